What follows belongs to an exercise in optimizing a design on an open flow for small area; a production flow would make more cautious choices.
Only simulation tests tie the RTL to the original design; equivalence was not proved.
The runs stand in the order in which they began. Some may have run side by side, so a run need not build on the results above it, and the first need not be the original design.
Some runs may be left out. An edit can pass the tests and still lose a function that they never use.
In runs 17 and 18 the design's own scripts or RTL, not TritonCTS, make the clock network.
The clock input has no modelled driver; a real chip could not lean on it and would need a root buffer or a full tree.
Power and IR drop assume default switching activity.

--- design/flow/config.mk ---
export PLATFORM = sky130hd
export DESIGN_NAME = top
export DESIGN_NICKNAME = top
export VERILOG_FILES = /design/flow/design.v
export SDC_FILE = /design/flow/constraint.sdc
export NUM_CORES = 4
export LEC_CHECK = 0
export CAP_MARGIN = 20
export CORE_MARGIN = 2
export CORE_UTILIZATION = 40
export SLEW_MARGIN = 20
--- design/flow/design.v ---
module sync(input clk, rst, output hsync, vsync, output reg [9:0] row, col, output indisplayinterval);
localparam
	H_DISPLAY = 640,
	H_FRONT_PORCH = 16,
	H_BACK_PORCH = 48,
	H_SYNC_PULSE = 96;
localparam
	V_DISPLAY = 480,
	V_FRONT_PORCH = 10,
	V_BACK_PORCH = 33,
	V_SYNC_PULSE = 2;
wire hsync_done, vsync_done;
reg hsync_pulse, vsync_pulse;
reg pclk;
	always @(posedge clk or posedge rst)
	begin
		if(rst == 1)
			pclk <= 1'b0;
		else
			pclk <= ~ pclk;
	end
always @(posedge clk or posedge rst)
begin
	if(rst == 1)
	begin
		row <= 10'd0;
		col <= 10'd0;
	end
	else if(pclk == 1'b0)
	begin
		if(hsync_done)
		begin
			col <= 10'd0;
			if(vsync_done)
				row <= 10'd0;
			else
				row <= row + 10'd1;
		end
		else
			col <= col + 10'd1;
	end
end
always @(posedge clk or posedge rst)
begin
	if(rst == 1)
	begin
		hsync_pulse <= 1'b0;
		vsync_pulse <= 1'b0;
	end
	else if(pclk == 1'b0)
	begin
	hsync_pulse <= (col >= (H_DISPLAY + H_FRONT_PORCH)) && (col < (H_DISPLAY + H_FRONT_PORCH + H_BACK_PORCH));  
	vsync_pulse <= (row >= (V_DISPLAY + V_FRONT_PORCH)) && (row < (V_DISPLAY + V_FRONT_PORCH + V_BACK_PORCH));  
	end
end
assign indisplayinterval = (col < H_DISPLAY) && (row < V_DISPLAY);
assign hsync_done = (col >= (H_DISPLAY + H_FRONT_PORCH + H_BACK_PORCH + H_SYNC_PULSE));
assign vsync_done = (row >= (V_DISPLAY + V_FRONT_PORCH + V_BACK_PORCH + V_SYNC_PULSE));
assign hsync = hsync_pulse;
assign vsync = vsync_pulse;
endmodule
module render(
	input clk, reset,
	input sw,
	input indisplayinterval,
	input square_on,
	output [11:0]rgb,
	input [8:0] switches
	);
	reg [11:0] rgb_reg;
	always @(posedge clk)
	begin
			if(square_on)
			begin
				rgb_reg[11] = 1'b0;
				rgb_reg[7] = 1'b0;
				rgb_reg[3] = 1'b0;
				rgb_reg[10:8] = switches[8:6];
				rgb_reg[6:4] = switches[5:3];
				rgb_reg[2:0] = switches[2:0];
			end
			else
				rgb_reg <= 12'b111111111111;
	end
	assign rgb = (indisplayinterval) ? rgb_reg : 12'b000000000000;
endmodule
module shapeselector(input[9:0] x, y,
            input clk, input rst,
				output square_on,
				input fkey,input bkey);
reg so;
reg [1:0] shapeSel;
integer temp, abc, abp,apb, pbc;
reg rec_on;
reg[31:0] fshapecounter;
reg[31:0] bshapecounter;
localparam
	centerX = 320,
	centerY = 240,
	radius = 100;
localparam
	RECT = 0,
	SQUARE = 1,
	CIRCLE = 2,
	TRIANGLE = 3;
localparam
	SAx = 270, SAy=340,
	SCx = 370, SCy = 340,
	SBx = 320, SBy = 140;
always @(posedge clk or posedge rst)
begin
  if(rst == 1)
  begin
    fshapecounter <= 32'd0;
    bshapecounter <= 32'd0;
    shapeSel <= 2'd0;
    rec_on <= 1'b0;
  end
  else
  begin
   if(fkey == 0)
	begin
	  fshapecounter = fshapecounter + 32'd1;
	  bshapecounter = 32'd0;
	end
	else if(bkey == 0)
	begin
	  bshapecounter = bshapecounter + 32'd1;
	  fshapecounter = 32'd0;
	end
	if(fkey == 1 && fshapecounter > 0)
	begin
	   fshapecounter = 32'd0;
		bshapecounter = 32'd0;
		if(shapeSel == 2'd3)
		   shapeSel = 2'd0;
	   else
	      shapeSel = shapeSel + 2'd1;
	end
	else if(bkey == 1 && bshapecounter > 0)
	begin
	   bshapecounter = 32'd0;
		fshapecounter = 32'd0;
		if(shapeSel == 2'd0)
		   shapeSel = 2'd3;
		else
	      shapeSel = shapeSel - 2'd1;
	end
   if(shapeSel == RECT)
	  rec_on <= (x >= (centerX-200) && x <= (centerX+200)) && (y>= (centerY-100) && y <= (centerY+100)) ?1:0;
	else if(shapeSel == SQUARE)
	  rec_on <= (x >= (centerX-150) && x <= (centerX+150)) && (y>= (centerY-150) && y <= (centerY+150)) ?1:0;
	else if(shapeSel == CIRCLE)
	begin
		temp = ((x - centerX) * (x - centerX)) + ((y - centerY) * (y - centerY));
		rec_on <= temp <= (radius * radius);
	end
	else if(shapeSel == TRIANGLE)
	begin
		 abc = ((SAx * (SBy-SCy)) + (SBx * (SCy-SAy)) + (SCx * (SAy-SBy)));
		 if(abc[31] == 1'b1)
		     abc = -abc;
		 abp = ((SAx * (SBy-y)) + (SBx * (y-SAy)) + (x *(SAy-SBy)));
		 if(abp[31] == 1'b1)
		     abp = -abp;
		 apb = ((SAx * (y-SCy)) + (x * (SCy-SAy)) + (SCx * (SAy-y)));
		 if(apb[31] == 1'b1)
		     apb = -apb;
		 pbc = ((x * (SBy-SCy)) + (SBx * (SCy-y)) + (SCx * (y-SBy)));
		 if(pbc[31] == 1'b1)
		     pbc = -pbc;
		 rec_on <= abc == (abp+apb+pbc);
	end
  end
end
assign square_on = rec_on;
endmodule 
module top (
	input clk, reset,
	input[8:0] switches,
	input fkey,
	input bkey,
	output [11:0] rgb,
	output [7:0]sevseg0,sevseg1,sevseg2,
	output hsync, vsync
	);
	wire [9:0] x,y;
	wire indisplayinterval;
	wire square_on;
	sync v1 (.clk(clk), .rst(reset), .hsync(hsync), .vsync(vsync), .col(x), .row(y), .indisplayinterval(indisplayinterval));
	render r1 (.clk(clk), .reset(reset), .sw(1'b0), .indisplayinterval(indisplayinterval), .square_on(square_on), .rgb(rgb),.switches(switches));
	shapeselector ss1 (.x(x), .y(y), .clk(clk), .rst(reset), .square_on(square_on), .fkey(fkey),.bkey(bkey));
	DisplayDecoder d2({1'b0, switches[8:6]},sevseg2[6:0]);
	DisplayDecoder d1({1'b0, switches[5:3]},sevseg1[6:0]);
	DisplayDecoder d0({1'b0, switches[2:0]},sevseg0[6:0]);
	assign sevseg2[7] = 1'b1;
	assign sevseg1[7] = 1'b1;
	assign sevseg0[7] = 1'b1;
endmodule
module DisplayDecoder(hex_input,sevseg);
   input [0:3]hex_input;
   output [0:6]sevseg;
	hex1 zero(sevseg,hex_input);
endmodule
module hex1(out,H);
  input  [3:0] H;
  output [6:0]out;
	assign out[0] = (~H[3]&~H[2]&~H[1]&H[0])|(~H[3]&H[2]&~H[1]&~H[0])|(H[3]&~H[2]&H[1]&H[0])|(H[3]&H[2]&~H[1]&H[0]);
	assign out[1] = (~H[3]&H[2]&~H[1]&H[0])|(~H[3]&H[2]&H[1]&~H[0])|(H[3]&~H[2]&H[1]&H[0])|(H[3]&H[2]&~H[1]&~H[0])|(H[3]&H[2]&H[1]&~H[0])|(H[3]&H[2]&H[1]&H[0]);
	assign out[2] = (~H[3]&~H[2]&H[1]&~H[0])|(H[3]&H[2]&~H[1]&~H[0])|(H[3]&H[2]&H[1]&~H[0])|(H[3]&H[2]&H[1]&H[0]);
	assign out[3] = (~H[3]&~H[2]&~H[1]&H[0])|(~H[3]&H[2]&~H[1]&~H[0])|(~H[3]&H[2]&H[1]&H[0])|(H[3]&~H[2]&~H[1]&H[0])|(H[3]&~H[2]&H[1]&~H[0])|(H[3]&H[2]&H[1]&H[0]);
	assign out[4] = (~H[3]&~H[2]&~H[1]&H[0])|(~H[3]&~H[2]&H[1]&H[0])|(~H[3]&H[2]&~H[1]&~H[0])|(~H[3]&H[2]&~H[1]&H[0])|(~H[3]&H[2]&H[1]&H[0])|(H[3]&~H[2]&~H[1]&H[0]);
	assign out[5] = (~H[3]&~H[2]&~H[1]&H[0])|(~H[3]&~H[2]&H[1]&~H[0])|(~H[3]&~H[2]&H[1]&H[0])|(~H[3]&H[2]&H[1]&H[0])|(H[3]&H[2]&~H[1]&H[0]);
	assign out[6] = (~H[3]&~H[2]&~H[1]&~H[0])|(~H[3]&~H[2]&~H[1]&H[0])|(~H[3]&H[2]&H[1]&H[0])|(H[3]&H[2]&~H[1]&~H[0]);
endmodule
--- design/flow/constraint.sdc ---
create_clock -name core_clock -period 20.0 [get_ports {clk}]
set_input_delay 4.0000 -clock core_clock [delete_from_list [all_inputs] [get_ports {clk}]]
set_output_delay 4.0000 -clock core_clock [all_outputs]
set_load 0.01 [all_outputs]
--- design/flow/run.sh ---
#!/bin/bash
# synth_recipe.tcl (not shown) runs the flow's synth.tcl, then flattens the netlist and writes it again
# the make line also repeats each setting of config.mk as NAME=value (left out here)
make -C /OpenROAD-flow-scripts/flow DESIGN_CONFIG=/design/flow/config.mk WORK_HOME=/design/flow/orfs CLKGATE_MAP_FILE= SYNTH_SCRIPT=/design/flow/synth_recipe.tcl finish
==> results of run 1 <==
## cell type report
type | count | area share
sequential | 100 | 0.0506
clock buffer | 9 | 0.00465
clock inverter | 7 | 0.00178
timing repair buffer | 83 | 0.0153
inverter | 1203 | 0.0933
tap | 1512 | 0.0391
multi-input combinational | 3882 | 0.795
## cells by family after synthesis
family	after synthesis
AND/OR/NAND/NOR	1137
AO/OA/AOI/OAI	878
flip-flops	100
XOR/XNOR	423
other	2
buffers and inverters	1318
multiplexers	28
adder cells (fa/ha/maj)	1411
## where the power goes
| part | internal [mW] | total (mW) | switching [mW] |
|---|---|---|---|
| logic | 0.155 | 0.395 | 0.240 |
| clock network | 0.0908 | 0.194 | 0.103 |
| registers | 0.205 | 0.207 | 0.00291 |
| total | 0.451 | 0.796 | 0.345 |
## cells in the final DEF, fill, tap and decap left out, types with 11 or more instances in the layout
cell | synthesis | routed
a2111oi_0 | 12 | 11
a211oi_1 | 22 | 22
a21boi_0 | 24 | 23
a21o_1 | 76 | 76
a21oi_1 | 241 | 239
a31oi_1 | 33 | 33
and2_1 | 47 | 47
and3_1 | 41 | 41
buf_4 | 7 | 36
clkdlybuf4s50_1 | 0 | 47
dfrtp_1 | 90 | 90
fa_1 | 732 | 732
ha_1 | 679 | 679
inv_1 | 1192 | 1191
mux2_2 | 11 | 11
mux2i_1 | 17 | 17
nand2_1 | 272 | 272
nand2b_1 | 66 | 66
nand3_1 | 94 | 94
nand3b_1 | 13 | 13
nand4_1 | 39 | 39
nor2_1 | 326 | 325
nor2b_1 | 38 | 38
nor3_1 | 75 | 75
nor4_1 | 21 | 21
o211ai_1 | 24 | 24
o21a_1 | 50 | 50
o21ai_0 | 207 | 207
o21bai_1 | 30 | 30
o22ai_1 | 11 | 11
o31ai_1 | 34 | 33
or2_2 | 12 | 12
or3_1 | 26 | 26
or4_1 | 11 | 11
xnor2_1 | 282 | 280
xor2_1 | 140 | 139
## metal layers
| metal | part of all wire | wire [um] | vias up |
|---|---|---|---|
| met5 | 0 | 0 | - |
| met4 | 0.021 | 2460 | 0 |
| met3 | 0.041 | 4860 | 103 |
| met2 | 0.49 | 59200 | 675 |
| met1 | 0.44 | 53200 | 17400 |
| li1 | - | - | 17000 |
## worst max path at each step
stage / endpoint / slack (ns)
6_report: ss1.rec_on / 5.26
5_1_grt: ss1.rec_on / 4.12
4_1_cts: ss1.rec_on / 4.86
3_5_place_dp: ss1.rec_on / 4.90
3_3_place_gp: ss1.rec_on / 5.23
2_1_floorplan: ss1.rec_on / 7.31
## critical path, delay by kind of cell, from the launching register on
family | cells | cell delay, ns
compound gates | 21 | 4.74
fa+ha+maj | 9 | 3.91
simple gates | 14 | 3.26
buf+inv | 8 | 1.70
flops | 1 | 0.65
xor+xnor | 2 | 0.35
==> run notes, run 1 <==
Compound-Gate Fraction of Synth Area 0.124; via/cell ratio 5.18; Hold-fix buffers, CTS 0; Max-Slew Margin vs Limit 0.270; hold slack 0.540 ns; clk sinks 100; Area contributors post-synth fa_1 (32%), ha_1 (19%), inv_1 (9.7%); # fillers 11500; core box area 114000 um^2; setup bufs post-CTS 0; vias in the first global route 36500; maximum clock rate 67.9 MHz; CP Class flip-flop to flip-flop; PnR Total Power 796 uW; Slowest-stage cell, CP inv_1; DRC 0; Tightest Pin Transition 1.09 ns; R2R Setup Slk 5.26 ns; Core Rows 124; Area Overhead vs Synth 5.53%; most frequent cell after synthesis inv_1; Leakage 24.2 nW; GPL Wtd Cong 0.927; die height 343 um; IO Count 51; mux share of post-synthesis cell area 0.00641; share of Yosys cell area claimed by the top area cell type 0.319; Final Core Density 0.425; CTS Buffer Depth 2; final net count 6703; R2R Path End ss1.rec_on; Final min period 14.74 ns; Post-Synth Simple-Gate Area 0.122; Inst Count DP 6780; Global Route Usage Sum 0.210; IO Port Bufs 47; total power per unit cell area 16.4 nW/um^2; Remaining Overflow, GRT 0; clock latency (worst-skew pair) 0.39 ns; Die Footprint 117000 um^2; EDFF count, synth 0; status finished clean; post-synth top area cell fa_1; layout cells sized above 1 0.0208; storage element area 2450 um^2; TNS Setup 0 ns; clk_skew 0.0183 ns; post-synthesis sequential area ratio 0.0534; hold path endpoint v1.hsync_pulse; DP Wirelength 105000 um; Post-Syn Instances 5297; Worst path max stage delay 0.70 ns; TritonCTS clock tree built; post-CTS resize count 0; post-synthesis cell type count 100; post-synthesis xor/xnor area fraction 0.0810; H-tree depth 3; Slew Viols, Final 0; placed cell areas 48100 um^2; CTS root buf clkbuf_16; Final period util 0.737; Final Setup Violations 0; gr busiest metal met2; Tightest Hold Check Type flip-flop to flip-flop; CP max FO 17; commonest cells in the netlist inv_1 (1192), fa_1 (732), ha_1 (679), nor2_1 (326), xnor2_1 (282); worst r2r src v1.row[2]; Non-Filler Instances 6796; crit start category flip-flop; CP most frequent cell inv_1; RSZ-0062 raised after global routing false; First-pass DRT Iterations 6; n_diodes 0; Syn Area/Cell 8.66 um^2; dpl ws 4.90 ns; Die W 343 um; DR iter-0 viols 2114; Hold Vio Cnt, Final 0; CTS Buf Count 9; reg2reg path depth 54; M3 GR Usage 0.0194; Worst VDD drop 0.0000433 V; number of max-cap violations 0; clock slew at reported path FFs 0.08 ns; register bit total from synthesis 100; starting density of the core 0.402; Adder-Cell Fraction of Synth Area 0.504; Hold Path Depth 1; fin area 48400 um^2; async set-or-reset flop fraction in the synthesized netlist 0.900; area of the multi-input gates 38500 um^2; worst hold path startpoint v1.hsync_pulse; Final WS setup 5.26 ns; crit end category flip-flop; met2 Usage GRT 0.370; worst setup path startpoint v1.row[2]; WL per Instance 17.6 um; largest net degree at the start of global routing 51; Final ANT Viol Nets 0; Required @ worst endpoint 20.30 ns; CP arrival 15.03 ns; initial antenna violation count 0; Synth Cell Area 45900 um^2; final wirelength 120000 um; Vias 35200; largest family of logic cells by synthesized area adder cells; predominant post-synthesis flop cell dfrtp_1; M1 GR Usage 0.282; first-pass GRT wire length 197000 um; YS warnings 3
==> inputs of run 2 (changes only) <==
==> design/flow/design.v (replaced) <==
module sync(input clk, rst, output hsync, vsync, output reg [9:0] row, col, output indisplayinterval);
reg pclk;
reg hsync_pulse, vsync_pulse;
wire hsync_done = col[9] & col[8] & col[5];
wire vsync_done = row[9] & row[3] & row[2] & row[0];
always @(posedge clk or posedge rst)
begin
	if (rst)
		pclk <= 1'b0;
	else
		pclk <= ~pclk;
end
always @(posedge clk or posedge rst)
begin
	if (rst) begin
		row <= 10'd0;
		col <= 10'd0;
	end else if (!pclk) begin
		if (hsync_done) begin
			col <= 10'd0;
			if (vsync_done)
				row <= 10'd0;
			else
				row <= row + 10'd1;
		end else
			col <= col + 10'd1;
	end
end
always @(posedge clk or posedge rst)
begin
	if (rst) begin
		hsync_pulse <= 1'b0;
		vsync_pulse <= 1'b0;
	end else if (!pclk) begin
		hsync_pulse <= (col >= 10'd656) && (col < 10'd704);
		vsync_pulse <= (row >= 10'd490) && (row < 10'd523);
	end
end
assign indisplayinterval = (col < 10'd640) && (row < 10'd480);
assign hsync = hsync_pulse;
assign vsync = vsync_pulse;
endmodule
module render(
	input clk,
	input indisplayinterval,
	input square_on,
	output [11:0] rgb,
	input [8:0] switches
	);
reg [8:0] sw_reg;
reg hitd;
always @(posedge clk)
begin
	sw_reg <= switches;
	hitd <= square_on;
end
wire [11:0] rgb_reg = hitd ? {1'b0, sw_reg[8:6], 1'b0, sw_reg[5:3], 1'b0, sw_reg[2:0]} : 12'hFFF;
assign rgb = indisplayinterval ? rgb_reg : 12'h000;
endmodule
module shapeselector(input [9:0] x, y,
		input clk, input rst,
		output square_on,
		input fkey, input bkey);
reg [1:0] shapeSel;
reg fpend, bpend;
reg rec_on;
wire fgo = fkey & bkey & fpend;
wire bgo = fkey & bkey & bpend;
wire [1:0] s_new = fgo ? shapeSel + 2'd1 : bgo ? shapeSel - 2'd1 : shapeSel;
always @(posedge clk or posedge rst)
begin
	if (rst) begin
		shapeSel <= 2'd0;
		fpend <= 1'b0;
		bpend <= 1'b0;
	end else begin
		shapeSel <= s_new;
		fpend <= ~fkey | (bkey & fpend & ~fgo);
		bpend <= fkey & (~bkey | (bpend & ~bgo));
	end
end
wire [9:0] m = (x >= 10'd320) ? x - 10'd320 : 10'd320 - x;
wire [9:0] dy = (y >= 10'd240) ? y - 10'd240 : 10'd240 - y;
reg [7:0] wc;
always @(*)
begin
	case (dy[6:0])
		7'd0: wc = 8'd100;
		7'd1: wc = 8'd99;
		7'd2: wc = 8'd99;
		7'd3: wc = 8'd99;
		7'd4: wc = 8'd99;
		7'd5: wc = 8'd99;
		7'd6: wc = 8'd99;
		7'd7: wc = 8'd99;
		7'd8: wc = 8'd99;
		7'd9: wc = 8'd99;
		7'd10: wc = 8'd99;
		7'd11: wc = 8'd99;
		7'd12: wc = 8'd99;
		7'd13: wc = 8'd99;
		7'd14: wc = 8'd99;
		7'd15: wc = 8'd98;
		7'd16: wc = 8'd98;
		7'd17: wc = 8'd98;
		7'd18: wc = 8'd98;
		7'd19: wc = 8'd98;
		7'd20: wc = 8'd97;
		7'd21: wc = 8'd97;
		7'd22: wc = 8'd97;
		7'd23: wc = 8'd97;
		7'd24: wc = 8'd97;
		7'd25: wc = 8'd96;
		7'd26: wc = 8'd96;
		7'd27: wc = 8'd96;
		7'd28: wc = 8'd96;
		7'd29: wc = 8'd95;
		7'd30: wc = 8'd95;
		7'd31: wc = 8'd95;
		7'd32: wc = 8'd94;
		7'd33: wc = 8'd94;
		7'd34: wc = 8'd94;
		7'd35: wc = 8'd93;
		7'd36: wc = 8'd93;
		7'd37: wc = 8'd92;
		7'd38: wc = 8'd92;
		7'd39: wc = 8'd92;
		7'd40: wc = 8'd91;
		7'd41: wc = 8'd91;
		7'd42: wc = 8'd90;
		7'd43: wc = 8'd90;
		7'd44: wc = 8'd89;
		7'd45: wc = 8'd89;
		7'd46: wc = 8'd88;
		7'd47: wc = 8'd88;
		7'd48: wc = 8'd87;
		7'd49: wc = 8'd87;
		7'd50: wc = 8'd86;
		7'd51: wc = 8'd86;
		7'd52: wc = 8'd85;
		7'd53: wc = 8'd84;
		7'd54: wc = 8'd84;
		7'd55: wc = 8'd83;
		7'd56: wc = 8'd82;
		7'd57: wc = 8'd82;
		7'd58: wc = 8'd81;
		7'd59: wc = 8'd80;
		7'd60: wc = 8'd80;
		7'd61: wc = 8'd79;
		7'd62: wc = 8'd78;
		7'd63: wc = 8'd77;
		7'd64: wc = 8'd76;
		7'd65: wc = 8'd75;
		7'd66: wc = 8'd75;
		7'd67: wc = 8'd74;
		7'd68: wc = 8'd73;
		7'd69: wc = 8'd72;
		7'd70: wc = 8'd71;
		7'd71: wc = 8'd70;
		7'd72: wc = 8'd69;
		7'd73: wc = 8'd68;
		7'd74: wc = 8'd67;
		7'd75: wc = 8'd66;
		7'd76: wc = 8'd64;
		7'd77: wc = 8'd63;
		7'd78: wc = 8'd62;
		7'd79: wc = 8'd61;
		7'd80: wc = 8'd60;
		7'd81: wc = 8'd58;
		7'd82: wc = 8'd57;
		7'd83: wc = 8'd55;
		7'd84: wc = 8'd54;
		7'd85: wc = 8'd52;
		7'd86: wc = 8'd51;
		7'd87: wc = 8'd49;
		7'd88: wc = 8'd47;
		7'd89: wc = 8'd45;
		7'd90: wc = 8'd43;
		7'd91: wc = 8'd41;
		7'd92: wc = 8'd39;
		7'd93: wc = 8'd36;
		7'd94: wc = 8'd34;
		7'd95: wc = 8'd31;
		7'd96: wc = 8'd28;
		7'd97: wc = 8'd24;
		7'd98: wc = 8'd19;
		7'd99: wc = 8'd14;
		7'd100: wc = 8'd0;
		7'd101: wc = 8'd0;
		7'd102: wc = 8'd0;
		7'd103: wc = 8'd0;
		7'd104: wc = 8'd0;
		7'd105: wc = 8'd0;
		7'd106: wc = 8'd0;
		7'd107: wc = 8'd0;
		7'd108: wc = 8'd0;
		7'd109: wc = 8'd0;
		7'd110: wc = 8'd0;
		7'd111: wc = 8'd0;
		7'd112: wc = 8'd0;
		7'd113: wc = 8'd0;
		7'd114: wc = 8'd0;
		7'd115: wc = 8'd0;
		7'd116: wc = 8'd0;
		7'd117: wc = 8'd0;
		7'd118: wc = 8'd0;
		7'd119: wc = 8'd0;
		7'd120: wc = 8'd0;
		7'd121: wc = 8'd0;
		7'd122: wc = 8'd0;
		7'd123: wc = 8'd0;
		7'd124: wc = 8'd0;
		7'd125: wc = 8'd0;
		7'd126: wc = 8'd0;
		7'd127: wc = 8'd0;
	endcase
end
wire rows_mid = (y >= 10'd140) && (y <= 10'd340);
wire rows_sq  = (y >= 10'd90) && (y <= 10'd390);
wire [7:0] wt = y[9:2] - 8'd35;
reg [7:0] w;
reg valid;
always @(*)
begin
	case (s_new)
	2'd0: begin w = 8'd200; valid = rows_mid; end
	2'd1: begin w = 8'd150; valid = rows_sq; end
	2'd2: begin w = wc;     valid = rows_mid; end
	default: begin w = wt;  valid = rows_mid; end
	endcase
end
always @(posedge clk or posedge rst)
begin
	if (rst)
		rec_on <= 1'b0;
	else
		rec_on <= valid && (m <= {2'b00, w});
end
assign square_on = rec_on;
endmodule
module top (
	input clk, reset,
	input [8:0] switches,
	input fkey,
	input bkey,
	output [11:0] rgb,
	output [7:0] sevseg0, sevseg1, sevseg2,
	output hsync, vsync
	);
	wire [9:0] x, y;
	wire indisplayinterval;
	wire square_on;
	sync v1 (.clk(clk), .rst(reset), .hsync(hsync), .vsync(vsync), .col(x), .row(y), .indisplayinterval(indisplayinterval));
	render r1 (.clk(clk), .indisplayinterval(indisplayinterval), .square_on(square_on), .rgb(rgb), .switches(switches));
	shapeselector ss1 (.x(x), .y(y), .clk(clk), .rst(reset), .square_on(square_on), .fkey(fkey), .bkey(bkey));
	DisplayDecoder d2(switches[8:6], sevseg2);
	DisplayDecoder d1(switches[5:3], sevseg1);
	DisplayDecoder d0(switches[2:0], sevseg0);
endmodule
module DisplayDecoder(input [2:0] v, output reg [7:0] seg);
	always @(*)
	begin
		case (v)
		3'd0: seg = 8'hC0;
		3'd1: seg = 8'hF9;
		3'd2: seg = 8'hA4;
		3'd3: seg = 8'hB0;
		3'd4: seg = 8'h99;
		3'd5: seg = 8'h92;
		3'd6: seg = 8'h82;
		default: seg = 8'hF8;
		endcase
	end
endmodule
--- a/design/flow/config.mk
+++ b/design/flow/config.mk
@@ -6,4 +6,5 @@
 export NUM_CORES = 4
 export LEC_CHECK = 0
+export ABC_AREA = 1
 export CAP_MARGIN = 20
 export CORE_MARGIN = 2
==> run 2 against run 1 <==
Against the previous run:
- non-clock buffer count is 35 lower
- utilization rose by 5.9 points
- clock-buffer cell count decreased by 1
- clock skew decreased by 0.0047 ns
- still clean
- critical endpoint is now sevseg0[3]
- clock power down 67%
- register-to-register slack improved by 11 ns
- total power is 75% lower
- largest power group is now sequential cells
- critical path depth decreased by 49
==> run notes, run 2 <==
Remaining Overflow, GRT 0; initial antenna violation count 0; most common cell after layout, fill and taps aside nand2_1; status finished clean; commonest non-fill, non-tap cells in the layout nand2_1 (120), inv_1 (73), nor2_1 (50), nand3_1 (50), clkdlybuf4s50_1 (47); post-synth top area cell dfrtp_1; first-pass GRT wire length 17400 um; CP Class input port to output pin; Combinational Power Share 0.281; GPL Wtd Cong 0.909; RSZ-0062 raised after global routing false; total power per unit cell area 44.7 nW/um^2; P_int 138 uW; Die W 102 um; CTS Buf Count 5; H-tree depth 2; R2R Setup Slk 16.06 ns; final net count 667; number of max-cap violations 0; CP Capture Point sevseg0[3]; DRC 0; post-synthesis sequential area ratio 0.233; PnR Total Power 202 uW; clk_skew 0.0136 ns; Global Route Usage Sum 0.206; reg2reg path depth 25; IO Port Bufs 47; Final ANT Viol Nets 0; setup bufs post-CTS 0; crit start category input port; Hold-fix buffers, CTS 0; CTS Buffer Depth 2; TritonCTS clock tree built; Leakage 2.18 nW; maximum clock rate 105 MHz; Sw Ratio 0.315; final wirelength 10400 um; post-CTS resize count 0; CP arrival 5.51 ns; Area contributors post-synth dfrtp_1 (18%), nand2_1 (12%), ha_1 (11%); YS warnings 4; async set-or-reset flop fraction in the synthesized netlist 0.737; Tightest Hold Check Type flip-flop to flip-flop; via/cell ratio 5.12; Vias 3847; most frequent cell after synthesis nand2_1; First-pass DRT Iterations 5; Worst path depth 5; Post-Syn Instances 579; Area Overhead vs Synth 16.8%; WL per Instance 13.8 um; share of Yosys cell area claimed by the top area cell type 0.181; clock share of power 0.316; Die Footprint 10500 um^2; IO Count 51; worst r2r src v1.row[2]; Core Rows 35; layout cells sized above 1 0.0772; EDFF count, synth 0; worst setup path startpoint switches[0]; DP Wirelength 8030 um; TNS Setup 0 ns; Slew Viols, Final 0; Synth Cell Area 3860 um^2; largest net degree at the start of global routing 29; Psw 63.5 uW; register bit total from synthesis 38; Final min period 9.51 ns; Seq pwr share 0.403; clock latency (worst-skew pair) 0.29 ns; Final Setup Violations 0; core box area 9330 um^2; commonest cells in the netlist nand2_1 (120), inv_1 (73), nand3_1 (50), nor2_1 (50), a21oi_1 (45); Slowest-stage cell, CP clkdlybuf4s50_1; predominant post-synthesis flop cell dfrtp_1; n_diodes 0; Final WS setup 10.49 ns; crit path buf inv count 2; dpl ws 10.50 ns; die height 102 um; DR iter-0 viols 149; Max-Slew Margin vs Limit 0.616; vias in the first global route 3641; Syn Area/Cell 6.68 um^2; post-synthesis cell type count 47; clk sinks 38; Required @ worst endpoint 16.00 ns; Final period util 0.475; CP max FO 7; Hold Vio Cnt, Final 0; Tightest Pin Transition 0.571 ns; crit end category output pin; R2R Path End ss1.rec_on; CP delay by family, top buffers and inverters; clock slew at reported path FFs 0.08 ns; starting density of the core 0.414; Critical Path, Cell by Cell clkdlybuf4s50_1 > nor2_1 > nor2_1 > o21ai_0 > clkdlybuf4s50_1; Worst VDD drop 0.0000297 V; CTS root buf clkbuf_8; Worst path max stage delay 0.55 ns
-- run 2: metrics by stage --
step	util	hold WS, ns	cells	area [um^2]
after CTS	0.484	0.338	751	4510
after global routing	0.484	0.351	751	4510
after global placement	0.472	0.335	743	4400
after detailed placement	0.472	0.335	743	4400
after floorplan	-	0.324	581	3870
final	0.484	0.333	751	4510
-- run 2: how the worst min path moves through the flow --
stage | slack [ns] | cells after the start | from | to
finish | 0.33 | 0 | ss1.rec_on | r1.hitd
CTS | 0.34 | 0 | ss1.rec_on | r1.hitd
floorplan | 0.32 | 0 | ss1.rec_on | r1.hitd
detailed placement | 0.33 | 0 | ss1.rec_on | r1.hitd
global placement | 0.33 | 0 | ss1.rec_on | r1.hitd
global route | 0.35 | 0 | ss1.rec_on | r1.hitd
-- run 2: logic make-up (layout without fill, tap and decap cells) --
kind of cell,after synthesis,after routing,synth area share
AO/OA/AOI/OAI,110,110,0.162
other,1,3,0.000970
buffers and inverters,97,138,0.108
AND/OR/NAND/NOR,282,282,0.348
adder cells (fa/ha/maj),33,33,0.107
multiplexers,1,1,0.00259
flip-flops,38,38,0.233
XOR/XNOR,17,17,0.0385
-- run 2: cell type report --
class	instances	area (um^2)
flip-flops and latches	38	901
inverters	82	310
clock buffers	8	111
fillers	976	4810
multi-input cells	446	2550
repair buffers	48	478
well taps	129	161
-- run 2: routing by layer --
layer,wire length (um),up-vias,GRT usage
li1,-,1981,-
met1,4830,1739,0.287
met2,4780,114,0.329
met3,609,13,0.0424
met4,136,0,0.0472
met5,0,-,0
-- run 2: power by group through the flow --
stage	clock, mW	sequential (mW)	combinational, mW
2_1_floorplan	0	0.0826	0.0375
3_3_place_gp	0	0.0829	0.0550
3_5_place_dp	0	0.0830	0.0567
4_1_cts	0.0662	0.0813	0.0573
5_1_grt	0.0708	0.0818	0.0639
6_report	0.0638	0.0813	0.0567
==> inputs of run 3 (changes only) <==
==> design/flow/design.v (replaced) <==
module sync(input clk, rst, output hsync, vsync, output reg [9:0] row, col, output indisplayinterval);
reg pclk;
wire hsync_done = col[9] & col[8] & col[5];
wire vsync_done = row[9] & row[3] & row[2] & row[0];
always @(posedge clk or posedge rst)
begin
	if (rst)
		pclk <= 1'b0;
	else
		pclk <= ~pclk;
end
always @(posedge clk or posedge rst)
begin
	if (rst) begin
		row <= 10'd0;
		col <= 10'd0;
	end else if (!pclk) begin
		if (hsync_done) begin
			col <= 10'd0;
			if (vsync_done)
				row <= 10'd0;
			else
				row <= row + 10'd1;
		end else
			col <= col + 10'd1;
	end
end
assign indisplayinterval = (col < 10'd640) && (row < 10'd480);
assign hsync = (col >= 10'd657) && (col <= 10'd704);
assign vsync = (col == 10'd0) ? ((row >= 10'd491) && (row <= 10'd523)) : ((row >= 10'd490) && (row <= 10'd522));
endmodule
module render(
	input clk,
	input indisplayinterval,
	input square_on,
	output [11:0] rgb,
	input [8:0] switches
	);
reg [8:0] sw_reg;
reg hitd;
always @(posedge clk)
begin
	sw_reg <= switches;
	hitd <= square_on;
end
wire [11:0] rgb_reg = hitd ? {1'b0, sw_reg[8:6], 1'b0, sw_reg[5:3], 1'b0, sw_reg[2:0]} : 12'hFFF;
assign rgb = indisplayinterval ? rgb_reg : 12'h000;
endmodule
module shapeselector(input [9:0] x, y,
		input clk, input rst,
		output square_on,
		input fkey, input bkey);
reg [1:0] shapeSel;
reg fpend, bpend;
reg rec_on;
wire fgo = fkey & bkey & fpend;
wire bgo = fkey & bkey & bpend;
wire [1:0] s_new = fgo ? shapeSel + 2'd1 : bgo ? shapeSel - 2'd1 : shapeSel;
always @(posedge clk or posedge rst)
begin
	if (rst) begin
		shapeSel <= 2'd0;
		fpend <= 1'b0;
		bpend <= 1'b0;
	end else begin
		shapeSel <= s_new;
		fpend <= ~fkey;
		bpend <= fkey & ~bkey;
	end
end
wire [9:0] ady = (y >= 10'd240) ? y - 10'd240 : 10'd240 - y;
reg [6:0] wc;
always @(*)
begin
	case (ady[6:0])
	7'd0: wc = 7'd100;
	7'd1: wc = 7'd99;
	7'd2: wc = 7'd99;
	7'd3: wc = 7'd99;
	7'd4: wc = 7'd99;
	7'd5: wc = 7'd99;
	7'd6: wc = 7'd99;
	7'd7: wc = 7'd99;
	7'd8: wc = 7'd99;
	7'd9: wc = 7'd99;
	7'd10: wc = 7'd99;
	7'd11: wc = 7'd99;
	7'd12: wc = 7'd99;
	7'd13: wc = 7'd99;
	7'd14: wc = 7'd99;
	7'd15: wc = 7'd98;
	7'd16: wc = 7'd98;
	7'd17: wc = 7'd98;
	7'd18: wc = 7'd98;
	7'd19: wc = 7'd98;
	7'd20: wc = 7'd97;
	7'd21: wc = 7'd97;
	7'd22: wc = 7'd97;
	7'd23: wc = 7'd97;
	7'd24: wc = 7'd97;
	7'd25: wc = 7'd96;
	7'd26: wc = 7'd96;
	7'd27: wc = 7'd96;
	7'd28: wc = 7'd96;
	7'd29: wc = 7'd95;
	7'd30: wc = 7'd95;
	7'd31: wc = 7'd95;
	7'd32: wc = 7'd94;
	7'd33: wc = 7'd94;
	7'd34: wc = 7'd94;
	7'd35: wc = 7'd93;
	7'd36: wc = 7'd93;
	7'd37: wc = 7'd92;
	7'd38: wc = 7'd92;
	7'd39: wc = 7'd92;
	7'd40: wc = 7'd91;
	7'd41: wc = 7'd91;
	7'd42: wc = 7'd90;
	7'd43: wc = 7'd90;
	7'd44: wc = 7'd89;
	7'd45: wc = 7'd89;
	7'd46: wc = 7'd88;
	7'd47: wc = 7'd88;
	7'd48: wc = 7'd87;
	7'd49: wc = 7'd87;
	7'd50: wc = 7'd86;
	7'd51: wc = 7'd86;
	7'd52: wc = 7'd85;
	7'd53: wc = 7'd84;
	7'd54: wc = 7'd84;
	7'd55: wc = 7'd83;
	7'd56: wc = 7'd82;
	7'd57: wc = 7'd82;
	7'd58: wc = 7'd81;
	7'd59: wc = 7'd80;
	7'd60: wc = 7'd80;
	7'd61: wc = 7'd79;
	7'd62: wc = 7'd78;
	7'd63: wc = 7'd77;
	7'd64: wc = 7'd76;
	7'd65: wc = 7'd75;
	7'd66: wc = 7'd75;
	7'd67: wc = 7'd74;
	7'd68: wc = 7'd73;
	7'd69: wc = 7'd72;
	7'd70: wc = 7'd71;
	7'd71: wc = 7'd70;
	7'd72: wc = 7'd69;
	7'd73: wc = 7'd68;
	7'd74: wc = 7'd67;
	7'd75: wc = 7'd66;
	7'd76: wc = 7'd64;
	7'd77: wc = 7'd63;
	7'd78: wc = 7'd62;
	7'd79: wc = 7'd61;
	7'd80: wc = 7'd60;
	7'd81: wc = 7'd58;
	7'd82: wc = 7'd57;
	7'd83: wc = 7'd55;
	7'd84: wc = 7'd54;
	7'd85: wc = 7'd52;
	7'd86: wc = 7'd51;
	7'd87: wc = 7'd49;
	7'd88: wc = 7'd47;
	7'd89: wc = 7'd45;
	7'd90: wc = 7'd43;
	7'd91: wc = 7'd41;
	7'd92: wc = 7'd39;
	7'd93: wc = 7'd36;
	7'd94: wc = 7'd34;
	7'd95: wc = 7'd31;
	7'd96: wc = 7'd28;
	7'd97: wc = 7'd24;
	7'd98: wc = 7'd19;
	7'd99: wc = 7'd14;
	7'd100: wc = 7'd0;
	default: wc = 7'd0;
	endcase
end
wire rows_mid = (y >= 10'd140) && (y <= 10'd340);
wire rows_sq  = (y >= 10'd90) && (y <= 10'd390);
wire [6:0] wt = y[8:2] - 7'd35;
wire [6:0] wv = s_new[0] ? wt : wc;
wire nx = x < 10'd320;
wire [9:0] dx = x - 10'd320;
wire [8:0] m1 = dx[8:0] ^ {9{nx}};
wire inv = (m1[8:7] == 2'b00) && ({m1[6:0], nx} <= {wv, 1'b0});
wire in_rect = (x >= 10'd120) && (x <= 10'd520);
wire in_sq   = (x >= 10'd170) && (x <= 10'd470);
wire hit = s_new[1] ? (rows_mid & inv) :
           s_new[0] ? (rows_sq & in_sq) : (rows_mid & in_rect);
always @(posedge clk)
	rec_on <= hit;
assign square_on = rec_on;
endmodule
module top (
	input clk, reset,
	input [8:0] switches,
	input fkey,
	input bkey,
	output [11:0] rgb,
	output [7:0] sevseg0, sevseg1, sevseg2,
	output hsync, vsync
	);
	wire [9:0] x, y;
	wire indisplayinterval;
	wire square_on;
	sync v1 (.clk(clk), .rst(reset), .hsync(hsync), .vsync(vsync), .col(x), .row(y), .indisplayinterval(indisplayinterval));
	render r1 (.clk(clk), .indisplayinterval(indisplayinterval), .square_on(square_on), .rgb(rgb), .switches(switches));
	shapeselector ss1 (.x(x), .y(y), .clk(clk), .rst(reset), .square_on(square_on), .fkey(fkey), .bkey(bkey));
	DisplayDecoder d2(switches[8:6], sevseg2);
	DisplayDecoder d1(switches[5:3], sevseg1);
	DisplayDecoder d0(switches[2:0], sevseg0);
endmodule
module DisplayDecoder(input [2:0] v, output reg [7:0] seg);
	always @(*)
	begin
		case (v)
		3'd0: seg = 8'hC0;
		3'd1: seg = 8'hF9;
		3'd2: seg = 8'hA4;
		3'd3: seg = 8'hB0;
		3'd4: seg = 8'h99;
		3'd5: seg = 8'h92;
		3'd6: seg = 8'h82;
		default: seg = 8'hF8;
		endcase
	end
endmodule
==> design/flow/flow/run.sh (new file) <==
#!/bin/bash
# Layout flow: the standard synthesis, then the combinational logic between the
# registers is re-optimised and re-mapped for area with ABC (registers, their names
# and cells are kept as the standard synthesis made them), then the standard ORFS
# steps from floorplan to finish, with the port buffers made of the smallest buffer.
set -euo pipefail
HERE=$(pwd)
export BUFFER_PORTS_ARGS="-buffer_cell sky130_fd_sc_hd__buf_1"

bash standard.sh synth > log_synth.txt 2>&1

RES=$HERE/orfs/results/$FLOW_PLATFORM/top/base
LIB=$FLOW_HOME/platforms/sky130hd/lib/sky130_fd_sc_hd__tt_025C_1v80.lib
cp $RES/1_2_yosys.v $HERE/std_synth.v
DONT=$(grep -o "cell *( *\"\?sky130_fd_sc_hd__[a-z0-9_]*" $LIB | grep -o "sky130_fd_sc_hd__[a-z0-9_]*" | grep -E "probe|lpflow|clkdly|dlygate|dlymetal|clkbuf|clkinv|einv|ebuf|sparecell|__fa_|__ha_|__fah" | sed "s/^/-dont_use /" | tr "\n" " ")
cat > remap.ys <<EOT
read_liberty -ignore_miss_func $LIB
setattr -mod -set blackbox 1 sky130_fd_sc_hd__df* sky130_fd_sc_hd__conb*
read_verilog $HERE/std_synth.v
hierarchy -top $FLOW_TOP
flatten
opt_clean -purge
tee -o $HERE/stat_before.txt stat -liberty $LIB
abc -liberty $LIB $DONT -script $HERE/flow/remap.abc
opt_clean -purge
write_verilog -noattr $HERE/remap_raw.v
design -reset
read_liberty -lib $LIB
read_verilog $HERE/remap_raw.v
hierarchy -top $FLOW_TOP
check -assert
splitnets
opt_clean -purge
hilomap -hicell sky130_fd_sc_hd__conb_1 HI -locell sky130_fd_sc_hd__conb_1 LO
insbuf -buf sky130_fd_sc_hd__buf_1 A X
opt_clean -purge
check -assert -mapped
tee -o $HERE/stat_after.txt stat -liberty $LIB
write_verilog -noattr -noexpr -nohex -nodec $HERE/remapped.v
EOT
yosys remap.ys > log_remap.txt 2>&1

# equivalence of the re-mapped netlist with the standard one (registers matched by name)
cat > equiv.ys <<EOT
read_liberty -ignore_miss_func $LIB
read_verilog $HERE/std_synth.v
rename $FLOW_TOP gold
read_verilog $HERE/remapped.v
rename $FLOW_TOP gate
hierarchy -check
flatten
opt_clean
async2sync
equiv_make gold gate eq
hierarchy -top eq
equiv_simple -undef
equiv_induct -undef
equiv_status -assert
EOT
yosys equiv.ys > log_equiv.txt 2>&1

cp $HERE/remapped.v $RES/1_2_yosys.v
rm -f $RES/1_synth.odb $RES/1_synth.sdc
bash standard.sh finish > log_finish.txt 2>&1
==> design/flow/flow/remap.abc (new file) <==
strash
&get -n
&deepsyn -T 30
&put
dch
amap
topo
==> design/flow/standard.sh (new file) <==
#!/bin/bash
# synth_recipe.tcl (not shown) runs the flow's synth.tcl, then flattens the netlist and writes it again
# the make line also repeats each setting of config.mk as NAME=value (left out here)
make -C /OpenROAD-flow-scripts/flow DESIGN_CONFIG=/design/flow/config.mk WORK_HOME=/design/flow/orfs CLKGATE_MAP_FILE= SYNTH_SCRIPT=/design/flow/synth_recipe.tcl "${@:-finish}"
removed: design/flow/run.sh
==> run 3 against run 2 <==
Against the previous run:
- setup slack improved by 0.41 ns
- clock-buffer cell count fell by 3
- combinational power fell by 62%
- utilization fell by 1.2 points
- clock power fell by about 20%
- critical endpoint is now sevseg0[1]
- largest cell class unchanged
==> run notes, run 3 <==
Final period util 0.455; most common cell after layout, fill and taps aside nor2_1; setup bufs post-CTS 0; Synth Cell Area 2550 um^2; # fillers 650; initial antenna violation count 0; First-pass DRT Iterations 5; status finished clean; Die Footprint 7030 um^2; WL per Instance 13.4 um; YS warnings 4; Slew Viols, Final 0; Required @ worst endpoint 16.00 ns; clock slew at reported path FFs 0.08 ns; CTS root buf clkbuf_8; DRC 0; TNS Setup 0 ns; Worst VDD drop 0.0000291 V; CP delay by family, top buffers and inverters; reg2reg path depth 19; first-pass GRT wire length 11600 um; DR iter-0 viols 231; Critical Path, Cell by Cell buf_1 > inv_1 > o21ai_0 > or2_0 > o21ai_0 > nor2_1 > buf_1; Leakage 1.22 nW; Global Route Usage Sum 0.197; Final WS setup 10.91 ns; commonest non-fill, non-tap cells in the layout nor2_1 (110), inv_1 (55), buf_1 (47), nand2_1 (30), o21ai_0 (29); Syn Area/Cell 6.62 um^2; Max-Slew Margin vs Limit 0.404; final net count 453; Slowest-stage cell, CP o21ai_0; Area Overhead vs Synth 15.7%; crit path buf inv count 3; largest net degree at the start of global routing 26; layout cells sized above 1 0.0272; H-tree depth 2; via/cell ratio 5.61; R2R Path End ss1.rec_on; RSZ-0062 raised after global routing false; Final Setup Violations 0; Remaining Overflow, GRT 0; die height 83.8 um; CTS Buf Count 5; Hold-fix buffers, CTS 0; clk_skew 0.00892 ns; vias in the first global route 2602; starting density of the core 0.408; Hold Vio Cnt, Final 0; CP Class input port to output pin; Die W 83.8 um; IO Port Bufs 47; TritonCTS clock tree built; Worst path max stage delay 0.25 ns; dpl ws 10.92 ns; CP arrival 5.09 ns; total power per unit cell area 50.3 nW/um^2; Core Rows 29; Tightest Pin Transition 0.888 ns; clk sinks 36; Final min period 9.09 ns; IO Count 51; hold path endpoint r1.hitd; crit start category input port; Final ANT Viol Nets 0; worst hold path startpoint ss1.rec_on; GPL Wtd Cong 0.971; CTS Buffer Depth 2; DP Wirelength 5360 um; Vias 2905; n_diodes 0; number of max-cap violations 0; crit end category output pin; Post-Syn Instances 385; core box area 6240 um^2; Tightest Hold Check Type flip-flop to flip-flop; worst r2r src v1.row[4]; post-CTS resize count 0; R2R Setup Slk 15.66 ns; maximum clock rate 110 MHz; Hold Path Depth 0; clock latency (worst-skew pair) 0.29 ns; CP max FO 5; final wirelength 6930 um
run 3: changes by cell type in the layout (fill, tap and decap cells not counted), moves of 7 or more:
| cell | before | now |
|---|---|---|
| a211oi_1 | 0 | 13 |
| a21oi_1 | 45 | 18 |
| o22ai_1 | 3 | 12 |
| nor2_1 | 50 | 110 |
| inv_1 | 73 | 55 |
| clkdlybuf4s50_1 | 47 | 0 |
| nand2_1 | 120 | 30 |
| xor2_1 | 15 | 0 |
| o21ai_1 | 8 | 1 |
| ha_1 | 33 | 0 |
| nand2_2 | 10 | 0 |
| nand3_1 | 50 | 1 |
| buf_1 | 0 | 47 |
run 3: report_power, final:
group / switching, mW / internal [mW]
Clock: 0.0266 / 0.0243
Sequential: 0.000823 / 0.0751
Combinational: 0.0140 / 0.00736
Total: 0.0415 / 0.107
run 3: metrics by stage:
| stage | utilization | area [um^2] | std cells | hold WS (ns) | power (mW) |
|---|---|---|---|---|---|
| 2_1_floorplan | - | 2560 | 387 | 0.310 | 0.0907 |
| 3_3_place_gp | 0.454 | 2830 | 509 | 0.332 | 0.0976 |
| 3_5_place_dp | 0.454 | 2830 | 509 | 0.320 | 0.0981 |
| 4_1_cts | 0.468 | 2920 | 517 | 0.343 | 0.149 |
| 5_1_grt | 0.472 | 2950 | 518 | 0.357 | 0.156 |
| 6_report | 0.472 | 2950 | 518 | 0.334 | 0.148 |
run 3: routing by layer:
layer | GRT usage | share of wire
met1 | 0.270 | 0.47
met2 | 0.321 | 0.44
met3 | 0.0307 | 0.069
met4 | 0.0601 | 0.020
met5 | 0 | 0
run 3: how the worst max path moves through the flow:
| stage | endpoint | start | cells past startpoint | slack (ns) |
|---|---|---|---|---|
| 2_1_floorplan | sevseg2[1] | switches[8] | 5 | 11.15 |
| 3_3_place_gp | sevseg0[1] | switches[2] | 7 | 11.05 |
| 4_1_cts | sevseg0[1] | switches[2] | 7 | 10.91 |
| 3_5_place_dp | sevseg0[1] | switches[2] | 7 | 10.92 |
| 5_1_grt | sevseg0[1] | switches[2] | 7 | 10.67 |
| 6_report | sevseg0[1] | switches[2] | 7 | 10.91 |
run 3: area by class of cell:
cell class	count	area [um^2]	area share
clock buffer	5	68.8	0.0233
timing repair buffer	51	226	0.0768
inverter	55	206	0.0700
tap	77	96.3	0.0327
sequential	36	846	0.287
clock inverter	3	18.8	0.00637
multi-input combinational	291	1490	0.504
==> inputs of run 4 (changes only) <==
--- a/design/flow/flow/run.sh
+++ b/design/flow/flow/run.sh
@@ -7,4 +7,5 @@
 HERE=$(pwd)
 export BUFFER_PORTS_ARGS="-buffer_cell sky130_fd_sc_hd__buf_1"
+export CTS_ARGS="-buf_list sky130_fd_sc_hd__clkbuf_8 -root_buf sky130_fd_sc_hd__clkbuf_8 -sink_clustering_enable -sink_clustering_size 50 -sink_clustering_max_diameter 500 -dont_use_dummy_load -repair_clock_nets"
 
 bash standard.sh synth > log_synth.txt 2>&1
==> run 4 against run 3 <==
Against the previous run:
- setup slack improved by 0.0016 ns
- die area unchanged
- worst hold slack got worse by 0.011 ns
- clock skew up 0.013 ns
- critical path type unchanged
- largest cell class unchanged
==> run notes, run 4 <==
status finished clean; DR iter-0 viols 194; WL per Instance 13.4 um; vias in the first global route 2595; Final period util 0.455; largest net degree at the start of global routing 26; Hold-fix buffers, CTS 0; number of max-cap violations 0; Post-Syn Instances 385; Final min period 9.09 ns; Tightest Hold Check Type flip-flop to flip-flop; clock latency (worst-skew pair) 0.29 ns; maximum clock rate 110 MHz; crit start category input port; Die Footprint 7030 um^2; clk sinks 36; clk_skew 0.0223 ns; H-tree depth 2; Max-Slew Margin vs Limit 0.402; final wirelength 6910 um; TritonCTS clock tree built; layout cells sized above 1 0.0205; TNS Setup 0 ns; Global Route Usage Sum 0.197; Final Setup Violations 0; Worst VDD drop 0.0000281 V; first-pass GRT wire length 11600 um; placed cell areas 2830 um^2; Core Rows 29; PnR Total Power 142 uW; Synth Cell Area 2550 um^2; via/cell ratio 5.58; fin area 2930 um^2; # fillers 648; initial antenna violation count 0; Vias 2875; setup bufs post-CTS 0; CP Class input port to output pin; GPL Wtd Cong 0.971; Slew Viols, Final 0; final net count 453; Tightest Pin Transition 0.890 ns; DRC 0; Leakage 1.21 nW; RSZ-0062 raised after global routing false; starting density of the core 0.408; YS warnings 4; Die W 83.8 um; CTS Buf Count 5; most common cell after layout, fill and taps aside nor2_1; core box area 6240 um^2; Remaining Overflow, GRT 0; die height 83.8 um; CP max FO 5; CP arrival 5.09 ns; Area Overhead vs Synth 14.9%; total power per unit cell area 48.6 nW/um^2; Syn Area/Cell 6.62 um^2; IO Count 51; CTS root buf clkbuf_8; First-pass DRT Iterations 6; DP Wirelength 5360 um; crit end category output pin; n_diodes 0; Hold Vio Cnt, Final 0; CTS Buffer Depth 2; IO Port Bufs 47; post-CTS resize count 0; Required @ worst endpoint 16.00 ns; Final ANT Viol Nets 0; commonest non-fill, non-tap cells in the layout nor2_1 (110), inv_1 (55), buf_1 (47), nand2_1 (30), o21ai_0 (29); clock slew at reported path FFs 0.08 ns
run 4: cell count changes in the layout (fill, tap and decap cells not counted), sizes merged:
cell / delta
clkinv: -3
run 4: stage by stage:
stage / setup WS (ns) / util / hold slack [ns] / instances
floorplan: 11.15 / - / 0.310 / 387
detailed placement: 10.92 / 0.454 / 0.320 / 509
finish: 10.91 / 0.469 / 0.323 / 515
global placement: 11.05 / 0.454 / 0.332 / 509
global route: 10.67 / 0.469 / 0.346 / 515
CTS: 10.91 / 0.465 / 0.334 / 514
run 4: path summary, 6_finish.rpt:
kind                       cells after the start        start  slack (ns)              end
max reg2reg                                   19    v1.row[4]       15.69       ss1.rec_on
min                                            0   ss1.rec_on        0.32          r1.hitd
max in group asynchronous                      3        reset       15.84  ss1.shapeSel[1]
min reg2reg                                    0   ss1.rec_on        0.32          r1.hitd
max                                            7  switches[2]       10.91       sevseg0[1]
min in group asynchronous                      2        reset        3.72        v1.row[5]
run 4: layer usage:
metal / track usage / vias up / wire length (um)
met2: 0.321 / 142 / 3070
met4: 0.0587 / 0 / 105
met5: 0 / - / 0
met3: 0.0307 / 10 / 491
met1: 0.270 / 1276 / 3240
li1: - / 1447 / -
run 4: final cells by class:
type | instances | area (um^2) | share of cell area
inverters | 55 | 206 | 0.0705
repair buffers | 51 | 226 | 0.0773
well taps | 77 | 96.3 | 0.0329
flip-flops and latches | 36 | 846 | 0.289
clock buffers | 5 | 68.8 | 0.0235
multi-input cells | 291 | 1490 | 0.507
run 4: where the power goes:
part / leakage [nW] / internal (mW) / switching [mW]
sequential: 0.412 / 0.0752 / 0.000831
clock: 0.0359 / 0.0224 / 0.0226
combinational: 0.757 / 0.00736 / 0.0140
total: 1.21 / 0.105 / 0.0374
run 4: worst max-delay path, cell delays in order:
cell and delay [ns]:
buf_1 0.17, inv_1 0.10, o21ai_0 0.24, or2_0 0.17
o21ai_0 0.13, nor2_1 0.12, buf_1 0.16
==> inputs of run 5 (changes only) <==
--- a/design/flow/flow/run.sh
+++ b/design/flow/flow/run.sh
@@ -7,5 +7,5 @@
 HERE=$(pwd)
 export BUFFER_PORTS_ARGS="-buffer_cell sky130_fd_sc_hd__buf_1"
-export CTS_ARGS="-buf_list sky130_fd_sc_hd__clkbuf_8 -root_buf sky130_fd_sc_hd__clkbuf_8 -sink_clustering_enable -sink_clustering_size 50 -sink_clustering_max_diameter 500 -dont_use_dummy_load -repair_clock_nets"
+export CTS_ARGS="-buf_list sky130_fd_sc_hd__clkbuf_4 -root_buf sky130_fd_sc_hd__clkbuf_4 -sink_clustering_enable -sink_clustering_size 50 -sink_clustering_max_diameter 500 -dont_use_dummy_load -repair_clock_nets"
 
 bash standard.sh synth > log_synth.txt 2>&1
==> run 5 against run 4 <==
Against the previous run:
- sequential share of layout area increased by 0.31 points
- still clean on timing, DRC and antenna
- highest routed layer unchanged
- clock skew increased by 0.013 ns
- clock-buffer cell count unchanged
- wire length increased by 0.55%
- sequential cell count unchanged
- non-clock buffer count unchanged
- clock power decreased by 26%
- combinational power about the same
==> run notes, run 5 <==
layout cells sized above 1 0.0205; dpl ws 10.92 ns; crit end category output pin; Die W 83.8 um; Final Setup Violations 0; R2R Path End ss1.rec_on; most common cell after layout, fill and taps aside nor2_1; clock latency (worst-skew pair) 0.35 ns; CTS root buf clkbuf_4; TNS Setup 0 ns; Required @ worst endpoint 16.00 ns; CP Class input port to output pin; GPL Wtd Cong 0.971; vias in the first global route 2606; initial antenna violation count 0; status finished clean; Max Used Layer met4; R2R Setup Slk 15.70 ns; IO Count 51; maximum clock rate 110 MHz; First-pass DRT Iterations 5; Area Overhead vs Synth 13.7%; CP arrival 5.09 ns; Hold-fix buffers, CTS 0; largest net degree at the start of global routing 26; TritonCTS clock tree built; RSZ-0062 raised after global routing false; Hold Vio Cnt, Final 0; commonest non-fill, non-tap cells in the layout nor2_1 (110), inv_1 (55), buf_1 (47), nand2_1 (30), o21ai_0 (29); Die Footprint 7030 um^2; Max-Slew Margin vs Limit 0.401; worst setup path startpoint switches[2]; CP Capture Point sevseg0[1]; DRC 0; IO Port Bufs 47; Synth Cell Area 2550 um^2; DR iter-0 viols 206; n_diodes 0; Final Core Density 0.464; Post-Syn Instances 385; setup bufs post-CTS 0; core box area 6240 um^2; Slew Viols, Final 0; wire length on met3 413 um; Core Rows 29; Tightest Pin Transition 0.891 ns; reg2reg path depth 19; Global Route Usage Sum 0.199; Final ANT Viol Nets 0; clk sinks 36; number of max-cap violations 0; clk_skew 0.0351 ns; worst r2r src v1.row[4]; CTS Buffer Depth 2; Final WS setup 10.91 ns; CTS Buf Count 5; Remaining Overflow, GRT 0; CP max FO 5; post-CTS resize count 0; crit start category input port; Non-Filler Instances 515; die height 83.8 um; Final min period 9.09 ns; Inst Count DP 509; Worst VDD drop 0.0000256 V; # fillers 658; final net count 453; starting density of the core 0.408; DRT met1 WL 3310 um; Vias 2899; final wirelength 6950 um; DR WL met2 3110 um; via/cell ratio 5.63; H-tree depth 2; Final period util 0.455; WL per Instance 13.5 um; first-pass GRT wire length 11600 um; total power per unit cell area 45.0 nW/um^2; Syn Area/Cell 6.62 um^2; Tightest Hold Check Type flip-flop to flip-flop; clock slew at reported path FFs 0.12 ns; DP Wirelength 5360 um; Leakage 1.19 nW; YS warnings 4
## run 5: how the worst min path moves through the flow
stage | from | endpoint | cells past startpoint
after floorplan | ss1.rec_on | r1.hitd | 0
after global placement | ss1.rec_on | r1.hitd | 0
after global routing | ss1.rec_on | r1.hitd | 0
after detailed placement | ss1.rec_on | r1.hitd | 0
after CTS | ss1.rec_on | r1.hitd | 0
final | ss1.rec_on | r1.hitd | 0
## run 5: area by class of cell
class / count / area [um^2] / area share
clock buffers: 5 / 37.5 / 0.0130
multi-input cells: 291 / 1490 / 0.513
well taps: 77 / 96.3 / 0.0332
flip-flops and latches: 36 / 846 / 0.292
inverters: 55 / 206 / 0.0712
repair buffers: 51 / 226 / 0.0782
## run 5: critical path: stages
cell     delay [ns]
buf_1          0.17
inv_1          0.10
o21ai_0        0.24
or2_0          0.17
o21ai_0        0.13
nor2_1         0.12
buf_1          0.16
## run 5: power breakdown
part / internal [mW] / total (mW) / leakage (nW) / switching (mW)
Clock: 0.0117 / 0.0331 / 0.0230 / 0.0214
Sequential: 0.0751 / 0.0759 / 0.412 / 0.000824
Combinational: 0.00736 / 0.0213 / 0.757 / 0.0140
Total: 0.0942 / 0.130 / 1.19 / 0.0361
## run 5: per-layer routing
metal	track usage	up-vias
met5	0	-
met4	0.0660	0
met3	0.0376	9
met2	0.321	130
met1	0.269	1307
li1	-	1453
## run 5: metrics by stage
step	cell area [um^2]	power [mW]	hold slack (ns)
detailed placement	2830	0.0981	0.320
global route	2900	0.139	0.339
finish	2900	0.130	0.321
floorplan	2560	0.0907	0.310
CTS	2870	0.131	0.325
global placement	2830	0.0976	0.332
==> inputs of run 6 (changes only) <==
--- a/design/flow/design.v
+++ b/design/flow/design.v
@@ -1,6 +1,10 @@
-module sync(input clk, rst, output hsync, vsync, output reg [9:0] row, col, output indisplayinterval);
+module sync(input clk, rst, output hsync, vsync, output reg [8:0] cdist, rdist,
+	output reg cleft, rtop, output indisplayinterval);
 reg pclk;
-wire hsync_done = col[9] & col[8] & col[5];
-wire vsync_done = row[9] & row[3] & row[2] & row[0];
+wire hsync_done = ~cleft & cdist[8] & cdist[7] & cdist[6] & cdist[5];
+wire vsync_done = ~rtop & rdist[8] & rdist[4] & rdist[3] & rdist[2] & rdist[0];
+wire cdist_one = (cdist == 9'd1);
+wire rdist_one = (rdist == 9'd1);
+wire col_zero = cleft & cdist[8] & cdist[6];
 always @(posedge clk or posedge rst)
 begin
@@ -13,20 +17,30 @@
 begin
 	if (rst) begin
-		row <= 10'd0;
-		col <= 10'd0;
+		cleft <= 1'b1;
+		cdist <= 9'd320;    
+		rtop <= 1'b1;
+		rdist <= 9'd240;    
 	end else if (!pclk) begin
 		if (hsync_done) begin
-			col <= 10'd0;
-			if (vsync_done)
-				row <= 10'd0;
-			else
-				row <= row + 10'd1;
+			cleft <= 1'b1;
+			cdist <= 9'd320;
+			if (rtop) begin
+				rdist <= rdist - 9'd1;
+				rtop <= ~rdist_one;
+			end else if (vsync_done) begin
+				rtop <= 1'b1;
+				rdist <= 9'd240;
+			end else
+				rdist <= rdist + 9'd1;
+		end else if (cleft) begin
+			cdist <= cdist - 9'd1;
+			cleft <= ~cdist_one;
 		end else
-			col <= col + 10'd1;
+			cdist <= cdist + 9'd1;
 	end
 end
-assign indisplayinterval = (col < 10'd640) && (row < 10'd480);
-assign hsync = (col >= 10'd657) && (col <= 10'd704);
-assign vsync = (col == 10'd0) ? ((row >= 10'd491) && (row <= 10'd523)) : ((row >= 10'd490) && (row <= 10'd522));
+assign hsync = ~cleft && (cdist >= 9'd337) && (cdist <= 9'd384);
+assign vsync = ~rtop && (col_zero ? ((rdist >= 9'd251) && (rdist <= 9'd283)) : ((rdist >= 9'd250) && (rdist <= 9'd282)));
+assign indisplayinterval = (cleft || (cdist < 9'd320)) && (rtop || (rdist < 9'd240));
 endmodule
 module render(
@@ -47,5 +61,5 @@
 assign rgb = indisplayinterval ? rgb_reg : 12'h000;
 endmodule
-module shapeselector(input [9:0] x, y,
+module shapeselector(input [8:0] m, d, input top,
 		input clk, input rst,
 		output square_on,
@@ -69,9 +83,8 @@
 	end
 end
-wire [9:0] ady = (y >= 10'd240) ? y - 10'd240 : 10'd240 - y;
 reg [6:0] wc;
 always @(*)
 begin
-	case (ady[6:0])
+	case (d[6:0])
 	7'd0: wc = 7'd100;
 	7'd1: wc = 7'd99;
@@ -178,16 +191,14 @@
 	endcase
 end
-wire rows_mid = (y >= 10'd140) && (y <= 10'd340);
-wire rows_sq  = (y >= 10'd90) && (y <= 10'd390);
-wire [6:0] wt = y[8:2] - 7'd35;
-wire [6:0] wv = s_new[0] ? wt : wc;
-wire nx = x < 10'd320;
-wire [9:0] dx = x - 10'd320;
-wire [8:0] m1 = dx[8:0] ^ {9{nx}};
-wire inv = (m1[8:7] == 2'b00) && ({m1[6:0], nx} <= {wv, 1'b0});
-wire in_rect = (x >= 10'd120) && (x <= 10'd520);
-wire in_sq   = (x >= 10'd170) && (x <= 10'd470);
-wire hit = s_new[1] ? (rows_mid & inv) :
-           s_new[0] ? (rows_sq & in_sq) : (rows_mid & in_rect);
+wire [4:0] q = d[6:2];
+wire frac = d[1] | d[0];
+wire [6:0] wt = top ? 7'd25 - q - frac : 7'd25 + q;
+wire rows_mid = d <= 9'd100;
+wire in_circ = rows_mid && (m <= {2'b00, wc});
+wire in_tri  = rows_mid && (m <= {2'b00, wt});
+wire in_rect = rows_mid && (m <= 9'd200);
+wire in_sq   = (d <= 9'd150) && (m <= 9'd150);
+wire hit = s_new[1] ? (s_new[0] ? in_tri : in_circ) :
+           (s_new[0] ? in_sq : in_rect);
 always @(posedge clk)
 	rec_on <= hit;
@@ -203,10 +214,11 @@
 	output hsync, vsync
 	);
-	wire [9:0] x, y;
+	wire [8:0] m, d;
+	wire cleft, rtop;
 	wire indisplayinterval;
 	wire square_on;
-	sync v1 (.clk(clk), .rst(reset), .hsync(hsync), .vsync(vsync), .col(x), .row(y), .indisplayinterval(indisplayinterval));
+	sync v1 (.clk(clk), .rst(reset), .hsync(hsync), .vsync(vsync), .cdist(m), .rdist(d), .cleft(cleft), .rtop(rtop), .indisplayinterval(indisplayinterval));
 	render r1 (.clk(clk), .indisplayinterval(indisplayinterval), .square_on(square_on), .rgb(rgb), .switches(switches));
-	shapeselector ss1 (.x(x), .y(y), .clk(clk), .rst(reset), .square_on(square_on), .fkey(fkey), .bkey(bkey));
+	shapeselector ss1 (.m(m), .d(d), .top(rtop), .clk(clk), .rst(reset), .square_on(square_on), .fkey(fkey), .bkey(bkey));
 	DisplayDecoder d2(switches[8:6], sevseg2);
 	DisplayDecoder d1(switches[5:3], sevseg1);
--- a/design/flow/flow/run.sh
+++ b/design/flow/flow/run.sh
@@ -7,5 +7,5 @@
 HERE=$(pwd)
 export BUFFER_PORTS_ARGS="-buffer_cell sky130_fd_sc_hd__buf_1"
-export CTS_ARGS="-buf_list sky130_fd_sc_hd__clkbuf_4 -root_buf sky130_fd_sc_hd__clkbuf_4 -sink_clustering_enable -sink_clustering_size 50 -sink_clustering_max_diameter 500 -dont_use_dummy_load -repair_clock_nets"
+export CTS_ARGS="-buf_list {sky130_fd_sc_hd__clkbuf_2 sky130_fd_sc_hd__clkbuf_4} -root_buf sky130_fd_sc_hd__clkbuf_4 -sink_clustering_enable -sink_clustering_size 8 -sink_clustering_max_diameter 40 -dont_use_dummy_load -repair_clock_nets"
 
 bash standard.sh synth > log_synth.txt 2>&1
==> run 6 against run 5 <==
Against the previous run:
- register-to-register slack got worse by 0.24 ns
- critical path depth increased by 1
- cell area decreased by 4.7%
- worst hold slack improved by 0.017 ns
- synthesized cell count decreased by 6.8%
- largest cell class unchanged
==> run notes, run 6 <==
Synth Cell Area 2470 um^2; Max-Slew Margin vs Limit 0.382; DRC 0; YS warnings 4; starting density of the core 0.414; IO Port Bufs 47; commonest non-fill, non-tap cells in the layout nor2_1 (85), inv_1 (47), buf_1 (47), o21ai_0 (35), nand2_1 (29); TNS Setup 0 ns; Final ANT Viol Nets 0; initial antenna violation count 0; Worst VDD drop 0.0000421 V; # fillers 613; CP max FO 6; CP delay by family, top compound AO/OA/AOI/OAI gates; clk_skew 0.0118 ns; H-tree depth 2; Syn Area/Cell 6.87 um^2; vias in the first global route 2534; Hold Vio Cnt, Final 0; WL per Instance 15.1 um; layout cells sized above 1 0.0319; clock latency (worst-skew pair) 0.33 ns; storage element area 856 um^2; first-pass GRT wire length 12300 um; total power per unit cell area 50.9 nW/um^2; First-pass DRT Iterations 8; CP Class input port to output pin; Die Footprint 6810 um^2; Tightest Hold Check Type flip-flop to flip-flop; Worst path max stage delay 0.22 ns; post-CTS resize count 0; Final Setup Violations 0; met2 Usage GRT 0.349; crit end category output pin; Final min period 9.12 ns; GPL Wtd Cong 0.947; CP arrival 5.12 ns; maximum clock rate 110 MHz; most common cell after layout, fill and taps aside nor2_1; Required @ worst endpoint 16.00 ns; Inst Count DP 478; Tightest Pin Transition 0.922 ns; PnR Total Power 141 uW; DR iter-0 viols 332; core box area 5960 um^2; Final period util 0.456; Slew Viols, Final 0; M3 GR Usage 0.0457; RSZ-0062 raised after global routing false; final wirelength 7280 um; Slowest-stage cell, CP o21ai_0; clock slew at reported path FFs 0.11 ns; CP most frequent cell o21ai_0; crit start category input port; CTS Buf Count 5; Critical Path, Cell by Cell buf_1 > inv_1 > o21ai_0 > o21ai_0 > nand2_1 > o21ai_0 > nor2_1 > buf_1; setup bufs post-CTS 0; CTS root buf clkbuf_4; n_diodes 0; area of the multi-input gates 1420 um^2; Global Route Usage Sum 0.232; M1 GR Usage 0.333; Vias 2849; clk sinks 36; fin area 2760 um^2; Hold-fix buffers, CTS 0; Area Overhead vs Synth 12.0%; Core Rows 28; gr busiest metal met2; Non-Filler Instances 483; Remaining Overflow, GRT 0; final net count 423; DP Wirelength 5390 um; IO Count 51; placed cell areas 2730 um^2; crit path buf inv count 3; die height 82.5 um; Leakage 1.10 nW; number of max-cap violations 0; TritonCTS clock tree built; Die W 82.5 um; status finished clean; via/cell ratio 5.90; largest net degree at the start of global routing 26; CTS Buffer Depth 2; Post-Syn Instances 359
## run 6: routing by layer
layer  vias up  part of all wire
li1       1363                 -
met1      1264              0.45
met2       192              0.42
met3        30              0.10
met4         0             0.029
met5         -                 0
## run 6: cell type report
type,instances,share of cell area
Clock buffer,5,0.0136
Tap cell,75,0.0340
Sequential cell,36,0.310
Inverter,48,0.0652
Multi-Input combinational cell,272,0.514
Timing Repair Buffer,47,0.0639
## run 6: worst reg2reg max path: stages, from the launching register on
cell	delay [ns]
dfrtp_1	0.56
inv_1	0.29
nor2_1	0.33
inv_1	0.10
nor2_1	0.31
inv_1	0.15
nor2_1	0.21
a21oi_1	0.07
o22ai_1	0.43
nor2_1	0.10
a21oi_1	0.30
nor2_1	0.07
a21oi_1	0.12
nor2_1	0.07
a211oi_1	0.27
a21oi_1	0.11
o211ai_1	0.08
o21ai_0	0.09
o21ai_0	0.08
o211ai_1	0.10
nand2_1	0.09
a222oi_1	0.08
nor3_1	0.17
nor2_1	0.07
nor4_1	0.21
## run 6: worst paths after layout
path | startpoint | to | slack (ns) | depth (start not counted)
min in group asynchronous | reset | ss1.shapeSel[0] | 3.71 | 2
hold reg to reg | ss1.rec_on | r1.hitd | 0.34 | 0
hold / removal | ss1.rec_on | r1.hitd | 0.34 | 0
max in group asynchronous | reset | v1.rdist[2] | 15.85 | 2
setup reg to reg | v1.rdist[3] | ss1.rec_on | 15.46 | 24
setup / recovery | switches[2] | sevseg0[1] | 10.88 | 8
## run 6: metrics by stage
stage / utilization / hold slack, ns / setup slack [ns]
2_1_floorplan: - / 0.310 / 10.99
3_3_place_gp: 0.458 / 0.319 / 11.00
3_5_place_dp: 0.458 / 0.312 / 10.92
4_1_cts: 0.464 / 0.338 / 10.90
5_1_grt: 0.464 / 0.348 / 10.72
6_report: 0.464 / 0.338 / 10.88
## run 6: power by group
group          total, mW  switching, mW  internal, mW
clock network     0.0344         0.0227        0.0118
registers         0.0776        0.00131        0.0763
logic             0.0285         0.0186       0.00989
==> inputs of run 7 (changes only) <==
--- a/design/flow/flow/run.sh
+++ b/design/flow/flow/run.sh
@@ -7,5 +7,5 @@
 HERE=$(pwd)
 export BUFFER_PORTS_ARGS="-buffer_cell sky130_fd_sc_hd__buf_1"
-export CTS_ARGS="-buf_list {sky130_fd_sc_hd__clkbuf_2 sky130_fd_sc_hd__clkbuf_4} -root_buf sky130_fd_sc_hd__clkbuf_4 -sink_clustering_enable -sink_clustering_size 8 -sink_clustering_max_diameter 40 -dont_use_dummy_load -repair_clock_nets"
+export CTS_ARGS="-buf_list sky130_fd_sc_hd__clkbuf_4 -root_buf sky130_fd_sc_hd__clkbuf_4 -sink_clustering_enable -sink_clustering_size 12 -sink_clustering_max_diameter 60 -dont_use_dummy_load -repair_clock_nets"
 
 bash standard.sh synth > log_synth.txt 2>&1
==> run 7 against run 6 <==
Against the previous run:
- register-to-register slack better by 0.93 ns
- utilization is 0.19 points higher
- combinational power shrank 2%
- first-iteration DRC count shrank 9.0%
- non-clock buffer count increased by 1
- sequential share of layout area increased by 0.056 points
- critical path depth decreased by 1
- total power shrank 1.2%
- largest power group unchanged
- sequential power about the same
- synthesized cell count grew 0.28%
==> run notes, run 7 <==
status finished clean; first-pass GRT wire length 11500 um; RSZ-0062 raised after global routing false; clk_skew 0.0130 ns; M3 GR Usage 0.0424; Remaining Overflow, GRT 0; First-pass DRT Iterations 7; Final ANT Viol Nets 0; # fillers 605; crit start category input port; Combinational Power Share 0.201; initial antenna violation count 0; Seq pwr share 0.558; layout cells sized above 1 0.0366; CTS Buffer Depth 2; CP max FO 6; dpl ws 10.93 ns; Final Setup Violations 0; gr busiest metal met2; Inst Count DP 480; die height 82.3 um; DP Wirelength 5190 um; CTS root buf clkbuf_4; final net count 425; core box area 5920 um^2; YS warnings 4; H-tree depth 2; CP arrival 5.10 ns; Worst VDD drop 0.0000582 V; GPL Wtd Cong 0.907; clock latency (worst-skew pair) 0.34 ns; Syn Area/Cell 6.82 um^2; largest net degree at the start of global routing 26; Final period util 0.455; R2R Path End ss1.rec_on; TNS Setup 0 ns; via/cell ratio 5.65; Psw 41.7 uW; clock share of power 0.241; Non-Filler Instances 485; Die Footprint 6780 um^2; post-CTS resize count 0; TritonCTS clock tree built; worst r2r src v1.rdist[0]; vias in the first global route 2443; P_int 97.2 uW; WL per Instance 14.4 um; Slew Viols, Final 0; hold slack 0.338 ns; DRC 0; setup bufs post-CTS 0; Hold Path Depth 0; starting density of the core 0.414; Leakage 1.19 nW; clk sinks 36; Hold Vio Cnt, Final 0; Final WS setup 10.90 ns; maximum clock rate 110 MHz; Final min period 9.10 ns; Max-Slew Margin vs Limit 0.332; IO Port Bufs 47; Tightest Hold Check Type flip-flop to flip-flop; Post-Syn Instances 360; PnR Total Power 139 uW; Synth Cell Area 2450 um^2; hold path endpoint r1.hitd; CTS Buf Count 5; n_diodes 0; Hold-fix buffers, CTS 0; IO Count 51; DR iter-0 viols 302; met2 Usage GRT 0.343; Sw Ratio 0.300; Area Overhead vs Synth 12.4%; reg2reg path depth 17; Die W 82.3 um; Required @ worst endpoint 16.00 ns; R2R Setup Slk 16.39 ns; M1 GR Usage 0.305; final wirelength 6970 um; total power per unit cell area 50.4 nW/um^2; worst hold path startpoint ss1.rec_on; CP Class input port to output pin; most common cell after layout, fill and taps aside nor2_1; number of max-cap violations 0; crit end category output pin; Tightest Pin Transition 0.992 ns; clock slew at reported path FFs 0.10 ns; commonest non-fill, non-tap cells in the layout nor2_1 (98), inv_1 (48), buf_1 (47), o21ai_0 (30), nand2_1 (28); Core Rows 28; Vias 2741; Global Route Usage Sum 0.219
## run 7: layout make-up
type	instances	area [um^2]	area share
clock buffer	5	37.5	0.0136
sequential	36	856	0.310
inverter	49	184	0.0667
timing repair buffer	48	184	0.0667
tap	75	93.8	0.0340
multi-input combinational	272	1400	0.509
## run 7: how the worst max path moves through the flow
stage | depth (start not counted) | endpoint | startpoint | slack [ns]
after floorplan | 5 | sevseg2[5] | switches[6] | 10.97
after global placement | 7 | sevseg2[5] | switches[6] | 10.97
after detailed placement | 7 | sevseg1[1] | switches[5] | 10.93
after CTS | 7 | sevseg1[1] | switches[5] | 10.93
after global routing | 7 | sevseg1[1] | switches[5] | 10.68
final | 7 | sevseg1[1] | switches[5] | 10.90
## run 7: routing by layer
layer  vias to the layer above  wire length (um)  part of all wire
met1                      1207              3180              0.46
met4                         0               129             0.019
met3                        16               620             0.089
li1                       1367                 -                 -
met5                         -                 0                 0
met2                       151              3040              0.44
## run 7: critical path: stages
cell and delay (ns):
buf_1 0.18, inv_1 0.09, a22oi_1 0.35, nand3_1 0.14, o21ai_0 0.14, nor2_1 0.08, buf_1 0.13
## run 7: through the flow
step	utilization	instance area (um^2)
after floorplan	-	2460
after global placement	0.459	2720
after detailed placement	0.459	2720
after CTS	0.466	2760
after global routing	0.466	2760
final	0.466	2760
## run 7: power groups by stage
stage	registers, mW	logic (mW)	clock network, mW
2_1_floorplan	0.0788	0.0190	0
3_3_place_gp	0.0790	0.0279	0
3_5_place_dp	0.0791	0.0279	0
4_1_cts	0.0776	0.0282	0.0353
5_1_grt	0.0781	0.0318	0.0379
6_report	0.0775	0.0279	0.0335
==> inputs of run 8 (changes only) <==
--- a/design/flow/flow/run.sh
+++ b/design/flow/flow/run.sh
@@ -2,6 +2,8 @@
 # Layout flow: the standard synthesis, then the combinational logic between the
 # registers is re-optimised and re-mapped for area with ABC (registers, their names
-# and cells are kept as the standard synthesis made them), then the standard ORFS
-# steps from floorplan to finish, with the port buffers made of the smallest buffer.
+# and cells are kept as the standard synthesis made them; several ABC seeds are
+# tried and the smallest result is kept), then the standard ORFS steps from
+# floorplan to finish, with the port buffers made of the smallest buffer and a
+# small clock tree.
 set -euo pipefail
 HERE=$(pwd)
@@ -15,5 +17,9 @@
 cp $RES/1_2_yosys.v $HERE/std_synth.v
 DONT=$(grep -o "cell *( *\"\?sky130_fd_sc_hd__[a-z0-9_]*" $LIB | grep -o "sky130_fd_sc_hd__[a-z0-9_]*" | grep -E "probe|lpflow|clkdly|dlygate|dlymetal|clkbuf|clkinv|einv|ebuf|sparecell|__fa_|__ha_|__fah" | sed "s/^/-dont_use /" | tr "\n" " ")
-cat > remap.ys <<EOT
+
+remap() {
+  local S=$1
+  sed "s/SEED/$S/" $HERE/flow/remap.abc > $HERE/remap_$S.abc
+  cat > remap_$S.ys <<EOT
 read_liberty -ignore_miss_func $LIB
 setattr -mod -set blackbox 1 sky130_fd_sc_hd__df* sky130_fd_sc_hd__conb*
@@ -23,10 +29,10 @@
 opt_clean -purge
 tee -o $HERE/stat_before.txt stat -liberty $LIB
-abc -liberty $LIB $DONT -script $HERE/flow/remap.abc
+abc -liberty $LIB $DONT -script $HERE/remap_$S.abc
 opt_clean -purge
-write_verilog -noattr $HERE/remap_raw.v
+write_verilog -noattr $HERE/remap_raw_$S.v
 design -reset
 read_liberty -lib $LIB
-read_verilog $HERE/remap_raw.v
+read_verilog $HERE/remap_raw_$S.v
 hierarchy -top $FLOW_TOP
 check -assert
@@ -37,8 +43,26 @@
 opt_clean -purge
 check -assert -mapped
-tee -o $HERE/stat_after.txt stat -liberty $LIB
-write_verilog -noattr -noexpr -nohex -nodec $HERE/remapped.v
+tee -o $HERE/stat_after_$S.txt stat -liberty $LIB
+write_verilog -noattr -noexpr -nohex -nodec $HERE/remapped_$S.v
 EOT
-yosys remap.ys > log_remap.txt 2>&1
+  yosys remap_$S.ys > log_remap_$S.txt 2>&1 || true
+}
+
+SEEDS="0 1 2 3 4 5 6 7"
+for S in $SEEDS; do
+  remap $S &
+  while [ $(jobs -r | wc -l) -ge 4 ]; do sleep 1; done
+done
+wait
+
+BEST=""; BESTA=""
+for S in $SEEDS; do
+  [ -f $HERE/remapped_$S.v ] || continue
+  A=$(grep "Chip area" $HERE/stat_after_$S.txt | awk '{print $NF}')
+  echo "seed $S area $A" >> $HERE/remap_areas.txt
+  if [ -z "$BEST" ] || awk -v a=$A -v b=$BESTA 'BEGIN{exit !(a<b)}'; then BEST=$S; BESTA=$A; fi
+done
+echo "best seed $BEST area $BESTA" >> $HERE/remap_areas.txt
+cp $HERE/remapped_$BEST.v $HERE/remapped.v
 
 # equivalence of the re-mapped netlist with the standard one (registers matched by name)
==> design/flow/flow/remap.abc (replaced) <==
strash
&get -n
&deepsyn -T 30 -S SEED
&put
dch
amap
topo
==> run 8 against run 7 <==
Against the previous run:
- still clean on timing, DRC and antenna
- global-route usage increased by 1.0 points
- total power decreased by 8.4%
- clock-buffer cell count unchanged
- synthesized cell count increased by 0.28%
- register-to-register slack got worse by 0.13 ns
- largest power group unchanged
==> run notes, run 8 <==
clock latency (worst-skew pair) 0.34 ns; Core Rows 28; Hold Path Depth 0; status finished clean; IO Count 51; Die W 82.0 um; initial antenna violation count 0; CTS Buf Count 5; n_diodes 0; Synth Cell Area 2440 um^2; fin area 2760 um^2; Final min period 9.13 ns; reg2reg path depth 13; maximum clock rate 110 MHz; CP Class input port to output pin; Critical Path, Cell by Cell buf_1 > inv_1 > o21ai_0 > o21ai_0 > nand2_1 > o21ai_0 > nor2_1 > buf_1; vias in the first global route 2459; Worst path max stage delay 0.21 ns; CP arrival 5.13 ns; DR iter-0 viols 250; via/cell ratio 5.81; first-pass GRT wire length 12000 um; total power per unit cell area 46.1 nW/um^2; CTS root buf clkbuf_4; clk_skew 0.0280 ns; setup bufs post-CTS 0; Slowest-stage cell, CP o21ai_0; clock slew at reported path FFs 0.12 ns; R2R Setup Slk 16.26 ns; CTS Buffer Depth 2; crit end category output pin; starting density of the core 0.411; placed cell areas 2700 um^2; CP most frequent cell o21ai_0; Leakage 1.15 nW; Hold-fix buffers, CTS 0; TNS Setup 0 ns; TritonCTS clock tree built; Hold Vio Cnt, Final 0; Final period util 0.456; die height 82.0 um; H-tree depth 2; Slew Viols, Final 0; crit path buf inv count 3; commonest non-fill, non-tap cells in the layout nor2_1 (93), buf_1 (47), inv_1 (43), o21ai_0 (35), nand2_1 (26); most common cell after layout, fill and taps aside nor2_1; Worst VDD drop 0.0000256 V; Vias 2824; Final Setup Violations 0; CP max FO 6; IO Port Bufs 47; # fillers 620; R2R Path End v1.rdist[7]; GPL Wtd Cong 0.984; worst hold path startpoint ss1.rec_on; core box area 5920 um^2; post-CTS resize count 0; RSZ-0062 raised after global routing false; worst r2r src v1.cdist[6]; YS warnings 4; DP Wirelength 5540 um; DRC 0; Post-Syn Instances 361; hold path endpoint r1.hitd; WL per Instance 15.1 um; Required @ worst endpoint 16.00 ns; First-pass DRT Iterations 5; Remaining Overflow, GRT 0; final wirelength 7350 um; Tightest Hold Check Type flip-flop to flip-flop; number of max-cap violations 0; Global Route Usage Sum 0.230; hold slack 0.342 ns; Final ANT Viol Nets 0; Area Overhead vs Synth 13.3%; largest net degree at the start of global routing 26; layout cells sized above 1 0.0341; Tightest Pin Transition 0.573 ns; crit start category input port; Die Footprint 6730 um^2; clk sinks 36; CP delay by family, top compound AO/OA/AOI/OAI gates; Max-Slew Margin vs Limit 0.615; final net count 426; Syn Area/Cell 6.75 um^2
[run 8: metal layers]
layer | vias to the layer above | track usage | share of wire
met5 | - | 0 | 0
met4 | 0 | 0.0850 | 0.025
met3 | 19 | 0.0352 | 0.065
met2 | 137 | 0.367 | 0.46
met1 | 1308 | 0.313 | 0.45
li1 | 1360 | - | -
[run 8: through the flow]
step / worst slack [ns] / power, mW / std cells / utilization
after global placement: 11.00 / 0.0940 / 480 / 0.455
after CTS: 10.88 / 0.129 / 485 / 0.462
after floorplan: 10.99 / 0.0876 / 363 / -
after detailed placement: 10.89 / 0.0944 / 480 / 0.455
final: 10.87 / 0.127 / 486 / 0.466
after global routing: 10.67 / 0.135 / 486 / 0.466
[run 8: final cells by class]
| cell class | instances | area, um^2 | area share |
|---|---|---|---|
| flip-flops and latches | 36 | 856 | 0.310 |
| clock buffers | 5 | 37.5 | 0.0136 |
| repair buffers | 48 | 204 | 0.0739 |
| inverters | 44 | 165 | 0.0598 |
| well taps | 75 | 93.8 | 0.0340 |
| multi-input cells | 278 | 1400 | 0.509 |
[run 8: power breakdown]
part,switching (mW),total [mW],internal [mW]
registers,0.000892,0.0760,0.0752
clock network,0.0220,0.0338,0.0118
logic,0.0120,0.0175,0.00549
[run 8: worst max path at each step]
stage,endpoint,slack [ns],depth (start not counted),startpoint
after floorplan,sevseg1[5],10.99,5,switches[5]
after global placement,sevseg1[5],11.00,7,switches[5]
after detailed placement,sevseg0[1],10.89,8,switches[2]
after CTS,sevseg0[1],10.88,8,switches[2]
after global routing,sevseg0[1],10.67,8,switches[2]
final,sevseg0[1],10.87,8,switches[2]
[run 8: worst reg2reg max path, cell delays in order (launching register included)]
cell and delay [ns]:
dfstp_2 0.60, inv_1 0.12, nor2_1 0.20, nand3_1 0.35
nor2_1 0.43, nand3_1 0.27, a31oi_1 0.40, a21oi_1 0.18
or2_0 0.35, nor2_1 0.17, inv_1 0.09, nor3_1 0.26
o21ai_0 0.13, o311ai_0 0.10
==> inputs of run 9 (changes only) <==
--- a/design/flow/flow/run.sh
+++ b/design/flow/flow/run.sh
@@ -9,5 +9,5 @@
 HERE=$(pwd)
 export BUFFER_PORTS_ARGS="-buffer_cell sky130_fd_sc_hd__buf_1"
-export CTS_ARGS="-buf_list sky130_fd_sc_hd__clkbuf_4 -root_buf sky130_fd_sc_hd__clkbuf_4 -sink_clustering_enable -sink_clustering_size 12 -sink_clustering_max_diameter 60 -dont_use_dummy_load -repair_clock_nets"
+export CTS_ARGS="-buf_list sky130_fd_sc_hd__clkbuf_4 -root_buf sky130_fd_sc_hd__clkbuf_4 -sink_clustering_enable -sink_clustering_size 10 -sink_clustering_max_diameter 30 -dont_use_dummy_load -repair_clock_nets"
 
 bash standard.sh synth > log_synth.txt 2>&1
@@ -20,5 +20,7 @@
 remap() {
   local S=$1
-  sed "s/SEED/$S/" $HERE/flow/remap.abc > $HERE/remap_$S.abc
+  local SEED=${S%_*} MAP=${S#*_}
+  if [ "$MAP" = m ]; then MAPCMD="amap -m"; else MAPCMD="amap"; fi
+  sed -e "s/SEED/$SEED/" -e "s/MAPCMD/$MAPCMD/" $HERE/flow/remap.abc > $HERE/remap_$S.abc
   cat > remap_$S.ys <<EOT
 read_liberty -ignore_miss_func $LIB
@@ -49,5 +51,5 @@
 }
 
-SEEDS="0 1 2 3 4 5 6 7"
+SEEDS="0_a 0_m 1_a 1_m 2_a 2_m 3_a 3_m 4_a 4_m 5_a 5_m 6_a 6_m 7_a 7_m"
 for S in $SEEDS; do
   remap $S &
@@ -56,22 +58,23 @@
 wait
 
-BEST=""; BESTA=""
+# candidates from smallest to largest; keep the first that is proven equivalent
+# to the standard netlist (registers matched by name; the combinational cells'
+# own names are hidden so that only ports and registers are matched)
 for S in $SEEDS; do
   [ -f $HERE/remapped_$S.v ] || continue
   A=$(grep "Chip area" $HERE/stat_after_$S.txt | awk '{print $NF}')
-  echo "seed $S area $A" >> $HERE/remap_areas.txt
-  if [ -z "$BEST" ] || awk -v a=$A -v b=$BESTA 'BEGIN{exit !(a<b)}'; then BEST=$S; BESTA=$A; fi
-done
-echo "best seed $BEST area $BESTA" >> $HERE/remap_areas.txt
-cp $HERE/remapped_$BEST.v $HERE/remapped.v
-
-# equivalence of the re-mapped netlist with the standard one (registers matched by name)
-cat > equiv.ys <<EOT
+  echo "$A $S"
+done | sort -n > $HERE/remap_areas.txt
+BEST=""
+while read A S; do
+  cat > equiv_$S.ys <<EOT
 read_liberty -ignore_miss_func $LIB
 read_verilog $HERE/std_synth.v
 rename $FLOW_TOP gold
-read_verilog $HERE/remapped.v
+read_verilog $HERE/remapped_$S.v
 rename $FLOW_TOP gate
 hierarchy -check
+rename -hide gold/w:_* gate/w:_*
+rename -hide gold/c:_* gate/c:_*
 flatten
 opt_clean
@@ -83,5 +86,13 @@
 equiv_status -assert
 EOT
-yosys equiv.ys > log_equiv.txt 2>&1
+  if yosys equiv_$S.ys < /dev/null > log_equiv_$S.txt 2>&1; then BEST=$S; break; fi
+done < $HERE/remap_areas.txt
+if [ -n "$BEST" ]; then
+  echo "chosen $BEST" >> $HERE/remap_areas.txt
+  cp $HERE/remapped_$BEST.v $HERE/remapped.v
+else
+  echo "no candidate proven, keeping the standard netlist" >> $HERE/remap_areas.txt
+  cp $HERE/std_synth.v $HERE/remapped.v
+fi
 
 cp $HERE/remapped.v $RES/1_2_yosys.v
==> design/flow/flow/remap.abc (replaced) <==
strash
&get -n
&deepsyn -T 30 -S SEED
&put
dch
MAPCMD
topo
--- a/design/flow/config.mk
+++ b/design/flow/config.mk
@@ -7,6 +7,6 @@
 export LEC_CHECK = 0
 export ABC_AREA = 1
-export CAP_MARGIN = 20
+export CAP_MARGIN = 0
 export CORE_MARGIN = 2
 export CORE_UTILIZATION = 40
-export SLEW_MARGIN = 20
+export SLEW_MARGIN = 0
==> run 9 against run 8 <==
Against the previous run:
- largest cell class unchanged
- critical path depth is 1 lower
- critical endpoint is now sevseg0[5]
- clock power is 4% higher
- fmax is 2.1% higher
- largest power group unchanged
- still clean
- combinational power is 9% lower
==> run notes, run 9 <==
H-tree depth 2; Final ANT Viol Nets 0; clock share of power 0.276; Tightest Hold Check Type flip-flop to flip-flop; Remaining Overflow, GRT 0; vias in the first global route 2520; commonest non-fill, non-tap cells in the layout nor2_1 (89), inv_1 (52), buf_1 (47), o21ai_0 (30), nand2_1 (23); Vias 2829; clk sinks 36; Max-Slew Margin vs Limit 0.368; IO Count 51; Psw 35.0 uW; Hold-fix buffers, CTS 0; layout cells sized above 1 0.0322; Worst VDD drop 0.0000332 V; starting density of the core 0.412; GPL Wtd Cong 0.992; Slew Viols, Final 0; Tightest Pin Transition 0.947 ns; number of max-cap violations 0; CTS root buf clkbuf_4; PnR Total Power 127 uW; CP Class input port to output pin; Area Overhead vs Synth 12.2%; YS warnings 4; Worst path max stage delay 0.19 ns; crit start category input port; final wirelength 7160 um; first-pass GRT wire length 11700 um; Die Footprint 6740 um^2; crit end category output pin; First-pass DRT Iterations 5; core box area 5920 um^2; Synth Cell Area 2440 um^2; P_int 92.0 uW; initial antenna violation count 0; DR iter-0 viols 443; CTS Buffer Depth 2; RSZ-0062 raised after global routing false; most common cell after layout, fill and taps aside nor2_1; post-CTS resize count 0; CP arrival 4.94 ns; Critical Path, Cell by Cell buf_1 > nand2_1 > o211ai_1 > o21ai_0 > nor2b_1 > nor2_1 > buf_1; DRC 0; WL per Instance 15.0 um; crit path buf inv count 2; Global Route Usage Sum 0.223; status finished clean; maximum clock rate 112 MHz; CP delay by family, top simple AND/OR/NAND/NOR gates; Slowest-stage cell, CP buf_1; clock slew at reported path FFs 0.12 ns; IO Port Bufs 47; Die W 82.1 um; Combinational Power Share 0.125; Syn Area/Cell 6.87 um^2; Required @ worst endpoint 16.00 ns; hold slack 0.369 ns; clock latency (worst-skew pair) 0.36 ns; CTS Buf Count 5; Final Setup Violations 0; TNS Setup 0 ns; Core Rows 28; die height 82.1 um; via/cell ratio 5.91; total power per unit cell area 46.4 nW/um^2; Seq pwr share 0.599; Hold Vio Cnt, Final 0; final net count 419; Sw Ratio 0.275; TritonCTS clock tree built; # fillers 617; R2R Setup Slk 16.38 ns; setup bufs post-CTS 0; CP most frequent cell buf_1; Leakage 1.17 nW; n_diodes 0; Final period util 0.447; DP Wirelength 5360 um; largest net degree at the start of global routing 26; clk_skew 0.0283 ns; Final min period 8.94 ns; CP max FO 6; Post-Syn Instances 355
## run 9: path summary, 6_finish.rpt
kind                          endpoint   startpoint  cells after the start
max                         sevseg0[5]  switches[2]                      7
min                            r1.hitd   ss1.rec_on                      0
max reg2reg                 ss1.rec_on  v1.rdist[2]                     19
min reg2reg                    r1.hitd   ss1.rec_on                      0
max in group asynchronous  v1.cdist[1]        reset                      2
min in group asynchronous  v1.cdist[7]        reset                      2
## run 9: stage by stage
stage          area [um^2]  setup WS (ns)  std cells  utilization
5_1_grt               2740          10.90        479        0.462
3_3_place_gp          2700          11.14        474        0.456
2_1_floorplan         2450          11.13        357            -
6_report              2740          11.06        479        0.462
4_1_cts               2740          11.05        479        0.462
3_5_place_dp          2700          11.06        474        0.456
## run 9: metal layers
metal  part of all wire  GRT usage  vias up
li1                   -          -     1357
met1               0.43      0.303     1266
met2               0.45      0.350      180
met3              0.095     0.0478       26
met4              0.025     0.0783        0
met5                  0          0        -
## run 9: cell type report
| cell class | instances | area, um^2 | share of cell area |
|---|---|---|---|
| Clock buffer | 5 | 37.5 | 0.0137 |
| Inverter | 52 | 195 | 0.0713 |
| Multi-Input combinational cell | 264 | 1380 | 0.503 |
| Sequential cell | 36 | 856 | 0.313 |
| Tap cell | 75 | 93.8 | 0.0343 |
| Timing Repair Buffer | 47 | 176 | 0.0645 |
## run 9: power groups by stage
stage                     Sequential [mW]  Combinational, mW  Clock, mW
after CTS                          0.0761             0.0162     0.0363
after floorplan                    0.0773             0.0104          0
after detailed placement           0.0775             0.0160          0
after global placement             0.0775             0.0157          0
after global routing               0.0766             0.0187     0.0393
final                              0.0761             0.0159     0.0351
==> inputs of run 10 (changes only) <==
--- a/design/flow/flow/run.sh
+++ b/design/flow/flow/run.sh
@@ -9,5 +9,5 @@
 HERE=$(pwd)
 export BUFFER_PORTS_ARGS="-buffer_cell sky130_fd_sc_hd__buf_1"
-export CTS_ARGS="-buf_list sky130_fd_sc_hd__clkbuf_4 -root_buf sky130_fd_sc_hd__clkbuf_4 -sink_clustering_enable -sink_clustering_size 10 -sink_clustering_max_diameter 30 -dont_use_dummy_load -repair_clock_nets"
+export CTS_ARGS="-buf_list sky130_fd_sc_hd__clkbuf_4 -root_buf sky130_fd_sc_hd__clkbuf_8 -sink_clustering_enable -sink_clustering_size 12 -sink_clustering_max_diameter 60 -dont_use_dummy_load -repair_clock_nets"
 
 bash standard.sh synth > log_synth.txt 2>&1
==> run 10 against run 9 <==
Against the previous run:
- first-iteration DRC count is 28% lower
- clock skew is 0.016 ns lower
- utilization grew 0.68 points
- setup slack got worse by 0.10 ns
- final cell count is 0.21% lower
- via count is 0.46% lower
- cell area increased by 1.5%
- die area about the same
- global-route usage shrank 0.93 points
- fmax decreased by 1.1%
- worst hold slack lost 0.037 ns
- synthesized area is essentially flat
- largest cell class unchanged
- largest power group unchanged
==> run notes, run 10 <==
status finished clean; Core Rows 28; Final ANT Viol Nets 0; CTS Buffer Depth 2; CP delay by family, top simple AND/OR/NAND/NOR gates; maximum clock rate 111 MHz; Critical Path, Cell by Cell buf_1 > or2_0 > and3_1 > o21bai_1 > nor2b_1 > nor2_1 > buf_1; CP Class input port to output pin; M1 GR Usage 0.304; final net count 418; CP most frequent cell buf_1; IO Port Bufs 47; Remaining Overflow, GRT 0; DR iter-0 viols 319; First-pass DRT Iterations 6; setup bufs post-CTS 0; CTS root buf clkbuf_8; fin area 2780 um^2; Worst VDD drop 0.0000319 V; Global Route Usage Sum 0.214; Syn Area/Cell 6.92 um^2; initial antenna violation count 0; crit start category input port; Slew Viols, Final 0; Final min period 9.05 ns; final wirelength 7190 um; Hold-fix buffers, CTS 0; met2 Usage GRT 0.323; starting density of the core 0.412; layout cells sized above 1 0.0347; core box area 5920 um^2; TritonCTS clock tree built; CP max FO 5; YS warnings 4; die height 82.1 um; Post-Syn Instances 353; gr busiest metal met2; RSZ-0062 raised after global routing false; CTS Buf Count 5; Synth Cell Area 2440 um^2; n_diodes 0; Slowest-stage cell, CP or2_0; crit end category output pin; largest net degree at the start of global routing 26; Tightest Pin Transition 1.17 ns; number of max-cap violations 0; Leakage 1.12 nW; clock latency (worst-skew pair) 0.29 ns; dpl ws 10.95 ns; Area Overhead vs Synth 13.7%; TNS Setup 0 ns; M3 GR Usage 0.0511; DRC 0; total power per unit cell area 50.0 nW/um^2; Die W 82.1 um; Die Footprint 6740 um^2; GPL Wtd Cong 1.03; vias in the first global route 2368; Max-Slew Margin vs Limit 0.213; H-tree depth 2; placed cell areas 2710 um^2; most common cell after layout, fill and taps aside nor2_1; Final Setup Violations 0; Vias 2816; CP arrival 5.05 ns; DP Wirelength 5420 um; WL per Instance 15.0 um; post-CTS resize count 0; Hold Vio Cnt, Final 0; Final period util 0.452; commonest non-fill, non-tap cells in the layout nor2_1 (91), inv_1 (48), buf_1 (47), nand2_1 (24); IO Count 51; via/cell ratio 5.89; Worst path max stage delay 0.24 ns; Required @ worst endpoint 16.00 ns; Tightest Hold Check Type flip-flop to flip-flop; clk_skew 0.0127 ns; crit path buf inv count 2; clk sinks 36; Final WS setup 10.95 ns; clock slew at reported path FFs 0.08 ns; first-pass GRT wire length 11200 um
[run 10: per-stage QoR]
stage | hold slack (ns) | power (mW) | utilization | cells
2_1_floorplan | 0.310 | 0.0877 | - | 355
3_3_place_gp | 0.314 | 0.0930 | 0.457 | 473
3_5_place_dp | 0.318 | 0.0936 | 0.457 | 473
4_1_cts | 0.336 | 0.141 | 0.469 | 478
5_1_grt | 0.351 | 0.147 | 0.469 | 478
6_report | 0.332 | 0.139 | 0.469 | 478
[run 10: final timing paths]
kind,endpoint,cells past startpoint,slack (ns),start
min,r1.hitd,0,0.33,ss1.rec_on
min in group asynchronous,v1.cdist[4],2,3.89,reset
max reg2reg,ss1.rec_on,18,16.27,v1.rdist[2]
max,sevseg1[5],7,10.95,switches[5]
min reg2reg,r1.hitd,0,0.33,ss1.rec_on
max in group asynchronous,v1.pclk,2,15.52,reset
[run 10: area by class of cell]
class                      count  area (um^2)
timing repair buffer          48          184
sequential                    36          856
tap                           75         93.8
clock buffer                   5         68.8
inverter                      48          180
fill                         642         3140
multi-input combinational    266         1390
[run 10: where the power goes]
group | internal (mW) | switching, mW
combinational | 0.00528 | 0.0105
sequential | 0.0752 | 0.000911
clock | 0.0225 | 0.0244
[run 10: worst register-to-register path: cells and delay by family (launching register included)]
kind | cells | cell delay (ns)
simple gates | 8 | 1.66
compound gates | 7 | 0.99
buf+inv | 3 | 0.52
flops | 1 | 0.46
[run 10: per-layer routing]
metal | vias to the layer above | wire length [um]
met2 | 165 | 3170
met5 | - | 0
li1 | 1354 | -
met4 | 0 | 118
met3 | 16 | 665
met1 | 1281 | 3240
==> inputs of run 11 (changes only) <==
--- a/design/flow/design.v
+++ b/design/flow/design.v
@@ -83,117 +83,51 @@
 	end
 end
+wire dbig = d > 9'd70;
+wire mbig = m > 9'd70;
+wire [8:0] greater = dbig ? d : m;
+wire [8:0] lesser = dbig ? m : d;
+wire [8:0] bi = greater - 9'd71;
 reg [6:0] wc;
 always @(*)
 begin
-	case (d[6:0])
-	7'd0: wc = 7'd100;
-	7'd1: wc = 7'd99;
-	7'd2: wc = 7'd99;
-	7'd3: wc = 7'd99;
-	7'd4: wc = 7'd99;
-	7'd5: wc = 7'd99;
-	7'd6: wc = 7'd99;
-	7'd7: wc = 7'd99;
-	7'd8: wc = 7'd99;
-	7'd9: wc = 7'd99;
-	7'd10: wc = 7'd99;
-	7'd11: wc = 7'd99;
-	7'd12: wc = 7'd99;
-	7'd13: wc = 7'd99;
-	7'd14: wc = 7'd99;
-	7'd15: wc = 7'd98;
-	7'd16: wc = 7'd98;
-	7'd17: wc = 7'd98;
-	7'd18: wc = 7'd98;
-	7'd19: wc = 7'd98;
-	7'd20: wc = 7'd97;
-	7'd21: wc = 7'd97;
-	7'd22: wc = 7'd97;
-	7'd23: wc = 7'd97;
-	7'd24: wc = 7'd97;
-	7'd25: wc = 7'd96;
-	7'd26: wc = 7'd96;
-	7'd27: wc = 7'd96;
-	7'd28: wc = 7'd96;
-	7'd29: wc = 7'd95;
-	7'd30: wc = 7'd95;
-	7'd31: wc = 7'd95;
-	7'd32: wc = 7'd94;
-	7'd33: wc = 7'd94;
-	7'd34: wc = 7'd94;
-	7'd35: wc = 7'd93;
-	7'd36: wc = 7'd93;
-	7'd37: wc = 7'd92;
-	7'd38: wc = 7'd92;
-	7'd39: wc = 7'd92;
-	7'd40: wc = 7'd91;
-	7'd41: wc = 7'd91;
-	7'd42: wc = 7'd90;
-	7'd43: wc = 7'd90;
-	7'd44: wc = 7'd89;
-	7'd45: wc = 7'd89;
-	7'd46: wc = 7'd88;
-	7'd47: wc = 7'd88;
-	7'd48: wc = 7'd87;
-	7'd49: wc = 7'd87;
-	7'd50: wc = 7'd86;
-	7'd51: wc = 7'd86;
-	7'd52: wc = 7'd85;
-	7'd53: wc = 7'd84;
-	7'd54: wc = 7'd84;
-	7'd55: wc = 7'd83;
-	7'd56: wc = 7'd82;
-	7'd57: wc = 7'd82;
-	7'd58: wc = 7'd81;
-	7'd59: wc = 7'd80;
-	7'd60: wc = 7'd80;
-	7'd61: wc = 7'd79;
-	7'd62: wc = 7'd78;
-	7'd63: wc = 7'd77;
-	7'd64: wc = 7'd76;
-	7'd65: wc = 7'd75;
-	7'd66: wc = 7'd75;
-	7'd67: wc = 7'd74;
-	7'd68: wc = 7'd73;
-	7'd69: wc = 7'd72;
-	7'd70: wc = 7'd71;
-	7'd71: wc = 7'd70;
-	7'd72: wc = 7'd69;
-	7'd73: wc = 7'd68;
-	7'd74: wc = 7'd67;
-	7'd75: wc = 7'd66;
-	7'd76: wc = 7'd64;
-	7'd77: wc = 7'd63;
-	7'd78: wc = 7'd62;
-	7'd79: wc = 7'd61;
-	7'd80: wc = 7'd60;
-	7'd81: wc = 7'd58;
-	7'd82: wc = 7'd57;
-	7'd83: wc = 7'd55;
-	7'd84: wc = 7'd54;
-	7'd85: wc = 7'd52;
-	7'd86: wc = 7'd51;
-	7'd87: wc = 7'd49;
-	7'd88: wc = 7'd47;
-	7'd89: wc = 7'd45;
-	7'd90: wc = 7'd43;
-	7'd91: wc = 7'd41;
-	7'd92: wc = 7'd39;
-	7'd93: wc = 7'd36;
-	7'd94: wc = 7'd34;
-	7'd95: wc = 7'd31;
-	7'd96: wc = 7'd28;
-	7'd97: wc = 7'd24;
-	7'd98: wc = 7'd19;
-	7'd99: wc = 7'd14;
-	7'd100: wc = 7'd0;
+	case (bi[4:0])
+	5'd0: wc = 7'd70;
+	5'd1: wc = 7'd69;
+	5'd2: wc = 7'd68;
+	5'd3: wc = 7'd67;
+	5'd4: wc = 7'd66;
+	5'd5: wc = 7'd64;
+	5'd6: wc = 7'd63;
+	5'd7: wc = 7'd62;
+	5'd8: wc = 7'd61;
+	5'd9: wc = 7'd60;
+	5'd10: wc = 7'd58;
+	5'd11: wc = 7'd57;
+	5'd12: wc = 7'd55;
+	5'd13: wc = 7'd54;
+	5'd14: wc = 7'd52;
+	5'd15: wc = 7'd51;
+	5'd16: wc = 7'd49;
+	5'd17: wc = 7'd47;
+	5'd18: wc = 7'd45;
+	5'd19: wc = 7'd43;
+	5'd20: wc = 7'd41;
+	5'd21: wc = 7'd39;
+	5'd22: wc = 7'd36;
+	5'd23: wc = 7'd34;
+	5'd24: wc = 7'd31;
+	5'd25: wc = 7'd28;
+	5'd26: wc = 7'd24;
+	5'd27: wc = 7'd19;
+	5'd28: wc = 7'd14;
+	5'd29: wc = 7'd0;
 	default: wc = 7'd0;
 	endcase
 end
+wire in_circ = (!dbig && !mbig) || (!(dbig && mbig) && (greater <= 9'd100) && (lesser <= {2'b00, wc}));
 wire [4:0] q = d[6:2];
 wire frac = d[1] | d[0];
 wire [6:0] wt = top ? 7'd25 - q - frac : 7'd25 + q;
 wire rows_mid = d <= 9'd100;
-wire in_circ = rows_mid && (m <= {2'b00, wc});
 wire in_tri  = rows_mid && (m <= {2'b00, wt});
 wire in_rect = rows_mid && (m <= 9'd200);
--- a/design/flow/flow/run.sh
+++ b/design/flow/flow/run.sh
@@ -9,5 +9,5 @@
 HERE=$(pwd)
 export BUFFER_PORTS_ARGS="-buffer_cell sky130_fd_sc_hd__buf_1"
-export CTS_ARGS="-buf_list sky130_fd_sc_hd__clkbuf_4 -root_buf sky130_fd_sc_hd__clkbuf_8 -sink_clustering_enable -sink_clustering_size 12 -sink_clustering_max_diameter 60 -dont_use_dummy_load -repair_clock_nets"
+export CTS_ARGS="-buf_list sky130_fd_sc_hd__clkbuf_4 -root_buf sky130_fd_sc_hd__clkbuf_4 -sink_clustering_enable -sink_clustering_size 8 -sink_clustering_max_diameter 60 -dont_use_dummy_load -repair_clock_nets"
 
 bash standard.sh synth > log_synth.txt 2>&1
==> run 11 against run 10 <==
Against the previous run:
- synthesized cell count down 6.5%
- die area down 2.5%
- final cell count down 5.0%
- cell area down 3.7%
- register-to-register slack worse by 0.31 ns
- critical path depth up 1
- synthesized area down 2.7%
- sequential power up 2%
- fmax down 0.41%
- critical endpoint is now sevseg2[1]
==> run notes, run 11 <==
status finished clean; Leakage 1.10 nW; # fillers 631; first-pass GRT wire length 10600 um; Sw Ratio 0.301; most common cell after layout, fill and taps aside nor2_1; crit end category output pin; post-CTS resize count 0; Post-Syn Instances 330; largest net degree at the start of global routing 26; Vias 2636; worst r2r src v1.rdist[6]; commonest non-fill, non-tap cells in the layout nor2_1 (67), inv_1 (52), buf_1 (47), o21ai_0 (30), a21oi_1 (26); CTS Buffer Depth 2; Final Setup Violations 0; CP arrival 5.08 ns; Area Overhead vs Synth 12.5%; Worst VDD drop 0.0000322 V; DP Wirelength 4890 um; TNS Setup 0 ns; Final period util 0.454; CTS Buf Count 5; n_diodes 0; maximum clock rate 110 MHz; setup bufs post-CTS 0; IO Port Bufs 47; final wirelength 6500 um; M1 GR Usage 0.285; CTS root buf clkbuf_4; Critical Path, Cell by Cell buf_1 > inv_1 > o21ai_0 > o21ai_0 > inv_1 > o22ai_1 > nor2_1 > buf_1; WL per Instance 14.3 um; Core Rows 28; TritonCTS clock tree built; Hold Vio Cnt, Final 0; Seq pwr share 0.551; gr busiest metal met2; Tightest Pin Transition 0.991 ns; Global Route Usage Sum 0.206; M3 GR Usage 0.0289; layout cells sized above 1 0.0343; Tightest Hold Check Type flip-flop to flip-flop; core box area 5820 um^2; Die W 81.1 um; Die Footprint 6570 um^2; CP Class input port to output pin; Syn Area/Cell 7.20 um^2; initial antenna violation count 0; Max-Slew Margin vs Limit 0.334; DRC 0; H-tree depth 2; GPL Wtd Cong 0.880; Remaining Overflow, GRT 0; RSZ-0062 raised after global routing false; Final min period 9.08 ns; Combinational Power Share 0.208; clock slew at reported path FFs 0.11 ns; hold slack 0.354 ns; IO Count 51; Psw 42.4 uW; total power per unit cell area 52.7 nW/um^2; Slowest-stage cell, CP o21ai_0; Slew Viols, Final 0; DR iter-0 viols 242; CP max FO 5; worst setup path startpoint switches[8]; clk_skew 0.0187 ns; Required @ worst endpoint 16.00 ns; worst hold path startpoint ss1.rec_on; final net count 394; crit start category input port; Hold-fix buffers, CTS 0; clk sinks 36; clock share of power 0.241; vias in the first global route 2278; via/cell ratio 5.81; clock latency (worst-skew pair) 0.34 ns; First-pass DRT Iterations 5; starting density of the core 0.409; YS warnings 4; met2 Usage GRT 0.331; Worst path max stage delay 0.24 ns; P_int 98.4 uW; number of max-cap violations 0; die height 81.1 um; Final ANT Viol Nets 0; Synth Cell Area 2380 um^2
-- run 11: stage by stage --
stage	total power, mW	area (um^2)	instances	setup slack, ns	utilization
4_1_cts	0.143	2670	454	10.92	0.460
3_3_place_gp	0.108	2640	449	11.03	0.453
3_5_place_dp	0.108	2640	449	10.92	0.453
6_report	0.141	2670	454	10.92	0.460
5_1_grt	0.151	2670	454	10.74	0.460
2_1_floorplan	0.0985	2380	332	11.11	-
-- run 11: power groups by stage --
stage	clock, mW	sequential, mW	combinational (mW)
6_report	0.0339	0.0776	0.0293
5_1_grt	0.0392	0.0783	0.0331
4_1_cts	0.0359	0.0776	0.0293
3_5_place_dp	0	0.0790	0.0291
3_3_place_gp	0	0.0790	0.0290
2_1_floorplan	0	0.0788	0.0198
-- run 11: worst max-delay path: cells and delay by family --
| family | cells | cell delay [ns] |
|---|---|---|
| AO/OA/AOI/OAI | 3 | 0.48 |
| buffers and inverters | 4 | 0.51 |
| AND/OR/NAND/NOR | 1 | 0.09 |
-- run 11: path summary, 6_finish.rpt --
kind	end	slack, ns	cells past startpoint
min	r1.hitd	0.35	0
max in group asynchronous	v1.rdist[8]	15.58	2
max	sevseg2[1]	10.92	8
min reg2reg	r1.hitd	0.35	0
max reg2reg	ss1.rec_on	15.96	18
min in group asynchronous	ss1.bpend	3.82	2
-- run 11: final cells by class --
type | instances | area [um^2] | share of cell area
inverter | 52 | 195 | 0.0730
tap | 75 | 93.8 | 0.0351
clock buffer | 5 | 37.5 | 0.0140
multi-input combinational | 239 | 1310 | 0.492
sequential | 36 | 856 | 0.320
timing repair buffer | 47 | 176 | 0.0660
-- run 11: per-layer routing --
metal | vias to the layer above | routed length [um]
met3 | 15 | 374
met1 | 1211 | 3000
met5 | - | 0
li1 | 1280 | -
met2 | 130 | 3010
met4 | 0 | 113
==> inputs of run 12 (changes only) <==
--- a/design/flow/flow/run.sh
+++ b/design/flow/flow/run.sh
@@ -9,5 +9,5 @@
 HERE=$(pwd)
 export BUFFER_PORTS_ARGS="-buffer_cell sky130_fd_sc_hd__buf_1"
-export CTS_ARGS="-buf_list sky130_fd_sc_hd__clkbuf_4 -root_buf sky130_fd_sc_hd__clkbuf_4 -sink_clustering_enable -sink_clustering_size 8 -sink_clustering_max_diameter 60 -dont_use_dummy_load -repair_clock_nets"
+export CTS_ARGS="-buf_list sky130_fd_sc_hd__clkbuf_4 -root_buf sky130_fd_sc_hd__clkbuf_4 -sink_clustering_enable -sink_clustering_size 6 -sink_clustering_max_diameter 40 -dont_use_dummy_load -repair_clock_nets"
 
 bash standard.sh synth > log_synth.txt 2>&1
==> run 12 against run 11 <==
Against the previous run:
- global-route usage stayed put
- die area stayed put
- clock-buffer cell count stayed put
- clock power hardly changed
- critical path depth stayed put
- register-to-register slack hardly changed
- largest power group unchanged
==> run notes, run 12 <==
status finished clean; H-tree depth 2; clk sinks 36; Tightest Hold Check Type flip-flop to flip-flop; CP max FO 5; clock latency (worst-skew pair) 0.34 ns; starting density of the core 0.409; clk_skew 0.0187 ns; TritonCTS clock tree built; DR iter-0 viols 242; Critical Path, Cell by Cell buf_1 > inv_1 > o21ai_0 > o21ai_0 > inv_1 > o22ai_1 > nor2_1 > buf_1; first-pass GRT wire length 10600 um; RSZ-0062 raised after global routing false; via/cell ratio 5.81; worst r2r src v1.rdist[6]; First-pass DRT Iterations 5; crit start category input port; DRC 0; WL per Instance 14.3 um; Final min period 9.08 ns; crit end category output pin; worst setup path startpoint switches[8]; vias in the first global route 2278; CTS Buf Count 5; Worst path max stage delay 0.24 ns; storage element area 856 um^2; Slowest-stage cell, CP o21ai_0; IO Port Bufs 47; DP Wirelength 4890 um; Leakage 1.10 nW; commonest non-fill, non-tap cells in the layout nor2_1 (67), inv_1 (52), buf_1 (47), o21ai_0 (30), a21oi_1 (26); # fillers 631; total power per unit cell area 52.7 nW/um^2; final wirelength 6500 um; GPL Wtd Cong 0.880; n_diodes 0; worst hold path startpoint ss1.rec_on; Synth Cell Area 2380 um^2; die height 81.1 um; Global Route Usage Sum 0.206; Max-Slew Margin vs Limit 0.334; Final period util 0.454; setup bufs post-CTS 0; Area Overhead vs Synth 12.5%; Die W 81.1 um; Core Rows 28; Final ANT Viol Nets 0; Hold-fix buffers, CTS 0; Final Setup Violations 0; CP arrival 5.08 ns; core box area 5820 um^2; largest net degree at the start of global routing 26; initial antenna violation count 0; layout cells sized above 1 0.0343; CTS Buffer Depth 2; post-CTS resize count 0; Syn Area/Cell 7.20 um^2; maximum clock rate 110 MHz; Tightest Pin Transition 0.991 ns; YS warnings 4; CTS root buf clkbuf_4; clock slew at reported path FFs 0.11 ns; final net count 394; PnR Total Power 141 uW; Remaining Overflow, GRT 0; Vias 2636; most common cell after layout, fill and taps aside nor2_1; Slew Viols, Final 0; IO Count 51; TNS Setup 0 ns; Required @ worst endpoint 16.00 ns; Die Footprint 6570 um^2; number of max-cap violations 0; Worst VDD drop 0.0000322 V; CP Class input port to output pin; Post-Syn Instances 330; Hold Vio Cnt, Final 0; area of the multi-input gates 1310 um^2
-- run 12: worst paths after layout --
path | end | slack (ns) | depth (start not counted)
worst max-delay path | sevseg2[1] | 10.92 | 8
worst min-delay path | r1.hitd | 0.35 | 0
worst max register to register | ss1.rec_on | 15.96 | 18
worst min register to register | r1.hitd | 0.35 | 0
max in group asynchronous | v1.rdist[8] | 15.58 | 2
min in group asynchronous | ss1.bpend | 3.82 | 2
-- run 12: layer usage --
metal / part of all wire / global-route usage / up-vias
met2: 0.46 / 0.331 / 130
met3: 0.058 / 0.0289 / 15
met4: 0.017 / 0.0644 / 0
met5: 0 / 0 / -
li1: - / - / 1280
met1: 0.46 / 0.285 / 1211
-- run 12: per-stage QoR --
stage / std cells / utilization / area (um^2) / setup WS (ns) / hold slack (ns)
after floorplan: 332 / - / 2380 / 11.11 / 0.310
after global placement: 449 / 0.453 / 2640 / 11.03 / 0.316
after detailed placement: 449 / 0.453 / 2640 / 10.92 / 0.317
after CTS: 454 / 0.460 / 2670 / 10.92 / 0.364
after global routing: 454 / 0.460 / 2670 / 10.74 / 0.385
final: 454 / 0.460 / 2670 / 10.92 / 0.354
-- run 12: area by class of cell --
class	instances	area share
Sequential cell	36	0.320
Timing Repair Buffer	47	0.0660
Tap cell	75	0.0351
Clock buffer	5	0.0140
Multi-Input combinational cell	239	0.492
Inverter	52	0.0730
-- run 12: critical path: cells and delay by family --
family | cells | cell delay, ns
simple gates | 1 | 0.09
compound gates | 3 | 0.48
buf+inv | 4 | 0.51
-- run 12: power by group --
part	total (mW)	internal, mW	leakage (nW)	switching [mW]
clock network	0.0339	0.0118	0.0230	0.0222
registers	0.0776	0.0763	0.383	0.00126
logic	0.0293	0.0103	0.690	0.0190
==> inputs of run 13 (changes only) <==
--- a/design/flow/flow/run.sh
+++ b/design/flow/flow/run.sh
@@ -9,5 +9,5 @@
 HERE=$(pwd)
 export BUFFER_PORTS_ARGS="-buffer_cell sky130_fd_sc_hd__buf_1"
-export CTS_ARGS="-buf_list sky130_fd_sc_hd__clkbuf_4 -root_buf sky130_fd_sc_hd__clkbuf_4 -sink_clustering_enable -sink_clustering_size 6 -sink_clustering_max_diameter 40 -dont_use_dummy_load -repair_clock_nets"
+export CTS_ARGS="-buf_list sky130_fd_sc_hd__clkbuf_4 -root_buf sky130_fd_sc_hd__clkbuf_4 -sink_clustering_enable -sink_clustering_size 8 -sink_clustering_max_diameter 60 -dont_use_dummy_load -repair_clock_nets"
 
 bash standard.sh synth > log_synth.txt 2>&1
--- a/design/flow/config.mk
+++ b/design/flow/config.mk
@@ -9,4 +9,4 @@
 export CAP_MARGIN = 0
 export CORE_MARGIN = 2
-export CORE_UTILIZATION = 40
+export CORE_UTILIZATION = 65
 export SLEW_MARGIN = 0
==> run 13 against run 12 <==
Against the previous run:
- still clean on timing, DRC and antenna
- final cell count shrank 6.4%
- via count grew 0.99%
- sequential cell count is the same
- synthesized cell count is the same
- setup slack lost 0.040 ns
- fmax shrank 0.44%
- utilization grew 31 points
- register-to-register slack gained 0.21 ns
==> run notes, run 13 <==
CP max FO 5; crit start category input port; starting density of the core 0.696; Slowest-stage cell, CP o21ai_0; crit end category output pin; First-pass DRT Iterations 5; YS warnings 4; initial antenna violation count 0; status finished clean; Vias 2662; Hold Vio Cnt, Final 0; maximum clock rate 110 MHz; clock latency (worst-skew pair) 0.36 ns; via/cell ratio 6.26; Final WS setup 10.88 ns; Die Footprint 4160 um^2; Sw Ratio 0.307; post-CTS resize count 0; Die W 64.5 um; Final min period 9.12 ns; Worst VDD drop 0.0000505 V; layout cells sized above 1 0.0343; GPL Wtd Cong 0.991; RSZ-0062 raised after global routing false; die height 64.5 um; vias in the first global route 2417; clk_skew 0.0162 ns; Tightest Hold Check Type flip-flop to flip-flop; Slew Viols, Final 0; DP Wirelength 4830 um; Leakage 1.10 nW; Post-Syn Instances 330; first-pass GRT wire length 10700 um; n_diodes 0; H-tree depth 2; Critical Path, Cell by Cell buf_1 > inv_1 > o21ai_0 > o21ai_0 > inv_1 > o22ai_1 > nor2_1 > buf_1; Final ANT Viol Nets 0; clk sinks 36; CTS Buf Count 5; clock slew at reported path FFs 0.09 ns; Final Setup Violations 0; Core Rows 21; Global Route Usage Sum 0.327; Remaining Overflow, GRT 0; Final period util 0.456; Max-Slew Margin vs Limit 0.326; Tightest Pin Transition 1.00 ns; CP arrival 5.12 ns; TNS Setup 0 ns; largest net degree at the start of global routing 26; dpl ws 10.89 ns; Hold Path Depth 0; commonest non-fill, non-tap cells in the layout nor2_1 (67), inv_1 (52), buf_1 (47), o21ai_0 (30), a21oi_1 (26); IO Count 51; Seq pwr share 0.547; placed cell areas 2600 um^2; TritonCTS clock tree built; Required @ worst endpoint 16.00 ns; CP delay by family, top buffers and inverters; setup bufs post-CTS 0; Final Core Density 0.772; fin area 2640 um^2; number of max-cap violations 0; core box area 3420 um^2; CP Class input port to output pin; Combinational Power Share 0.205; DRC 0; clock share of power 0.248; Hold-fix buffers, CTS 0; Synth Cell Area 2380 um^2; most common cell after layout, fill and taps aside nor2_1; CTS Buffer Depth 2; total power per unit cell area 53.8 nW/um^2; IO Port Bufs 47; Area Overhead vs Synth 11.0%; R2R Setup Slk 16.17 ns; CTS root buf clkbuf_4; final wirelength 6260 um; Worst path max stage delay 0.24 ns; crit path buf inv count 4; Worst path depth 8; # fillers 267; WL per Instance 14.7 um; DR iter-0 viols 335; Psw 43.6 uW; Syn Area/Cell 7.20 um^2; final net count 394; reg2reg path depth 18; P_int 98.4 uW
==> run 13: path summary, 6_finish.rpt <==
kind / startpoint / to
max: switches[8] / sevseg2[1]
min: ss1.rec_on / r1.hitd
max reg2reg: v1.rdist[6] / ss1.rec_on
min reg2reg: ss1.rec_on / r1.hitd
max in group asynchronous: reset / v1.rdist[2]
min in group asynchronous: reset / ss1.shapeSel[1]
==> run 13: per-layer routing <==
layer | track usage | up-vias | wire, um
li1 | - | 1283 | -
met1 | 0.440 | 1218 | 2700
met2 | 0.533 | 148 | 2910
met3 | 0.0573 | 13 | 543
met4 | 0.114 | 0 | 102
met5 | 0 | - | 0
==> run 13: stage by stage <==
stage / std cells / hold slack (ns) / total power [mW]
6_report: 425 / 0.337 / 0.142
5_1_grt: 425 / 0.352 / 0.148
4_1_cts: 425 / 0.338 / 0.141
3_5_place_dp: 420 / 0.316 / 0.108
3_3_place_gp: 420 / 0.315 / 0.107
2_1_floorplan: 332 / 0.310 / 0.0985
==> run 13: power by group through the flow <==
stage	clock, mW	combinational [mW]	sequential [mW]
finish	0.0352	0.0291	0.0776
global route	0.0368	0.0326	0.0782
CTS	0.0345	0.0291	0.0777
detailed placement	0	0.0290	0.0790
global placement	0	0.0282	0.0790
floorplan	0	0.0198	0.0788
==> run 13: final cells by class <==
type,count,area [um^2],area share
clock buffers,5,37.5,0.0142
inverters,52,195,0.0740
multi-input cells,239,1310,0.498
flip-flops and latches,36,856,0.325
well taps,46,57.6,0.0218
repair buffers,47,176,0.0669
==> run 13: worst reg2reg max path, stage by stage (launching register included) <==
cell      delay, ns
dfstp_2        0.45
inv_1          0.21
a21oi_1        0.11
a21oi_1        0.38
inv_1          0.22
o22ai_1        0.30
inv_1          0.15
nor2_1         0.26
o21ai_0        0.13
a222oi_1       0.33
a221o_1        0.21
a222oi_1       0.06
a211oi_1       0.24
nor2_1         0.09
o21ai_0        0.16
o21ai_0        0.12
nand3_1        0.11
nor2b_1        0.14
nor4_1         0.06
==> inputs of run 14 (changes only) <==
--- a/design/flow/flow/run.sh
+++ b/design/flow/flow/run.sh
@@ -51,5 +51,5 @@
 }
 
-SEEDS="0_a 0_m 1_a 1_m 2_a 2_m 3_a 3_m 4_a 4_m 5_a 5_m 6_a 6_m 7_a 7_m"
+SEEDS=$(for i in $(seq 0 23); do echo -n "${i}_a ${i}_m "; done)
 for S in $SEEDS; do
   remap $S &
==> design/flow/flow/remap.abc (replaced) <==
strash
&get -n
&deepsyn -T 20 -S SEED
&put
dch
MAPCMD
topo
--- a/design/flow/config.mk
+++ b/design/flow/config.mk
@@ -9,4 +9,4 @@
 export CAP_MARGIN = 0
 export CORE_MARGIN = 2
-export CORE_UTILIZATION = 65
+export CORE_UTILIZATION = 40
 export SLEW_MARGIN = 0
==> run 14 against run 13 <==
Against the previous run:
- synthesized cell count unchanged
- still clean
- wire length increased by 3.8%
- fmax increased by 0.44%
- non-clock buffer count unchanged
- clock power decreased by 4%
- sequential share of layout area decreased by 0.44 points
- synthesized area unchanged
- total power decreased by 0.80%
- global-route usage decreased by 12 points
- cell area increased by 1.4%
- via count decreased by 0.98%
- utilization decreased by 31 points
==> run notes, run 14 <==
Synth Cell Area 2380 um^2; clk sinks 36; Hold Path Depth 0; worst r2r src v1.rdist[6]; Final period util 0.454; R2R Path End ss1.rec_on; met2 Usage GRT 0.331; Slew Viols, Final 0; vias in the first global route 2278; hold path endpoint r1.hitd; crit end category output pin; Leakage 1.10 nW; DRC 0; M1 GR Usage 0.285; placed cell areas 2640 um^2; TNS Setup 0 ns; CP Class input port to output pin; Tightest Hold Check Type flip-flop to flip-flop; GPL Wtd Cong 0.880; WL per Instance 14.3 um; initial antenna violation count 0; YS warnings 4; first-pass GRT wire length 10600 um; clock latency (worst-skew pair) 0.34 ns; fin area 2670 um^2; Global Route Usage Sum 0.206; IO Port Bufs 47; post-CTS resize count 0; final wirelength 6500 um; DR iter-0 viols 242; clk_skew 0.0187 ns; most common cell after layout, fill and taps aside nor2_1; Die W 81.1 um; worst hold path startpoint ss1.rec_on; Hold-fix buffers, CTS 0; CP arrival 5.08 ns; DP Wirelength 4890 um; Max-Slew Margin vs Limit 0.334; largest net degree at the start of global routing 26; CTS Buf Count 5; H-tree depth 2; First-pass DRT Iterations 5; IO Count 51; core box area 5820 um^2; commonest non-fill, non-tap cells in the layout nor2_1 (67), inv_1 (52), buf_1 (47), o21ai_0 (30), a21oi_1 (26); maximum clock rate 110 MHz; R2R Setup Slk 15.96 ns; Tightest Pin Transition 0.991 ns; crit start category input port; die height 81.1 um; number of max-cap violations 0; # fillers 631; Required @ worst endpoint 16.00 ns; reg2reg path depth 18; setup bufs post-CTS 0; final net count 394; Vias 2636; dpl ws 10.92 ns; starting density of the core 0.409; Area Overhead vs Synth 12.5%; CTS root buf clkbuf_4; Final Setup Violations 0; Core Rows 28; Remaining Overflow, GRT 0; Post-Syn Instances 330; CTS Buffer Depth 2; Final min period 9.08 ns; n_diodes 0; gr busiest metal met2; M3 GR Usage 0.0289; Final WS setup 10.92 ns; TritonCTS clock tree built; Worst VDD drop 0.0000322 V; Inst Count DP 449; Hold Vio Cnt, Final 0; layout cells sized above 1 0.0343; clock slew at reported path FFs 0.11 ns; Die Footprint 6570 um^2; total power per unit cell area 52.7 nW/um^2; status finished clean; RSZ-0062 raised after global routing false; CP max FO 5; Non-Filler Instances 454; Final ANT Viol Nets 0; Syn Area/Cell 7.20 um^2; via/cell ratio 5.81
## run 14: cell counts in the layout (fill, tap and decap cells not counted)
Identical to the previous run, type by type.
## run 14: stage by stage
| stage | hold slack [ns] | total power [mW] | util |
|---|---|---|---|
| detailed placement | 0.317 | 0.108 | 0.453 |
| floorplan | 0.310 | 0.0985 | - |
| global route | 0.385 | 0.151 | 0.460 |
| CTS | 0.364 | 0.143 | 0.460 |
| global placement | 0.316 | 0.108 | 0.453 |
| finish | 0.354 | 0.141 | 0.460 |
## run 14: layout make-up
class | count | area, um^2 | area share
repair buffers | 47 | 176 | 0.0660
clock buffers | 5 | 37.5 | 0.0140
inverters | 52 | 195 | 0.0730
well taps | 75 | 93.8 | 0.0351
flip-flops and latches | 36 | 856 | 0.320
multi-input cells | 239 | 1310 | 0.492
## run 14: where the power goes
part / internal, mW / total, mW / leakage [nW] / switching, mW
Combinational: 0.0103 / 0.0293 / 0.690 / 0.0190
Clock: 0.0118 / 0.0339 / 0.0230 / 0.0222
Sequential: 0.0763 / 0.0776 / 0.383 / 0.00126
## run 14: layer usage
| layer | vias to the layer above | share of wire |
|---|---|---|
| li1 | 1280 | - |
| met5 | - | 0 |
| met1 | 1211 | 0.46 |
| met3 | 15 | 0.058 |
| met4 | 0 | 0.017 |
| met2 | 130 | 0.46 |
## run 14: how the worst max path moves through the flow
stage                            from          to  slack [ns]  cells after the start
after detailed placement  switches[8]  sevseg2[1]       10.92                      8
after floorplan           switches[5]  sevseg1[1]       11.11                      5
final                     switches[8]  sevseg2[1]       10.92                      8
after global placement    switches[8]  sevseg2[1]       11.03                      8
after global routing      switches[8]  sevseg2[1]       10.74                      8
after CTS                 switches[8]  sevseg2[1]       10.92                      8
## run 14: worst max-delay path, stage by stage
cell and delay (ns):
buf_1 0.15, inv_1 0.11, o21ai_0 0.24, o21ai_0 0.16, inv_1 0.10, o22ai_1 0.08, nor2_1 0.09, buf_1 0.15
==> inputs of run 15 (changes only) <==
--- a/design/flow/design.v
+++ b/design/flow/design.v
@@ -1,5 +1,11 @@
-module sync(input clk, rst, output hsync, vsync, output reg [8:0] cdist, rdist,
-	output reg cleft, rtop, output indisplayinterval);
+module sync(input clk, rst, output hsync, vsync, output [8:0] cdist, rdist,
+	output cleft, rtop, output indisplayinterval);
 reg pclk;
+reg [8:0] cdist_r, rdist_r;
+reg cright, rbottom;
+assign cdist = cdist_r ^ 9'd320;
+assign rdist = rdist_r ^ 9'd240;
+assign cleft = ~cright;
+assign rtop = ~rbottom;
 wire hsync_done = ~cleft & cdist[8] & cdist[7] & cdist[6] & cdist[5];
 wire vsync_done = ~rtop & rdist[8] & rdist[4] & rdist[3] & rdist[2] & rdist[0];
@@ -17,25 +23,25 @@
 begin
 	if (rst) begin
-		cleft <= 1'b1;
-		cdist <= 9'd320;    
-		rtop <= 1'b1;
-		rdist <= 9'd240;    
+		cright <= 1'b0;
+		cdist_r <= 9'd0;    
+		rbottom <= 1'b0;
+		rdist_r <= 9'd0;    
 	end else if (!pclk) begin
 		if (hsync_done) begin
-			cleft <= 1'b1;
-			cdist <= 9'd320;
+			cright <= 1'b0;
+			cdist_r <= 9'd0;
 			if (rtop) begin
-				rdist <= rdist - 9'd1;
-				rtop <= ~rdist_one;
+				rdist_r <= (rdist - 9'd1) ^ 9'd240;
+				rbottom <= rdist_one;
 			end else if (vsync_done) begin
-				rtop <= 1'b1;
-				rdist <= 9'd240;
+				rbottom <= 1'b0;
+				rdist_r <= 9'd0;
 			end else
-				rdist <= rdist + 9'd1;
+				rdist_r <= (rdist + 9'd1) ^ 9'd240;
 		end else if (cleft) begin
-			cdist <= cdist - 9'd1;
-			cleft <= ~cdist_one;
+			cdist_r <= (cdist - 9'd1) ^ 9'd320;
+			cright <= cdist_one;
 		end else
-			cdist <= cdist + 9'd1;
+			cdist_r <= (cdist + 9'd1) ^ 9'd320;
 	end
 end
==> run 15 against run 14 <==
Against the previous run:
- still clean
- setup slack better by 0.15 ns
- sequential share of layout area is 0.12 points lower
- final cell count is 0.66% lower
- synthesized area fell by 1.1%
- clock-buffer cell count unchanged
==> run notes, run 15 <==
status finished clean; Synth Cell Area 2350 um^2; IO Count 51; clk sinks 36; Non-Filler Instances 451; CP max FO 5; storage element area 846 um^2; TritonCTS clock tree built; H-tree depth 2; CP arrival 4.94 ns; WL per Instance 14.6 um; crit path buf inv count 2; DRC 0; Slew Viols, Final 0; DR iter-0 viols 287; GPL Wtd Cong 0.902; maximum clock rate 112 MHz; Syn Area/Cell 7.15 um^2; final net count 394; total power per unit cell area 47.0 nW/um^2; DP Wirelength 4970 um; Vias 2583; Die W 80.7 um; clk_skew 0.0260 ns; number of max-cap violations 0; Required @ worst endpoint 16.00 ns; clock latency (worst-skew pair) 0.34 ns; final wirelength 6590 um; Global Route Usage Sum 0.209; Max-Slew Margin vs Limit 0.299; Inst Count DP 446; largest net degree at the start of global routing 26; IO Port Bufs 47; commonest non-fill, non-tap cells in the layout nor2_1 (67), inv_1 (50), buf_1 (47), o21ai_0 (25), dfrtp_1 (25); Worst VDD drop 0.0000291 V; First-pass DRT Iterations 7; Hold Vio Cnt, Final 0; core box area 5610 um^2; Tightest Pin Transition 1.04 ns; YS warnings 4; Post-Syn Instances 329; Core Rows 27; CTS root buf clkbuf_4; crit start category input port; vias in the first global route 2317; Slowest-stage cell, CP or2_0; crit end category output pin; Final Setup Violations 0; post-CTS resize count 0; CP most frequent cell buf_1; Final ANT Viol Nets 0; Hold-fix buffers, CTS 0; # fillers 602; Area Overhead vs Synth 12.8%; Final min period 8.94 ns; CTS Buffer Depth 2; Die Footprint 6510 um^2; Tightest Hold Check Type flip-flop to flip-flop; TNS Setup 0 ns; CP Class input port to output pin; initial antenna violation count 0; n_diodes 0; die height 80.7 um; Final WS setup 11.06 ns; Leakage 1.07 nW; CTS Buf Count 5; area of the multi-input gates 1310 um^2; Remaining Overflow, GRT 0; CP delay by family, top simple AND/OR/NAND/NOR gates; dpl ws 11.08 ns; Worst path max stage delay 0.25 ns; RSZ-0062 raised after global routing false; most common cell after layout, fill and taps aside nor2_1; starting density of the core 0.419; Final period util 0.447; Critical Path, Cell by Cell buf_1 > or2_0 > nand3_1 > o21ai_0 > nor2b_1 > nor2_1 > buf_1; layout cells sized above 1 0.0158; setup bufs post-CTS 0; via/cell ratio 5.73; clock slew at reported path FFs 0.11 ns; first-pass GRT wire length 10700 um
==> run 15: cell types whose count changed in the layout (fill, tap and decap cells not counted), moves of 5 or more <==
cell | before | now
a21oi_1 | 26 | 17
dfrtp_1 | 17 | 25
dfstp_2 | 8 | 0
nand2_1 | 10 | 17
nor3_1 | 9 | 15
o221ai_1 | 6 | 0
o21ai_0 | 30 | 25
==> run 15: path summary, 6_finish.rpt <==
kind / startpoint / to / slack [ns] / cells after the start
max in group asynchronous: reset / v1.rdist_r[0] / 15.54 / 2
hold / removal: ss1.rec_on / r1.hitd / 0.34 / 0
min in group asynchronous: reset / ss1.shapeSel[0] / 3.84 / 2
setup reg to reg: v1.rdist_r[5] / ss1.rec_on / 15.99 / 20
setup / recovery: switches[5] / sevseg1[5] / 11.06 / 7
hold reg to reg: ss1.rec_on / r1.hitd / 0.34 / 0
==> run 15: routing by layer <==
layer,share of wire,global-route usage
met3,0.053,0.0427
met1,0.47,0.294
met4,0.013,0.0627
met5,0,0
met2,0.46,0.323
==> run 15: through the flow <==
stage	total power, mW	util	hold WS (ns)	cell area [um^2]
3_5_place_dp	0.0923	0.466	0.318	2610
2_1_floorplan	0.0867	-	0.310	2360
4_1_cts	0.126	0.473	0.342	2650
5_1_grt	0.132	0.473	0.354	2650
3_3_place_gp	0.0920	0.466	0.314	2610
6_report	0.125	0.473	0.339	2650
==> run 15: final cells by class <==
class | instances | area share
clock buffers | 5 | 0.0142
inverters | 50 | 0.0708
multi-input cells | 240 | 0.493
flip-flops and latches | 36 | 0.319
well taps | 72 | 0.0340
repair buffers | 48 | 0.0694
==> run 15: where the power goes <==
| group | leakage (nW) | switching, mW | internal, mW |
|---|---|---|---|
| logic | 0.650 | 0.0101 | 0.00449 |
| registers | 0.401 | 0.000938 | 0.0751 |
| clock network | 0.0230 | 0.0222 | 0.0118 |
==> inputs of run 16 (changes only) <==
--- a/design/flow/design.v
+++ b/design/flow/design.v
@@ -11,4 +11,16 @@
 wire vsync_done = ~rtop & rdist[8] & rdist[4] & rdist[3] & rdist[2] & rdist[0];
 wire cdist_one = (cdist == 9'd1);
+wire [8:0] cflip, rflip;
+assign cflip[0] = 1'b1;
+assign rflip[0] = 1'b1;
+genvar i;
+generate
+	for (i = 1; i < 9; i = i + 1) begin : updown
+		assign cflip[i] = cflip[i-1] & (cdist[i-1] ^ cleft);
+		assign rflip[i] = rflip[i-1] & (rdist[i-1] ^ rtop);
+	end
+endgenerate
+wire [8:0] cnext = cdist ^ cflip;
+wire [8:0] rnext = rdist ^ rflip;
 wire rdist_one = (rdist == 9'd1);
 wire col_zero = cleft & cdist[8] & cdist[6];
@@ -32,5 +44,5 @@
 			cdist_r <= 9'd0;
 			if (rtop) begin
-				rdist_r <= (rdist - 9'd1) ^ 9'd240;
+				rdist_r <= rnext ^ 9'd240;
 				rbottom <= rdist_one;
 			end else if (vsync_done) begin
@@ -38,10 +50,10 @@
 				rdist_r <= 9'd0;
 			end else
-				rdist_r <= (rdist + 9'd1) ^ 9'd240;
+				rdist_r <= rnext ^ 9'd240;
 		end else if (cleft) begin
-			cdist_r <= (cdist - 9'd1) ^ 9'd320;
+			cdist_r <= cnext ^ 9'd320;
 			cright <= cdist_one;
 		end else
-			cdist_r <= (cdist + 9'd1) ^ 9'd320;
+			cdist_r <= cnext ^ 9'd320;
 	end
 end
==> run 16 against run 15 <==
Against the previous run:
- still clean
- combinational power rose by 12%
- global-route usage rose by 0.14 points
- fmax fell by 2.1%
- register-to-register slack got worse by 0.18 ns
- cell area barely moved
- non-clock buffer count stayed put
- final cell count increased by 2.0%
- wire length fell by 3.2%
- utilization rose by 0.24 points
- highest routed layer unchanged
==> run notes, run 16 <==
status finished clean; Final period util 0.456; Core Rows 27; crit start category input port; layout cells sized above 1 0.0155; Final min period 9.13 ns; Slew Viols, Final 0; R2R Path End ss1.rec_on; Hold-fix buffers, CTS 0; Global Route Usage Sum 0.211; Die W 80.6 um; vias in the first global route 2382; Tightest Hold Check Type flip-flop to flip-flop; CTS root buf clkbuf_4; initial antenna violation count 0; IO Count 51; R2R Setup Slk 15.81 ns; die height 80.6 um; commonest non-fill, non-tap cells in the layout nor2_1 (81), inv_1 (49), buf_1 (47), nand2_1 (25), dfrtp_1 (25); Hold Path Depth 0; Non-Filler Instances 460; total power per unit cell area 47.9 nW/um^2; Die Footprint 6500 um^2; TNS Setup 0 ns; first-pass GRT wire length 10900 um; Synth Cell Area 2350 um^2; RSZ-0062 raised after global routing false; reg2reg path depth 19; DR iter-0 viols 192; final net count 403; starting density of the core 0.421; via/cell ratio 5.60; Remaining Overflow, GRT 0; IO Port Bufs 47; YS warnings 4; Hold Vio Cnt, Final 0; H-tree depth 2; DP Wirelength 4840 um; Worst VDD drop 0.0000426 V; Max-Slew Margin vs Limit 0.268; Tightest Pin Transition 1.09 ns; WL per Instance 13.9 um; First-pass DRT Iterations 7; TritonCTS clock tree built; setup bufs post-CTS 0; # fillers 582; Leakage 1.06 nW; post-CTS resize count 0; largest net degree at the start of global routing 26; PnR Total Power 127 uW; Vias 2575; placed cell areas 2610 um^2; clock latency (worst-skew pair) 0.35 ns; Inst Count DP 455; worst hold path startpoint ss1.rec_on; clk_skew 0.0286 ns; fin area 2650 um^2; core box area 5570 um^2; most common cell after layout, fill and taps aside nor2_1; Final Setup Violations 0; clock slew at reported path FFs 0.12 ns; Final ANT Viol Nets 0; CP max FO 5; Area Overhead vs Synth 12.8%; CP Class input port to output pin; Syn Area/Cell 6.95 um^2; worst r2r src v1.rdist_r[4]; maximum clock rate 110 MHz; Required @ worst endpoint 16.00 ns; Post-Syn Instances 338; hold slack 0.342 ns; clk sinks 36; GPL Wtd Cong 0.935; DRC 0; CTS Buffer Depth 2; CP arrival 5.13 ns; hold path endpoint r1.hitd; n_diodes 0; crit end category output pin; number of max-cap violations 0; final wirelength 6370 um; CTS Buf Count 5
run 16: metal layers:
layer | up-vias | GRT usage | share of wire
li1 | 1286 | - | -
met1 | 1164 | 0.288 | 0.48
met2 | 116 | 0.349 | 0.45
met3 | 9 | 0.0404 | 0.065
met4 | 0 | 0.0390 | 0.012
met5 | - | 0 | 0
run 16: critical path, stage by stage:
cell and delay (ns):
buf_1 0.13, or2_0 0.25, and3_1 0.21, o21bai_1 0.17, nor2b_1 0.17, nor2_1 0.08, buf_1 0.13
run 16: area by class of cell:
class / count / area [um^2] / share of cell area
tap: 72 / 90.1 / 0.0340
timing repair buffer: 48 / 184 / 0.0694
inverter: 49 / 184 / 0.0694
sequential: 36 / 846 / 0.319
multi-input combinational: 250 / 1310 / 0.494
clock buffer: 5 / 37.5 / 0.0142
run 16: worst max-delay path by stage:
stage / from / endpoint / slack, ns
floorplan: switches[5] / sevseg1[5] / 10.97
global placement: switches[8] / sevseg2[5] / 10.98
detailed placement: switches[5] / sevseg1[5] / 10.89
CTS: switches[5] / sevseg1[5] / 10.90
global route: switches[5] / sevseg1[5] / 10.78
finish: switches[5] / sevseg1[5] / 10.87
run 16: per-stage QoR:
| step | worst slack [ns] | utilization |
|---|---|---|
| after floorplan | 10.97 | - |
| after global placement | 10.98 | 0.468 |
| after detailed placement | 10.89 | 0.468 |
| after CTS | 10.90 | 0.475 |
| after global routing | 10.78 | 0.475 |
| final | 10.87 | 0.475 |
run 16: power breakdown:
part,total (mW),switching (mW),internal [mW]
clock network,0.0344,0.0227,0.0118
logic,0.0164,0.0108,0.00553
registers,0.0759,0.000883,0.0751
total,0.127,0.0344,0.0924
==> inputs of run 17 (changes only) <==
--- a/design/flow/design.v
+++ b/design/flow/design.v
@@ -11,16 +11,4 @@
 wire vsync_done = ~rtop & rdist[8] & rdist[4] & rdist[3] & rdist[2] & rdist[0];
 wire cdist_one = (cdist == 9'd1);
-wire [8:0] cflip, rflip;
-assign cflip[0] = 1'b1;
-assign rflip[0] = 1'b1;
-genvar i;
-generate
-	for (i = 1; i < 9; i = i + 1) begin : updown
-		assign cflip[i] = cflip[i-1] & (cdist[i-1] ^ cleft);
-		assign rflip[i] = rflip[i-1] & (rdist[i-1] ^ rtop);
-	end
-endgenerate
-wire [8:0] cnext = cdist ^ cflip;
-wire [8:0] rnext = rdist ^ rflip;
 wire rdist_one = (rdist == 9'd1);
 wire col_zero = cleft & cdist[8] & cdist[6];
@@ -44,5 +32,5 @@
 			cdist_r <= 9'd0;
 			if (rtop) begin
-				rdist_r <= rnext ^ 9'd240;
+				rdist_r <= (rdist - 9'd1) ^ 9'd240;
 				rbottom <= rdist_one;
 			end else if (vsync_done) begin
@@ -50,10 +38,10 @@
 				rdist_r <= 9'd0;
 			end else
-				rdist_r <= rnext ^ 9'd240;
+				rdist_r <= (rdist + 9'd1) ^ 9'd240;
 		end else if (cleft) begin
-			cdist_r <= cnext ^ 9'd320;
+			cdist_r <= (cdist - 9'd1) ^ 9'd320;
 			cright <= cdist_one;
 		end else
-			cdist_r <= cnext ^ 9'd320;
+			cdist_r <= (cdist + 9'd1) ^ 9'd320;
 	end
 end
--- a/design/flow/flow/run.sh
+++ b/design/flow/flow/run.sh
@@ -9,5 +9,8 @@
 HERE=$(pwd)
 export BUFFER_PORTS_ARGS="-buffer_cell sky130_fd_sc_hd__buf_1"
-export CTS_ARGS="-buf_list sky130_fd_sc_hd__clkbuf_4 -root_buf sky130_fd_sc_hd__clkbuf_4 -sink_clustering_enable -sink_clustering_size 8 -sink_clustering_max_diameter 60 -dont_use_dummy_load -repair_clock_nets"
+# the clock tree: a root buffer and 4 leaf buffers, each at the centre of a group of
+# nearby registers (flow/cts_clusters.tcl, run before ORFS's clock tree step, which it replaces)
+sed -e "s/NCLUSTER/4/" -e "s/CLOCK_BUFFER_CELL/sky130_fd_sc_hd__clkbuf_4/" $HERE/flow/cts_clusters.tcl > $HERE/cts_clusters.tcl
+export PRE_CTS_TCL=$HERE/cts_clusters.tcl
 
 bash standard.sh synth > log_synth.txt 2>&1
@@ -51,5 +54,5 @@
 }
 
-SEEDS=$(for i in $(seq 0 23); do echo -n "${i}_a ${i}_m "; done)
+SEEDS="20_m 1_m"
 for S in $SEEDS; do
   remap $S &
==> design/flow/flow/cts_clusters.tcl (new file) <==
# Clock tree: the clock port drives one root buffer, which drives NCLUSTER leaf
# buffers; each leaf buffer sits at the centre of a group of nearby registers
# (k-means on the register positions) and drives their clock pins.
# Sourced by ORFS's cts.tcl before clock_tree_synthesis (PRE_CTS_TCL), which is
# then skipped.
set nclust NCLUSTER
set bufcell CLOCK_BUFFER_CELL
set block [ord::get_db_block]
set dbu [$block getDbUnitsPerMicron]
set regs {}
foreach inst [$block getInsts] {
  if { [[$inst getMaster] isSequential] } {
    set box [$inst getBBox]
    lappend regs [list $inst [expr { ([$box xMin] + [$box xMax]) / 2.0 / $dbu }] [expr { ([$box yMin] + [$box yMax]) / 2.0 / $dbu }]]
  }
}
set n [llength $regs]
# initial centres: registers spread along the sorted x order
set sorted [lsort -real -index 1 $regs]
set centres {}
for { set k 0 } { $k < $nclust } { incr k } {
  set r [lindex $sorted [expr { int(($k + 0.5) * $n / $nclust) }]]
  lappend centres [list [lindex $r 1] [lindex $r 2]]
}
for { set iter 0 } { $iter < 50 } { incr iter } {
  set assign {}
  foreach r $regs {
    set best 0
    set bestd 1e30
    for { set k 0 } { $k < $nclust } { incr k } {
      set c [lindex $centres $k]
      set d [expr { abs([lindex $r 1] - [lindex $c 0]) + abs([lindex $r 2] - [lindex $c 1]) }]
      if { $d < $bestd } { set bestd $d; set best $k }
    }
    lappend assign $best
  }
  set newc {}
  for { set k 0 } { $k < $nclust } { incr k } {
    set sx 0.0; set sy 0.0; set m 0
    foreach r $regs a $assign {
      if { $a == $k } { set sx [expr { $sx + [lindex $r 1] }]; set sy [expr { $sy + [lindex $r 2] }]; incr m }
    }
    if { $m > 0 } { lappend newc [list [expr { $sx / $m }] [expr { $sy / $m }]] } else { lappend newc [lindex $centres $k] }
  }
  set centres $newc
}
set ax 0.0; set ay 0.0
for { set k 0 } { $k < $nclust } { incr k } {
  set pins {}
  foreach r $regs a $assign {
    if { $a == $k } {
      set inst [lindex $r 0]
      set si [sta::find_instance [$inst getName]]
      lappend pins [$si find_pin CLK]
    }
  }
  if { [llength $pins] == 0 } { continue }
  set c [lindex $centres $k]
  set ax [expr { $ax + [lindex $c 0] }]; set ay [expr { $ay + [lindex $c 1] }]
  puts "clock leaf $k: [llength $pins] registers at $c"
  insert_buffer -buffer_cell $bufcell -net clk -load_pins $pins -location $c -buffer_name clkleaf$k -net_name clk_leaf$k
}
insert_buffer -buffer_cell $bufcell -net clk -location [list [expr { $ax / $nclust }] [expr { $ay / $nclust }]] -buffer_name clkroot -net_name clk_root
proc clock_tree_synthesis { args } {
  puts "clock_tree_synthesis skipped: the clock tree was built by cts_clusters.tcl"
}
==> run 17 against run 16 <==
Against the previous run:
- still clean
- total power shrank 1.9%
- die area rose by 0.25%
- worst hold slack improved by 0.012 ns
- final cell count is 0.43% higher
- setup slack improved by 0.19 ns
- register-to-register slack improved by 0.40 ns
- synthesized cell count is 0.59% higher
- highest routed layer unchanged
==> run notes, run 17 <==
status finished clean; CP max FO 5; Final Core Density 0.473; final net count 405; Non-Filler Instances 462; Sw Ratio 0.266; Post-Syn Instances 340; Area Overhead vs Synth 12.8%; RSZ-0062 raised after global routing false; post-CTS resize count 0; most common cell after layout, fill and taps aside nor2_1; Tightest Hold Check Type flip-flop to flip-flop; CP arrival 4.94 ns; Required @ worst endpoint 16.00 ns; crit end category output pin; clock share of power 0.275; final wirelength 6480 um; placed cell areas 2620 um^2; Die W 80.7 um; CP most frequent cell buf_1; commonest non-fill, non-tap cells in the layout nor2_1 (91), inv_1 (47), buf_1 (47), dfrtp_1 (25), o21ai_0 (24); Final Setup Violations 0; Seq pwr share 0.611; via/cell ratio 5.64; number of max-cap violations 0; Combinational Power Share 0.114; crit start category input port; starting density of the core 0.420; vias in the first global route 2317; first-pass GRT wire length 10500 um; Max-Slew Margin vs Limit 0.305; DP Wirelength 4990 um; Worst path max stage delay 0.25 ns; Final min period 8.94 ns; GPL Wtd Cong 0.917; Worst VDD drop 0.0000332 V; Psw 33.1 uW; # fillers 612; Hold-fix buffers, CTS 0; Slowest-stage cell, CP or2_0; WL per Instance 14.0 um; Tightest Pin Transition 1.03 ns; die height 80.7 um; Synth Cell Area 2350 um^2; IO Port Bufs 47; Final ANT Viol Nets 0; Slew Viols, Final 0; largest net degree at the start of global routing 26; TNS Setup 0 ns; Hold Vio Cnt, Final 0; crit path buf inv count 2; setup bufs post-CTS 0; Global Route Usage Sum 0.197; clock slew at reported path FFs 0.11 ns; Leakage 1.13 nW; YS warnings 4; Critical Path, Cell by Cell buf_1 > or2_0 > nand3_1 > o21ai_0 > nor2b_1 > nor2_1 > buf_1; Vias 2604; initial antenna violation count 0; maximum clock rate 112 MHz; DRC 0; Core Rows 27; Inst Count DP 457; CP delay by family, top simple AND/OR/NAND/NOR gates; Die Footprint 6520 um^2; Remaining Overflow, GRT 0; P_int 91.2 uW; Syn Area/Cell 6.93 um^2; Final period util 0.447; core box area 5610 um^2; DR iter-0 viols 289; IO Count 51; n_diodes 0; fin area 2660 um^2; total power per unit cell area 46.8 nW/um^2; CP Class input port to output pin; clk_skew 0.0350 ns; layout cells sized above 1 0.0154; First-pass DRT Iterations 6; hold slack 0.354 ns; clock latency (worst-skew pair) 0.37 ns
[run 17: final timing paths]
check	from	to	slack (ns)	depth (start not counted)
hold / removal	ss1.rec_on	r1.hitd	0.35	0
hold reg to reg	ss1.rec_on	r1.hitd	0.35	0
setup / recovery	switches[5]	sevseg1[5]	11.06	7
min in group asynchronous	reset	ss1.bpend	3.81	2
setup reg to reg	v1.rdist_r[4]	ss1.rec_on	16.21	14
max in group asynchronous	reset	v1.cdist_r[4]	15.54	2
[run 17: area by class of cell, clock buffers not listed]
cell class                 instances  area (um^2)  share of cell area
sequential                        36          846               0.319
inverter                          47          176              0.0664
tap                               72         90.1              0.0339
timing repair buffer              48          184              0.0693
multi-input combinational        254         1320               0.498
[run 17: metrics by stage]
| stage | total power [mW] | setup WS, ns |
|---|---|---|
| 2_1_floorplan | 0.0866 | 11.12 |
| 3_3_place_gp | 0.0918 | 11.12 |
| 3_5_place_dp | 0.0919 | 11.06 |
| 4_1_cts | 0.116 | 11.06 |
| 5_1_grt | 0.131 | 10.92 |
| 6_report | 0.124 | 11.06 |
[run 17: power groups by stage]
stage / registers [mW] / clock network (mW) / logic (mW)
global placement: 0.0774 / 0 / 0.0144
detailed placement: 0.0775 / 0 / 0.0144
CTS: 0.0775 / 0.0241 / 0.0145
floorplan: 0.0773 / 0 / 0.00924
finish: 0.0759 / 0.0342 / 0.0142
global route: 0.0763 / 0.0379 / 0.0164
[run 17: layer usage]
metal	vias to the layer above	routed length [um]	global-route usage
met5	-	0	0
met4	0	103	0.0271
met3	15	469	0.0202
met2	93	3000	0.332
met1	1200	2910	0.281
li1	1296	-	-
==> inputs of run 18 (changes only) <==
--- a/design/flow/flow/run.sh
+++ b/design/flow/flow/run.sh
@@ -9,7 +9,7 @@
 HERE=$(pwd)
 export BUFFER_PORTS_ARGS="-buffer_cell sky130_fd_sc_hd__buf_1"
-# the clock tree: a root buffer and 4 leaf buffers, each at the centre of a group of
+# the clock tree: a root buffer and 3 leaf buffers, each at the centre of a group of
 # nearby registers (flow/cts_clusters.tcl, run before ORFS's clock tree step, which it replaces)
-sed -e "s/NCLUSTER/4/" -e "s/CLOCK_BUFFER_CELL/sky130_fd_sc_hd__clkbuf_4/" $HERE/flow/cts_clusters.tcl > $HERE/cts_clusters.tcl
+sed -e "s/NCLUSTER/3/" -e "s/CLOCK_BUFFER_CELL/sky130_fd_sc_hd__clkbuf_4/" $HERE/flow/cts_clusters.tcl > $HERE/cts_clusters.tcl
 export PRE_CTS_TCL=$HERE/cts_clusters.tcl
 
==> run 18 against run 17 <==
Against the previous run:
- still clean
- wire length decreased by 1.1%
- final cell count down 0.22%
- combinational power hardly changed
- setup slack worse by 0.0010 ns
==> run notes, run 18 <==
Leakage 1.12 nW; Required @ worst endpoint 16.00 ns; YS warnings 4; Core Rows 27; commonest non-fill, non-tap cells in the layout nor2_1 (91), inv_1 (47), buf_1 (47), dfrtp_1 (25), o21ai_0 (24); Slowest-stage cell, CP or2_0; IO Count 51; Worst path max stage delay 0.25 ns; crit end category output pin; Slew Viols, Final 0; Tightest Pin Transition 1.03 ns; post-CTS resize count 0; WL per Instance 13.9 um; Synth Cell Area 2350 um^2; vias in the first global route 2318; Die W 80.7 um; IO Port Bufs 47; largest net degree at the start of global routing 26; clock latency (worst-skew pair) 0.35 ns; Hold Vio Cnt, Final 0; GPL Wtd Cong 0.917; clock slew at reported path FFs 0.11 ns; R2R Setup Slk 16.19 ns; Hold-fix buffers, CTS 0; DR iter-0 viols 245; first-pass GRT wire length 10500 um; starting density of the core 0.420; Tightest Hold Check Type flip-flop to flip-flop; Critical Path, Cell by Cell buf_1 > or2_0 > nand3_1 > o21ai_0 > nor2b_1 > nor2_1 > buf_1; Final WS setup 11.06 ns; DRC 0; CP most frequent cell buf_1; Remaining Overflow, GRT 0; Vias 2589; Global Route Usage Sum 0.197; final net count 404; Final ANT Viol Nets 0; number of max-cap violations 0; most common cell after layout, fill and taps aside nor2_1; Area Overhead vs Synth 12.4%; Max-Slew Margin vs Limit 0.307; Final min period 8.94 ns; Worst VDD drop 0.0000299 V; CP arrival 4.94 ns; final wirelength 6400 um; n_diodes 0; CP Class input port to output pin; CP max FO 5; layout cells sized above 1 0.0129; clk_skew 0.0102 ns; Die Footprint 6520 um^2; total power per unit cell area 45.6 nW/um^2; Post-Syn Instances 340; TNS Setup 0 ns; crit start category input port; Final period util 0.447; Syn Area/Cell 6.93 um^2; DP Wirelength 4990 um; dpl ws 11.06 ns; core box area 5610 um^2; status finished clean; die height 80.7 um; RSZ-0062 raised after global routing false; maximum clock rate 112 MHz; initial antenna violation count 0; setup bufs post-CTS 0; via/cell ratio 5.62; Final Setup Violations 0; First-pass DRT Iterations 5
## run 18: changes by cell type in the layout (fill, tap and decap cells not counted), sizes merged
| cell | previous run | this run |
|---|---|---|
| clkbuf | 5 | 4 |
## run 18: where the power goes
part           switching, mW  internal [mW]  leakage, nW
combinational        0.00976        0.00443        0.703
clock                 0.0212        0.00946       0.0184
sequential          0.000872         0.0751        0.401
## run 18: through the flow
step	hold WS (ns)	total power, mW	cells	util	area, um^2
after detailed placement	0.338	0.0919	457	0.467	2620
after CTS	0.336	0.113	461	0.472	2650
after global routing	0.357	0.128	461	0.472	2650
after floorplan	0.310	0.0866	342	-	2360
final	0.354	0.121	461	0.472	2650
after global placement	0.314	0.0918	457	0.467	2620
## run 18: worst max-delay path, delay by kind of cell
kind	cells	cell delay, ns
simple gates	4	0.58
buf+inv	2	0.23
compound gates	1	0.13
## run 18: path summary, 6_finish.rpt
kind	from	endpoint	cells after the start
min in group asynchronous	reset	v1.rdist_r[4]	2
max in group asynchronous	reset	v1.rdist_r[7]	2
worst max register to register	v1.rdist_r[4]	ss1.rec_on	14
worst max-delay path	switches[5]	sevseg1[5]	7
worst min-delay path	ss1.rec_on	r1.hitd	0
worst min register to register	ss1.rec_on	r1.hitd	0
## run 18: cell type report, clock buffers not listed
| class | instances | area [um^2] |
|---|---|---|
| Fill cell | 611 | 2960 |
| Multi-Input combinational cell | 254 | 1320 |
| Sequential cell | 36 | 846 |
| Timing Repair Buffer | 48 | 184 |
| Inverter | 47 | 176 |
| Tap cell | 72 | 90.1 |
## run 18: metal layers
metal / routed length, um / up-vias / GRT usage
li1: - / 1291 / -
met1: 2920 / 1204 / 0.282
met2: 2970 / 81 / 0.332
met3: 401 / 13 / 0.0157
met4: 105 / 0 / 0.0288
met5: 0 / - / 0

## separate check: timing with driven ports
No port has a modelled driver above. Below, the same layouts with a new extraction and two added sets of constraints. Step 1, drivers: a clkbuf_16 drives clk and a buf_2 each remaining input, both assumed. Step 2 moves the port delays by t, midway between the first and last clock arrival at a register: inputs arrive t later, outputs are due t later. That takes back most of the time a late clock gives input paths. Slacks: ideal ports / drivers / drivers and shift; pairs: ideal ports / drivers.
run	t, ns	setup WS [ns]	worst setup path at the end	worst register clock-pin slew, ns
run 1	0.443	5.263 / 5.263 / 5.263	register to register	0.09 / 0.09
run 2	0.308	10.494 / 10.472 / 10.472	input to output	0.08 / 0.08
run 3	0.312	10.908 / 10.887 / 10.887	input to output	0.08 / 0.08
run 4	0.305	10.909 / 10.889 / 10.889	input to output	0.08 / 0.08
run 5	0.356	10.909 / 10.889 / 10.889	input to output	0.12 / 0.12
run 6	0.350	10.879 / 10.858 / 10.858	input to output	0.11 / 0.11
run 7	0.356	10.899 / 10.872 / 10.872	input to output	0.10 / 0.10
run 8	0.351	10.872 / 10.847 / 10.847	input to output	0.12 / 0.12
run 9	0.371	11.058 / 11.036 / 11.036	input to output	0.12 / 0.12
run 10	0.310	10.954 / 10.934 / 10.934	input to output	0.08 / 0.08
run 11	0.355	10.917 / 10.897 / 10.897	input to output	0.11 / 0.11
run 12	0.355	10.917 / 10.897 / 10.897	input to output	0.11 / 0.11
run 13	0.372	10.877 / 10.854 / 10.854	input to output	0.11 / 0.11
run 14	0.355	10.917 / 10.897 / 10.897	input to output	0.11 / 0.11
run 15	0.358	11.065 / 11.044 / 11.044	input to output	0.11 / 0.11
run 16	0.353	10.871 / 10.849 / 10.849	input to output	0.12 / 0.12
run 17	0.381	11.062 / 11.042 / 11.042	input to output	0.12 / 0.12
run 18	0.368	11.061 / 11.041 / 11.041	input to output	0.12 / 0.12
After both steps every run listed still meets setup and hold. For run 7, which loses most, drivers alone change the setup slack by -0.027 ns; drivers and shift together by -0.027 ns.
